From an optimization exercise on the open Yosys and OpenROAD flow, aimed at small area, a short achievable clock period and few clock cycles; shortcuts taken in it are not production practice. The RTL was checked by simulation tests, not by an equivalence proof against the original design. The runs stand in the order in which they began. Some may have run side by side, so a run need not build on the results above it, and the first need not be the original design. Some runs may be left out. An edit can pass the tests and still lose a function that they never use. Power and IR drop assume default switching activity.

===== flow/run.sh =====
#!/bin/bash
# synth_recipe.tcl (not shown) runs the flow's synth.tcl, then flattens the netlist and writes it again
# the make line also repeats each setting of config.mk as NAME=value (left out here)
make -C /OpenROAD-flow-scripts/flow DESIGN_CONFIG=/design/flow/config.mk WORK_HOME=/design/flow/orfs CLKGATE_MAP_FILE= SYNTH_SCRIPT=/design/flow/synth_recipe.tcl finish

===== flow/config.mk =====
export PLATFORM = sky130hd
export DESIGN_NAME = AtomRV
export DESIGN_NICKNAME = AtomRV
export VERILOG_FILES = /design/flow/design.v
export SDC_FILE = /design/flow/constraint.sdc
export NUM_CORES = 8
export LEC_CHECK = 0
export CAP_MARGIN = 20
export CORE_MARGIN = 2
export CORE_UTILIZATION = 40
export SLEW_MARGIN = 20

===== flow/constraint.sdc =====
create_clock -name core_clock -period 180.0 [get_ports {clk_i}]
set_input_delay 36.0000 -clock core_clock [delete_from_list [all_inputs] [get_ports {clk_i}]]
set_output_delay 36.0000 -clock core_clock [all_outputs]
set_load 0.01 [all_outputs]

===== flow/design.v =====
`default_nettype none
module Decode
(
    input   wire    [31:0]  instr_i,
    output  wire    [4:0]   rd_sel_o,
    output  wire    [4:0]   rs1_sel_o,
    output  wire    [4:0]   rs2_sel_o,
    output  wire    [31:0]  imm_o,
    output  reg             jump_en_o,
    output  reg     [2:0]   comparison_type_o,
    output  reg             rf_we_o,
    output  reg     [2:0]   rf_din_sel_o,
    output  reg             a_op_sel_o,
    output  reg             b_op_sel_o,
    output  reg             cmp_b_op_sel_o,
    output  reg     [3:0]   alu_op_sel_o,
    output  wire    [2:0]   mem_access_width_o,
    output  reg             d_mem_load_store,
    output  reg             mem_we_o,
    output  wire    [2:0]   csru_op_sel_o,
    output  reg             csru_we_o
);
    wire    [6:0]   opcode  = instr_i[6:0];
    wire    [2:0]   func3   = instr_i[14:12];
    wire    [6:0]   func7   = instr_i[31:25];
    assign mem_access_width_o = func3;
    assign csru_op_sel_o = func3;
    assign  rd_sel_o    = instr_i[11:7];
    assign  rs1_sel_o   = instr_i[19:15];
    assign  rs2_sel_o   = instr_i[24:20];
    reg    [2:0] imm_format;
    reg [31:0] getExtImm;
    always @(*)   
    begin
        case(imm_format)
                3'd0    :   getExtImm = {{21{instr_i[31]}}, instr_i[30:25], instr_i[24:21], instr_i[20]};
                3'd1    :   getExtImm = {{21{instr_i[31]}}, instr_i[30:25], instr_i[11:8], instr_i[7]};
                3'd2    :   getExtImm = {{20{instr_i[31]}}, instr_i[7], instr_i[30:25], instr_i[11:8], 1'b0};
                3'd3    :   getExtImm = {instr_i[31], instr_i[30:20], instr_i[19:12], {12{1'b0}}};
                3'd4    :   getExtImm = {{12{instr_i[31]}}, instr_i[19:12], instr_i[20], instr_i[30:25], instr_i[24:21], 1'b0};
                default:
                    getExtImm = 32'd0;
        endcase
    end
    assign imm_o = getExtImm;
    always @(*) begin
        jump_en_o = 1'b0;
        comparison_type_o = 3'd0;
        rf_we_o = 1'b0;
        rf_din_sel_o = 3'd0;
        a_op_sel_o = 1'b0;
        b_op_sel_o = 1'b0;
        cmp_b_op_sel_o = 1'b0;
        alu_op_sel_o = 4'd0;
        mem_we_o = 1'b0;
        d_mem_load_store = 1'b0;
        imm_format = 3'd3;
        csru_we_o = 0;
        casez({func7, func3, opcode})
            17'b???????_???_0110111: 
            begin
                rf_we_o = 1'b1;
                rf_din_sel_o = 3'd0;
                imm_format = 3'd3;
            end
            17'b???????_???_0010111: 
            begin
                rf_we_o = 1'b1;
                rf_din_sel_o = 3'd2;
                a_op_sel_o = 1'b1;
                b_op_sel_o = 1'b1;
                alu_op_sel_o = 4'd0;
                imm_format = 3'd3;
            end
            17'b???????_???_1101111: 
            begin
                jump_en_o = 1'b1;
                comparison_type_o = 3'd0;
                rf_we_o = 1'b1;
                rf_din_sel_o = 3'd1;
                a_op_sel_o = 1'b1;
                b_op_sel_o = 1'b1;
                alu_op_sel_o = 4'd0;
                imm_format = 3'd4;
            end
            17'b???????_000_1100111: 
            begin
                jump_en_o = 1'b1;
                comparison_type_o = 3'd0;
                rf_we_o = 1'b1;
                rf_din_sel_o = 3'd1;
                a_op_sel_o = 1'b0;
                b_op_sel_o = 1'b1;
                alu_op_sel_o = 4'd0;
                imm_format = 3'd0;
            end
            17'b???????_000_1100011: begin
                jump_en_o = 1'b1;
                comparison_type_o = 3'd1;
                a_op_sel_o = 1'b1;
                b_op_sel_o = 1'b1;
                cmp_b_op_sel_o = 1'b0;
                alu_op_sel_o = 4'd0;
                imm_format = 3'd2;
            end
            17'b???????_001_1100011: 
            begin
                jump_en_o = 1'b1;
                comparison_type_o = 3'd2;
                a_op_sel_o = 1'b1;
                b_op_sel_o = 1'b1;
                cmp_b_op_sel_o = 1'b0;
                alu_op_sel_o = 4'd0;
                imm_format = 3'd2;
            end
            17'b???????_100_1100011:
            begin
                jump_en_o = 1'b1;
                comparison_type_o = 3'd3;
                a_op_sel_o = 1'b1;
                b_op_sel_o = 1'b1;
                cmp_b_op_sel_o = 1'b0;
                alu_op_sel_o = 4'd0;
                imm_format = 3'd2;
            end
            17'b???????_101_1100011: 
            begin
                jump_en_o = 1'b1;
                comparison_type_o = 3'd4;
                a_op_sel_o = 1'b1;
                b_op_sel_o = 1'b1;
                cmp_b_op_sel_o = 1'b0;
                alu_op_sel_o = 4'd0;
                imm_format = 3'd2;
            end
            17'b???????_110_1100011: 
            begin
                jump_en_o = 1'b1;
                comparison_type_o = 3'd5;
                a_op_sel_o = 1'b1;
                b_op_sel_o = 1'b1;
                cmp_b_op_sel_o = 1'b0;
                alu_op_sel_o = 4'd0;
                imm_format = 3'd2;
            end
            17'b???????_111_1100011: 
            begin
                jump_en_o = 1'b1;
                comparison_type_o = 3'd6;
                a_op_sel_o = 1'b1;
                b_op_sel_o = 1'b1;
                cmp_b_op_sel_o = 1'b0;
                alu_op_sel_o = 4'd0;
                imm_format = 3'd2;
            end
            17'b???????_???_0000011: 
            begin
                rf_we_o = 1'b1;
                rf_din_sel_o = 3'd4;
                a_op_sel_o = 1'b0;
                b_op_sel_o = 1'b1;
                alu_op_sel_o = 4'd0;
                mem_we_o = 1'b0;
                d_mem_load_store = 1'b1;
                imm_format = 3'd0;
            end
            17'b???????_???_0100011: 
            begin
                a_op_sel_o = 1'b0;
                b_op_sel_o = 1'b1;
                alu_op_sel_o = 4'd0;
                mem_we_o = 1'b1;
                d_mem_load_store = 1'b1;
                imm_format = 3'd1;
            end
            17'b???????_000_0010011: 
            begin
                rf_we_o = 1'b1;
                rf_din_sel_o = 3'd2;
                a_op_sel_o = 1'b0;
                b_op_sel_o = 1'b1;
                alu_op_sel_o = 4'd0;
                imm_format = 3'd0;
            end
            17'b???????_010_0010011: 
            begin
                comparison_type_o = 3'd3;
                rf_we_o = 1'b1;
                rf_din_sel_o = 3'd3;
                cmp_b_op_sel_o = 1'b1;
                imm_format = 3'd0;
            end
            17'b???????_011_0010011: 
            begin
                comparison_type_o = 3'd5;
                rf_we_o = 1'b1;
                rf_din_sel_o = 3'd3;
                cmp_b_op_sel_o = 1'b1;
                imm_format = 3'd0;
            end
            17'b???????_100_0010011: 
            begin
                rf_we_o = 1'b1;
                rf_din_sel_o = 3'd2;
                a_op_sel_o = 1'b0;
                b_op_sel_o = 1'b1;
                alu_op_sel_o = 4'd2;
                imm_format = 3'd0;
            end
            17'b???????_110_0010011: 
            begin
                rf_we_o = 1'b1;
                rf_din_sel_o = 3'd2;
                a_op_sel_o = 1'b0;
                b_op_sel_o = 1'b1;
                alu_op_sel_o = 4'd3;
                imm_format = 3'd0;
            end
            17'b???????_111_0010011: 
            begin
                rf_we_o = 1'b1;
                rf_din_sel_o = 3'd2;
                a_op_sel_o = 1'b0;
                b_op_sel_o = 1'b1;
                alu_op_sel_o = 4'd4;
                imm_format = 3'd0;
            end
            17'b0000000_001_0010011: 
            begin
                rf_we_o = 1'b1;
                rf_din_sel_o = 3'd2;
                a_op_sel_o = 1'b0;
                b_op_sel_o = 1'b1;
                alu_op_sel_o = 4'd5;
                imm_format = 3'd0;
            end
            17'b0000000_101_0010011: 
            begin
                rf_we_o = 1'b1;
                rf_din_sel_o = 3'd2;
                a_op_sel_o = 1'b0;
                b_op_sel_o = 1'b1;
                alu_op_sel_o = 4'd6;
                imm_format = 3'd0;
            end
            17'b0100000_101_0010011: 
            begin
                rf_we_o = 1'b1;
                rf_din_sel_o = 3'd2;
                a_op_sel_o = 1'b0;
                b_op_sel_o = 1'b1;
                alu_op_sel_o = 4'd7;
                imm_format = 3'd0;
            end
            17'b0000000_000_0110011: 
            begin
                rf_we_o = 1'b1;
                rf_din_sel_o = 3'd2;
                a_op_sel_o = 1'b0;
                b_op_sel_o = 1'b0;
                alu_op_sel_o = 4'd0;
            end
            17'b0100000_000_0110011:
            begin
                rf_we_o = 1'b1;
                rf_din_sel_o = 3'd2;
                a_op_sel_o = 1'b0;
                b_op_sel_o = 1'b0;
                alu_op_sel_o = 4'd1;
            end
            17'b0000000_001_0110011:
            begin
                rf_we_o = 1'b1;
                rf_din_sel_o = 3'd2;
                a_op_sel_o = 1'b0;
                b_op_sel_o = 1'b0;
                alu_op_sel_o = 4'd5;
            end
            17'b0000000_010_0110011:
            begin
                comparison_type_o = 3'd3;
                rf_we_o = 1'b1;
                rf_din_sel_o = 3'd3;
                cmp_b_op_sel_o = 1'b0;
            end
            17'b0000000_011_0110011:
            begin
                comparison_type_o = 3'd5;
                rf_we_o = 1'b1;
                rf_din_sel_o = 3'd3;
                cmp_b_op_sel_o = 1'b0;
            end
            17'b0000000_100_0110011:
            begin
                rf_we_o = 1'b1;
                rf_din_sel_o = 3'd2;
                a_op_sel_o = 1'b0;
                b_op_sel_o = 1'b0;
                alu_op_sel_o = 4'd2;
            end
            17'b0000000_101_0110011: 
            begin
                rf_we_o = 1'b1;
                rf_din_sel_o = 3'd2;
                a_op_sel_o = 1'b0;
                b_op_sel_o = 1'b0;
                alu_op_sel_o = 4'd6;
            end
            17'b0100000_101_0110011:
            begin
                rf_we_o = 1'b1;
                rf_din_sel_o = 3'd2;
                a_op_sel_o = 1'b0;
                b_op_sel_o = 1'b0;
                alu_op_sel_o = 4'd7;
            end
            17'b0000000_110_0110011:begin
                rf_we_o = 1'b1;
                rf_din_sel_o = 3'd2;
                a_op_sel_o = 1'b0;
                b_op_sel_o = 1'b0;
                alu_op_sel_o = 4'd3;
            end
            17'b0000000_111_0110011: 
            begin
                rf_we_o = 1'b1;
                rf_din_sel_o = 3'd2;
                a_op_sel_o = 1'b0;
                b_op_sel_o = 1'b0;
                alu_op_sel_o = 4'd4;
            end
            17'b0000001_000_0110011: 
            begin
                rf_we_o = 1'b1;
                rf_din_sel_o = 3'd2;
                a_op_sel_o = 1'b0;
                b_op_sel_o = 1'b0;
                alu_op_sel_o = 4'd8;
            end
            17'b0000001_001_0110011: 
            begin
                rf_we_o = 1'b1;
                rf_din_sel_o = 3'd2;
                a_op_sel_o = 1'b0;
                b_op_sel_o = 1'b0;
                alu_op_sel_o = 4'd9;
            end
            17'b0000001_011_0110011: 
            begin
                rf_we_o = 1'b1;
                rf_din_sel_o = 3'd2;
                a_op_sel_o = 1'b0;
                b_op_sel_o = 1'b0;
                alu_op_sel_o = 4'd10;
            end
            17'b0000001_010_0110011: 
            begin
                rf_we_o = 1'b1;
                rf_din_sel_o = 3'd2;
                a_op_sel_o = 1'b0;
                b_op_sel_o = 1'b0;
                alu_op_sel_o = 4'd11;
            end
            17'b0000001_100_0110011: 
            begin
                rf_we_o = 1'b1;
                rf_din_sel_o = 3'd2;
                a_op_sel_o = 1'b0;
                b_op_sel_o = 1'b0;
                alu_op_sel_o = 4'd12;
            end
            17'b0000001_101_0110011: 
            begin
                rf_we_o = 1'b1;
                rf_din_sel_o = 3'd2;
                a_op_sel_o = 1'b0;
                b_op_sel_o = 1'b0;
                alu_op_sel_o = 4'd13;
            end
            17'b0000001_110_0110011: 
            begin
                rf_we_o = 1'b1;
                rf_din_sel_o = 3'd2;
                a_op_sel_o = 1'b0;
                b_op_sel_o = 1'b0;
                alu_op_sel_o = 4'd14;
            end
            17'b0000001_111_0110011: 
            begin
                rf_we_o = 1'b1;
                rf_din_sel_o = 3'd2;
                a_op_sel_o = 1'b0;
                b_op_sel_o = 1'b0;
                alu_op_sel_o = 4'd15;
            end
            17'b???????_???_1110011:begin
                rf_we_o = (rd_sel_o!=0);    
                rf_din_sel_o = 3'd5;
                csru_we_o = 1;
                imm_format = 3'd0;
            end
            default: begin
                jump_en_o = 0;
                comparison_type_o = 3'd0;
                rf_we_o = 0;
                rf_din_sel_o = 0;
                a_op_sel_o = 0;
                b_op_sel_o = 0;
                cmp_b_op_sel_o = 0;
                alu_op_sel_o = 0;
                mem_we_o = 1'b0;
                imm_format = 0;
                csru_we_o = 0;
                    if(opcode != 7'b1110011 && opcode != 7'b0001111)  
                        $display("!Warning: Unimplemented Opcode: %b", opcode);
            end            
        endcase
    end
endmodule
`default_nettype none
module RegisterFile  #(    
    parameter	REG_WIDTH = 16, 
    parameter	REG_ADDR_WIDTH =  4
) (
    input	wire    [REG_ADDR_WIDTH-1:0]	Ra_Sel_i,
    output  wire	[REG_WIDTH-1:0]         Ra_o,
    input   wire	[REG_ADDR_WIDTH-1:0]   	Rb_Sel_i,
    output  wire    [REG_WIDTH-1:0]        	Rb_o,
    input   wire                            Data_We_i,
    input   wire    [REG_ADDR_WIDTH-1:0]    Rd_Sel_i,
    input   wire    [REG_WIDTH-1:0]         Data_i,
    input   wire    Clk_i, 
    input   wire    Rst_i
);
    localparam REG_COUNT = 2**REG_ADDR_WIDTH;
        reg	[REG_WIDTH-1:0]	regs	[1:REG_COUNT-1] ;     
    integer i;
    always @ (posedge Clk_i) begin
        if (Rst_i) begin
            for(i=1; i<REG_COUNT; i=i+1)
                regs[i] <= {REG_WIDTH{1'b0}};
        end
        else if(Data_We_i) begin
                if(Rd_Sel_i != 0)
                    regs[Rd_Sel_i] <= Data_i;
        end
    end
        assign	Ra_o = (Ra_Sel_i == 0) ? {REG_WIDTH{1'b0}} : regs[Ra_Sel_i];
        assign	Rb_o = (Rb_Sel_i == 0) ? {REG_WIDTH{1'b0}} : regs[Rb_Sel_i];
endmodule
`default_nettype none
module Alu
(
    input   wire    [31:0]  a_i,
    input   wire    [31:0]  b_i,
    input   wire    [3:0]   sel_i,
    output  reg     [31:0]  result_o
);
    wire sel_add    = (sel_i == 4'd0);
    wire sel_sub    = (sel_i == 4'd1);
    wire sel_xor    = (sel_i == 4'd2);
    wire sel_or     = (sel_i == 4'd3);
    wire sel_and    = (sel_i == 4'd4);
    wire sel_sll    = (sel_i == 4'd5);
    wire sel_srl    = (sel_i == 4'd6);
    wire sel_sra    = (sel_i == 4'd7);
    wire sel_mul    = (sel_i == 4'd8);
    wire sel_mulh   = (sel_i == 4'd9);
    wire sel_mulhu  = (sel_i == 4'd10);
    wire sel_mulhsu = (sel_i == 4'd11);
    wire sel_div    = (sel_i == 4'd12);
    wire sel_divu   = (sel_i == 4'd13);
    wire sel_rem    = (sel_i == 4'd14);
    wire sel_remu   = (sel_i == 4'd15);
    wire [31:0] arith_result = a_i + (sel_sub ? ((~b_i)+1) : b_i);
    wire [63:0] extend_a_i = (sel_mul | sel_mulh) ? {{32{a_i[31]}}, a_i} :
                             sel_mulhu            ? {32'd0, a_i} :
                                                    {{32{a_i[31]}}, a_i};  
    wire [63:0] extend_b_i = (sel_mul | sel_mulh) ? {{32{b_i[31]}}, b_i} :
                             sel_mulhu            ? {32'd0, b_i} :
                                                    {32'd0, b_i};          
    wire [63:0] full_mul_result = extend_a_i * extend_b_i;
    wire [31:0] final_mul_result = sel_mul ? full_mul_result[31:0] : full_mul_result[63:32];
    wire sign_a = a_i[31];
    wire sign_b = b_i[31];
    wire [31:0] tmp_div_a = (sign_a & (sel_div | sel_rem)) ? (~{a_i} + 32'd1) : a_i;
    wire [31:0] tmp_div_b = (sign_b & (sel_div | sel_rem)) ? (~{b_i} + 32'd1) : b_i;
    wire [31:0] sign_div_result = tmp_div_a / tmp_div_b;
    wire [31:0] sign_rem_result = tmp_div_a % tmp_div_b;
    wire div_by_zero  = (b_i == 32'd0);
    wire div_overflow = (a_i == (32'd1 << 31) && b_i == -32'd1 && (sel_div || sel_rem));
    wire [31:0] final_div_result =
        div_by_zero                    ? -32'd1 :
        div_overflow                   ? (32'd1 << 31) :
        ((sign_a ^ sign_b) & sel_div)  ? (~{sign_div_result} + 32'd1) :
                                         sign_div_result;
    wire [31:0] final_rem_result =
        div_by_zero                    ? a_i :
        div_overflow                   ? 32'd0 :
        (sign_a & sel_rem)             ? (~{sign_rem_result} + 32'd1) :
                                         sign_rem_result;
    function [31:0] reverse;
        input [31:0]    ain;
        integer i;
        begin
            for(i=0; i<32; i=i+1) begin
                reverse[32-1-i] = ain[i];
            end
        end
    endfunction
    wire signed [32:0] shift_input = sel_srl ? {1'b0, a_i} :
                                     sel_sra ? {a_i[31], a_i} :
                                               {1'b0, reverse(a_i)};  
    /*verilator lint_off UNUSED*/
    wire [32:0] shift_output = shift_input >>> b_i[4:0];     
    /*verilator lint_on UNUSED*/
    wire [31:0] final_shift_output = sel_sll ? reverse(shift_output[31:0]) : shift_output[31:0];
    always @(*) begin
        result_o = (sel_add | sel_sub)                       ? arith_result :
                   (sel_sll | sel_srl | sel_sra)             ? final_shift_output :
                   sel_xor                                   ? (a_i ^ b_i) :
                   sel_or                                    ? (a_i | b_i) :
                   sel_and                                   ? (a_i & b_i) :
                   (sel_mul | sel_mulh | sel_mulhu | sel_mulhsu) ? final_mul_result :
                   (sel_div | sel_divu)                      ? final_div_result :
                   (sel_rem | sel_remu)                      ? final_rem_result :
                                                               arith_result;
    end        
endmodule
`default_nettype none
module CSR_Unit
(
    input   wire    clk_i,
    input   wire    rst_i,
    input   wire [11:0]     addr_i,
    input   wire [31:0]     data_i,
    input   wire [1:0]      op_i,
    input   wire            we_i,
    output  wire [31:0]     data_o
);
    always @(we_i) begin end
    reg  [31:0] write_value;     
    always @(write_value) begin end
    reg  [31:0] read_value;      
    always @(*)   begin
        case(op_i[1:0])
            2'b00: write_value = data_i;                    
            2'b01: write_value = data_i & read_value;       
            2'b10: write_value = ~(data_i & read_value);    
            default:
            write_value = read_value;
        endcase
    end
    reg [63:0]  csr_cycle;
    always @(posedge clk_i) begin
        if(rst_i)
            csr_cycle <= 64'd0;
        else
            csr_cycle <= csr_cycle + 1'b1;
    end
    always @(*)   begin
        read_value = 0;
        case(addr_i)
            12'hc00: begin
                read_value = csr_cycle[31:0];
            end
            12'hc80: begin
                read_value = csr_cycle[63:32];
            end
            default: begin
                read_value = 0;
            end
        endcase
    end
    assign data_o = read_value;
endmodule
`default_nettype none
module AtomRV
(
    input   wire            clk_i,           
    input   wire            rst_i,           
    output  wire    [31:0]  imem_addr_o,     
    input   wire    [31:0]  imem_data_i,     
    output  wire            imem_valid_o,    
    input   wire            imem_ack_i,      
    output  wire    [31:0]  dmem_addr_o,     
    input   wire    [31:0]  dmem_data_i,     
    output  reg     [31:0]  dmem_data_o,     
    output  reg      [3:0]  dmem_sel_o,      
    output  wire            dmem_we_o,       
    output  wire            dmem_valid_o,    
    input   wire            dmem_ack_i       
);
    wire jump_decision = d_jump_en & comparison_result;  
    wire raw_imem_handshake = (imem_valid_o && imem_ack_i);
    wire imem_handshake = raw_imem_handshake && !ignore_imem_handshake;
    wire dmem_handshake = (dmem_valid_o && dmem_ack_i);
    wire waiting_for_dbus_response = (!dmem_handshake && dmem_valid_o);
    wire stall_stage2 = waiting_for_dbus_response;
    wire waiting_for_ibus_response = !imem_handshake;
    wire stall_stage1 = waiting_for_ibus_response || stall_stage2;
    wire flush_pipeline = jump_decision || (stall_stage2 ? 0 : stall_stage1);
    reg ignore_imem_handshake;
    always @(posedge clk_i) begin
        if(rst_i)
            ignore_imem_handshake <= 0;
        else begin
            case(ignore_imem_handshake)
                0:  if(jump_decision)
                        ignore_imem_handshake <= 1;
                1:  if(raw_imem_handshake)
                        ignore_imem_handshake <= 0;
            endcase
        end
    end
    reg imem_valid_q;
    always @(posedge clk_i)
        imem_valid_q <= !rst_i;
    assign imem_valid_o = imem_valid_q;
    reg [31:0] ProgramCounter   ;
    wire [31:0] pc_plus_four = ProgramCounter + 32'd4;
    always @(posedge clk_i) begin 
        if(rst_i)
            ProgramCounter <= 32'h0000000;
        else if(jump_decision)
            ProgramCounter <= {alu_out[31:1], 1'b0};     
        else if (!stall_stage1) begin
            ProgramCounter <= pc_plus_four;
        end
    end
    assign imem_addr_o = ProgramCounter;
    reg [31:0]  ProgramCounter_Old ;
    always @(posedge clk_i) begin 
        if(rst_i)
            ProgramCounter_Old <= 32'd0;
        else if(!stall_stage1)
            ProgramCounter_Old <= ProgramCounter;
    end
    reg [31:0]  link_address;
    always @(posedge clk_i) begin 
        if(rst_i)
            link_address <= 32'd0;
        else if(!stall_stage1)
            link_address <= pc_plus_four;
    end
    reg [31:0] InstructionRegister;
    always @(posedge clk_i) begin
        if(rst_i)
            InstructionRegister <= 32'h00000013;
        else begin
            if(flush_pipeline)
                InstructionRegister <= 32'h00000013;
            else if(!stall_stage1)
                InstructionRegister <= imem_data_i;
        end
    end
    wire    [4:0]   d_rd_sel;
    wire    [4:0]   d_rs1_sel;
    wire    [4:0]   d_rs2_sel;
    wire    [31:0]  d_imm;
    wire            d_jump_en;
    wire    [2:0]   d_comparison_type;
    wire            d_rf_we;
    wire    [2:0]   d_rf_din_sel;
    wire            d_a_op_sel;
    wire            d_b_op_sel;
    wire            d_cmp_b_op_sel;
    wire    [3:0]   d_alu_op_sel;
    wire    [2:0]   d_mem_access_width;
    wire            d_mem_load_store;
    wire            d_mem_we;
    wire    [2:0]   d_csru_op_sel;
    wire            d_csru_we;
    Decode decode
    (
        .instr_i            (InstructionRegister),
        .rd_sel_o           (d_rd_sel),
        .rs1_sel_o          (d_rs1_sel),
        .rs2_sel_o          (d_rs2_sel),
        .imm_o              (d_imm),
        .jump_en_o          (d_jump_en),
        .comparison_type_o  (d_comparison_type),
        .rf_we_o            (d_rf_we),
        .rf_din_sel_o       (d_rf_din_sel),
        .a_op_sel_o         (d_a_op_sel),
        .b_op_sel_o         (d_b_op_sel),
        .cmp_b_op_sel_o     (d_cmp_b_op_sel),
        .alu_op_sel_o       (d_alu_op_sel),
        .mem_access_width_o (d_mem_access_width),
        .d_mem_load_store   (d_mem_load_store),
        .mem_we_o           (d_mem_we),
        .csru_op_sel_o      (d_csru_op_sel),
        .csru_we_o          (d_csru_we)
    );
    reg    [31:0]  rf_rd_data;
    always @(*) begin
        case(d_rf_din_sel)
            3'd0:   rf_rd_data = d_imm;
            3'd1:   rf_rd_data = link_address;
            3'd2:   rf_rd_data = alu_out;
            3'd3:   rf_rd_data = {31'd0, comparison_result};
            3'd4:   rf_rd_data = memload;
            3'd5:   rf_rd_data = csru_data_o;
            default: rf_rd_data = 32'd0;
        endcase
    end
    wire    [31:0]  rf_rs1;
    wire    [31:0]  rf_rs2;
    RegisterFile  #(.REG_WIDTH(32), .REG_ADDR_WIDTH(5)) rf
    (
        .Ra_Sel_i   (d_rs1_sel),
        .Ra_o       (rf_rs1),
        .Rb_Sel_i   (d_rs2_sel),
        .Rb_o       (rf_rs2),
        .Data_We_i  (d_rf_we & !stall_stage2),
        .Rd_Sel_i   (d_rd_sel),
        .Data_i     (rf_rd_data),
        .Clk_i      (clk_i),
        .Rst_i      (rst_i)
    );
    wire    [31:0]  alu_a_in = (d_a_op_sel) ? ProgramCounter_Old : rf_rs1;
    wire    [31:0]  alu_b_in = (d_b_op_sel) ? d_imm : rf_rs2;
    wire    [31:0]  alu_out;
    Alu alu
    (
        .a_i        (alu_a_in),
        .b_i        (alu_b_in),
        .sel_i      (d_alu_op_sel),
        .result_o   (alu_out)
    );
    reg comparison_result;
    wire [31:0] cmp_A = rf_rs1;
    wire [31:0] cmp_B = (d_cmp_b_op_sel) ? d_imm : rf_rs2;
    wire signed  [31:0]  cmp_A_signed = cmp_A;
    wire signed  [31:0]  cmp_B_signed = cmp_B;
    always @(*)      
    begin
        case(d_comparison_type)
            3'd0:   comparison_result = 1'b1;
            3'd1:   comparison_result = (cmp_A == cmp_B);
            3'd2:   comparison_result = (cmp_A != cmp_B);
            3'd3:   comparison_result = (cmp_A_signed < cmp_B_signed);
            3'd4:   comparison_result = (cmp_A_signed >= cmp_B_signed);
            3'd5:  comparison_result = (cmp_A < cmp_B);
            3'd6:  comparison_result = (cmp_A >= cmp_B);
            default:    comparison_result = 1'b0;
        endcase
    end
    wire    [11:0]  csru_addr_i = d_imm[11:0];
    wire    [31:0]  csru_data_o;
    wire    [31:0]  csru_data_i = d_csru_op_sel[2] ? {{27{1'b0}}, d_rs1_sel} : rf_rs1;
    CSR_Unit csr_unit
    (
        .clk_i   (clk_i),
        .rst_i   (rst_i),
        .addr_i (csru_addr_i),
        .data_i (csru_data_i),
        .op_i   (d_csru_op_sel[1:0]),
        .we_i   (d_csru_we),
        .data_o (csru_data_o)
    );
    wire [31:0] dmem_address = alu_out;
    wire [31:0] dmem_data_out = rf_rs2;
    assign dmem_addr_o = {dmem_address[31:2], {2{1'b0}}};  
    assign dmem_valid_o = d_mem_load_store;
    assign dmem_we_o = d_mem_we; 
    reg [31:0] memload;
    always @(*)  
    begin
        case(d_mem_access_width[1:0])
            2'b00:  begin    
                        case(dmem_address[1:0])
                            2'b00:  memload = {{24{d_mem_access_width[2] ? 1'b0 : dmem_data_i[7]}},  dmem_data_i[7:0]};
                            2'b01:  memload = {{24{d_mem_access_width[2] ? 1'b0 : dmem_data_i[15]}}, dmem_data_i[15:8]};
                            2'b10:  memload = {{24{d_mem_access_width[2] ? 1'b0 : dmem_data_i[23]}}, dmem_data_i[23:16]};
                            2'b11:  memload = {{24{d_mem_access_width[2] ? 1'b0 : dmem_data_i[31]}}, dmem_data_i[31:24]};
                        endcase
                    end
            2'b01:  begin    
                        case(dmem_address[1])
                            1'b0:  memload = {{16{d_mem_access_width[2] ? 1'b0 : dmem_data_i[15]}}, dmem_data_i[15:0]};
                            1'b1:  memload = {{16{d_mem_access_width[2] ? 1'b0 : dmem_data_i[31]}}, dmem_data_i[31:16]};
                        endcase
                    end
            2'b10:  begin    
                        memload = dmem_data_i;
                    end
            default: memload = 32'h00000000;
        endcase 
    end
    always @(*) begin  
        if (d_mem_we) begin
            case(d_mem_access_width[1:0])
                2'b00:  begin  
                            case(dmem_address[1:0])
                                2'b00:  dmem_sel_o = 4'b0001;
                                2'b01:  dmem_sel_o = 4'b0010;
                                2'b10:  dmem_sel_o = 4'b0100;
                                2'b11:  dmem_sel_o = 4'b1000;
                            endcase
                        end
                2'b01:  begin  
                            case(dmem_address[1])
                                1'b0:  dmem_sel_o = 4'b0011;
                                1'b1:  dmem_sel_o = 4'b1100;
                            endcase
                        end
                2'b10: dmem_sel_o = 4'b1111;    
                default: dmem_sel_o = 4'b1111;
            endcase
        end
        else
            dmem_sel_o = 4'b1111;    
    end
    always @(*) begin  
        if (d_mem_we) begin
            case(d_mem_access_width[1:0])
                2'b00:  begin  
                            case(dmem_address[1:0])
                                2'b00:  dmem_data_o = { {24{1'b0}}, dmem_data_out[7:0] };
                                2'b01:  dmem_data_o = { {16{1'b0}}, dmem_data_out[7:0], {8{1'b0}} };
                                2'b10:  dmem_data_o = { {8{1'b0}} , dmem_data_out[7:0], {16{1'b0}} };
                                2'b11:  dmem_data_o = { dmem_data_out[7:0], {24{1'b0}} };
                            endcase
                        end
                2'b01:  begin  
                            case(dmem_address[1])
                                1'b0:  dmem_data_o = { {16{1'b0}}, dmem_data_out[15:0] };
                                1'b1:  dmem_data_o = { dmem_data_out[15:0], {16{1'b0}} };
                            endcase
                        end
                2'b10: dmem_data_o = dmem_data_out;    
                default: dmem_data_o = dmem_data_out;
            endcase
        end
        else
            dmem_data_o = 32'h00000000;    
    end
endmodule

==> summary.md, run 1 <==
| Metric | Value |
|---|---|
| Filler Cell Count | `37600` |
| Area delta synth->final | `8.78%` |
| Post-synthesis xor/xnor area fraction | `0.0412` |
| CP max stage delay | `0.89 ns` |
| Final WL | `780000 um` |
| Chip Height | `623 um` |
| Startpoint Class | `register` |
| Final GP Congestion | `1.09` |
| Final Max Slew Viols | `0` |
| CTS Hold Bufs | `0` |
| Post-CTS setup buffers | `0` |
| Cts bufs inserted | `119` |
| Worst-skew pair later-pin latency | `0.83 ns` |
| Top_reg_cell synth | `edfxtp_1` |
| Post-synthesis compound-gate area fraction | `0.136` |
| Finish-stage setup viols | `0` |
| Core Region | `382000 um^2` |
| DPL Wire Length | `591000 um` |
| Vias in the first global route | `136000` |
| Async set-reset flop share out of synthesis | `0` |
| Total Neg Setup Slack | `0 ns` |
| Worst-path fanout max | `93` |
| Pin count of the biggest net entering global routing | `94` |
| Post-synthesis cell count | `16800` |
| Tcrit/Tclk final | `0.860` |
| Clock-pin slew on the worst setup and hold paths | `0.07 ns` |
| Via/cell ratio | `6.44` |
| WL/cell | `35.7 um` |
| Most frequent cell after synthesis | `nor2_1` |
| Yosys warns | `5` |
| Total grt overflow | `0` |
| TritonRoute pass-1 iters | `10` |
| Clock Tree Buf Depth | `3` |
| Final Skew | `0.0600 ns` |
| Worst slew margin | `0.0997` |
| Sequential share of the synthesized area | `0.227` |
| CP most frequent cell | `a21oi_1` |
| CTS tree | `built` |
| Area leader, netlist | `edfxtp_1` |
| Yosys cell types | `138` |
| Least-Margin Pin Slew | `1.34 ns` |
| Ports | `171` |
| Clk Tree Root Cell | `clkbuf_16` |
| 1st-iter DRT viols | `20300` |
| Final layout net count | `19100` |
| Num Clock Sinks | `1224` |
| Worst setup path category | `register to primary output` |
| Synthesized area | `153000 um^2` |
| Unrepaired setup endpoints after global routing | `no` |
| Hold depth | `2` |
| Mux contribution to synthesized area | `0.0929` |
| Number of max-cap violations | `0` |
| Reg2Reg Depth | `432` |
| Initial antenna violation count | `58` |
| DRC | `0` |
| Fmax | `6.46 MHz` |
| Adder-Cell Fraction of Synth Area | `0.267` |
| CTS resizes | `0` |
| Synth Area per Inst | `9.11 um^2` |
| #FFs+latches synth | `1224` |
| Vias post-DR | `141000` |
| WP data required | `144.00 ns` |
| Status | `complete, no violations` |
| Min-delay worst type | `register to register` |
| Synth top area share | `0.201` |
| Post-synth top cells | `nor2_1 (2437), nand2_1 (1877), inv_1 (1556)` |
| Synth Area in Simple Gates | `0.167` |
| Arr. time, crit path | `118.86 ns` |
| Std-Cell Rows | `227` |
| Synth top area cells | `edfxtp_1 (20%), fa_1 (19%), ha_1 (7.8%)` |
| Main combinational cell family by area after synthesis | `adder cells` |
| Antenna Violating Nets Remaining | `0` |
| PortBufs | `167` |
| Worst setup EP type | `primary output` |
| Total track usage | `0.394` |
| CP max-delay cell | `dfxtp_4` |
| Initial Util | `0.401` |
| H-Tree Level Count | `3` |
| Die Width | `623 um` |
| Post-synth EDFFs | `1024` |
| Global-route wire length before repair | `1080000 um` |
| Fraction of layout cells with a size suffix above 1 | `0.105` |
| Final hold violations | `0` |
| Fin crit period | `154.86 ns` |
| Die ar. | `388000 um^2` |
## per-stage QoR
step	hold WS [ns]	util	worst slack, ns	instance area (um^2)	instances
finish	0.458	0.436	25.14	167000	21900
CTS	0.458	0.436	28.15	166000	21800
global placement	0.442	0.425	30.87	162000	21600
global route	0.472	0.436	16.68	166000	21800
floorplan	0.434	-	45.24	153000	16800
detailed placement	0.447	0.425	29.39	162000	21600
## layout by cell type, fill, tap and decap left out, types with 61 or more instances in the layout
cell type,netlist,final
and3_1,113,113
or2_2,76,76
o21a_1,176,174
nand4_1,114,114
nand2_1,1877,1811
ha_1,958,958
o211ai_1,79,79
o21ai_0,545,540
nand2b_1,104,103
a211oi_1,145,136
o31ai_1,78,76
buf_4,29,563
xnor2_1,473,454
clkbuf_16,0,119
nand2_2,1,61
and2_1,71,71
a21oi_1,917,892
mux2_2,73,73
mux2i_1,259,252
a22oi_1,155,155
a31oi_1,165,162
nor3_1,291,281
clkdlybuf4s50_1,0,166
nor2b_1,105,102
nand3_1,290,289
or3_1,102,102
dfxtp_1,200,188
a21o_1,208,207
mux4_2,476,476
inv_1,1556,1546
xor2_1,246,246
edfxtp_1,1024,1024
nor2_1,2437,2424
fa_1,1443,1442
## critical path, delay by kind of cell, from the launching register on
family / cells / cell delay (ns)
adders and majority gates: 32 / 10.81
AOI/OAI and AO/OA: 241 / 61.99
and+or+nand+nor: 122 / 30.96
DFF: 1 / 0.89
muxes: 9 / 3.61
xor gates and xnor gates: 1 / 0.21
buffers and inverters: 28 / 8.92
## logic make-up after synthesis
logic type,after synthesis
flip-flops,1224
buffers and inverters,2624
other,1
AND/OR/NAND/NOR,5850
adder cells (fa/ha/maj),2401
multiplexers,815
AO/OA/AOI/OAI,3167
XOR/XNOR,720
## worst paths after layout
kind / start / to / slack (ns)
worst max-delay path: register / dmem_addr_o[17] / 25.14
worst min-delay path: link_address[3] / link_address[3] / 0.46
worst max register to register: register / rf.regs[13][1] / 60.90
worst min register to register: link_address[3] / link_address[3] / 0.46
## registers in the layout, summed over array words and instances (netlist names), named ones only
| signal | flops |
|---|---|
| InstructionRegister | 32 |
| csr_unit.csr_cycle | 64 |
| link_address | 31 |
| ProgramCounter_Old | 30 |
| ProgramCounter | 31 |
| ignore_imem_handshake | 1 |
| imem_valid_q | 1 |
| rf.regs | 1024 |
## metal layers
layer / global-route usage / routed length [um] / vias to the layer above
met5: 0.000494 / 153 / -
met4: 0.329 / 80700 / 26
met3: 0.110 / 92000 / 2619
met2: 0.585 / 331000 / 10100
met1: 0.475 / 277000 / 70000
li1: - / - / 58000
## area by class of cell
cell class	instances	area, um^2	area share
clock inverter	75	987	0.00593
multi-input combinational	13000	109000	0.656
tap	5038	6300	0.0379
clock buffer	149	3140	0.0189
inverter	1608	6040	0.0363
timing repair buffer	734	6000	0.0360
sequential	1224	34800	0.209
antenna	41	103	0.000616
Testbench counts, summed over its fixed seeds: cycles 43,286.
Power of run 1 is not shown: default switching activity piles up to over one toggle a cycle in this logic, so the estimate is an artifact.
==> inputs of run 2 (changes only) <==
==> flow/design.v (replaced) <==
`default_nettype none
module AtomRV_mul (
    input  wire [32:0] A,
    input  wire [4:0]  C,
    input  wire [63:0] P,
    output wire [63:0] S
);
    wire t0 = ~(A[0] & C[0]);
    wire t1 = ~(A[1] & C[0]);
    wire t2 = ~(A[2] & C[0]);
    wire t3 = ~(A[3] & C[0]);
    wire t4 = ~(A[4] & C[0]);
    wire t5 = ~(A[5] & C[0]);
    wire t6 = ~(A[6] & C[0]);
    wire t7 = ~(A[7] & C[0]);
    wire t8 = ~(A[8] & C[0]);
    wire t9 = ~(A[9] & C[0]);
    wire t10 = ~(A[10] & C[0]);
    wire t11 = ~(A[11] & C[0]);
    wire t12 = ~(A[12] & C[0]);
    wire t13 = ~(A[13] & C[0]);
    wire t14 = ~(A[14] & C[0]);
    wire t15 = ~(A[15] & C[0]);
    wire t16 = ~(A[16] & C[0]);
    wire t17 = ~(A[17] & C[0]);
    wire t18 = ~(A[18] & C[0]);
    wire t19 = ~(A[19] & C[0]);
    wire t20 = ~(A[20] & C[0]);
    wire t21 = ~(A[21] & C[0]);
    wire t22 = ~(A[22] & C[0]);
    wire t23 = ~(A[23] & C[0]);
    wire t24 = ~(A[24] & C[0]);
    wire t25 = ~(A[25] & C[0]);
    wire t26 = ~(A[26] & C[0]);
    wire t27 = ~(A[27] & C[0]);
    wire t28 = ~(A[28] & C[0]);
    wire t29 = ~(A[29] & C[0]);
    wire t30 = ~(A[30] & C[0]);
    wire t31 = ~(A[31] & C[0]);
    wire t32 = ~(A[32] & C[0]);
    wire t33 = ~(A[0] & C[1]);
    wire t34 = ~(A[1] & C[1]);
    wire t35 = ~(A[2] & C[1]);
    wire t36 = ~(A[3] & C[1]);
    wire t37 = ~(A[4] & C[1]);
    wire t38 = ~(A[5] & C[1]);
    wire t39 = ~(A[6] & C[1]);
    wire t40 = ~(A[7] & C[1]);
    wire t41 = ~(A[8] & C[1]);
    wire t42 = ~(A[9] & C[1]);
    wire t43 = ~(A[10] & C[1]);
    wire t44 = ~(A[11] & C[1]);
    wire t45 = ~(A[12] & C[1]);
    wire t46 = ~(A[13] & C[1]);
    wire t47 = ~(A[14] & C[1]);
    wire t48 = ~(A[15] & C[1]);
    wire t49 = ~(A[16] & C[1]);
    wire t50 = ~(A[17] & C[1]);
    wire t51 = ~(A[18] & C[1]);
    wire t52 = ~(A[19] & C[1]);
    wire t53 = ~(A[20] & C[1]);
    wire t54 = ~(A[21] & C[1]);
    wire t55 = ~(A[22] & C[1]);
    wire t56 = ~(A[23] & C[1]);
    wire t57 = ~(A[24] & C[1]);
    wire t58 = ~(A[25] & C[1]);
    wire t59 = ~(A[26] & C[1]);
    wire t60 = ~(A[27] & C[1]);
    wire t61 = ~(A[28] & C[1]);
    wire t62 = ~(A[29] & C[1]);
    wire t63 = ~(A[30] & C[1]);
    wire t64 = ~(A[31] & C[1]);
    wire t65 = ~(A[32] & C[1]);
    wire t66 = ~(A[0] & C[2]);
    wire t67 = ~(A[1] & C[2]);
    wire t68 = ~(A[2] & C[2]);
    wire t69 = ~(A[3] & C[2]);
    wire t70 = ~(A[4] & C[2]);
    wire t71 = ~(A[5] & C[2]);
    wire t72 = ~(A[6] & C[2]);
    wire t73 = ~(A[7] & C[2]);
    wire t74 = ~(A[8] & C[2]);
    wire t75 = ~(A[9] & C[2]);
    wire t76 = ~(A[10] & C[2]);
    wire t77 = ~(A[11] & C[2]);
    wire t78 = ~(A[12] & C[2]);
    wire t79 = ~(A[13] & C[2]);
    wire t80 = ~(A[14] & C[2]);
    wire t81 = ~(A[15] & C[2]);
    wire t82 = ~(A[16] & C[2]);
    wire t83 = ~(A[17] & C[2]);
    wire t84 = ~(A[18] & C[2]);
    wire t85 = ~(A[19] & C[2]);
    wire t86 = ~(A[20] & C[2]);
    wire t87 = ~(A[21] & C[2]);
    wire t88 = ~(A[22] & C[2]);
    wire t89 = ~(A[23] & C[2]);
    wire t90 = ~(A[24] & C[2]);
    wire t91 = ~(A[25] & C[2]);
    wire t92 = ~(A[26] & C[2]);
    wire t93 = ~(A[27] & C[2]);
    wire t94 = ~(A[28] & C[2]);
    wire t95 = ~(A[29] & C[2]);
    wire t96 = ~(A[30] & C[2]);
    wire t97 = ~(A[31] & C[2]);
    wire t98 = ~(A[32] & C[2]);
    wire t99 = ~(A[0] & C[3]);
    wire t100 = ~(A[1] & C[3]);
    wire t101 = ~(A[2] & C[3]);
    wire t102 = ~(A[3] & C[3]);
    wire t103 = ~(A[4] & C[3]);
    wire t104 = ~(A[5] & C[3]);
    wire t105 = ~(A[6] & C[3]);
    wire t106 = ~(A[7] & C[3]);
    wire t107 = ~(A[8] & C[3]);
    wire t108 = ~(A[9] & C[3]);
    wire t109 = ~(A[10] & C[3]);
    wire t110 = ~(A[11] & C[3]);
    wire t111 = ~(A[12] & C[3]);
    wire t112 = ~(A[13] & C[3]);
    wire t113 = ~(A[14] & C[3]);
    wire t114 = ~(A[15] & C[3]);
    wire t115 = ~(A[16] & C[3]);
    wire t116 = ~(A[17] & C[3]);
    wire t117 = ~(A[18] & C[3]);
    wire t118 = ~(A[19] & C[3]);
    wire t119 = ~(A[20] & C[3]);
    wire t120 = ~(A[21] & C[3]);
    wire t121 = ~(A[22] & C[3]);
    wire t122 = ~(A[23] & C[3]);
    wire t123 = ~(A[24] & C[3]);
    wire t124 = ~(A[25] & C[3]);
    wire t125 = ~(A[26] & C[3]);
    wire t126 = ~(A[27] & C[3]);
    wire t127 = ~(A[28] & C[3]);
    wire t128 = ~(A[29] & C[3]);
    wire t129 = ~(A[30] & C[3]);
    wire t130 = ~(A[31] & C[3]);
    wire t131 = ~(A[32] & C[3]);
    wire t132 = ~(A[0] & C[4]);
    wire t133 = ~(A[1] & C[4]);
    wire t134 = ~(A[2] & C[4]);
    wire t135 = ~(A[3] & C[4]);
    wire t136 = ~(A[4] & C[4]);
    wire t137 = ~(A[5] & C[4]);
    wire t138 = ~(A[6] & C[4]);
    wire t139 = ~(A[7] & C[4]);
    wire t140 = ~(A[8] & C[4]);
    wire t141 = ~(A[9] & C[4]);
    wire t142 = ~(A[10] & C[4]);
    wire t143 = ~(A[11] & C[4]);
    wire t144 = ~(A[12] & C[4]);
    wire t145 = ~(A[13] & C[4]);
    wire t146 = ~(A[14] & C[4]);
    wire t147 = ~(A[15] & C[4]);
    wire t148 = ~(A[16] & C[4]);
    wire t149 = ~(A[17] & C[4]);
    wire t150 = ~(A[18] & C[4]);
    wire t151 = ~(A[19] & C[4]);
    wire t152 = ~(A[20] & C[4]);
    wire t153 = ~(A[21] & C[4]);
    wire t154 = ~(A[22] & C[4]);
    wire t155 = ~(A[23] & C[4]);
    wire t156 = ~(A[24] & C[4]);
    wire t157 = ~(A[25] & C[4]);
    wire t158 = ~(A[26] & C[4]);
    wire t159 = ~(A[27] & C[4]);
    wire t160 = ~(A[28] & C[4]);
    wire t161 = ~(A[29] & C[4]);
    wire t162 = ~(A[30] & C[4]);
    wire t163 = ~(A[31] & C[4]);
    wire t164 = ~(A[32] & C[4]);
    wire t165 = t132 ^ P[4];
    wire t166 = t132 & P[4];
    wire t167 = t133 ^ P[5];
    wire t168 = t133 & P[5];
    wire t169 = t134 ^ P[6];
    wire t170 = t134 & P[6];
    wire t171 = t135 ^ P[7];
    wire t172 = t135 & P[7];
    wire t173 = t136 ^ P[8];
    wire t174 = t136 & P[8];
    wire t175 = t137 ^ P[9];
    wire t176 = t137 & P[9];
    wire t177 = t138 ^ P[10];
    wire t178 = t138 & P[10];
    wire t179 = t139 ^ P[11];
    wire t180 = t139 & P[11];
    wire t181 = t140 ^ P[12];
    wire t182 = t140 & P[12];
    wire t183 = t141 ^ P[13];
    wire t184 = t141 & P[13];
    wire t185 = t142 ^ P[14];
    wire t186 = t142 & P[14];
    wire t187 = t143 ^ P[15];
    wire t188 = t143 & P[15];
    wire t189 = t144 ^ P[16];
    wire t190 = t144 & P[16];
    wire t191 = t145 ^ P[17];
    wire t192 = t145 & P[17];
    wire t193 = t146 ^ P[18];
    wire t194 = t146 & P[18];
    wire t195 = t147 ^ P[19];
    wire t196 = t147 & P[19];
    wire t197 = t148 ^ P[20];
    wire t198 = t148 & P[20];
    wire t199 = t149 ^ P[21];
    wire t200 = t149 & P[21];
    wire t201 = t150 ^ P[22];
    wire t202 = t150 & P[22];
    wire t203 = t151 ^ P[23];
    wire t204 = t151 & P[23];
    wire t205 = t152 ^ P[24];
    wire t206 = t152 & P[24];
    wire t207 = t153 ^ P[25];
    wire t208 = t153 & P[25];
    wire t209 = t154 ^ P[26];
    wire t210 = t154 & P[26];
    wire t211 = t155 ^ P[27];
    wire t212 = t155 & P[27];
    wire t213 = t156 ^ P[28];
    wire t214 = t156 & P[28];
    wire t215 = t157 ^ P[29];
    wire t216 = t157 & P[29];
    wire t217 = t158 ^ P[30];
    wire t218 = t158 & P[30];
    wire t219 = t159 ^ P[31];
    wire t220 = t159 & P[31];
    wire t221 = t32 ^ t160 ^ P[32];
    wire t222 = (t32 & t160) | (P[32] & (t32 ^ t160));
    wire t223 = ~t3;
    wire t224 = P[3] ^ t223;
    wire t225 = P[3] & t223;
    wire t226 = ~t165;
    wire t227 = t226 ^ t4 ^ t36;
    wire t228 = (t226 & t4) | (t36 & (t226 ^ t4));
    wire t229 = ~t68;
    wire t230 = ~t100;
    wire t231 = t229 ^ t230;
    wire t232 = t229 & t230;
    wire t233 = ~t5;
    wire t234 = t166 ^ t167 ^ t233;
    wire t235 = (t166 & t167) | (t233 & (t166 ^ t167));
    wire t236 = t37 ^ t69 ^ t101;
    wire t237 = (t37 & t69) | (t101 & (t37 ^ t69));
    wire t238 = ~t6;
    wire t239 = t168 ^ t169 ^ t238;
    wire t240 = (t168 & t169) | (t238 & (t168 ^ t169));
    wire t241 = t38 ^ t70 ^ t102;
    wire t242 = (t38 & t70) | (t102 & (t38 ^ t70));
    wire t243 = ~t7;
    wire t244 = t170 ^ t171 ^ t243;
    wire t245 = (t170 & t171) | (t243 & (t170 ^ t171));
    wire t246 = t39 ^ t71 ^ t103;
    wire t247 = (t39 & t71) | (t103 & (t39 ^ t71));
    wire t248 = ~t8;
    wire t249 = t172 ^ t173 ^ t248;
    wire t250 = (t172 & t173) | (t248 & (t172 ^ t173));
    wire t251 = t40 ^ t72 ^ t104;
    wire t252 = (t40 & t72) | (t104 & (t40 ^ t72));
    wire t253 = ~t9;
    wire t254 = t174 ^ t175 ^ t253;
    wire t255 = (t174 & t175) | (t253 & (t174 ^ t175));
    wire t256 = t41 ^ t73 ^ t105;
    wire t257 = (t41 & t73) | (t105 & (t41 ^ t73));
    wire t258 = ~t10;
    wire t259 = t176 ^ t177 ^ t258;
    wire t260 = (t176 & t177) | (t258 & (t176 ^ t177));
    wire t261 = t42 ^ t74 ^ t106;
    wire t262 = (t42 & t74) | (t106 & (t42 ^ t74));
    wire t263 = ~t11;
    wire t264 = t178 ^ t179 ^ t263;
    wire t265 = (t178 & t179) | (t263 & (t178 ^ t179));
    wire t266 = t43 ^ t75 ^ t107;
    wire t267 = (t43 & t75) | (t107 & (t43 ^ t75));
    wire t268 = ~t12;
    wire t269 = t180 ^ t181 ^ t268;
    wire t270 = (t180 & t181) | (t268 & (t180 ^ t181));
    wire t271 = t44 ^ t76 ^ t108;
    wire t272 = (t44 & t76) | (t108 & (t44 ^ t76));
    wire t273 = ~t13;
    wire t274 = t182 ^ t183 ^ t273;
    wire t275 = (t182 & t183) | (t273 & (t182 ^ t183));
    wire t276 = t45 ^ t77 ^ t109;
    wire t277 = (t45 & t77) | (t109 & (t45 ^ t77));
    wire t278 = ~t14;
    wire t279 = t184 ^ t185 ^ t278;
    wire t280 = (t184 & t185) | (t278 & (t184 ^ t185));
    wire t281 = t46 ^ t78 ^ t110;
    wire t282 = (t46 & t78) | (t110 & (t46 ^ t78));
    wire t283 = ~t15;
    wire t284 = t186 ^ t187 ^ t283;
    wire t285 = (t186 & t187) | (t283 & (t186 ^ t187));
    wire t286 = t47 ^ t79 ^ t111;
    wire t287 = (t47 & t79) | (t111 & (t47 ^ t79));
    wire t288 = ~t16;
    wire t289 = t188 ^ t189 ^ t288;
    wire t290 = (t188 & t189) | (t288 & (t188 ^ t189));
    wire t291 = t48 ^ t80 ^ t112;
    wire t292 = (t48 & t80) | (t112 & (t48 ^ t80));
    wire t293 = ~t17;
    wire t294 = t190 ^ t191 ^ t293;
    wire t295 = (t190 & t191) | (t293 & (t190 ^ t191));
    wire t296 = t49 ^ t81 ^ t113;
    wire t297 = (t49 & t81) | (t113 & (t49 ^ t81));
    wire t298 = ~t18;
    wire t299 = t192 ^ t193 ^ t298;
    wire t300 = (t192 & t193) | (t298 & (t192 ^ t193));
    wire t301 = t50 ^ t82 ^ t114;
    wire t302 = (t50 & t82) | (t114 & (t50 ^ t82));
    wire t303 = ~t19;
    wire t304 = t194 ^ t195 ^ t303;
    wire t305 = (t194 & t195) | (t303 & (t194 ^ t195));
    wire t306 = t51 ^ t83 ^ t115;
    wire t307 = (t51 & t83) | (t115 & (t51 ^ t83));
    wire t308 = ~t20;
    wire t309 = t196 ^ t197 ^ t308;
    wire t310 = (t196 & t197) | (t308 & (t196 ^ t197));
    wire t311 = t52 ^ t84 ^ t116;
    wire t312 = (t52 & t84) | (t116 & (t52 ^ t84));
    wire t313 = ~t21;
    wire t314 = t198 ^ t199 ^ t313;
    wire t315 = (t198 & t199) | (t313 & (t198 ^ t199));
    wire t316 = t53 ^ t85 ^ t117;
    wire t317 = (t53 & t85) | (t117 & (t53 ^ t85));
    wire t318 = ~t22;
    wire t319 = t200 ^ t201 ^ t318;
    wire t320 = (t200 & t201) | (t318 & (t200 ^ t201));
    wire t321 = t54 ^ t86 ^ t118;
    wire t322 = (t54 & t86) | (t118 & (t54 ^ t86));
    wire t323 = ~t23;
    wire t324 = t202 ^ t203 ^ t323;
    wire t325 = (t202 & t203) | (t323 & (t202 ^ t203));
    wire t326 = t55 ^ t87 ^ t119;
    wire t327 = (t55 & t87) | (t119 & (t55 ^ t87));
    wire t328 = ~t24;
    wire t329 = t204 ^ t205 ^ t328;
    wire t330 = (t204 & t205) | (t328 & (t204 ^ t205));
    wire t331 = t56 ^ t88 ^ t120;
    wire t332 = (t56 & t88) | (t120 & (t56 ^ t88));
    wire t333 = ~t25;
    wire t334 = t206 ^ t207 ^ t333;
    wire t335 = (t206 & t207) | (t333 & (t206 ^ t207));
    wire t336 = t57 ^ t89 ^ t121;
    wire t337 = (t57 & t89) | (t121 & (t57 ^ t89));
    wire t338 = ~t26;
    wire t339 = t208 ^ t209 ^ t338;
    wire t340 = (t208 & t209) | (t338 & (t208 ^ t209));
    wire t341 = t58 ^ t90 ^ t122;
    wire t342 = (t58 & t90) | (t122 & (t58 ^ t90));
    wire t343 = ~t27;
    wire t344 = t210 ^ t211 ^ t343;
    wire t345 = (t210 & t211) | (t343 & (t210 ^ t211));
    wire t346 = t59 ^ t91 ^ t123;
    wire t347 = (t59 & t91) | (t123 & (t59 ^ t91));
    wire t348 = ~t28;
    wire t349 = t212 ^ t213 ^ t348;
    wire t350 = (t212 & t213) | (t348 & (t212 ^ t213));
    wire t351 = t60 ^ t92 ^ t124;
    wire t352 = (t60 & t92) | (t124 & (t60 ^ t92));
    wire t353 = ~t29;
    wire t354 = t214 ^ t215 ^ t353;
    wire t355 = (t214 & t215) | (t353 & (t214 ^ t215));
    wire t356 = t61 ^ t93 ^ t125;
    wire t357 = (t61 & t93) | (t125 & (t61 ^ t93));
    wire t358 = ~t30;
    wire t359 = t216 ^ t217 ^ t358;
    wire t360 = (t216 & t217) | (t358 & (t216 ^ t217));
    wire t361 = t62 ^ t94 ^ t126;
    wire t362 = (t62 & t94) | (t126 & (t62 ^ t94));
    wire t363 = ~t31;
    wire t364 = t218 ^ t219 ^ t363;
    wire t365 = (t218 & t219) | (t363 & (t218 ^ t219));
    wire t366 = t63 ^ t95 ^ t127;
    wire t367 = (t63 & t95) | (t127 & (t63 ^ t95));
    wire t368 = ~t64;
    wire t369 = t220 ^ t221 ^ t368;
    wire t370 = (t220 & t221) | (t368 & (t220 ^ t221));
    wire t371 = t96 ^ t128 ^ 1'b0;
    wire t372 = (t96 & t128) | (1'b0 & (t96 ^ t128));
    wire t373 = t222 ^ t65 ^ t161;
    wire t374 = (t222 & t65) | (t161 & (t222 ^ t65));
    wire t375 = ~P[33];
    wire t376 = t375 ^ t97 ^ t129;
    wire t377 = (t375 & t97) | (t129 & (t375 ^ t97));
    wire t378 = t98 ^ t162 ^ P[34];
    wire t379 = (t98 & t162) | (P[34] & (t98 ^ t162));
    wire t380 = ~t2;
    wire t381 = P[2] ^ t380;
    wire t382 = P[2] & t380;
    wire t383 = ~t224;
    wire t384 = t383 ^ t35 ^ t67;
    wire t385 = (t383 & t35) | (t67 & (t383 ^ t35));
    wire t386 = ~t227;
    wire t387 = t225 ^ t231 ^ t386;
    wire t388 = (t225 & t231) | (t386 & (t225 ^ t231));
    wire t389 = ~t228;
    wire t390 = t232 ^ t234 ^ t389;
    wire t391 = (t232 & t234) | (t389 & (t232 ^ t234));
    wire t392 = ~t237;
    wire t393 = t235 ^ t239 ^ t392;
    wire t394 = (t235 & t239) | (t392 & (t235 ^ t239));
    wire t395 = ~t242;
    wire t396 = t240 ^ t244 ^ t395;
    wire t397 = (t240 & t244) | (t395 & (t240 ^ t244));
    wire t398 = ~t247;
    wire t399 = t245 ^ t249 ^ t398;
    wire t400 = (t245 & t249) | (t398 & (t245 ^ t249));
    wire t401 = ~t252;
    wire t402 = t250 ^ t254 ^ t401;
    wire t403 = (t250 & t254) | (t401 & (t250 ^ t254));
    wire t404 = ~t257;
    wire t405 = t255 ^ t259 ^ t404;
    wire t406 = (t255 & t259) | (t404 & (t255 ^ t259));
    wire t407 = ~t262;
    wire t408 = t260 ^ t264 ^ t407;
    wire t409 = (t260 & t264) | (t407 & (t260 ^ t264));
    wire t410 = ~t267;
    wire t411 = t265 ^ t269 ^ t410;
    wire t412 = (t265 & t269) | (t410 & (t265 ^ t269));
    wire t413 = ~t272;
    wire t414 = t270 ^ t274 ^ t413;
    wire t415 = (t270 & t274) | (t413 & (t270 ^ t274));
    wire t416 = ~t277;
    wire t417 = t275 ^ t279 ^ t416;
    wire t418 = (t275 & t279) | (t416 & (t275 ^ t279));
    wire t419 = ~t282;
    wire t420 = t280 ^ t284 ^ t419;
    wire t421 = (t280 & t284) | (t419 & (t280 ^ t284));
    wire t422 = ~t287;
    wire t423 = t285 ^ t289 ^ t422;
    wire t424 = (t285 & t289) | (t422 & (t285 ^ t289));
    wire t425 = ~t292;
    wire t426 = t290 ^ t294 ^ t425;
    wire t427 = (t290 & t294) | (t425 & (t290 ^ t294));
    wire t428 = ~t297;
    wire t429 = t295 ^ t299 ^ t428;
    wire t430 = (t295 & t299) | (t428 & (t295 ^ t299));
    wire t431 = ~t302;
    wire t432 = t300 ^ t304 ^ t431;
    wire t433 = (t300 & t304) | (t431 & (t300 ^ t304));
    wire t434 = ~t307;
    wire t435 = t305 ^ t309 ^ t434;
    wire t436 = (t305 & t309) | (t434 & (t305 ^ t309));
    wire t437 = ~t312;
    wire t438 = t310 ^ t314 ^ t437;
    wire t439 = (t310 & t314) | (t437 & (t310 ^ t314));
    wire t440 = ~t317;
    wire t441 = t315 ^ t319 ^ t440;
    wire t442 = (t315 & t319) | (t440 & (t315 ^ t319));
    wire t443 = ~t322;
    wire t444 = t320 ^ t324 ^ t443;
    wire t445 = (t320 & t324) | (t443 & (t320 ^ t324));
    wire t446 = ~t327;
    wire t447 = t325 ^ t329 ^ t446;
    wire t448 = (t325 & t329) | (t446 & (t325 ^ t329));
    wire t449 = ~t332;
    wire t450 = t330 ^ t334 ^ t449;
    wire t451 = (t330 & t334) | (t449 & (t330 ^ t334));
    wire t452 = ~t337;
    wire t453 = t335 ^ t339 ^ t452;
    wire t454 = (t335 & t339) | (t452 & (t335 ^ t339));
    wire t455 = ~t342;
    wire t456 = t340 ^ t344 ^ t455;
    wire t457 = (t340 & t344) | (t455 & (t340 ^ t344));
    wire t458 = ~t347;
    wire t459 = t345 ^ t349 ^ t458;
    wire t460 = (t345 & t349) | (t458 & (t345 ^ t349));
    wire t461 = ~t352;
    wire t462 = t350 ^ t354 ^ t461;
    wire t463 = (t350 & t354) | (t461 & (t350 ^ t354));
    wire t464 = ~t357;
    wire t465 = t355 ^ t359 ^ t464;
    wire t466 = (t355 & t359) | (t464 & (t355 ^ t359));
    wire t467 = ~t362;
    wire t468 = t360 ^ t364 ^ t467;
    wire t469 = (t360 & t364) | (t467 & (t360 ^ t364));
    wire t470 = ~t367;
    wire t471 = t365 ^ t369 ^ t470;
    wire t472 = (t365 & t369) | (t470 & (t365 ^ t369));
    wire t473 = ~t372;
    wire t474 = t370 ^ t373 ^ t473;
    wire t475 = (t370 & t373) | (t473 & (t370 ^ t373));
    wire t476 = ~t377;
    wire t477 = t374 ^ t378 ^ t476;
    wire t478 = (t374 & t378) | (t476 & (t374 ^ t378));
    wire t479 = t379 ^ t131 ^ t163;
    wire t480 = (t379 & t131) | (t163 & (t379 ^ t131));
    wire t481 = ~t1;
    wire t482 = P[1] ^ t481;
    wire t483 = P[1] & t481;
    wire t484 = ~t381;
    wire t485 = t484 ^ t34 ^ t66;
    wire t486 = (t484 & t34) | (t66 & (t484 ^ t34));
    wire t487 = ~t382;
    wire t488 = t487 ^ t384 ^ t99;
    wire t489 = (t487 & t384) | (t99 & (t487 ^ t384));
    wire t490 = ~t387;
    wire t491 = t490 ^ t385 ^ 1'b0;
    wire t492 = (t490 & t385) | (1'b0 & (t490 ^ t385));
    wire t493 = ~t236;
    wire t494 = t388 ^ t390 ^ t493;
    wire t495 = (t388 & t390) | (t493 & (t388 ^ t390));
    wire t496 = ~t241;
    wire t497 = t391 ^ t393 ^ t496;
    wire t498 = (t391 & t393) | (t496 & (t391 ^ t393));
    wire t499 = ~t246;
    wire t500 = t394 ^ t396 ^ t499;
    wire t501 = (t394 & t396) | (t499 & (t394 ^ t396));
    wire t502 = ~t251;
    wire t503 = t397 ^ t399 ^ t502;
    wire t504 = (t397 & t399) | (t502 & (t397 ^ t399));
    wire t505 = ~t256;
    wire t506 = t400 ^ t402 ^ t505;
    wire t507 = (t400 & t402) | (t505 & (t400 ^ t402));
    wire t508 = ~t261;
    wire t509 = t403 ^ t405 ^ t508;
    wire t510 = (t403 & t405) | (t508 & (t403 ^ t405));
    wire t511 = ~t266;
    wire t512 = t406 ^ t408 ^ t511;
    wire t513 = (t406 & t408) | (t511 & (t406 ^ t408));
    wire t514 = ~t271;
    wire t515 = t409 ^ t411 ^ t514;
    wire t516 = (t409 & t411) | (t514 & (t409 ^ t411));
    wire t517 = ~t276;
    wire t518 = t412 ^ t414 ^ t517;
    wire t519 = (t412 & t414) | (t517 & (t412 ^ t414));
    wire t520 = ~t281;
    wire t521 = t415 ^ t417 ^ t520;
    wire t522 = (t415 & t417) | (t520 & (t415 ^ t417));
    wire t523 = ~t286;
    wire t524 = t418 ^ t420 ^ t523;
    wire t525 = (t418 & t420) | (t523 & (t418 ^ t420));
    wire t526 = ~t291;
    wire t527 = t421 ^ t423 ^ t526;
    wire t528 = (t421 & t423) | (t526 & (t421 ^ t423));
    wire t529 = ~t296;
    wire t530 = t424 ^ t426 ^ t529;
    wire t531 = (t424 & t426) | (t529 & (t424 ^ t426));
    wire t532 = ~t301;
    wire t533 = t427 ^ t429 ^ t532;
    wire t534 = (t427 & t429) | (t532 & (t427 ^ t429));
    wire t535 = ~t306;
    wire t536 = t430 ^ t432 ^ t535;
    wire t537 = (t430 & t432) | (t535 & (t430 ^ t432));
    wire t538 = ~t311;
    wire t539 = t433 ^ t435 ^ t538;
    wire t540 = (t433 & t435) | (t538 & (t433 ^ t435));
    wire t541 = ~t316;
    wire t542 = t436 ^ t438 ^ t541;
    wire t543 = (t436 & t438) | (t541 & (t436 ^ t438));
    wire t544 = ~t321;
    wire t545 = t439 ^ t441 ^ t544;
    wire t546 = (t439 & t441) | (t544 & (t439 ^ t441));
    wire t547 = ~t326;
    wire t548 = t442 ^ t444 ^ t547;
    wire t549 = (t442 & t444) | (t547 & (t442 ^ t444));
    wire t550 = ~t331;
    wire t551 = t445 ^ t447 ^ t550;
    wire t552 = (t445 & t447) | (t550 & (t445 ^ t447));
    wire t553 = ~t336;
    wire t554 = t448 ^ t450 ^ t553;
    wire t555 = (t448 & t450) | (t553 & (t448 ^ t450));
    wire t556 = ~t341;
    wire t557 = t451 ^ t453 ^ t556;
    wire t558 = (t451 & t453) | (t556 & (t451 ^ t453));
    wire t559 = ~t346;
    wire t560 = t454 ^ t456 ^ t559;
    wire t561 = (t454 & t456) | (t559 & (t454 ^ t456));
    wire t562 = ~t351;
    wire t563 = t457 ^ t459 ^ t562;
    wire t564 = (t457 & t459) | (t562 & (t457 ^ t459));
    wire t565 = ~t356;
    wire t566 = t460 ^ t462 ^ t565;
    wire t567 = (t460 & t462) | (t565 & (t460 ^ t462));
    wire t568 = ~t361;
    wire t569 = t463 ^ t465 ^ t568;
    wire t570 = (t463 & t465) | (t568 & (t463 ^ t465));
    wire t571 = ~t366;
    wire t572 = t466 ^ t468 ^ t571;
    wire t573 = (t466 & t468) | (t571 & (t466 ^ t468));
    wire t574 = ~t371;
    wire t575 = t469 ^ t471 ^ t574;
    wire t576 = (t469 & t471) | (t574 & (t469 ^ t471));
    wire t577 = ~t376;
    wire t578 = t472 ^ t474 ^ t577;
    wire t579 = (t472 & t474) | (t577 & (t472 ^ t474));
    wire t580 = ~t130;
    wire t581 = t475 ^ t477 ^ t580;
    wire t582 = (t475 & t477) | (t580 & (t475 ^ t477));
    wire t583 = t478 ^ t479 ^ P[35];
    wire t584 = (t478 & t479) | (P[35] & (t478 ^ t479));
    wire t585 = ~t164;
    wire t586 = t480 ^ P[36] ^ t585;
    wire t587 = (t480 & P[36]) | (t585 & (t480 ^ P[36]));
    wire t588 = ~1'b0;
    wire t589 = P[37] ^ t588;
    wire t590 = P[37] & t588;
    wire t591 = ~1'b0;
    wire t592 = P[38] ^ t591;
    wire t593 = P[38] & t591;
    wire t594 = ~1'b0;
    wire t595 = P[39] ^ t594;
    wire t596 = P[39] & t594;
    wire t597 = ~1'b0;
    wire t598 = P[40] ^ t597;
    wire t599 = P[40] & t597;
    wire t600 = ~1'b0;
    wire t601 = P[41] ^ t600;
    wire t602 = P[41] & t600;
    wire t603 = ~1'b0;
    wire t604 = P[42] ^ t603;
    wire t605 = P[42] & t603;
    wire t606 = ~1'b0;
    wire t607 = P[43] ^ t606;
    wire t608 = P[43] & t606;
    wire t609 = ~1'b0;
    wire t610 = P[44] ^ t609;
    wire t611 = P[44] & t609;
    wire t612 = ~1'b0;
    wire t613 = P[45] ^ t612;
    wire t614 = P[45] & t612;
    wire t615 = ~1'b0;
    wire t616 = P[46] ^ t615;
    wire t617 = P[46] & t615;
    wire t618 = ~1'b0;
    wire t619 = P[47] ^ t618;
    wire t620 = P[47] & t618;
    wire t621 = ~1'b0;
    wire t622 = P[48] ^ t621;
    wire t623 = P[48] & t621;
    wire t624 = ~1'b0;
    wire t625 = P[49] ^ t624;
    wire t626 = P[49] & t624;
    wire t627 = ~1'b0;
    wire t628 = P[50] ^ t627;
    wire t629 = P[50] & t627;
    wire t630 = ~1'b0;
    wire t631 = P[51] ^ t630;
    wire t632 = P[51] & t630;
    wire t633 = ~1'b0;
    wire t634 = P[52] ^ t633;
    wire t635 = P[52] & t633;
    wire t636 = ~1'b0;
    wire t637 = P[53] ^ t636;
    wire t638 = P[53] & t636;
    wire t639 = ~1'b0;
    wire t640 = P[54] ^ t639;
    wire t641 = P[54] & t639;
    wire t642 = ~1'b0;
    wire t643 = P[55] ^ t642;
    wire t644 = P[55] & t642;
    wire t645 = ~1'b0;
    wire t646 = P[56] ^ t645;
    wire t647 = P[56] & t645;
    wire t648 = ~1'b0;
    wire t649 = P[57] ^ t648;
    wire t650 = P[57] & t648;
    wire t651 = ~1'b0;
    wire t652 = P[58] ^ t651;
    wire t653 = P[58] & t651;
    wire t654 = ~1'b0;
    wire t655 = P[59] ^ t654;
    wire t656 = P[59] & t654;
    wire t657 = ~1'b0;
    wire t658 = P[60] ^ t657;
    wire t659 = P[60] & t657;
    wire t660 = ~1'b0;
    wire t661 = P[61] ^ t660;
    wire t662 = P[61] & t660;
    wire t663 = ~1'b0;
    wire t664 = P[62] ^ t663;
    wire t665 = P[62] & t663;
    wire t666 = ~1'b0;
    wire t667 = P[63] ^ t666;
    wire t668 = P[63] & t666;
    wire t669 = ~t0;
    wire t670 = P[0] ^ t669;
    wire t671 = P[0] & t669;
    wire t672 = ~t33;
    wire t673 = t482 ^ t672 ^ t671;
    wire t674 = (t482 & t672) | (t671 & (t482 ^ t672));
    wire t675 = ~t485;
    wire t676 = t483 ^ t675 ^ t674;
    wire t677 = (t483 & t675) | (t674 & (t483 ^ t675));
    wire t678 = ~t486;
    wire t679 = ~t488;
    wire t680 = t678 ^ t679 ^ t677;
    wire t681 = (t678 & t679) | (t677 & (t678 ^ t679));
    wire t682 = ~t489;
    wire t683 = ~t491;
    wire t684 = t682 ^ t683 ^ t681;
    wire t685 = (t682 & t683) | (t681 & (t682 ^ t683));
    wire t686 = ~t492;
    wire t687 = t686 ^ t494 ^ t685;
    wire t688 = (t686 & t494) | (t685 & (t686 ^ t494));
    wire t689 = t495 ^ t497 ^ t688;
    wire t690 = (t495 & t497) | (t688 & (t495 ^ t497));
    wire t691 = t498 ^ t500 ^ t690;
    wire t692 = (t498 & t500) | (t690 & (t498 ^ t500));
    wire t693 = t501 ^ t503 ^ t692;
    wire t694 = (t501 & t503) | (t692 & (t501 ^ t503));
    wire t695 = t504 ^ t506 ^ t694;
    wire t696 = (t504 & t506) | (t694 & (t504 ^ t506));
    wire t697 = t507 ^ t509 ^ t696;
    wire t698 = (t507 & t509) | (t696 & (t507 ^ t509));
    wire t699 = t510 ^ t512 ^ t698;
    wire t700 = (t510 & t512) | (t698 & (t510 ^ t512));
    wire t701 = t513 ^ t515 ^ t700;
    wire t702 = (t513 & t515) | (t700 & (t513 ^ t515));
    wire t703 = t516 ^ t518 ^ t702;
    wire t704 = (t516 & t518) | (t702 & (t516 ^ t518));
    wire t705 = t519 ^ t521 ^ t704;
    wire t706 = (t519 & t521) | (t704 & (t519 ^ t521));
    wire t707 = t522 ^ t524 ^ t706;
    wire t708 = (t522 & t524) | (t706 & (t522 ^ t524));
    wire t709 = t525 ^ t527 ^ t708;
    wire t710 = (t525 & t527) | (t708 & (t525 ^ t527));
    wire t711 = t528 ^ t530 ^ t710;
    wire t712 = (t528 & t530) | (t710 & (t528 ^ t530));
    wire t713 = t531 ^ t533 ^ t712;
    wire t714 = (t531 & t533) | (t712 & (t531 ^ t533));
    wire t715 = t534 ^ t536 ^ t714;
    wire t716 = (t534 & t536) | (t714 & (t534 ^ t536));
    wire t717 = t537 ^ t539 ^ t716;
    wire t718 = (t537 & t539) | (t716 & (t537 ^ t539));
    wire t719 = t540 ^ t542 ^ t718;
    wire t720 = (t540 & t542) | (t718 & (t540 ^ t542));
    wire t721 = t543 ^ t545 ^ t720;
    wire t722 = (t543 & t545) | (t720 & (t543 ^ t545));
    wire t723 = t546 ^ t548 ^ t722;
    wire t724 = (t546 & t548) | (t722 & (t546 ^ t548));
    wire t725 = t549 ^ t551 ^ t724;
    wire t726 = (t549 & t551) | (t724 & (t549 ^ t551));
    wire t727 = t552 ^ t554 ^ t726;
    wire t728 = (t552 & t554) | (t726 & (t552 ^ t554));
    wire t729 = t555 ^ t557 ^ t728;
    wire t730 = (t555 & t557) | (t728 & (t555 ^ t557));
    wire t731 = t558 ^ t560 ^ t730;
    wire t732 = (t558 & t560) | (t730 & (t558 ^ t560));
    wire t733 = t561 ^ t563 ^ t732;
    wire t734 = (t561 & t563) | (t732 & (t561 ^ t563));
    wire t735 = t564 ^ t566 ^ t734;
    wire t736 = (t564 & t566) | (t734 & (t564 ^ t566));
    wire t737 = t567 ^ t569 ^ t736;
    wire t738 = (t567 & t569) | (t736 & (t567 ^ t569));
    wire t739 = t570 ^ t572 ^ t738;
    wire t740 = (t570 & t572) | (t738 & (t570 ^ t572));
    wire t741 = t573 ^ t575 ^ t740;
    wire t742 = (t573 & t575) | (t740 & (t573 ^ t575));
    wire t743 = t576 ^ t578 ^ t742;
    wire t744 = (t576 & t578) | (t742 & (t576 ^ t578));
    wire t745 = t579 ^ t581 ^ t744;
    wire t746 = (t579 & t581) | (t744 & (t579 ^ t581));
    wire t747 = t582 ^ t583 ^ t746;
    wire t748 = (t582 & t583) | (t746 & (t582 ^ t583));
    wire t749 = t584 ^ t586 ^ t748;
    wire t750 = (t584 & t586) | (t748 & (t584 ^ t586));
    wire t751 = t587 ^ t589 ^ t750;
    wire t752 = (t587 & t589) | (t750 & (t587 ^ t589));
    wire t753 = t590 ^ t592 ^ t752;
    wire t754 = (t590 & t592) | (t752 & (t590 ^ t592));
    wire t755 = t593 ^ t595 ^ t754;
    wire t756 = (t593 & t595) | (t754 & (t593 ^ t595));
    wire t757 = t596 ^ t598 ^ t756;
    wire t758 = (t596 & t598) | (t756 & (t596 ^ t598));
    wire t759 = t599 ^ t601 ^ t758;
    wire t760 = (t599 & t601) | (t758 & (t599 ^ t601));
    wire t761 = t602 ^ t604 ^ t760;
    wire t762 = (t602 & t604) | (t760 & (t602 ^ t604));
    wire t763 = t605 ^ t607 ^ t762;
    wire t764 = (t605 & t607) | (t762 & (t605 ^ t607));
    wire t765 = t608 ^ t610 ^ t764;
    wire t766 = (t608 & t610) | (t764 & (t608 ^ t610));
    wire t767 = t611 ^ t613 ^ t766;
    wire t768 = (t611 & t613) | (t766 & (t611 ^ t613));
    wire t769 = t614 ^ t616 ^ t768;
    wire t770 = (t614 & t616) | (t768 & (t614 ^ t616));
    wire t771 = t617 ^ t619 ^ t770;
    wire t772 = (t617 & t619) | (t770 & (t617 ^ t619));
    wire t773 = t620 ^ t622 ^ t772;
    wire t774 = (t620 & t622) | (t772 & (t620 ^ t622));
    wire t775 = t623 ^ t625 ^ t774;
    wire t776 = (t623 & t625) | (t774 & (t623 ^ t625));
    wire t777 = t626 ^ t628 ^ t776;
    wire t778 = (t626 & t628) | (t776 & (t626 ^ t628));
    wire t779 = t629 ^ t631 ^ t778;
    wire t780 = (t629 & t631) | (t778 & (t629 ^ t631));
    wire t781 = t632 ^ t634 ^ t780;
    wire t782 = (t632 & t634) | (t780 & (t632 ^ t634));
    wire t783 = t635 ^ t637 ^ t782;
    wire t784 = (t635 & t637) | (t782 & (t635 ^ t637));
    wire t785 = t638 ^ t640 ^ t784;
    wire t786 = (t638 & t640) | (t784 & (t638 ^ t640));
    wire t787 = t641 ^ t643 ^ t786;
    wire t788 = (t641 & t643) | (t786 & (t641 ^ t643));
    wire t789 = t644 ^ t646 ^ t788;
    wire t790 = (t644 & t646) | (t788 & (t644 ^ t646));
    wire t791 = t647 ^ t649 ^ t790;
    wire t792 = (t647 & t649) | (t790 & (t647 ^ t649));
    wire t793 = t650 ^ t652 ^ t792;
    wire t794 = (t650 & t652) | (t792 & (t650 ^ t652));
    wire t795 = t653 ^ t655 ^ t794;
    wire t796 = (t653 & t655) | (t794 & (t653 ^ t655));
    wire t797 = t656 ^ t658 ^ t796;
    wire t798 = (t656 & t658) | (t796 & (t656 ^ t658));
    wire t799 = t659 ^ t661 ^ t798;
    wire t800 = (t659 & t661) | (t798 & (t659 ^ t661));
    wire t801 = t662 ^ t664 ^ t800;
    wire t802 = (t662 & t664) | (t800 & (t662 ^ t664));
    wire t803 = t665 ^ t667 ^ t802;
    assign S = {t803, t801, t799, t797, t795, t793, t791, t789, t787, t785, t783, t781, t779, t777, t775, t773, t771, t769, t767, t765, t763, t761, t759, t757, t755, t753, t751, t749, t747, t745, t743, t741, t739, t737, t735, t733, t731, t729, t727, t725, t723, t721, t719, t717, t715, t713, t711, t709, t707, t705, t703, t701, t699, t697, t695, t693, t691, t689, t687, t684, t680, t676, t673, t670};
endmodule
`default_nettype none
module AtomRV
(
    input   wire            clk_i,
    input   wire            rst_i,
    output  wire    [31:0]  imem_addr_o,
    input   wire    [31:0]  imem_data_i,
    output  wire            imem_valid_o,
    input   wire            imem_ack_i,
    output  wire    [31:0]  dmem_addr_o,
    input   wire    [31:0]  dmem_data_i,
    output  reg     [31:0]  dmem_data_o,
    output  reg      [3:0]  dmem_sel_o,
    output  wire            dmem_we_o,
    output  wire            dmem_valid_o,
    input   wire            dmem_ack_i
);
    localparam CB  = 4;
    localparam NCH = 32 / CB;
    localparam CW  = (CB == 8) ? 2 : 3;      
    reg rst_q;
    always @(posedge clk_i) rst_q <= rst_i;
    wire        x_go;         
    wire        x_redirect;   
    wire [29:0] x_target;     
    reg  [29:0] pc_f;         
    reg         ivalid;
    reg         iout;         
    reg         idrop;        
    assign imem_addr_o  = {pc_f, 2'b00};
    assign imem_valid_o = ivalid;
    reg  [31:0] ir;
    reg         xv;           
    wire f_accept = imem_ack_i & !idrop & (!xv | x_go) & !x_redirect;
    wire [29:0] pc_inc;
    AtomRV_add #(30) u_pcinc (.x(pc_f), .y(30'd0), .ci(1'b1), .s(pc_inc), .co());
    always @(posedge clk_i) begin
        ivalid <= !rst_i;
        if (rst_q) begin
            iout  <= 1'b0;
            idrop <= 1'b0;
            pc_f  <= 30'd0;
            xv    <= 1'b0;
        end else begin
            iout  <= (iout | ivalid) & !imem_ack_i;
            idrop <= !imem_ack_i & (idrop | (x_redirect & (iout | ivalid)));
            if (x_redirect)
                pc_f <= x_target;
            else if (f_accept)
                pc_f <= pc_inc;
            if (f_accept)
                xv <= 1'b1;
            else if (x_go)
                xv <= 1'b0;
        end
        if (f_accept)
            ir <= imem_data_i;
    end
    wire [4:0] opc = ir[6:2];
    wire [2:0] f3  = ir[14:12];
    wire [4:0] rd  = ir[11:7];
    wire [4:0] rs1 = ir[19:15];
    wire [4:0] rs2 = ir[24:20];
    wire is_lui   = (opc == 5'b01101);
    wire is_auipc = (opc == 5'b00101);
    wire is_jal   = (opc == 5'b11011);
    wire is_jalr  = (opc == 5'b11001);
    wire is_br    = (opc == 5'b11000);
    wire is_ld    = (opc == 5'b00000);
    wire is_st    = (opc == 5'b01000);
    wire is_opi   = (opc == 5'b00100);
    wire is_op    = (opc == 5'b01100);
    wire is_sys   = (opc == 5'b11100);
    wire is_md    = is_op & ir[25];
    wire is_alu   = (is_op & !ir[25]) | is_opi;
    wire [31:0] imm_i = {{20{ir[31]}}, ir[31:20]};
    wire [31:0] imm_s = {{20{ir[31]}}, ir[31:25], ir[11:7]};
    wire [31:0] imm_b = {{20{ir[31]}}, ir[7], ir[30:25], ir[11:8], 1'b0};
    wire [31:0] imm_u = {ir[31:12], 12'd0};
    wire [31:0] imm_j = {{12{ir[31]}}, ir[19:12], ir[20], ir[30:21], 1'b0};
    wire uses_rs1 = !(is_lui | is_auipc | is_jal | is_sys);
    wire uses_rs2 = is_br | is_st | is_op;
    wire x_wen    = (rd != 5'd0) & !(is_br | is_st);
    reg         m_wen;
    reg  [4:0]  m_rd;
    reg         m_load;
    reg  [2:0]  m_ldf;
    reg  [31:0] m_res;
    reg         dvalid;
    reg         dwe;
    wire [31:0] wr_data;
    wire [31:0] rf [0:31];
    assign rf[0] = 32'd0;
    genvar gi;
    generate
        for (gi = 1; gi < 32; gi = gi + 1) begin : g_rf
            reg [31:0] q;
            always @(posedge clk_i)
                if (m_wen && m_rd == gi)
                    q <= wr_data;
            assign rf[gi] = q;
        end
    endgenerate
    reg [31:0] rf_a, rf_b;
    integer ri;
    always @(*) begin
        rf_a = 32'd0;
        rf_b = 32'd0;
        for (ri = 1; ri < 32; ri = ri + 1) begin
            if (rs1 == ri) rf_a = rf[ri];
            if (rs2 == ri) rf_b = rf[ri];
        end
    end
    wire m_fwd   = m_wen & !m_load;
    wire fwd_a   = m_fwd & (m_rd == rs1);
    wire fwd_b   = m_fwd & (m_rd == rs2);
    wire [31:0] a = fwd_a ? m_res : rf_a;
    wire [31:0] b = fwd_b ? m_res : rf_b;
    wire hazard = m_wen & m_load &
                  ((uses_rs1 & (m_rd == rs1)) | (uses_rs2 & (m_rd == rs2)));
    wire [31:0] opb = (is_op | is_br) ? b : (is_st ? imm_s : imm_i);
    wire is_slt = (f3 == 3'b010) | (f3 == 3'b011);
    wire sub    = is_br | (is_alu & is_slt) | (is_op & (f3 == 3'b000) & ir[30]);
    wire [31:0] sum;
    wire        sum_co;
    AtomRV_add #(32) u_alu (.x(a), .y(sub ? ~opb : opb), .ci(sub), .s(sum), .co(sum_co));
    wire ltu = !sum_co;
    wire lt  = (a[31] ^ opb[31]) ? a[31] : sum[31];
    wire eq  = (sum == 32'd0);
    wire br_cond = f3[0] ^ (f3[2] ? (f3[1] ? ltu : lt) : eq);
    reg          md_busy;
    reg          md_fix;       
    reg  [4:0]   md_cnt;
    reg  [63:0]  md_p;         
    reg  [31:0]  md_dn;        
    reg          md_nq, md_nr;
    wire md_act   = xv & is_md & !hazard;
    wire md_first = !md_busy;
    wire dv_setup = is_md & f3[2];           
    wire        dv_sgn = !f3[0];
    wire        dv_na  = dv_sgn & a[31];
    wire        dv_nd  = dv_sgn & b[31];
    wire [31:0] dv_ua, dv_ud;
    AtomRV_add #(32) u_nega (.x(a ^ {32{dv_na}}), .y(32'd0), .ci(dv_na), .s(dv_ua), .co());
    AtomRV_add #(32) u_negd (.x(b ^ {32{dv_nd}}), .y(32'd0), .ci(dv_nd), .s(dv_ud), .co());
    function [5:0] clz32;
        input [31:0] v;
        reg [15:0] v16;
        reg [7:0]  v8;
        reg [3:0]  v4;
        reg [1:0]  v2;
        reg        z16, z8, z4, z2;
        begin
            z16 = (v[31:16] == 16'd0);
            v16 = z16 ? v[15:0] : v[31:16];
            z8  = (v16[15:8] == 8'd0);
            v8  = z8 ? v16[7:0] : v16[15:8];
            z4  = (v8[7:4] == 4'd0);
            v4  = z4 ? v8[3:0] : v8[7:4];
            z2  = (v4[3:2] == 2'd0);
            v2  = z2 ? v4[1:0] : v4[3:2];
            clz32 = (v == 32'd0) ? 6'd32 : {1'b0, z16, z8, z4, z2, !v2[1]};
        end
    endfunction
    wire [5:0]  dv_za = clz32(dv_ua);
    wire [5:0]  dv_zd = clz32(dv_ud);
    wire [6:0]  dv_j0;
    AtomRV_add #(7) u_j0 (.x({1'b0, dv_zd}), .y(~{1'b0, dv_za}), .ci(1'b1), .s(dv_j0), .co());
    wire        dv_d0 = (b == 32'd0);
    wire        dv_q0 = dv_j0[6];              
    function [31:0] rev32;
        input [31:0] v;
        integer k;
        begin
            for (k = 0; k < 32; k = k + 1) rev32[k] = v[31-k];
        end
    endfunction
    wire        sh_left = !f3[2] | dv_setup;
    wire [31:0] sh_src  = dv_setup ? dv_ud : a;
    wire [4:0]  sh_amt  = dv_setup ? dv_j0[4:0] : opb[4:0];
    wire [31:0] sh_in   = sh_left ? rev32(sh_src) : sh_src;
    wire        sh_fill = ir[30] & !sh_left & a[31];
    wire signed [32:0] sh_sin  = {sh_fill, sh_in};
    wire signed [32:0] sh_wide = sh_sin >>> sh_amt;
    wire [31:0] sh_out  = sh_left ? rev32(sh_wide[31:0]) : sh_wide[31:0];
    reg [31:0] alu_out;
    always @(*) begin
        case (f3)
            3'b000:  alu_out = sum;
            3'b001:  alu_out = sh_out;
            3'b010:  alu_out = {31'd0, lt};
            3'b011:  alu_out = {31'd0, ltu};
            3'b100:  alu_out = a ^ opb;
            3'b101:  alu_out = sh_out;
            3'b110:  alu_out = a | opb;
            default: alu_out = a & opb;
        endcase
    end
    wire [29:0] pc_x;
    AtomRV_add #(30) u_pcdec (.x(pc_f), .y(30'h3FFF_FFFF), .ci(1'b0), .s(pc_x), .co());
    wire [31:0] pc_imm = is_auipc ? imm_u : (is_jal ? imm_j : imm_b);
    wire [29:0] pct;
    AtomRV_add #(30) u_pct (.x(pc_x), .y(pc_imm[31:2]), .ci(1'b0), .s(pct), .co());
    wire x_taken = is_jal | is_jalr | (is_br & br_cond);
    assign x_target = is_jalr ? sum[31:2] : pct;
    reg  [63:0] cyc;
    wire [63:0] cyc_inc;
    AtomRV_add #(64) u_cyc (.x(cyc), .y(64'd0), .ci(1'b1), .s(cyc_inc), .co());
    always @(posedge clk_i)
        if (rst_q) cyc <= 64'd1;
        else       cyc <= cyc_inc;
    wire [31:0] csr_val = (ir[31:20] == 12'hC00) ? cyc[31:0] :
                          (ir[31:20] == 12'hC80) ? cyc[63:32] : 32'd0;
    wire        mu_sa = (f3[1:0] != 2'b11) & a[31];
    wire        mu_sb = !f3[1] & b[31];
    wire [32:0] mu_A  = {mu_sa, a};
    wire [32:0] mu_B  = {mu_sb, b};
    wire [NCH-1:0] mu_need;
    assign mu_need[0] = 1'b1;
    genvar gm;
    generate
        for (gm = 1; gm < NCH; gm = gm + 1) begin : g_mk
            assign mu_need[gm] = (mu_B[32:CB*gm] != {(33-CB*gm){1'b0}}) &&
                                 (mu_B[32:CB*gm] != {(33-CB*gm){1'b1}});
        end
    endgenerate
    reg  [CW-1:0] mu_k1;     
    integer mi;
    always @(*) begin
        mu_k1 = {CW{1'b0}};
        for (mi = 1; mi < NCH; mi = mi + 1)
            if (mu_need[mi])
                mu_k1 = mi[CW-1:0];
    end
    wire [CW-1:0] mu_c     = md_first ? mu_k1 : md_cnt[CW-1:0];
    wire [CB-1:0] mu_chunk = b[CB*mu_c +: CB];
    wire [CB:0]   mu_C     = {md_first & mu_sb, mu_chunk};
    wire [63:0]   mu_acc   = md_first ? 64'd0 : {md_p[63-CB:0], {CB{1'b0}}};
    wire [63:0]   mu_p;
    AtomRV_mul u_mul (.A(mu_A), .C(mu_C), .P(mu_acc), .S(mu_p));
    wire          mu_done  = (mu_c == {CW{1'b0}});
    wire [CW-1:0] mu_cn    = mu_c - {{(CW-1){1'b0}}, 1'b1};
    wire [31:0] dv_r0 = md_p[63:32];
    wire [31:0] dv_q  = md_p[31:0];
    wire [31:0] dv_s1;
    wire        dv_b1;                     
    AtomRV_add #(32) u_dv1 (.x(dv_r0), .y(md_dn), .ci(1'b1), .s(dv_s1), .co(dv_b1));
    wire [31:0] dv_r1 = dv_b1 ? dv_s1 : dv_r0;
    wire [31:0] dv_s2;
    wire        dv_b2;
    AtomRV_add #(32) u_dv2 (.x(dv_r1), .y({1'b1, md_dn[31:1]}), .ci(1'b1), .s(dv_s2), .co(dv_b2));
    wire [31:0] dv_r2 = dv_b2 ? dv_s2 : dv_r1;
    wire        dv_one = (md_cnt == 5'd0);                 
    wire [31:0] dv_qn  = dv_one ? {dv_q[30:0], dv_b1} : {dv_q[29:0], dv_b1, dv_b2};
    wire [31:0] dv_rn  = dv_one ? dv_r1 : dv_r2;
    wire        dv_last = (md_cnt[4:1] == 4'd0);
    wire        dv_neg  = f3[1] ? md_nr : md_nq;
    wire [31:0] dv_fx;
    wire [31:0] dv_fsel = f3[1] ? md_p[63:32] : md_p[31:0];
    AtomRV_add #(32) u_dvneg (.x(~dv_fsel), .y(32'd0), .ci(1'b1), .s(dv_fx), .co());
    reg  [31:0] dv_res;
    reg         dv_done;
    always @(*) begin
        if (md_first) begin
            dv_done = dv_d0 | dv_q0;
            dv_res  = f3[1] ? a : (dv_d0 ? 32'hFFFF_FFFF : 32'd0);
        end else if (md_fix) begin
            dv_done = 1'b1;
            dv_res  = dv_fx;
        end else begin
            dv_done = dv_last & !dv_neg;
            dv_res  = f3[1] ? dv_rn : dv_qn;
        end
    end
    wire        md_done = f3[2] ? dv_done : mu_done;
    wire [31:0] md_res  = f3[2] ? dv_res : ((f3[1:0] == 2'b00) ? mu_p[31:0] : mu_p[63:32]);
    wire m_hold = dvalid & !dmem_ack_i;
    always @(posedge clk_i) begin
        if (rst_q) begin
            md_busy <= 1'b0;
            md_fix  <= 1'b0;
        end else begin
            md_busy <= md_act & !md_done & (md_busy | !m_hold);
            md_fix  <= md_act & md_busy & f3[2] & !md_fix & dv_last & dv_neg;
        end
        if (!f3[2]) begin
            md_p   <= mu_p;
            md_cnt <= {{(5-CW){1'b0}}, mu_cn};
        end else if (md_first) begin
            md_p   <= {dv_ua, 32'd0};
            md_dn  <= ~sh_out;
            md_cnt <= dv_j0[4:0];
            md_nq  <= dv_na ^ dv_nd;
            md_nr  <= dv_na;
        end else if (!md_fix) begin
            md_p   <= {dv_rn, dv_qn};
            md_dn  <= {2'b11, md_dn[31:2]};
            md_cnt <= md_cnt - 5'd2;
        end
    end
    wire [31:0] link = {pc_f, 2'b00};
    reg  [31:0] x_res;
    always @(*) begin
        if (is_lui)                 x_res = imm_u;
        else if (is_auipc)          x_res = {pct, 2'b00};
        else if (is_jal | is_jalr)  x_res = link;
        else if (is_sys)            x_res = csr_val;
        else if (is_md)             x_res = md_res;
        else if (is_ld | is_st)     x_res = sum;
        else                        x_res = alu_out;
    end
    wire x_stall = hazard | (is_md & !md_done) | m_hold;
    assign x_go       = xv & !x_stall;
    assign x_redirect = x_go & x_taken;
    wire [1:0] sa = sum[1:0];
    wire [3:0] st_sel = f3[1] ? 4'b1111 :
                        f3[0] ? (sa[1] ? 4'b1100 : 4'b0011) :
                        (4'b0001 << sa);
    wire [31:0] st_data = {f3[1] ? b[31:24] : (f3[0] ? b[15:8] : b[7:0]),
                           f3[1] ? b[23:16] : b[7:0],
                           (f3[1] | f3[0]) ? b[15:8] : b[7:0],
                           b[7:0]};
    always @(posedge clk_i) begin
        if (rst_i | rst_q)
            dvalid <= 1'b0;
        else if (x_go)
            dvalid <= is_ld | is_st;
        else if (dmem_ack_i)
            dvalid <= 1'b0;
        if (rst_q)
            m_wen <= 1'b0;
        else if (x_go)
            m_wen <= x_wen;
        else if (!m_hold)
            m_wen <= 1'b0;
        if (!m_hold) begin
            m_rd        <= rd;
            m_load      <= is_ld;
            m_ldf       <= f3;
            m_res       <= x_res;
            dwe         <= is_st;
            dmem_sel_o  <= st_sel;
            dmem_data_o <= st_data;
        end
    end
    assign dmem_addr_o  = {m_res[31:2], 2'b00};
    assign dmem_valid_o = dvalid;
    assign dmem_we_o    = dwe;
    wire [1:0]  la = m_res[1:0];
    wire [7:0]  ld_b = la[1] ? (la[0] ? dmem_data_i[31:24] : dmem_data_i[23:16])
                             : (la[0] ? dmem_data_i[15:8]  : dmem_data_i[7:0]);
    wire [15:0] ld_h = la[1] ? dmem_data_i[31:16] : dmem_data_i[15:0];
    wire [31:0] ld_data = m_ldf[1] ? dmem_data_i :
                          m_ldf[0] ? {{16{!m_ldf[2] & ld_h[15]}}, ld_h} :
                                     {{24{!m_ldf[2] & ld_b[7]}}, ld_b};
    assign wr_data = m_load ? ld_data : m_res;
endmodule
module AtomRV_add #(parameter W = 32)
(
    input  wire [W-1:0] x,
    input  wire [W-1:0] y,
    input  wire         ci,
    output wire [W-1:0] s,
    output wire         co
);
    wire [W:0] c;
    assign c[0] = ci;
    genvar i;
    generate
        for (i = 0; i < W; i = i + 1) begin : g
            assign s[i]   = x[i] ^ y[i] ^ c[i];
            assign c[i+1] = (x[i] & y[i]) | (c[i] & (x[i] ^ y[i]));
        end
    endgenerate
    assign co = c[W];
endmodule
--- a/flow/config.mk
+++ b/flow/config.mk
@@ -5,7 +5,8 @@
 export SDC_FILE = /design/flow/constraint.sdc
 export NUM_CORES = 8
 export LEC_CHECK = 0
+export ABC_AREA = 1
 export CAP_MARGIN = 20
 export CORE_MARGIN = 2
-export CORE_UTILIZATION = 40
+export CORE_UTILIZATION = 55
 export SLEW_MARGIN = 20
==> run 2 against run 1 <==
  * Routed wire length down 56%
  * Die area decreased by 60%
  * Maximum frequency grew to 3.9 times the previous value
  * Setup slack improved by 120 ns
  * Global-route usage rose by 4.0 points
  * Via count shrank 45%
  * Highest routed layer unchanged
  * Worst hold slack worse by 0.036 ns
  * Synthesized cell count decreased by 40%
  * Area after synthesis decreased by 45%
==> summary.md, run 2 <==
| Metric | Value |
|---|---|
| Status | `complete, no violations` |
| Std-Cell Rows | `143` |
| Switching Fraction | `0.400` |
| Comb pwr share | `0.407` |
| Filler Cell Count | `13000` |
| Vias in the first global route | `72000` |
| Die Width | `396 um` |
| Leak | `39.0 nW` |
| Finish-stage setup viols | `0` |
| Finished Layout Cells | `12300` |
| Number of max-cap violations | `0` |
| Top Metal Used | `met5` |
| CTS tree | `built` |
| Sw power | `459 uW` |
| Yosys cell types | `72` |
| Least-Margin Pin Slew | `1.20 ns` |
| WL/cell | `28.1 um` |
| Total Neg Setup Slack | `0 ns` |
| Worst-skew pair later-pin latency | `0.84 ns` |
| Most frequent cell after synthesis | `nand2_1` |
| Synth top area share | `0.427` |
| Synth top area cells | `edfxtp_1 (43%), nand2_1 (13%), fa_1 (7.3%)` |
| #FFs+latches synth | `1306` |
| Global-route wire length before repair | `493000 um` |
| Post-placement cell count | `12100` |
| Tcrit/Tclk final | `0.218` |
| Yosys warns | `1` |
| Area occupied by multi-input gates | `39700 um^2` |
| Initial Util | `0.555` |
| Chip Height | `396 um` |
| Largest Register | `g_rf.q` |
| H-Tree Level Count | `4` |
| Top flop regs | `g_rf.q (992), cyc (64), md_p (64)` |
| Register area | `38200 um^2` |
| Initial antenna violation count | `15` |
| Final Max Slew Viols | `0` |
| Worst-path fanout max | `31` |
| Area leader, netlist | `edfxtp_1` |
| Top_reg_cell synth | `edfxtp_1` |
| Post-CTS setup buffers | `0` |
| Min-delay worst type | `register to register` |
| Startpoint Class | `input pin` |
| Commonest non-fill, non-tap cell in the layout | `nand2_1` |
| Clock Power Share | `0.255` |
| DPL Wire Length | `247000 um` |
| Core Region | `152000 um^2` |
| Fraction of layout cells with a size suffix above 1 | `0.0657` |
| Final Skew | `0.0742 ns` |
| Flop pwr share | `0.338` |
| Final GP Congestion | `1.04` |
| PortBufs | `164` |
| Vias post-DR | `76800` |
| Final hold violations | `0` |
| Area delta synth->final | `11.1%` |
| Worst setup path category | `input pin to register` |
| Synthesized area | `84400 um^2` |
| Clock Tree Buf Depth | `3` |
| Met3 wire len | `55100 um` |
| Clock-pin slew on the worst setup and hold paths | `0.06 ns` |
| Sequential share of the synthesized area | `0.452` |
| TritonRoute pass-1 iters | `8` |
| CTS Hold Bufs | `0` |
| 1st-iter DRT viols | `11900` |
| Fmax | `25.5 MHz` |
| Fin crit period | `39.26 ns` |
| Final layout net count | `10800` |
| Cts bufs inserted | `146` |
| Met2 wire length | `140000 um` |
| Post-synth EDFFs | `1201` |
| Num Clock Sinks | `1306` |
| Pin count of the biggest net entering global routing | `69` |
| Post-synth top cells | `nand2_1 (2882), inv_1 (1273), edfxtp_1 (1201)` |
| Worst slew margin | `0.181` |
| Fin Hold WS | `0.423 ns` |
| Worst setup EP type | `register` |
| Total grt overflow | `0` |
| WP data required | `180.42 ns` |
| Commonest cells after routing, fill and taps aside | `nand2_1 (2881), inv_1 (1268), edfxtp_1 (1201)` |
| Die ar. | `157000 um^2` |
| Total track usage | `0.435` |
| CTS resizes | `0` |
| WL met1 | `134000 um` |
| Async set-reset flop share out of synthesis | `0` |
| Maximum vdd drop | `0.0118 mV` |
| Antenna Violating Nets Remaining | `0` |
| Arr. time, crit path | `39.68 ns` |
| Ports | `171` |
| Max reg flops | `992` |
| R2R setup slack | `141.61 ns` |
| Via/cell ratio | `6.23` |
| Unrepaired setup endpoints after global routing | `no` |
| PwrDens | `12.2 nW/um^2` |
| Post-synthesis cell count | `10100` |
| DRC | `0` |
| Synth Area per Inst | `8.34 um^2` |
| Final WL | `346000 um` |
| Clk Tree Root Cell | `clkbuf_16` |
| Pint | `689 uW` |
## run 2: stage by stage
step / worst slack, ns / area (um^2) / power [mW] / util
2_1_floorplan: 140.97 / 84400 / 0.666 / -
3_3_place_gp: 140.04 / 88800 / 0.829 / 0.584
3_5_place_dp: 140.01 / 88800 / 0.840 / 0.584
4_1_cts: 140.85 / 93500 / 1.13 / 0.615
5_1_grt: 140.35 / 93700 / 1.20 / 0.616
6_report: 140.74 / 93700 / 1.15 / 0.616
## run 2: logic make-up after synthesis
| kind of cell | share of synthesized area |
|---|---|
| flops | 0.452 |
| compound gates | 0.0820 |
| mux | 0.00529 |
| buf+inv | 0.0840 |
| simple gates | 0.249 |
| fa+ha+maj | 0.116 |
| xor+xnor | 0.0107 |
| other cells | 0.0000444 |
## run 2: final timing paths
check                           cells after the start         to  startpoint
worst max-delay path                               11     ir[24]  dmem_ack_i
worst min register to register                      1     cyc[0]      cyc[0]
worst max register to register                    121  m_res[30]      ir[24]
worst min-delay path                                1     cyc[0]      cyc[0]
## run 2: metal layers
metal	vias to the layer above	GRT usage
li1	33500	-
met1	36800	0.606
met2	5622	0.600
met3	856	0.169
met4	20	0.183
met5	-	0.0154
## run 2: worst max-delay path: stages
cell	delay, ns
clkdlybuf4s50_1	0.40
nor2_1	0.38
clkinv_2	0.42
nand3_1	0.25
nor2_1	0.10
nand2_1	0.07
buf_4	0.37
nand3_1	0.45
buf_4	0.38
inv_2	0.25
buf_4	0.53
## run 2: final cells by class
type,count,share of cell area
repair buffers,416,0.0399
multi-input cells,6997,0.424
clock inverters,81,0.00845
inverters,1312,0.0526
diodes,9,0.000240
well taps,2030,0.0271
flip-flops and latches,1306,0.407
clock buffers,179,0.0409
## run 2: power groups by stage
stage / logic [mW] / clock network (mW) / registers [mW]
2_1_floorplan: 0.281 / 0 / 0.385
3_3_place_gp: 0.436 / 0 / 0.393
3_5_place_dp: 0.447 / 0 / 0.393
4_1_cts: 0.450 / 0.293 / 0.387
5_1_grt: 0.505 / 0.306 / 0.388
6_report: 0.467 / 0.293 / 0.388
Testbench counts for the RTL of run 2, summed over its fixed seeds: cycles 46,307.
==> inputs of run 3 (changes only) <==
--- a/flow/design.v
+++ b/flow/design.v
@@ -675,25 +675,25 @@
     wire t667 = P[63] ^ t666;
     wire t668 = P[63] & t666;
     wire t669 = ~t0;
-    wire t670 = P[0] ^ t669;
-    wire t671 = P[0] & t669;
-    wire t672 = ~t33;
-    wire t673 = t482 ^ t672 ^ t671;
-    wire t674 = (t482 & t672) | (t671 & (t482 ^ t672));
-    wire t675 = ~t485;
-    wire t676 = t483 ^ t675 ^ t674;
-    wire t677 = (t483 & t675) | (t674 & (t483 ^ t675));
-    wire t678 = ~t486;
-    wire t679 = ~t488;
-    wire t680 = t678 ^ t679 ^ t677;
-    wire t681 = (t678 & t679) | (t677 & (t678 ^ t679));
-    wire t682 = ~t489;
-    wire t683 = ~t491;
-    wire t684 = t682 ^ t683 ^ t681;
-    wire t685 = (t682 & t683) | (t681 & (t682 ^ t683));
-    wire t686 = ~t492;
-    wire t687 = t686 ^ t494 ^ t685;
-    wire t688 = (t686 & t494) | (t685 & (t686 ^ t494));
+    wire t670 = ~t33;
+    wire t671 = ~t485;
+    wire t672 = ~t486;
+    wire t673 = ~t488;
+    wire t674 = ~t489;
+    wire t675 = ~t491;
+    wire t676 = ~t492;
+    wire t677 = P[0] ^ t669;
+    wire t678 = P[0] & t669;
+    wire t679 = t482 ^ t670 ^ t678;
+    wire t680 = (t482 & t670) | (t678 & (t482 ^ t670));
+    wire t681 = t483 ^ t671 ^ t680;
+    wire t682 = (t483 & t671) | (t680 & (t483 ^ t671));
+    wire t683 = t672 ^ t673 ^ t682;
+    wire t684 = (t672 & t673) | (t682 & (t672 ^ t673));
+    wire t685 = t674 ^ t675 ^ t684;
+    wire t686 = (t674 & t675) | (t684 & (t674 ^ t675));
+    wire t687 = t676 ^ t494 ^ t686;
+    wire t688 = (t676 & t494) | (t686 & (t676 ^ t494));
     wire t689 = t495 ^ t497 ^ t688;
     wire t690 = (t495 & t497) | (t688 & (t495 ^ t497));
     wire t691 = t498 ^ t500 ^ t690;
@@ -754,8 +754,8 @@
     wire t746 = (t579 & t581) | (t744 & (t579 ^ t581));
     wire t747 = t582 ^ t583 ^ t746;
     wire t748 = (t582 & t583) | (t746 & (t582 ^ t583));
-    wire t749 = t584 ^ t586 ^ t748;
-    wire t750 = (t584 & t586) | (t748 & (t584 ^ t586));
+    wire t749 = t584 ^ t586 ^ 1'b0;
+    wire t750 = (t584 & t586) | (1'b0 & (t584 ^ t586));
     wire t751 = t587 ^ t589 ^ t750;
     wire t752 = (t587 & t589) | (t750 & (t587 ^ t589));
     wire t753 = t590 ^ t592 ^ t752;
@@ -809,7 +809,92 @@
     wire t801 = t662 ^ t664 ^ t800;
     wire t802 = (t662 & t664) | (t800 & (t662 ^ t664));
     wire t803 = t665 ^ t667 ^ t802;
-    assign S = {t803, t801, t799, t797, t795, t793, t791, t789, t787, t785, t783, t781, t779, t777, t775, t773, t771, t769, t767, t765, t763, t761, t759, t757, t755, t753, t751, t749, t747, t745, t743, t741, t739, t737, t735, t733, t731, t729, t727, t725, t723, t721, t719, t717, t715, t713, t711, t709, t707, t705, t703, t701, t699, t697, t695, t693, t691, t689, t687, t684, t680, t676, t673, t670};
+    wire t804 = (t665 & t667) | (t802 & (t665 ^ t667));
+    wire t805 = t584 ^ t586 ^ 1'b1;
+    wire t806 = (t584 & t586) | (1'b1 & (t584 ^ t586));
+    wire t807 = t587 ^ t589 ^ t806;
+    wire t808 = (t587 & t589) | (t806 & (t587 ^ t589));
+    wire t809 = t590 ^ t592 ^ t808;
+    wire t810 = (t590 & t592) | (t808 & (t590 ^ t592));
+    wire t811 = t593 ^ t595 ^ t810;
+    wire t812 = (t593 & t595) | (t810 & (t593 ^ t595));
+    wire t813 = t596 ^ t598 ^ t812;
+    wire t814 = (t596 & t598) | (t812 & (t596 ^ t598));
+    wire t815 = t599 ^ t601 ^ t814;
+    wire t816 = (t599 & t601) | (t814 & (t599 ^ t601));
+    wire t817 = t602 ^ t604 ^ t816;
+    wire t818 = (t602 & t604) | (t816 & (t602 ^ t604));
+    wire t819 = t605 ^ t607 ^ t818;
+    wire t820 = (t605 & t607) | (t818 & (t605 ^ t607));
+    wire t821 = t608 ^ t610 ^ t820;
+    wire t822 = (t608 & t610) | (t820 & (t608 ^ t610));
+    wire t823 = t611 ^ t613 ^ t822;
+    wire t824 = (t611 & t613) | (t822 & (t611 ^ t613));
+    wire t825 = t614 ^ t616 ^ t824;
+    wire t826 = (t614 & t616) | (t824 & (t614 ^ t616));
+    wire t827 = t617 ^ t619 ^ t826;
+    wire t828 = (t617 & t619) | (t826 & (t617 ^ t619));
+    wire t829 = t620 ^ t622 ^ t828;
+    wire t830 = (t620 & t622) | (t828 & (t620 ^ t622));
+    wire t831 = t623 ^ t625 ^ t830;
+    wire t832 = (t623 & t625) | (t830 & (t623 ^ t625));
+    wire t833 = t626 ^ t628 ^ t832;
+    wire t834 = (t626 & t628) | (t832 & (t626 ^ t628));
+    wire t835 = t629 ^ t631 ^ t834;
+    wire t836 = (t629 & t631) | (t834 & (t629 ^ t631));
+    wire t837 = t632 ^ t634 ^ t836;
+    wire t838 = (t632 & t634) | (t836 & (t632 ^ t634));
+    wire t839 = t635 ^ t637 ^ t838;
+    wire t840 = (t635 & t637) | (t838 & (t635 ^ t637));
+    wire t841 = t638 ^ t640 ^ t840;
+    wire t842 = (t638 & t640) | (t840 & (t638 ^ t640));
+    wire t843 = t641 ^ t643 ^ t842;
+    wire t844 = (t641 & t643) | (t842 & (t641 ^ t643));
+    wire t845 = t644 ^ t646 ^ t844;
+    wire t846 = (t644 & t646) | (t844 & (t644 ^ t646));
+    wire t847 = t647 ^ t649 ^ t846;
+    wire t848 = (t647 & t649) | (t846 & (t647 ^ t649));
+    wire t849 = t650 ^ t652 ^ t848;
+    wire t850 = (t650 & t652) | (t848 & (t650 ^ t652));
+    wire t851 = t653 ^ t655 ^ t850;
+    wire t852 = (t653 & t655) | (t850 & (t653 ^ t655));
+    wire t853 = t656 ^ t658 ^ t852;
+    wire t854 = (t656 & t658) | (t852 & (t656 ^ t658));
+    wire t855 = t659 ^ t661 ^ t854;
+    wire t856 = (t659 & t661) | (t854 & (t659 ^ t661));
+    wire t857 = t662 ^ t664 ^ t856;
+    wire t858 = (t662 & t664) | (t856 & (t662 ^ t664));
+    wire t859 = t665 ^ t667 ^ t858;
+    wire t860 = (t665 & t667) | (t858 & (t665 ^ t667));
+    wire t861 = t748 ? t805 : t749;
+    wire t862 = t748 ? t807 : t751;
+    wire t863 = t748 ? t809 : t753;
+    wire t864 = t748 ? t811 : t755;
+    wire t865 = t748 ? t813 : t757;
+    wire t866 = t748 ? t815 : t759;
+    wire t867 = t748 ? t817 : t761;
+    wire t868 = t748 ? t819 : t763;
+    wire t869 = t748 ? t821 : t765;
+    wire t870 = t748 ? t823 : t767;
+    wire t871 = t748 ? t825 : t769;
+    wire t872 = t748 ? t827 : t771;
+    wire t873 = t748 ? t829 : t773;
+    wire t874 = t748 ? t831 : t775;
+    wire t875 = t748 ? t833 : t777;
+    wire t876 = t748 ? t835 : t779;
+    wire t877 = t748 ? t837 : t781;
+    wire t878 = t748 ? t839 : t783;
+    wire t879 = t748 ? t841 : t785;
+    wire t880 = t748 ? t843 : t787;
+    wire t881 = t748 ? t845 : t789;
+    wire t882 = t748 ? t847 : t791;
+    wire t883 = t748 ? t849 : t793;
+    wire t884 = t748 ? t851 : t795;
+    wire t885 = t748 ? t853 : t797;
+    wire t886 = t748 ? t855 : t799;
+    wire t887 = t748 ? t857 : t801;
+    wire t888 = t748 ? t859 : t803;
+    assign S = {t888, t887, t886, t885, t884, t883, t882, t881, t880, t879, t878, t877, t876, t875, t874, t873, t872, t871, t870, t869, t868, t867, t866, t865, t864, t863, t862, t861, t747, t745, t743, t741, t739, t737, t735, t733, t731, t729, t727, t725, t723, t721, t719, t717, t715, t713, t711, t709, t707, t705, t703, t701, t699, t697, t695, t693, t691, t689, t687, t685, t683, t681, t679, t677};
 endmodule
 `default_nettype none
 module AtomRV
@@ -842,18 +927,24 @@
     reg         idrop;        
     assign imem_addr_o  = {pc_f, 2'b00};
     assign imem_valid_o = ivalid;
+    reg  [31:0] fb;
     reg  [31:0] ir;
+    reg         cur_fb;       
     reg         xv;           
-    wire f_accept = imem_ack_i & !idrop & (!xv | x_go) & !x_redirect;
+    reg         nv;           
+    wire [31:0] cur = cur_fb ? fb : ir;
+    wire f_accept = imem_ack_i & !idrop & !nv & !x_redirect;
     wire [29:0] pc_inc;
     AtomRV_add #(30) u_pcinc (.x(pc_f), .y(30'd0), .ci(1'b1), .s(pc_inc), .co());
     always @(posedge clk_i) begin
         ivalid <= !rst_i;
         if (rst_q) begin
-            iout  <= 1'b0;
-            idrop <= 1'b0;
-            pc_f  <= 30'd0;
-            xv    <= 1'b0;
+            iout   <= 1'b0;
+            idrop  <= 1'b0;
+            pc_f   <= 30'd0;
+            xv     <= 1'b0;
+            nv     <= 1'b0;
+            cur_fb <= 1'b0;
         end else begin
             iout  <= (iout | ivalid) & !imem_ack_i;
             idrop <= !imem_ack_i & (idrop | (x_redirect & (iout | ivalid)));
@@ -861,19 +952,24 @@
                 pc_f <= x_target;
             else if (f_accept)
                 pc_f <= pc_inc;
-            if (f_accept)
-                xv <= 1'b1;
-            else if (x_go)
-                xv <= 1'b0;
+            if (xv & !x_go) begin
+                cur_fb <= 1'b0;
+                nv     <= (nv & !x_redirect) | f_accept;
+            end else begin
+                xv     <= (nv & !x_redirect) | f_accept;
+                cur_fb <= 1'b1;
+                nv     <= 1'b0;
+            end
         end
-        if (f_accept)
-            ir <= imem_data_i;
+        if (!nv)
+            fb <= imem_data_i;
+        ir <= cur;
     end
-    wire [4:0] opc = ir[6:2];
-    wire [2:0] f3  = ir[14:12];
-    wire [4:0] rd  = ir[11:7];
-    wire [4:0] rs1 = ir[19:15];
-    wire [4:0] rs2 = ir[24:20];
+    wire [4:0] opc = cur[6:2];
+    wire [2:0] f3  = cur[14:12];
+    wire [4:0] rd  = cur[11:7];
+    wire [4:0] rs1 = cur[19:15];
+    wire [4:0] rs2 = cur[24:20];
     wire is_lui   = (opc == 5'b01101);
     wire is_auipc = (opc == 5'b00101);
     wire is_jal   = (opc == 5'b11011);
@@ -884,13 +980,13 @@
     wire is_opi   = (opc == 5'b00100);
     wire is_op    = (opc == 5'b01100);
     wire is_sys   = (opc == 5'b11100);
-    wire is_md    = is_op & ir[25];
-    wire is_alu   = (is_op & !ir[25]) | is_opi;
-    wire [31:0] imm_i = {{20{ir[31]}}, ir[31:20]};
-    wire [31:0] imm_s = {{20{ir[31]}}, ir[31:25], ir[11:7]};
-    wire [31:0] imm_b = {{20{ir[31]}}, ir[7], ir[30:25], ir[11:8], 1'b0};
-    wire [31:0] imm_u = {ir[31:12], 12'd0};
-    wire [31:0] imm_j = {{12{ir[31]}}, ir[19:12], ir[20], ir[30:21], 1'b0};
+    wire is_md    = is_op & cur[25];
+    wire is_alu   = (is_op & !cur[25]) | is_opi;
+    wire [31:0] imm_i = {{20{cur[31]}}, cur[31:20]};
+    wire [31:0] imm_s = {{20{cur[31]}}, cur[31:25], cur[11:7]};
+    wire [31:0] imm_b = {{20{cur[31]}}, cur[7], cur[30:25], cur[11:8], 1'b0};
+    wire [31:0] imm_u = {cur[31:12], 12'd0};
+    wire [31:0] imm_j = {{12{cur[31]}}, cur[19:12], cur[20], cur[30:21], 1'b0};
     wire uses_rs1 = !(is_lui | is_auipc | is_jal | is_sys);
     wire uses_rs2 = is_br | is_st | is_op;
     wire x_wen    = (rd != 5'd0) & !(is_br | is_st);
@@ -933,7 +1029,7 @@
                   ((uses_rs1 & (m_rd == rs1)) | (uses_rs2 & (m_rd == rs2)));
     wire [31:0] opb = (is_op | is_br) ? b : (is_st ? imm_s : imm_i);
     wire is_slt = (f3 == 3'b010) | (f3 == 3'b011);
-    wire sub    = is_br | (is_alu & is_slt) | (is_op & (f3 == 3'b000) & ir[30]);
+    wire sub    = is_br | (is_alu & is_slt) | (is_op & (f3 == 3'b000) & cur[30]);
     wire [31:0] sum;
     wire        sum_co;
     AtomRV_add #(32) u_alu (.x(a), .y(sub ? ~opb : opb), .ci(sub), .s(sum), .co(sum_co));
@@ -992,7 +1088,7 @@
     wire [31:0] sh_src  = dv_setup ? dv_ud : a;
     wire [4:0]  sh_amt  = dv_setup ? dv_j0[4:0] : opb[4:0];
     wire [31:0] sh_in   = sh_left ? rev32(sh_src) : sh_src;
-    wire        sh_fill = ir[30] & !sh_left & a[31];
+    wire        sh_fill = cur[30] & !sh_left & a[31];
     wire signed [32:0] sh_sin  = {sh_fill, sh_in};
     wire signed [32:0] sh_wide = sh_sin >>> sh_amt;
     wire [31:0] sh_out  = sh_left ? rev32(sh_wide[31:0]) : sh_wide[31:0];
@@ -1009,8 +1105,9 @@
             default: alu_out = a & opb;
         endcase
     end
-    wire [29:0] pc_x;
-    AtomRV_add #(30) u_pcdec (.x(pc_f), .y(30'h3FFF_FFFF), .ci(1'b0), .s(pc_x), .co());
+    wire [29:0] pc_x, pc_x1;
+    AtomRV_add #(30) u_pcdec (.x(pc_f), .y({29'h1FFF_FFFF, !nv}), .ci(1'b0), .s(pc_x), .co());
+    AtomRV_add #(30) u_pcx1 (.x(pc_f), .y({30{nv}}), .ci(1'b0), .s(pc_x1), .co());
     wire [31:0] pc_imm = is_auipc ? imm_u : (is_jal ? imm_j : imm_b);
     wire [29:0] pct;
     AtomRV_add #(30) u_pct (.x(pc_x), .y(pc_imm[31:2]), .ci(1'b0), .s(pct), .co());
@@ -1022,8 +1119,8 @@
     always @(posedge clk_i)
         if (rst_q) cyc <= 64'd1;
         else       cyc <= cyc_inc;
-    wire [31:0] csr_val = (ir[31:20] == 12'hC00) ? cyc[31:0] :
-                          (ir[31:20] == 12'hC80) ? cyc[63:32] : 32'd0;
+    wire [31:0] csr_val = (cur[31:20] == 12'hC00) ? cyc[31:0] :
+                          (cur[31:20] == 12'hC80) ? cyc[63:32] : 32'd0;
     wire        mu_sa = (f3[1:0] != 2'b11) & a[31];
     wire        mu_sb = !f3[1] & b[31];
     wire [32:0] mu_A  = {mu_sa, a};
@@ -1070,7 +1167,7 @@
     wire        dv_neg  = f3[1] ? md_nr : md_nq;
     wire [31:0] dv_fx;
     wire [31:0] dv_fsel = f3[1] ? md_p[63:32] : md_p[31:0];
-    AtomRV_add #(32) u_dvneg (.x(~dv_fsel), .y(32'd0), .ci(1'b1), .s(dv_fx), .co());
+    AtomRV_add #(32) u_dvneg (.x(dv_fsel ^ {32{dv_neg}}), .y(32'd0), .ci(dv_neg), .s(dv_fx), .co());
     reg  [31:0] dv_res;
     reg         dv_done;
     always @(*) begin
@@ -1081,8 +1178,8 @@
             dv_done = 1'b1;
             dv_res  = dv_fx;
         end else begin
-            dv_done = dv_last & !dv_neg;
-            dv_res  = f3[1] ? dv_rn : dv_qn;
+            dv_done = 1'b0;
+            dv_res  = dv_fx;
         end
     end
     wire        md_done = f3[2] ? dv_done : mu_done;
@@ -1094,7 +1191,7 @@
             md_fix  <= 1'b0;
         end else begin
             md_busy <= md_act & !md_done & (md_busy | !m_hold);
-            md_fix  <= md_act & md_busy & f3[2] & !md_fix & dv_last & dv_neg;
+            md_fix  <= md_act & md_busy & f3[2] & !md_fix & dv_last;
         end
         if (!f3[2]) begin
             md_p   <= mu_p;
@@ -1111,7 +1208,7 @@
             md_cnt <= md_cnt - 5'd2;
         end
     end
-    wire [31:0] link = {pc_f, 2'b00};
+    wire [31:0] link = {pc_x1, 2'b00};
     reg  [31:0] x_res;
     always @(*) begin
         if (is_lui)                 x_res = imm_u;
@@ -1122,8 +1219,8 @@
         else if (is_ld | is_st)     x_res = sum;
         else                        x_res = alu_out;
     end
-    wire x_stall = hazard | (is_md & !md_done) | m_hold;
-    assign x_go       = xv & !x_stall;
+    wire x_stall_i = hazard | (is_md & !md_done);
+    assign x_go       = xv & !x_stall_i & !m_hold;
     assign x_redirect = x_go & x_taken;
     wire [1:0] sa = sum[1:0];
     wire [3:0] st_sel = f3[1] ? 4'b1111 :
==> run 3 against run 2 <==
  * Die area rose by 1.8%
  * Sequential cell count rose by 32
  * Setup slack got worse by 1.0 ns
  * Final area rose by 1.4%
  * Highest routed layer unchanged
  * Clock skew fell by 0.017 ns
  * Cell count rose by 0.88%
  * Via count rose by 1.8%
  * Maximum frequency fell by 2.5%
  * Area after synthesis rose by 1.9%
==> summary.md, run 3 <==
| Metric | Value |
|---|---|
| Core Region | `156000 um^2` |
| Via/cell ratio | `6.29` |
| Vias in the first global route | `72600` |
| Fraction of layout cells with a size suffix above 1 | `0.0687` |
| Ports | `171` |
| CTS resizes | `0` |
| Async set-reset flop share out of synthesis | `0` |
| Final Max Slew Viols | `0` |
| Worst-path fanout max | `35` |
| Least-Margin Pin Slew | `1.38 ns` |
| Top flop regs | `g_rf.q (992), cyc (64), md_p (64)` |
| Commonest non-fill, non-tap cell in the layout | `nand2_1` |
| Chip Height | `399 um` |
| Die ar. | `159000 um^2` |
| Clock Tree Buf Depth | `3` |
| Mux contribution to synthesized area | `0.000466` |
| Area delta synth->final | `10.6%` |
| Total track usage | `0.454` |
| Post-synthesis compound-gate area fraction | `0.0811` |
| Sequential share of the synthesized area | `0.452` |
| Post-synth EDFFs | `1201` |
| WP data required | `180.58 ns` |
| Die Width | `399 um` |
| Final WL | `366000 um` |
| CP max-delay cell | `a221oi_1` |
| Final hold violations | `0` |
| Final layout net count | `11000` |
| Worst setup path category | `register to register` |
| Synthesized area | `85900 um^2` |
| Synth Area per Inst | `8.41 um^2` |
| Commonest cells after routing, fill and taps aside | `nand2_1 (2796), inv_1 (1218), edfxtp_1 (1201)` |
| Post-synth top cells | `nand2_1 (2800), inv_1 (1224), edfxtp_1 (1201)` |
| TritonRoute pass-1 iters | `8` |
| Total Neg Setup Slack | `0 ns` |
| Arr. time, crit path | `40.84 ns` |
| Synth Area in Simple Gates | `0.249` |
| Tcrit/Tclk final | `0.224` |
| Initial antenna violation count | `30` |
| Fin crit period | `40.27 ns` |
| Global-route wire length before repair | `514000 um` |
| DRC | `0` |
| Unrepaired setup endpoints after global routing | `no` |
| CP max stage delay | `0.81 ns` |
| DPL Wire Length | `258000 um` |
| Most frequent cell after synthesis | `nand2_1` |
| Vias post-DR | `78200` |
| Synth top area share | `0.420` |
| Synth top area cells | `edfxtp_1 (42%), nand2_1 (12%), fa_1 (7.8%)` |
| Worst path top cell family by delay | `adder cells` |
| Post-synthesis xor/xnor area fraction | `0.0143` |
| Status | `complete, no violations` |
| Adder-Cell Fraction of Synth Area | `0.121` |
| #FFs+latches synth | `1338` |
| Max reg flops | `992` |
| WL/cell | `29.4 um` |
| Worst slew margin | `0.0689` |
| Pin count of the biggest net entering global routing | `93` |
| Final GP Congestion | `1.04` |
| Worst-skew pair later-pin latency | `0.84 ns` |
| Yosys cell types | `72` |
| CTS Hold Bufs | `0` |
| Clk Tree Root Cell | `clkbuf_16` |
| Std-Cell Rows | `145` |
| Top Metal Used | `met5` |
| Post-CTS setup buffers | `0` |
| Worst setup EP type | `register` |
| Largest Register | `g_rf.q` |
| WL met1 | `138000 um` |
| Area leader, netlist | `edfxtp_1` |
| Top_reg_cell synth | `edfxtp_1` |
| Met3 wire len | `63500 um` |
| Met2 wire length | `145000 um` |
| Num Clock Sinks | `1338` |
| CP bufs+invs | `9` |
| CP most frequent cell | `fa_1` |
| 1st-iter DRT viols | `13300` |
| Final core occ | `0.611` |
| Min-delay worst type | `register to register` |
| Antenna Violating Nets Remaining | `0` |
| Finish-stage setup viols | `0` |
| PortBufs | `164` |
| Clock-pin slew on the worst setup and hold paths | `0.06 ns` |
| Total grt overflow | `0` |
| Post-synthesis cell count | `10200` |
| H-Tree Level Count | `4` |
| Fmax | `24.8 MHz` |
| Number of max-cap violations | `0` |
| CTS tree | `built` |
| Final Skew | `0.0570 ns` |
| Cts bufs inserted | `146` |
| Initial Util | `0.552` |
| Main combinational cell family by area after synthesis | `simple AND/OR/NAND/NOR gates` |
| Yosys warns | `1` |
| Startpoint Class | `register` |
==> run 3: area by class of cell <==
cell class | count | area [um^2]
fillers | 13400 | 60600
multi-input cells | 7106 | 40700
flip-flops and latches | 1338 | 38800
inverters | 1266 | 4770
clock buffers | 194 | 3960
repair buffers | 397 | 3440
well taps | 2058 | 2570
clock inverters | 71 | 713
diodes | 9 | 22.5
==> run 3: path summary, 6_finish.rpt <==
| kind | from | to | slack [ns] | depth (start not counted) |
|---|---|---|---|---|
| max | cur_fb | m_res[30] | 139.73 | 117 |
| min | cyc[0] | cyc[0] | 0.42 | 1 |
| max reg2reg | cur_fb | m_res[30] | 139.73 | 117 |
| min reg2reg | cyc[0] | cyc[0] | 0.42 | 1 |
==> run 3: metrics by stage <==
step	cell area (um^2)	cells	hold slack (ns)	worst slack, ns
after floorplan	85900	10200	0.383	141.30
after global placement	90300	12200	0.398	140.51
after detailed placement	90300	12200	0.402	140.41
after CTS	95000	12400	0.415	140.32
after global routing	95000	12400	0.427	138.74
final	95000	12400	0.416	139.73
==> run 3: cell families after synthesis <==
family / Yosys count
compound gates: 1222
xor+xnor: 140
fa+ha+maj: 630
buf+inv: 1774
flops: 1338
mux: 4
other cells: 1
simple gates: 5106
==> run 3: metal layers <==
metal,vias to the layer above,track usage
met5,-,0
met4,30,0.205
met3,1010,0.192
met2,5904,0.615
met1,37500,0.628
li1,33800,-
Testbench counts for the RTL of run 3, summed over its fixed seeds: cycles 46,586.
Power of run 3 is not shown: the default activity estimate is doubtful for this run.
==> inputs of run 4 (changes only) <==
--- a/flow/design.v
+++ b/flow/design.v
@@ -1123,28 +1123,38 @@
                           (cur[31:20] == 12'hC80) ? cyc[63:32] : 32'd0;
     wire        mu_sa = (f3[1:0] != 2'b11) & a[31];
     wire        mu_sb = !f3[1] & b[31];
-    wire [32:0] mu_A  = {mu_sa, a};
-    wire [32:0] mu_B  = {mu_sb, b};
-    wire [NCH-1:0] mu_need;
-    assign mu_need[0] = 1'b1;
+    wire [32:0] mu_X  = {mu_sa, a};
+    wire [32:0] mu_Y  = {mu_sb, b};
+    wire [NCH-1:0] mu_nx, mu_ny;
+    assign mu_nx[0] = 1'b1;
+    assign mu_ny[0] = 1'b1;
     genvar gm;
     generate
         for (gm = 1; gm < NCH; gm = gm + 1) begin : g_mk
-            assign mu_need[gm] = (mu_B[32:CB*gm] != {(33-CB*gm){1'b0}}) &&
-                                 (mu_B[32:CB*gm] != {(33-CB*gm){1'b1}});
+            assign mu_nx[gm] = (mu_X[32:CB*gm] != {(33-CB*gm){1'b0}}) &&
+                               (mu_X[32:CB*gm] != {(33-CB*gm){1'b1}});
+            assign mu_ny[gm] = (mu_Y[32:CB*gm] != {(33-CB*gm){1'b0}}) &&
+                               (mu_Y[32:CB*gm] != {(33-CB*gm){1'b1}});
         end
     endgenerate
-    reg  [CW-1:0] mu_k1;     
+    reg  [CW-1:0] mu_kx, mu_ky;     
     integer mi;
     always @(*) begin
-        mu_k1 = {CW{1'b0}};
-        for (mi = 1; mi < NCH; mi = mi + 1)
-            if (mu_need[mi])
-                mu_k1 = mi[CW-1:0];
+        mu_kx = {CW{1'b0}};
+        mu_ky = {CW{1'b0}};
+        for (mi = 1; mi < NCH; mi = mi + 1) begin
+            if (mu_nx[mi]) mu_kx = mi[CW-1:0];
+            if (mu_ny[mi]) mu_ky = mi[CW-1:0];
+        end
     end
+    reg           md_swap;
+    wire          mu_swap  = md_first ? (mu_kx < mu_ky) : md_swap;
+    wire [32:0]   mu_A     = mu_swap ? mu_Y : mu_X;
+    wire [32:0]   mu_B     = mu_swap ? mu_X : mu_Y;
+    wire [CW-1:0] mu_k1    = mu_swap ? mu_kx : mu_ky;
     wire [CW-1:0] mu_c     = md_first ? mu_k1 : md_cnt[CW-1:0];
-    wire [CB-1:0] mu_chunk = b[CB*mu_c +: CB];
-    wire [CB:0]   mu_C     = {md_first & mu_sb, mu_chunk};
+    wire [CB-1:0] mu_chunk = mu_B[CB*mu_c +: CB];
+    wire [CB:0]   mu_C     = {md_first & mu_B[32], mu_chunk};
     wire [63:0]   mu_acc   = md_first ? 64'd0 : {md_p[63-CB:0], {CB{1'b0}}};
     wire [63:0]   mu_p;
     AtomRV_mul u_mul (.A(mu_A), .C(mu_C), .P(mu_acc), .S(mu_p));
@@ -1196,6 +1206,7 @@
         if (!f3[2]) begin
             md_p   <= mu_p;
             md_cnt <= {{(5-CW){1'b0}}, mu_cn};
+            md_swap <= mu_swap;
         end else if (md_first) begin
             md_p   <= {dv_ua, 32'd0};
             md_dn  <= ~sh_out;
==> flow/flow/run.sh (new file) <==
#!/bin/bash
# Own layout flow: the standard ORFS flow (standard.sh) with two changes:
#  - synthesis maps logic with an area-oriented ABC script (flow/abc_map.script)
#    instead of ORFS's; everything else in synth_recipe.tcl is unchanged, so the
#    registers are the standard synthesis's;
#  - the port buffers that global placement inserts are buf_2 cells;
#  - timing repair aims for 142 ns of setup slack (at the design's 180 ns
#    clock, with its input and output delays), so that it sizes and buffers
#    the paths that set the achieved period; the constraints are unchanged.
# Every tool writes its full log under orfs/logs (ORFS) or ./*.log here.
set -euo pipefail
W=$(pwd)
ABC_SCRIPT="$W/flow/abc_map.script"
{
  echo "proc abc {args} {"
  echo "  set i [lsearch \$args -script]"
  echo "  set args [lreplace \$args [expr {\$i + 1}] [expr {\$i + 1}] {$ABC_SCRIPT}]"
  echo "  puts \"own flow: abc \$args\""
  echo "  yosys abc {*}\$args"
  echo "}"
  cat "$W/synth_recipe.tcl"
} > "$W/own_synth.tcl"
sed -e "s#SYNTH_SCRIPT=[^ ]*#SYNTH_SCRIPT=$W/own_synth.tcl 'BUFFER_PORTS_ARGS=-buffer_cell sky130_fd_sc_hd__buf_2' SETUP_SLACK_MARGIN=142#" \
    "$W/standard.sh" > "$W/own_standard.sh"
grep -q own_synth.tcl "$W/own_standard.sh"
bash "$W/own_standard.sh" > "$W/own_flow.log" 2>&1
==> flow/flow/abc_map.script (new file) <==
&get -n
&st
&dch
&nf -R 1000
&put
==> flow/standard.sh (new file) <==
#!/bin/bash
# synth_recipe.tcl (not shown) runs the flow's synth.tcl, then flattens the netlist and writes it again
# the make line also repeats each setting of config.mk as NAME=value (left out here)
make -C /OpenROAD-flow-scripts/flow DESIGN_CONFIG=/design/flow/config.mk WORK_HOME=/design/flow/orfs CLKGATE_MAP_FILE= SYNTH_SCRIPT=/design/flow/synth_recipe.tcl "${@:-finish}"
--- a/flow/config.mk
+++ b/flow/config.mk
@@ -5,8 +5,7 @@
 export SDC_FILE = /design/flow/constraint.sdc
 export NUM_CORES = 8
 export LEC_CHECK = 0
-export ABC_AREA = 1
 export CAP_MARGIN = 20
 export CORE_MARGIN = 2
-export CORE_UTILIZATION = 55
+export CORE_UTILIZATION = 40
 export SLEW_MARGIN = 20
removed: flow/run.sh
==> run 4 against run 3 <==
  * Maximum frequency is 6.1% higher
  * Worst hold slack better by 0.014 ns
  * Critical endpoint is now dmem_addr_o[11]
  * Die area is 25% higher
  * Non-clock buffer count is 137 higher
  * Final area is 2.7% lower
  * Utilization is 14 points lower
  * Via count is 14% lower
  * Sequential share of layout area is 1.2 points higher
  * Routed wire length is 9.2% lower
  * Setup slack better by 2.3 ns
==> summary.md, run 4 <==
| Metric | Value |
|---|---|
| Die Width | `447 um` |
| Total grt overflow | `0` |
| Post-synth EDFFs | `1202` |
| Largest Register | `g_rf.q` |
| Sequential share of the synthesized area | `0.495` |
| Unrepaired setup endpoints after global routing | `yes` |
| Worst setup EP type | `primary output` |
| Initial Util | `0.403` |
| Total track usage | `0.328` |
| Total Neg Setup Slack | `0 ns` |
| Min-delay worst type | `register to register` |
| Worst-skew pair later-pin latency | `0.85 ns` |
| Worst slew margin | `0.134` |
| Worst path top cell family by delay | `flip-flops` |
| Most frequent cell after synthesis | `nand2_1` |
| Post-synthesis cell count | `7203` |
| Synthesized area | `78500 um^2` |
| Antenna Violating Nets Remaining | `0` |
| Cts bufs inserted | `152` |
| Std-Cell Rows | `162` |
| Vias in the first global route | `64500` |
| Clk Tree Root Cell | `clkbuf_16` |
| Least-Margin Pin Slew | `1.28 ns` |
| Ports | `171` |
| Die ar. | `200000 um^2` |
| 1st-iter DRT viols | `7891` |
| Startpoint Class | `register` |
| Pin count of the biggest net entering global routing | `89` |
| CTS tree | `built` |
| WL met1 | `125000 um` |
| Initial antenna violation count | `24` |
| Fmax | `26.3 MHz` |
| Final hold violations | `0` |
| CP bufs+invs | `1` |
| Synth top area cells | `edfxtp_1 (46%), fa_1 (8.5%), nand2_1 (6.5%)` |
| Fraction of layout cells with a size suffix above 1 | `0.132` |
| DRC | `0` |
| Commonest cells after routing, fill and taps aside | `nand2_1 (1334), edfxtp_1 (1202), o21ai_0 (533)` |
| #FFs+latches synth | `1339` |
| Status | `complete, no violations` |
| Met2 wire length | `153000 um` |
| Arr. time, crit path | `1.97 ns` |
| Worst setup path category | `register to primary output` |
| Final layout net count | `8592` |
| Cell Chain, Critical Path | `buf_2` |
| Final Skew | `0.0745 ns` |
| Max reg flops | `992` |
| Area leader, netlist | `edfxtp_1` |
| Yosys warns | `1` |
| Async set-reset flop share out of synthesis | `0` |
| Commonest non-fill, non-tap cell in the layout | `nand2_1` |
| Final GP Congestion | `1.05` |
| Synth Area per Inst | `10.9 um^2` |
| Finish-stage setup viols | `0` |
| Top_reg_cell synth | `edfxtp_1` |
| Tcrit/Tclk final | `0.211` |
| Final Max Slew Viols | `0` |
| CP max-delay cell | `edfxtp_1` |
| H-Tree Level Count | `4` |
| PortBufs | `164` |
| Synth top area share | `0.460` |
| TritonRoute pass-1 iters | `8` |
| Final WL | `333000 um` |
| Num Clock Sinks | `1339` |
| Met3 wire len | `26500 um` |
| Yosys cell types | `58` |
| WL/cell | `31.2 um` |
| Via/cell ratio | `6.28` |
| Core Region | `195000 um^2` |
| Post-synth top cells | `nand2_1 (1353), edfxtp_1 (1202), o21ai_0 (555)` |
| R2R setup slack | `142.78 ns` |
| Global-route wire length before repair | `473000 um` |
| Worst-path fanout max | `4` |
| WP data required | `144.00 ns` |
| Clock Tree Buf Depth | `3` |
| Vias post-DR | `67000` |
| Area delta synth->final | `17.7%` |
| Top flop regs | `g_rf.q (992), cyc (64), md_p (64)` |
| DPL Wire Length | `241000 um` |
| Number of max-cap violations | `0` |
| Chip Height | `447 um` |
| Top Metal Used | `met5` |
| CP max stage delay | `0.88 ns` |
| Clock-pin slew on the worst setup and hold paths | `0.07 ns` |
| CTS Hold Bufs | `0` |
| Fin crit period | `37.97 ns` |
-- run 4: cell types whose count changed after synthesis, moves of 340 or more --
| cell | before | now |
|---|---|---|
| clkinv_1 | 13 | 399 |
| inv_1 | 1224 | 0 |
| nand3_1 | 533 | 193 |
| nand2_1 | 2800 | 1353 |
| a221o_1 | 10 | 502 |
| clkbuf_1 | 358 | 0 |
| nor2_1 | 1161 | 430 |
-- run 4: cells by family (layout without fill, tap and decap cells) --
kind of cell	Yosys count	after routing	share of synthesized area
and+or+nand+nor	2493	2494	0.138
AOI/OAI and AO/OA	2063	2063	0.180
DFF	1339	1339	0.495
adders and majority gates	632	632	0.133
buffers and inverters	403	1207	0.0195
xor gates and xnor gates	145	145	0.0162
muxes	127	128	0.0192
other	1	23	0.0000478
-- run 4: area by class of cell --
cell class              instances  area [um^2]
multi-input cells            5466        39800
well taps                    2624         3280
fillers                     18100       103000
clock inverters                83          977
clock buffers                 191         3990
diodes                         19         47.5
flip-flops and latches       1339        38800
repair buffers                534         3890
inverters                     399         1580
-- run 4: per-layer routing --
layer	vias to the layer above	global-route usage
li1	29000	-
met3	973	0.0606
met5	-	0
met2	3629	0.520
met1	33300	0.401
met4	12	0.235
-- run 4: what timing repair did --
item,in CTS,in global routing
buffers inserted,39,12
gates cloned,5,2
gates resized for setup,93,38
setup endpoints to repair,15,38
pin swaps,10,7
-- run 4: final timing paths --
| path | from | to | cells past startpoint |
|---|---|---|---|
| max | m_res[11] | dmem_addr_o[11] | 1 |
| min | cyc[0] | cyc[0] | 1 |
| max reg2reg | cur_fb | m_res[31] | 118 |
| min reg2reg | cyc[0] | cyc[0] | 1 |
-- run 4: per-stage QoR --
stage	setup slack (ns)	hold slack, ns	area (um^2)	utilization	instances
global route	141.84	0.467	92400	0.474	10600
CTS	142.02	0.437	92100	0.472	10600
finish	142.03	0.430	92500	0.474	10700
global placement	138.52	0.409	86300	0.442	10300
floorplan	141.85	0.387	79000	-	7206
detailed placement	138.42	0.415	86300	0.443	10300
Testbench counts for the RTL of run 4, summed over its fixed seeds: cycles 45,160.
Power of run 4 is left out: the tool's default activity adds up to more than one toggle a clock period on the data nets, which glitch-free logic cannot reach.
==> inputs of run 5 (changes only) <==
--- a/flow/design.v
+++ b/flow/design.v
@@ -1177,7 +1177,7 @@
     wire        dv_neg  = f3[1] ? md_nr : md_nq;
     wire [31:0] dv_fx;
     wire [31:0] dv_fsel = f3[1] ? md_p[63:32] : md_p[31:0];
-    AtomRV_add #(32) u_dvneg (.x(dv_fsel ^ {32{dv_neg}}), .y(32'd0), .ci(dv_neg), .s(dv_fx), .co());
+    AtomRV_add #(32) u_dvneg (.x(~dv_fsel), .y(32'd0), .ci(1'b1), .s(dv_fx), .co());
     reg  [31:0] dv_res;
     reg         dv_done;
     always @(*) begin
@@ -1188,8 +1188,8 @@
             dv_done = 1'b1;
             dv_res  = dv_fx;
         end else begin
-            dv_done = 1'b0;
-            dv_res  = dv_fx;
+            dv_done = dv_last & !dv_neg;
+            dv_res  = f3[1] ? dv_rn : dv_qn;
         end
     end
     wire        md_done = f3[2] ? dv_done : mu_done;
@@ -1201,7 +1201,7 @@
             md_fix  <= 1'b0;
         end else begin
             md_busy <= md_act & !md_done & (md_busy | !m_hold);
-            md_fix  <= md_act & md_busy & f3[2] & !md_fix & dv_last;
+            md_fix  <= md_act & md_busy & f3[2] & !md_fix & dv_last & dv_neg;
         end
         if (!f3[2]) begin
             md_p   <= mu_p;
--- a/flow/flow/run.sh
+++ b/flow/flow/run.sh
@@ -1,5 +1,5 @@
 #!/bin/bash
-# Own layout flow: the standard ORFS flow (standard.sh) with two changes:
+# Own layout flow: the standard ORFS flow (standard.sh) with these changes:
 #  - synthesis maps logic with an area-oriented ABC script (flow/abc_map.script)
 #    instead of ORFS's; everything else in synth_recipe.tcl is unchanged, so the
 #    registers are the standard synthesis's;
--- a/flow/config.mk
+++ b/flow/config.mk
@@ -7,5 +7,5 @@
 export LEC_CHECK = 0
 export CAP_MARGIN = 20
 export CORE_MARGIN = 2
-export CORE_UTILIZATION = 40
+export CORE_UTILIZATION = 55
 export SLEW_MARGIN = 20
==> run 5 against run 4 <==
  * Critical endpoint is now dmem_addr_o[18]
  * Die area shrank 27%
  * Final area shrank 1.5%
  * Register-to-register slack gained 0.08 ns
  * Still clean
==> summary.md, run 5 <==
| Metric | Value |
|---|---|
| Die ar. | `146000 um^2` |
| CP max-delay cell | `edfxtp_1` |
| Total grt overflow | `0` |
| Clk Tree Root Cell | `clkbuf_16` |
| H-Tree Level Count | `4` |
| Final Skew | `0.0522 ns` |
| WL/cell | `32.6 um` |
| Post-synthesis cell count | `7078` |
| Finish-stage setup viols | `0` |
| Cell Chain, Critical Path | `buf_2` |
| WP data required | `144.00 ns` |
| Std-Cell Rows | `138` |
| Startpoint Class | `register` |
| Total Neg Setup Slack | `0 ns` |
| Status | `complete, no violations` |
| TritonRoute pass-1 iters | `7` |
| Yosys warns | `1` |
| Cell area after layout | `91000 um^2` |
| Largest Register | `g_rf.q` |
| Worst slew margin | `0.176` |
| CTS tree | `built` |
| Fraction of layout cells with a size suffix above 1 | `0.127` |
| Post-synth EDFFs | `1202` |
| Die Width | `382 um` |
| Num Clock Sinks | `1339` |
| Vias in the first global route | `64700` |
| Arr. time, crit path | `1.99 ns` |
| Post-synth top cells | `nand2_1 (1215), edfxtp_1 (1202), o21ai_0 (561)` |
| Initial Util | `0.555` |
| Worst setup EP type | `primary output` |
| Chip Height | `382 um` |
| Via/cell ratio | `6.93` |
| Area delta synth->final | `15.6%` |
| Commonest non-fill, non-tap cell in the layout | `nand2_1` |
| DRC | `0` |
| Worst path top cell family by delay | `flip-flops` |
| Synth top area share | `0.458` |
| Top flop regs | `g_rf.q (992), cyc (64), md_p (64)` |
| Min-delay worst type | `register to register` |
| Clock-pin slew on the worst setup and hold paths | `0.06 ns` |
| Post-DP Area | `85300 um^2` |
| Antenna Violating Nets Remaining | `0` |
| Total track usage | `0.427` |
| PortBufs | `164` |
| Area leader, netlist | `edfxtp_1` |
| Worst-path fanout max | `4` |
| Clock Tree Buf Depth | `3` |
| CP bufs+invs | `1` |
| Final layout net count | `8405` |
| Synth top area cells | `edfxtp_1 (46%), fa_1 (8.5%), a221o_1 (6.0%)` |
| #FFs+latches synth | `1339` |
| Initial antenna violation count | `23` |
| Number of max-cap violations | `0` |
| Global-route wire length before repair | `454000 um` |
| Top_reg_cell synth | `edfxtp_1` |
| Final GP Congestion | `1.07` |
| Worst setup path category | `register to primary output` |
| Synth Area per Inst | `11.1 um^2` |
| Fin crit period | `37.99 ns` |
| Sequential share of the synthesized area | `0.493` |
| Worst-skew pair later-pin latency | `0.80 ns` |
| DPL Wire Length | `222000 um` |
| Most frequent cell after synthesis | `nand2_1` |
| Unrepaired setup endpoints after global routing | `yes` |
| Core Region | `142000 um^2` |
| Final Max Slew Viols | `0` |
| Final WL | `317000 um` |
| Max reg flops | `992` |
| Async set-reset flop share out of synthesis | `0` |
| Pin count of the biggest net entering global routing | `135` |
| Least-Margin Pin Slew | `1.24 ns` |
| CTS Hold Bufs | `0` |
| Synthesized area | `78800 um^2` |
| CP max stage delay | `0.92 ns` |
| Vias post-DR | `67400` |
| Fmax | `26.3 MHz` |
| Cts bufs inserted | `144` |
| Ports | `171` |
| Tcrit/Tclk final | `0.211` |
| Final hold violations | `0` |
| Yosys cell types | `58` |
| R2R setup slack | `142.86 ns` |
| Commonest cells after routing, fill and taps aside | `nand2_1 (1205), edfxtp_1 (1202), o21ai_0 (546)` |
| 1st-iter DRT viols | `8839` |
[run 5: changes by cell type in the layout (fill, tap and decap cells not counted), moves of 16 or more]
| cell | before | now |
|---|---|---|
| a211oi_1 | 43 | 85 |
| nand4_1 | 139 | 155 |
| mux2i_1 | 85 | 192 |
| nand2_1 | 1334 | 1205 |
| a21oi_1 | 508 | 376 |
| a221oi_1 | 121 | 172 |
| buf_4 | 341 | 288 |
| a221o_1 | 502 | 473 |
| a22o_1 | 2 | 33 |
| xor2_1 | 45 | 20 |
| nor2_1 | 377 | 332 |
[run 5: cell type report]
type,instances,area (um^2)
Fill cell,11300,50900
Multi-Input combinational cell,5349,40200
Sequential cell,1339,38800
Clock buffer,175,3770
Timing Repair Buffer,478,3460
Tap cell,1890,2360
Inverter,394,1550
Clock inverter,84,841
Antenna cell,17,42.5
[run 5: worst paths after layout]
check | start | end | cells after the start
worst min-delay path | cyc[0] | cyc[0] | 1
worst max-delay path | m_res[18] | dmem_addr_o[18] | 1
worst min register to register | cyc[0] | cyc[0] | 1
worst max register to register | cur_fb | m_res[30] | 124
[run 5: cell families after synthesis]
group / synth area share
and+or+nand+nor: 0.129
AOI/OAI and AO/OA: 0.184
DFF: 0.493
adders and majority gates: 0.132
buffers and inverters: 0.0192
muxes: 0.0301
xor gates and xnor gates: 0.0126
other: 0.0000476
[run 5: worst reg2reg max path, delay by kind of cell, from the launching register on]
| kind | cells | cell delay (ns) |
|---|---|---|
| and+or+nand+nor | 15 | 2.31 |
| DFF | 1 | 0.40 |
| AOI/OAI and AO/OA | 31 | 7.03 |
| muxes | 2 | 0.38 |
| buffers and inverters | 15 | 2.14 |
| adders and majority gates | 61 | 24.49 |
[run 5: through the flow]
step            util  hold WS (ns)  cells  worst slack, ns
3_3_place_gp   0.600         0.396   9393           139.27
4_1_cts        0.637         0.438   9677           142.00
3_5_place_dp   0.601         0.403   9393           138.95
5_1_grt        0.641         0.454   9710           141.82
6_report       0.641         0.444   9726           142.01
2_1_floorplan      -         0.388   7081           141.84
[run 5: layer usage]
metal | wire length [um] | up-vias | GRT usage
li1 | - | 28700 | -
met1 | 113000 | 33100 | 0.521
met2 | 143000 | 4392 | 0.654
met3 | 35400 | 1092 | 0.118
met4 | 26200 | 12 | 0.311
met5 | 74 | - | 0
[run 5: what timing repair did]
| item | CTS | global route |
|---|---|---|
| setup buffers | 19 | 29 |
| pin swaps | 7 | 21 |
| gates resized for setup | 66 | 65 |
| gates cloned | 6 | 2 |
| setup endpoints to repair | 16 | 103 |
Testbench counts for the RTL of run 5, summed over its fixed seeds: cycles 44,881.
Power of run 5 is left out for the same reason.
==> inputs of run 6 (changes only) <==
--- a/flow/design.v
+++ b/flow/design.v
@@ -1040,7 +1040,7 @@
     reg          md_busy;
     reg          md_fix;       
     reg  [4:0]   md_cnt;
-    reg  [63:0]  md_p;         
+    wire [63:0]  md_p;         
     reg  [31:0]  md_dn;        
     reg          md_nq, md_nr;
     wire md_act   = xv & is_md & !hazard;
@@ -1204,21 +1204,29 @@
             md_fix  <= md_act & md_busy & f3[2] & !md_fix & dv_last & dv_neg;
         end
         if (!f3[2]) begin
-            md_p   <= mu_p;
             md_cnt <= {{(5-CW){1'b0}}, mu_cn};
             md_swap <= mu_swap;
         end else if (md_first) begin
-            md_p   <= {dv_ua, 32'd0};
             md_dn  <= ~sh_out;
             md_cnt <= dv_j0[4:0];
             md_nq  <= dv_na ^ dv_nd;
             md_nr  <= dv_na;
         end else if (!md_fix) begin
-            md_p   <= {dv_rn, dv_qn};
             md_dn  <= {2'b11, md_dn[31:2]};
             md_cnt <= md_cnt - 5'd2;
         end
     end
+    reg  [63:0] md_pn;
+    always @(*) begin
+        if (!f3[2])
+            md_pn = mu_p;
+        else if (md_first)
+            md_pn = {dv_ua, 32'd0};
+        else if (!md_fix)
+            md_pn = {dv_rn, dv_qn};
+        else
+            md_pn = md_p;
+    end
     wire [31:0] link = {pc_x1, 2'b00};
     reg  [31:0] x_res;
     always @(*) begin
@@ -1258,13 +1266,14 @@
             m_rd        <= rd;
             m_load      <= is_ld;
             m_ldf       <= f3;
-            m_res       <= x_res;
+            m_res       <= (is_md & !x_go) ? md_pn[63:32] : x_res;
             dwe         <= is_st;
             dmem_sel_o  <= st_sel;
-            dmem_data_o <= st_data;
+            dmem_data_o <= is_md ? md_pn[31:0] : st_data;
         end
     end
     assign dmem_addr_o  = {m_res[31:2], 2'b00};
+    assign md_p         = {m_res, dmem_data_o};
     assign dmem_valid_o = dvalid;
     assign dmem_we_o    = dwe;
     wire [1:0]  la = m_res[1:0];
--- a/flow/config.mk
+++ b/flow/config.mk
@@ -8,4 +8,6 @@
 export CAP_MARGIN = 20
 export CORE_MARGIN = 2
 export CORE_UTILIZATION = 55
+export CTS_CLUSTER_DIAMETER = 80
+export CTS_CLUSTER_SIZE = 28
 export SLEW_MARGIN = 20
==> run 6 against run 5 <==
  * Worst hold slack lost 0.011 ns
  * Final area shrank 5.2%
  * Sequential share of layout area grew 0.096 points
  * Cell count shrank 7.3%
  * Critical path type unchanged
  * Routed wire length grew 3.5%
  * Utilization shrank 1.3 points
  * Setup slack lost 0.030 ns
  * Clock skew grew 0.0053 ns
  * First-iteration DRC count grew 9.9%
==> summary.md, run 6 <==
| Metric | Value |
|---|---|
| Chip Height | `376 um` |
| Clock Tree Buf Depth | `3` |
| CP endpoint | `dmem_addr_o[16]` |
| Clock-pin slew on the worst setup and hold paths | `0.11 ns` |
| Reg2Reg Depth | `121` |
| Initial Util | `0.554` |
| Yosys warns | `1` |
| Post-synthesis cell count | `6551` |
| Final Skew | `0.0575 ns` |
| Status | `complete, no violations` |
| Final Max Slew Viols | `0` |
| CP max stage delay | `0.96 ns` |
| Core Region | `137000 um^2` |
| Vias post-DR | `65900` |
| Via/cell ratio | `7.31` |
| Tcrit/Tclk final | `0.211` |
| Unrepaired setup endpoints after global routing | `no` |
| Async set-reset flop share out of synthesis | `0` |
| Synthesized area | `76100 um^2` |
| Startpoint Class | `register` |
| Ports | `171` |
| Synth Area per Inst | `11.6 um^2` |
| Die Width | `376 um` |
| Initial antenna violation count | `33` |
| 1st-iter DRT viols | `9716` |
| Number of max-cap violations | `0` |
| Antenna Violating Nets Remaining | `0` |
| Finish-stage setup viols | `0` |
| Num Clock Sinks | `1275` |
| Largest Register | `g_rf.q` |
| Cts bufs inserted | `72` |
| Crit path launch | `m_res[16]` |
| Min-delay worst type | `register to register` |
| CTS tree | `built` |
| Arr. time, crit path | `2.02 ns` |
| Total Neg Setup Slack | `0 ns` |
| Pin count of the biggest net entering global routing | `80` |
| Final GP Congestion | `1.16` |
| Area delta synth->final | `13.5%` |
| Grt met1 use | `0.539` |
| Least-Margin Pin Slew | `1.37 ns` |
| TritonRoute pass-1 iters | `14` |
| WL/cell | `36.4 um` |
| Reg-to-Reg End | `m_res[31]` |
| Total track usage | `0.456` |
| Post-placement cell count | `8781` |
| Fmax | `26.3 MHz` |
| Fin crit period | `38.02 ns` |
| Final WL | `328000 um` |
| Vias in the first global route | `62200` |
| WP data required | `144.00 ns` |
| Synth top area cells | `edfxtp_1 (45%), a221o_1 (9.9%), fa_1 (8.8%)` |
| Cell Chain, Critical Path | `buf_2` |
| Post-synth top cells | `edfxtp_1 (1138), a221o_1 (755), nand2_1 (697)` |
| Grt met2 use | `0.693` |
| R2R setup slack | `143.15 ns` |
| H-Tree Level Count | `3` |
| Std-Cell Rows | `136` |
| Final core occ | `0.629` |
| Fin Hold WS | `0.433 ns` |
| Yosys cell types | `58` |
| Commonest non-fill, non-tap cell in the layout | `edfxtp_1` |
| DRC | `0` |
| Finished Layout Cells | `9017` |
| CP max-delay cell | `edfxtp_1` |
| Sequential share of the synthesized area | `0.485` |
| Worst-path fanout max | `7` |
| Worst-skew pair later-pin latency | `0.77 ns` |
| Die ar. | `141000 um^2` |
| Grt met3 use | `0.152` |
| Max reg flops | `992` |
| Cell count along the critical path | `1` |
| Reg-to-Reg Start | `cur_fb` |
| Synth top area share | `0.449` |
| Busiest grt layer | `met2` |
| Worst slew margin | `0.0878` |
| Post-synth EDFFs | `1138` |
| Most frequent cell after synthesis | `edfxtp_1` |
| Clk Tree Root Cell | `clkbuf_16` |
| PortBufs | `164` |
| Worst setup EP type | `primary output` |
| #FFs+latches synth | `1275` |
| Global-route wire length before repair | `460000 um` |
| CP bufs+invs | `1` |
| Top_reg_cell synth | `edfxtp_1` |
| Fraction of layout cells with a size suffix above 1 | `0.131` |
| DPL Wire Length | `236000 um` |
| Worst setup path category | `register to primary output` |
| Commonest cells after routing, fill and taps aside | `edfxtp_1 (1138), a221o_1 (755), nand2_1 (680)` |
| Worst path top cell family by delay | `flip-flops` |
| Total grt overflow | `0` |
| Top flop regs | `g_rf.q (992), cyc (64)` |
| Area leader, netlist | `edfxtp_1` |
| Final layout net count | `7846` |
| Final hold violations | `0` |
==> run 6: cell types whose count changed after synthesis, moves of 64 or more <==
cell,change
nand2_1,-518
nand3_1,-118
a21oi_1,+122
o21ai_0,-140
a221o_1,+282
nand4_1,-116
nor2_1,+96
edfxtp_1,-64
==> run 6: metrics by stage <==
stage               area, um^2  setup slack [ns]
finish                   86300            141.98
floorplan                76300            141.27
global route             86300            141.88
CTS                      85000            142.06
global placement         82300            141.24
detailed placement       82300            140.88
==> run 6: area by class of cell <==
cell class                      instances  area [um^2]
Clock buffer                           75         1820
Clock inverter                         46          732
Antenna cell                           19         47.5
Fill cell                           11000        51000
Sequential cell                      1275        36900
Tap cell                             1794         2240
Multi-Input combinational cell       4856        39000
Inverter                              392         1520
Timing Repair Buffer                  560         4070
==> run 6: worst min-delay path by stage <==
stage / startpoint / end / slack, ns / cells past startpoint
2_1_floorplan: cyc[0] / cyc[0] / 0.39 / 1
5_1_grt: cyc[0] / cyc[0] / 0.46 / 1
3_5_place_dp: cyc[0] / cyc[0] / 0.41 / 1
4_1_cts: cyc[0] / cyc[0] / 0.44 / 1
3_3_place_gp: cyc[0] / cyc[0] / 0.40 / 1
6_report: cyc[0] / cyc[0] / 0.43 / 1
==> run 6: cells by family (layout without fill, tap and decap cells) <==
kind of cell             count (synthesis)  after routing  share of synthesized area
XOR/XNOR                               115            115                     0.0132
multiplexers                           214            214                     0.0285
buffers and inverters                  426           1073                     0.0227
adder cells (fa/ha/maj)                622            622                      0.135
other                                    1             23                  0.0000493
flip-flops                            1275           1275                      0.485
AND/OR/NAND/NOR                       1621           1621                     0.0922
AO/OA/AOI/OAI                         2277           2280                      0.223
==> run 6: what timing repair did <==
item                                    CTS  global route
cloned                                    1             8
setup buffers                             1            81
gates resized for setup                  24            85
endpoints found under the setup margin    4             6
hold buffers                              0             0
pin swaps                                 0             8
==> run 6: metal layers <==
layer	vias to the layer above	share of wire	wire length, um
li1	27300	-	-
met1	32500	0.34	112000
met2	4751	0.44	145000
met3	1383	0.12	39800
met4	24	0.097	31800
met5	-	0.00088	290
Testbench counts for the RTL of run 6, summed over its fixed seeds: cycles 44,881.
Power of run 6 is left out for the same reason.
==> inputs of run 7 (changes only) <==
--- a/flow/design.v
+++ b/flow/design.v
@@ -933,12 +933,14 @@
     reg         xv;           
     reg         nv;           
     wire [31:0] cur = cur_fb ? fb : ir;
-    wire f_accept = imem_ack_i & !idrop & !nv & !x_redirect;
+    wire        md_hold_fb;
+    wire [31:0] md_dn_next;
+    wire f_accept = imem_ack_i & !idrop & !nv & !x_redirect & !md_hold_fb;
     wire [29:0] pc_inc;
     AtomRV_add #(30) u_pcinc (.x(pc_f), .y(30'd0), .ci(1'b1), .s(pc_inc), .co());
     always @(posedge clk_i) begin
-        ivalid <= !rst_i;
-        if (rst_q) begin
+        ivalid <= 1'b1;
+        if (rst_i) begin
             iout   <= 1'b0;
             idrop  <= 1'b0;
             pc_f   <= 30'd0;
@@ -962,7 +964,7 @@
             end
         end
         if (!nv)
-            fb <= imem_data_i;
+            fb <= md_hold_fb ? md_dn_next : imem_data_i;
         ir <= cur;
     end
     wire [4:0] opc = cur[6:2];
@@ -1041,7 +1043,7 @@
     reg          md_fix;       
     reg  [4:0]   md_cnt;
     wire [63:0]  md_p;         
-    reg  [31:0]  md_dn;        
+    wire [31:0]  md_dn = fb;   
     reg          md_nq, md_nr;
     wire md_act   = xv & is_md & !hazard;
     wire md_first = !md_busy;
@@ -1207,12 +1209,10 @@
             md_cnt <= {{(5-CW){1'b0}}, mu_cn};
             md_swap <= mu_swap;
         end else if (md_first) begin
-            md_dn  <= ~sh_out;
             md_cnt <= dv_j0[4:0];
             md_nq  <= dv_na ^ dv_nd;
             md_nr  <= dv_na;
         end else if (!md_fix) begin
-            md_dn  <= {2'b11, md_dn[31:2]};
             md_cnt <= md_cnt - 5'd2;
         end
     end
@@ -1239,6 +1239,8 @@
         else                        x_res = alu_out;
     end
     wire x_stall_i = hazard | (is_md & !md_done);
+    assign md_hold_fb = xv & is_md & (hazard | !md_done);
+    assign md_dn_next = md_first ? ~sh_out : {2'b11, md_dn[31:2]};
     assign x_go       = xv & !x_stall_i & !m_hold;
     assign x_redirect = x_go & x_taken;
     wire [1:0] sa = sum[1:0];
@@ -1266,7 +1268,7 @@
             m_rd        <= rd;
             m_load      <= is_ld;
             m_ldf       <= f3;
-            m_res       <= (is_md & !x_go) ? md_pn[63:32] : x_res;
+            m_res       <= (is_md & !md_done) ? md_pn[63:32] : x_res;
             dwe         <= is_st;
             dmem_sel_o  <= st_sel;
             dmem_data_o <= is_md ? md_pn[31:0] : st_data;
--- a/flow/flow/run.sh
+++ b/flow/flow/run.sh
@@ -4,7 +4,7 @@
 #    instead of ORFS's; everything else in synth_recipe.tcl is unchanged, so the
 #    registers are the standard synthesis's;
 #  - the port buffers that global placement inserts are buf_2 cells;
-#  - timing repair aims for 142 ns of setup slack (at the design's 180 ns
+#  - timing repair aims for 142.5 ns of setup slack (at the design's 180 ns
 #    clock, with its input and output delays), so that it sizes and buffers
 #    the paths that set the achieved period; the constraints are unchanged.
 # Every tool writes its full log under orfs/logs (ORFS) or ./*.log here.
@@ -20,7 +20,7 @@
   echo "}"
   cat "$W/synth_recipe.tcl"
 } > "$W/own_synth.tcl"
-sed -e "s#SYNTH_SCRIPT=[^ ]*#SYNTH_SCRIPT=$W/own_synth.tcl 'BUFFER_PORTS_ARGS=-buffer_cell sky130_fd_sc_hd__buf_2' SETUP_SLACK_MARGIN=142#" \
+sed -e "s#SYNTH_SCRIPT=[^ ]*#SYNTH_SCRIPT=$W/own_synth.tcl 'BUFFER_PORTS_ARGS=-buffer_cell sky130_fd_sc_hd__buf_2' SETUP_SLACK_MARGIN=142.5#" \
     "$W/standard.sh" > "$W/own_standard.sh"
 grep -q own_synth.tcl "$W/own_standard.sh"
 bash "$W/own_standard.sh" > "$W/own_flow.log" 2>&1
==> run 7 against run 6 <==
  * Still clean
  * Non-clock buffer count is 56 lower
  * Critical path depth stayed put
  * Register-to-register slack better by 0.30 ns
  * Via count is 2.7% higher
  * Final area is 1.1% lower
  * Setup slack better by 0.49 ns
  * Clock skew is 0.029 ns higher
  * Count of clock-buffer cells in the layout is 2 higher
  * First-iteration DRC count is 16% higher
  * Synthesized cell count hardly changed
  * Area after synthesis is 0.60% lower
  * Cell count is 0.67% lower
  * Critical endpoint is now dmem_addr_o[29]
==> summary.md, run 7 <==
| Metric | Value |
|---|---|
| Die ar. | `140000 um^2` |
| Yosys cell types | `59` |
| Cell Chain, Critical Path | `buf_2` |
| Max reg flops | `992` |
| Antenna Violating Nets Remaining | `0` |
| Die Width | `375 um` |
| Total grt overflow | `0` |
| Least-Margin Pin Slew | `1.35 ns` |
| Number of max-cap violations | `0` |
| Yosys warns | `1` |
| Arr. time, crit path | `1.53 ns` |
| Fmax | `26.6 MHz` |
| Fraction of layout cells with a size suffix above 1 | `0.128` |
| Via/cell ratio | `7.56` |
| CP bufs+invs | `1` |
| Cts bufs inserted | `74` |
| DRC | `0` |
| Top flop regs | `g_rf.q (992), cyc (64)` |
| Chip Height | `375 um` |
| Total track usage | `0.494` |
| Startpoint Class | `register` |
| Clk Tree Root Cell | `clkbuf_16` |
| Synth top area share | `0.440` |
| #FFs+latches synth | `1243` |
| Worst-path fanout max | `2` |
| PortBufs | `165` |
| Top_reg_cell synth | `edfxtp_1` |
| Synth Area per Inst | `11.6 um^2` |
| H-Tree Level Count | `3` |
| Clock Tree Buf Depth | `3` |
| Vias post-DR | `67700` |
| Area delta synth->final | `12.9%` |
| Synthesized area | `75600 um^2` |
| Finish-stage setup viols | `0` |
| Filler Cell Count | `11000` |
| CTS Hold Bufs | `0` |
| Largest Register | `g_rf.q` |
| Post-synthesis cell count | `6548` |
| Commonest non-fill, non-tap cell in the layout | `edfxtp_1` |
| 1st-iter DRT viols | `11300` |
| Total Neg Setup Slack | `0 ns` |
| Status | `complete, no violations` |
| Global-route wire length before repair | `489000 um` |
| Worst path top cell family by delay | `flip-flops` |
| Post-synth EDFFs | `1108` |
| Async set-reset flop share out of synthesis | `0` |
| Initial antenna violation count | `12` |
| Pin count of the biggest net entering global routing | `104` |
| Most frequent cell after synthesis | `edfxtp_1` |
| Commonest cells after routing, fill and taps aside | `edfxtp_1 (1108), a221o_1 (804), nand2_1 (659)` |
| Final hold violations | `0` |
| Worst setup EP type | `primary output` |
| WP data required | `144.00 ns` |
| Min-delay worst type | `register to register` |
| Sequential share of the synthesized area | `0.476` |
| CP max-delay cell | `edfxtp_1` |
| Final Skew | `0.0860 ns` |
| Initial Util | `0.552` |
| Unrepaired setup endpoints after global routing | `yes` |
| Worst slew margin | `0.0981` |
| Fin crit period | `37.53 ns` |
| Final GP Congestion | `1.12` |
| Synth top area cells | `edfxtp_1 (44%), a221o_1 (11%), fa_1 (8.8%)` |
| WL/cell | `39.4 um` |
| Post-placement cell count | `8765` |
| Final WL | `353000 um` |
| Clock-pin slew on the worst setup and hold paths | `0.09 ns` |
| CTS tree | `built` |
| Tcrit/Tclk final | `0.209` |
| Area leader, netlist | `edfxtp_1` |
| Num Clock Sinks | `1243` |
| DPL Wire Length | `243000 um` |
| Ports | `171` |
| CP max stage delay | `0.53 ns` |
| Final Max Slew Viols | `0` |
| Worst setup path category | `register to primary output` |
| Post-synth top cells | `edfxtp_1 (1108), a221o_1 (804), nand2_1 (667)` |
| Vias in the first global route | `64100` |
| TritonRoute pass-1 iters | `9` |
| Worst-skew pair later-pin latency | `0.78 ns` |
| Std-Cell Rows | `136` |
| Core Region | `137000 um^2` |
| Finished Layout Cells | `8957` |
| Final layout net count | `7789` |
## run 7: cell count changes after synthesis, sizes merged, moves of 25 or more
cell / before / now
a221o: 755 / 804
nor2: 484 / 529
a21o: 8 / 40
a21oi: 511 / 486
o21ai: 421 / 371
xnor2: 103 / 73
o211ai: 22 / 51
nand2: 697 / 667
edfxtp: 1138 / 1108
xor2: 12 / 43
a221oi: 182 / 156
## run 7: path summary, 6_finish.rpt
kind,startpoint,endpoint,slack (ns),depth (start not counted)
max,m_res[29],dmem_addr_o[29],142.47,1
min,cyc[0],cyc[0],0.43,1
max reg2reg,fb[15],m_res[31],143.45,125
min reg2reg,cyc[0],cyc[0],0.43,1
## run 7: what timing repair did
item                                    CTS  global route
endpoints found under the setup margin  245           167
pin swaps                                 0             1
gates resized for setup                  15            45
gates cloned                              0             4
hold endpoints to repair                  0             0
buffers inserted                         32            12
## run 7: final cells by class
type | instances | area (um^2) | area share
clock inverter | 48 | 752 | 0.00881
antenna | 14 | 35.0 | 0.000410
inverter | 380 | 1470 | 0.0172
timing repair buffer | 504 | 3510 | 0.0411
clock buffer | 77 | 1870 | 0.0219
tap | 1794 | 2240 | 0.0263
multi-input combinational | 4897 | 39500 | 0.463
sequential | 1243 | 36000 | 0.422
## run 7: kinds of logic (layout without fill, tap and decap cells)
| family | Yosys count | in the layout | share of synthesized area |
|---|---|---|---|
| other | 2 | 19 | 0.0000993 |
| muxes | 228 | 229 | 0.0309 |
| buffers and inverters | 415 | 1009 | 0.0223 |
| xor gates and xnor gates | 116 | 116 | 0.0134 |
| AOI/OAI and AO/OA | 2280 | 2282 | 0.228 |
| adders and majority gates | 622 | 622 | 0.136 |
| and+or+nand+nor | 1642 | 1643 | 0.0942 |
| DFF | 1243 | 1243 | 0.476 |
## run 7: metal layers
layer / vias to the layer above / track usage / routed length (um)
met1: 32900 / 0.574 / 116000
met4: 14 / 0.456 / 40500
met5: - / 0.00652 / 160
met3: 1728 / 0.165 / 46200
met2: 5882 / 0.720 / 151000
li1: 27300 / - / -
## run 7: metrics by stage
step / hold WS, ns / worst slack [ns] / utilization / area, um^2
3_5_place_dp: 0.408 / 141.23 / 0.599 / 82000
5_1_grt: 0.440 / 142.40 / 0.623 / 85400
4_1_cts: 0.430 / 142.44 / 0.620 / 84900
6_report: 0.429 / 142.47 / 0.623 / 85400
3_3_place_gp: 0.398 / 141.27 / 0.598 / 81900
2_1_floorplan: 0.388 / 141.74 / - / 76000
Testbench counts for the RTL of run 7, summed over its fixed seeds: cycles 44,833.
Power of run 7 is left out for the same reason.
==> inputs of run 8 (changes only) <==
--- a/flow/design.v
+++ b/flow/design.v
@@ -935,7 +935,8 @@
     wire [31:0] cur = cur_fb ? fb : ir;
     wire        md_hold_fb;
     wire [31:0] md_dn_next;
-    wire f_accept = imem_ack_i & !idrop & !nv & !x_redirect & !md_hold_fb;
+    wire        jmp_hold;
+    wire f_accept = imem_ack_i & !idrop & !nv & !x_redirect & !md_hold_fb & !jmp_hold;
     wire [29:0] pc_inc;
     AtomRV_add #(30) u_pcinc (.x(pc_f), .y(30'd0), .ci(1'b1), .s(pc_inc), .co());
     always @(posedge clk_i) begin
@@ -1107,9 +1108,9 @@
             default: alu_out = a & opb;
         endcase
     end
-    wire [29:0] pc_x, pc_x1;
+    wire [29:0] pc_x;
     AtomRV_add #(30) u_pcdec (.x(pc_f), .y({29'h1FFF_FFFF, !nv}), .ci(1'b0), .s(pc_x), .co());
-    AtomRV_add #(30) u_pcx1 (.x(pc_f), .y({30{nv}}), .ci(1'b0), .s(pc_x1), .co());
+    assign jmp_hold = xv & (is_jal | is_jalr);
     wire [31:0] pc_imm = is_auipc ? imm_u : (is_jal ? imm_j : imm_b);
     wire [29:0] pct;
     AtomRV_add #(30) u_pct (.x(pc_x), .y(pc_imm[31:2]), .ci(1'b0), .s(pct), .co());
@@ -1227,7 +1228,7 @@
         else
             md_pn = md_p;
     end
-    wire [31:0] link = {pc_x1, 2'b00};
+    wire [31:0] link = {pc_f, 2'b00};      
     reg  [31:0] x_res;
     always @(*) begin
         if (is_lui)                 x_res = imm_u;
==> run 8 against run 7 <==
  * Critical path depth grew 5
  * Utilization grew 1.1 points
  * Global-route usage grew 2.8 points
  * Clock skew shrank 0.020 ns
  * Non-clock buffer count grew 102
  * Cell count grew 0.95%
  * Synthesized cell count shrank 0.52%
  * Count of clock-buffer cells in the layout shrank 2
  * Largest cell class unchanged
  * Via count grew 3.1%
==> summary.md, run 8 <==
| Metric | Value |
|---|---|
| Top_reg_cell synth | `edfxtp_1` |
| Min-delay worst type | `register to register` |
| Synth top area share | `0.444` |
| Total grt overflow | `0` |
| TritonRoute pass-1 iters | `7` |
| Post-synthesis cell count | `6514` |
| Die ar. | `139000 um^2` |
| Final Max Slew Viols | `0` |
| Clock-pin slew on the worst setup and hold paths | `0.11 ns` |
| Tcrit/Tclk final | `0.209` |
| Startpoint Class | `input pin` |
| Area leader, netlist | `edfxtp_1` |
| Most frequent cell after synthesis | `edfxtp_1` |
| Clock Tree Buf Depth | `3` |
| Yosys warns | `1` |
| Final Skew | `0.0661 ns` |
| Chip Height | `373 um` |
| Num Clock Sinks | `1243` |
| Total Neg Setup Slack | `0 ns` |
| Synth top area cells | `edfxtp_1 (44%), a221o_1 (11%), fa_1 (8.1%)` |
| Clk Tree Root Cell | `clkbuf_16` |
| CP endpoint | `g_rf[1].q[24]` |
| DRC | `0` |
| Antenna Violating Nets Remaining | `0` |
| Unrepaired setup endpoints after global routing | `yes` |
| Largest Register | `g_rf.q` |
| #FFs+latches synth | `1243` |
| Final GP Congestion | `1.11` |
| Via/cell ratio | `7.72` |
| Core Region | `135000 um^2` |
| Reg-to-Reg End | `m_res[31]` |
| Least-Margin Pin Slew | `1.30 ns` |
| DPL Wire Length | `253000 um` |
| Sequential share of the synthesized area | `0.480` |
| Reg2Reg Depth | `121` |
| Commonest cells after routing, fill and taps aside | `edfxtp_1 (1108), a221o_1 (803), nand2_1 (612)` |
| Async set-reset flop share out of synthesis | `0` |
| Max reg flops | `992` |
| Area delta synth->final | `14.7%` |
| Vias in the first global route | `65100` |
| Number of max-cap violations | `0` |
| Global-route wire length before repair | `512000 um` |
| Die Width | `373 um` |
| Synth Area per Inst | `11.5 um^2` |
| Fmax | `26.5 MHz` |
| H-Tree Level Count | `3` |
| Final hold violations | `0` |
| Initial Util | `0.554` |
| Fin crit period | `37.67 ns` |
| Worst slew margin | `0.127` |
| R2R setup slack | `143.54 ns` |
| 1st-iter DRT viols | `12200` |
| CTS tree | `built` |
| Arr. time, crit path | `38.10 ns` |
| Total track usage | `0.522` |
| Pin count of the biggest net entering global routing | `68` |
| Ports | `171` |
| Worst setup EP type | `register` |
| CTS Hold Bufs | `0` |
| Worst-path fanout max | `24` |
| Finish-stage setup viols | `0` |
| Initial antenna violation count | `59` |
| Crit path launch | `dmem_data_i[23]` |
| Cts bufs inserted | `72` |
| Top flop regs | `g_rf.q (992), cyc (64)` |
| Fraction of layout cells with a size suffix above 1 | `0.139` |
| Final WL | `371000 um` |
| Commonest non-fill, non-tap cell in the layout | `edfxtp_1` |
| Filler Cell Count | `10800` |
| Final layout net count | `7835` |
| WL/cell | `41.1 um` |
| Synthesized area | `74900 um^2` |
| Post-synth top cells | `edfxtp_1 (1108), a221o_1 (803), nand2_1 (630)` |
| Worst setup path category | `input pin to register` |
| Worst-skew pair later-pin latency | `0.78 ns` |
| WP data required | `180.43 ns` |
| Post-synth EDFFs | `1108` |
| Status | `complete, no violations` |
| Yosys cell types | `61` |
| Reg-to-Reg Start | `fb[22]` |
| Vias post-DR | `69800` |
| PortBufs | `165` |
| Std-Cell Rows | `135` |
| Final core occ | `0.635` |
run 8: cell count changes in the layout (fill, tap and decap cells not counted), sizes merged, moves of 18 or more:
cell,previous run,this run
buf,503,600
fa,332,304
mux2,43,22
a211oi,79,102
nand2,667,632
diode,14,43
nor2,529,547
a21oi,488,517
o21ai,371,394
o211ai,51,22
o221ai,19,37
run 8: area by class of cell:
cell class | instances | area [um^2] | area share
multi-input cells | 4872 | 38900 | 0.453
flip-flops and latches | 1243 | 36000 | 0.419
repair buffers | 606 | 4660 | 0.0543
well taps | 1781 | 2230 | 0.0259
clock buffers | 75 | 1810 | 0.0211
inverters | 380 | 1500 | 0.0174
clock inverters | 42 | 726 | 0.00845
diodes | 43 | 108 | 0.00125
run 8: what timing repair did:
item / CTS / global route
setup endpoints to repair: 264 / 341
pin swaps: 7 / 15
buffers inserted: 57 / 66
gates cloned: 9 / 9
resized for setup: 51 / 104
run 8: how the worst min path moves through the flow:
stage          startpoint  endpoint  slack [ns]  cells after the start
6_report           cyc[0]    cyc[0]        0.43                      1
5_1_grt            cyc[0]    cyc[0]        0.47                      1
3_5_place_dp       cyc[0]    cyc[0]        0.41                      1
2_1_floorplan      cyc[0]    cyc[0]        0.39                      1
3_3_place_gp       cyc[0]    cyc[0]        0.40                      1
4_1_cts            cyc[0]    cyc[0]        0.44                      1
run 8: cells by family (layout without fill, tap and decap cells):
family                     count (synthesis)  count (layout)  synth area share
AOI/OAI and AO/OA                       2316            2326             0.233
DFF                                     1243            1243             0.480
and+or+nand+nor                         1637            1639            0.0954
other                                      2              48          0.000100
muxes                                    193             194            0.0262
xor gates and xnor gates                 115             115            0.0134
buffers and inverters                    415            1103            0.0226
adders and majority gates                593             593             0.129
run 8: stage by stage:
step	setup WS (ns)	cells	cell area, um^2	hold slack [ns]
after floorplan	139.60	6517	75100	0.388
after global placement	140.53	8731	81100	0.399
after detailed placement	140.34	8734	81200	0.412
after CTS	142.17	8917	84500	0.438
after global routing	142.25	9008	85800	0.470
final	142.33	9042	85900	0.435
run 8: metal layers:
layer  global-route usage  up-vias  wire length, um
met4                0.460       42            44500
met2                0.755     6619           154000
li1                     -    27400                -
met1                0.600    33700           118000
met3                0.205     2006            54200
met5              0.00559        -              376
run 8: critical path: stages:
cell,delay [ns]
buf_2,0.16
mux2i_1,0.11
nor3_1,0.15
a21oi_1,0.09
a211o_4,0.62
a31oi_2,0.94
Testbench counts for the RTL of run 8, summed over its fixed seeds: cycles 44,833.
Power of run 8 is left out for the same reason.
==> inputs of run 9 (changes only) <==
--- a/flow/design.v
+++ b/flow/design.v
@@ -1,4 +1,30 @@
 `default_nettype none
+module AtomRV_rfq
+(
+    input  wire         clk_i,
+    input  wire [991:0] d_i,
+    output reg  [991:0] q_o
+);
+    always @(posedge clk_i)
+        q_o <= d_i;
+endmodule
+module AtomRV_rfw
+(
+    input  wire [991:0] q_i,         
+    input  wire [30:0]  sel_i,       
+    input  wire [30:0]  keep_i,      
+    input  wire [31:0]  data_i,      
+    output wire [991:0] d_o          
+);
+    genvar i;
+    generate
+        for (i = 0; i < 31; i = i + 1) begin : g
+            assign d_o[32*i +: 32] = ({32{sel_i[i]}} & data_i) |
+                                     ({32{keep_i[i]}} & q_i[32*i +: 32]);
+        end
+    endgenerate
+endmodule
+`default_nettype none
 module AtomRV_mul (
     input  wire [32:0] A,
     input  wire [4:0]  C,
@@ -1003,16 +1029,17 @@
     wire [31:0] wr_data;
     wire [31:0] rf [0:31];
     assign rf[0] = 32'd0;
+    wire [991:0] rf_q, rf_d;
+    wire [30:0]  rf_sel;
     genvar gi;
     generate
         for (gi = 1; gi < 32; gi = gi + 1) begin : g_rf
-            reg [31:0] q;
-            always @(posedge clk_i)
-                if (m_wen && m_rd == gi)
-                    q <= wr_data;
-            assign rf[gi] = q;
+            assign rf_sel[gi-1] = m_wen && (m_rd == gi);
+            assign rf[gi] = rf_q[32*(gi-1) +: 32];
         end
     endgenerate
+    AtomRV_rfq u_rfq (.clk_i(clk_i), .d_i(rf_d), .q_o(rf_q));
+    AtomRV_rfw u_rfw (.q_i(rf_q), .sel_i(rf_sel), .keep_i(~rf_sel), .data_i(wr_data), .d_o(rf_d));
     reg [31:0] rf_a, rf_b;
     integer ri;
     always @(*) begin
--- a/flow/config.mk
+++ b/flow/config.mk
@@ -11,3 +11,5 @@
 export CTS_CLUSTER_DIAMETER = 80
 export CTS_CLUSTER_SIZE = 28
 export SLEW_MARGIN = 20
+export SYNTH_HIERARCHICAL = 1
+export SYNTH_MINIMUM_KEEP_SIZE = 2500
==> run 9 against run 8 <==
  * Still clean on timing, DRC and antenna
  * Worst hold slack got worse by 0.0032 ns
  * Sequential cell count did not move
  * Utilization up 0.51 points
  * Count of clock-buffer cells in the layout grew 2
  * Global-route usage is 7.6 points higher
  * Critical endpoint is now u_rfq.q_o[761]
  * Largest cell class unchanged
==> summary.md, run 9 <==
| Metric | Value |
|---|---|
| Cell Chain, Critical Path | `buf_2 > mux2_1 > nand2_1 > a211o_4 > a31oi_4 > a22o_1` |
| Worst-path fanout max | `16` |
| TritonRoute pass-1 iters | `28` |
| Finish-stage setup viols | `0` |
| DPL Wire Length | `278000 um` |
| Final WL | `425000 um` |
| Post-synth EDFFs | `116` |
| Cell area after layout | `85400 um^2` |
| Top_reg_cell synth | `dfxtp_1` |
| Area leader, netlist | `dfxtp_1` |
| Fin crit period | `37.69 ns` |
| Commonest non-fill, non-tap cell in the layout | `dfxtp_1` |
| Synth Area per Inst | `9.75 um^2` |
| Pin count of the biggest net entering global routing | `75` |
| Clk Tree Root Cell | `clkbuf_16` |
| R2R setup slack | `143.34 ns` |
| Fin Hold WS | `0.431 ns` |
| Top Metal Used | `met5` |
| Fmax | `26.5 MHz` |
| Initial Util | `0.554` |
| Crit path launch | `dmem_data_i[15]` |
| Most frequent cell after synthesis | `dfxtp_1` |
| CTS Hold Bufs | `0` |
| Number of max-cap violations | `0` |
| Arr. time, crit path | `38.42 ns` |
| Yosys cell types | `58` |
| Clock-pin slew on the worst setup and hold paths | `0.11 ns` |
| Die ar. | `137000 um^2` |
| Final core occ | `0.640` |
| PortBufs | `165` |
| Max reg flops | `992` |
| Fraction of layout cells with a size suffix above 1 | `0.120` |
| Initial antenna violation count | `67` |
| Hold Path End | `cyc[0]` |
| Tcrit/Tclk final | `0.209` |
| CP max stage delay | `0.87 ns` |
| Yosys warns | `8` |
| WL met1 | `134000 um` |
| Std-Cell Rows | `134` |
| Total grt overflow | `0` |
| Min-delay worst type | `register to register` |
| Worst setup path category | `input pin to register` |
| Area delta synth->final | `15.6%` |
| Reg-to-Reg Start | `cur_fb` |
| Final Max Slew Viols | `0` |
| Async set-reset flop share out of synthesis | `0` |
| Filler Cell Count | `10900` |
| H-Tree Level Count | `3` |
| 1st-iter DRT viols | `18400` |
| Core Region | `133000 um^2` |
| Largest Register | `u_rfq.q_o` |
| Num Clock Sinks | `1243` |
| Post-synth top cells | `dfxtp_1 (1127), a22o_1 (1052), a221o_1 (790)` |
| Reg2Reg Depth | `123` |
| Synthesized area | `73900 um^2` |
| Chip Height | `370 um` |
| Synth top area cells | `dfxtp_1 (31%), a22o_1 (12%), a221o_1 (11%)` |
| Post-synthesis cell count | `7578` |
| Status | `complete, no violations` |
| Vias post-DR | `83200` |
| Total Neg Setup Slack | `0 ns` |
| Ports | `171` |
| Worst-skew pair later-pin latency | `0.80 ns` |
| Startpoint of the worst hold path | `cyc[0]` |
| Reg-to-Reg End | `m_res[30]` |
| Vias in the first global route | `75400` |
| WL/cell | `41.9 um` |
| #FFs+latches synth | `1243` |
| Antenna Violating Nets Remaining | `0` |
| Clock Tree Buf Depth | `3` |
| Final GP Congestion | `1.16` |
| Worst setup EP type | `register` |
| Commonest cells after routing, fill and taps aside | `dfxtp_1 (1122), a22o_1 (1051), a221o_1 (789)` |
| Hold depth | `1` |
| Met2 wire length | `167000 um` |
| CP max-delay cell | `a31oi_4` |
| Sequential share of the synthesized area | `0.353` |
| Unrepaired setup endpoints after global routing | `yes` |
| Final Skew | `0.0797 ns` |
| Global-route wire length before repair | `587000 um` |
| Final layout net count | `8941` |
| Top flop regs | `u_rfq.q_o (992), cyc (64)` |
| Worst slew margin | `0.112` |
| WP data required | `180.72 ns` |
| Cts bufs inserted | `70` |
| Startpoint Class | `input pin` |
| DRC | `0` |
| Least-Margin Pin Slew | `1.33 ns` |
| CTS tree | `built` |
| Met3 wire len | `70000 um` |
| Die Width | `370 um` |
| Post-DP Area | `80000 um^2` |
| Total track usage | `0.597` |
| Via/cell ratio | `8.20` |
| Synth top area share | `0.305` |
| Final hold violations | `0` |
## run 9: cell count changes after synthesis, moves of 11 or more
cell      previous run  this run
a22o_1              60      1052
dfxtp_1            135      1127
edfxtp_1          1108       116
nand2_1            630       698
clkinv_1           380       412
mux2_1              22        40
nand3_1             47        61
a221o_1            803       790
nor2_1             547       534
o21ai_0            394       381
a31oi_1             27        39
nor3_1             113       102
o211ai_1            22        33
o32ai_1             13         2
## run 9: worst max path at each step
stage	end	depth (start not counted)	slack, ns
6_report	u_rfq.q_o[761]	6	142.31
2_1_floorplan	u_rfq.q_o[85]	6	141.64
5_1_grt	m_res[30]	129	141.91
4_1_cts	m_res[30]	125	142.21
3_3_place_gp	m_res[30]	122	140.85
3_5_place_dp	m_res[30]	122	140.49
## run 9: repair_timing
action / CTS / global route
cloned: 14 / 7
gates resized for setup: 77 / 153
pin swaps: 15 / 32
endpoints found under the setup margin: 526 / 586
hold endpoints to repair: 0 / 0
setup buffers: 65 / 91
## run 9: per-module statistics from Yosys (local to each module, per instance)
module | copies in the design | flip-flops and latches | cell area [um^2]
AtomRV | 1 | 1243 | 65200
AtomRV_rfw | 1 | 0 | 8690
## run 9: layer usage
layer | vias to the layer above | global-route usage
met4 | 64 | 0.538
met5 | - | 0.0528
met3 | 2998 | 0.321
met1 | 39500 | 0.655
met2 | 8914 | 0.822
li1 | 31700 | -
## run 9: worst max-delay path: cells and delay by family
family	cells	cell delay, ns
muxes	1	0.23
buffers and inverters	1	0.11
AOI/OAI and AO/OA	3	1.75
and+or+nand+nor	1	0.28
## run 9: stage by stage
stage          std cells  setup WS [ns]
2_1_floorplan       7581         141.64
3_3_place_gp        9784         140.85
3_5_place_dp        9790         140.49
4_1_cts             9980         142.21
5_1_grt            10100         141.91
6_report           10100         142.31
## run 9: cells by family (layout without fill, tap and decap cells)
| kind of cell | Yosys count | count (layout) | share of synthesized area |
|---|---|---|---|
| other | 2 | 55 | 0.000102 |
| AOI/OAI and AO/OA | 3288 | 3305 | 0.351 |
| xor gates and xnor gates | 116 | 116 | 0.0138 |
| buffers and inverters | 447 | 1169 | 0.0245 |
| DFF | 1243 | 1243 | 0.353 |
| muxes | 207 | 207 | 0.0287 |
| adders and majority gates | 593 | 593 | 0.131 |
| and+or+nand+nor | 1682 | 1682 | 0.0984 |
## run 9: area by class of cell
type / count / area, um^2 / area share
Timing Repair Buffer: 646 / 5300 / 0.0621
Sequential cell: 1243 / 26100 / 0.305
Tap cell: 1768 / 2210 / 0.0259
Inverter: 412 / 1610 / 0.0189
Clock inverter: 34 / 551 / 0.00645
Multi-Input combinational cell: 5908 / 47700 / 0.559
Clock buffer: 77 / 1810 / 0.0212
Antenna cell: 50 / 125 / 0.00147
Testbench counts for the RTL of run 9, summed over its fixed seeds: cycles 44,833.
Power of run 9 is left out for the same reason.

==> separate check: timing with driven ports <==
Ports are ideal in the flow. The routed layouts listed here were re-timed in OpenROAD.
Step 1 (the two cells are an assumption about what drives the block):
set clk [get_ports {clk_i}]
set_driving_cell -lib_cell sky130_fd_sc_hd__clkbuf_16 $clk
set_driving_cell -lib_cell sky130_fd_sc_hd__buf_2 [delete_from_list [all_inputs] $clk]
Step 2 adds t to the input delays and takes it off the output delays; t is the mean of the earliest and latest rising clock arrival at the registers after step 1. Input paths then give back, and output paths get back, about the clock's delay inside the block.
Three values: ideal, step 1, step 2; two values: the first two.
run	t (ns)	slack for setup (ns)	worst setup path after step 2	latest minus earliest clock arrival (ns)	worst data-port slew with drivers (ns)
run 1	0.872	25.142 / 25.068 / 25.940	register to output	0.060 / 0.060	0.16
run 2	0.889	140.740 / 140.809 / 139.920	input to register	0.083 / 0.083	0.06
run 3	0.910	139.732 / 139.732 / 139.732	register to register	0.057 / 0.057	0.08
run 4	0.899	142.033 / 141.942 / 141.339	input to register	0.075 / 0.075	0.09
run 5	0.863	142.012 / 141.927 / 141.329	input to register	0.053 / 0.053	0.24
run 6	0.830	141.982 / 141.896 / 141.287	input to register	0.057 / 0.058	0.16
run 7	0.826	142.468 / 142.379 / 141.779	input to register	0.086 / 0.086	0.05
run 8	0.834	142.328 / 142.271 / 141.437	input to register	0.066 / 0.066	0.21
run 9	0.852	142.306 / 142.291 / 141.522	input to register	0.080 / 0.080	0.22
After both steps setup and hold are still met in every run listed. The setup slack of run 8, which loses most, moves by -0.057 ns with the drivers and by -0.891 ns with both steps.
